This design comes from an exercise in tuning for small area on the open sky130 flow, not from production work.
The RTL was checked by simulation tests, not by an equivalence proof against the original design.
The runs stand in the order in which they began. Some may have run side by side, so a run need not build on the results above it, and the first need not be the original design.
Not every run is shown, and edits may drop behaviour that the tests do not exercise.
The clock port is modelled as an ideal driver; clocking choices that lean on that would not hold on a real chip.

### flow/config.mk
export PLATFORM = sky130hd
export DESIGN_NAME = top
export DESIGN_NICKNAME = top
export VERILOG_FILES = /design/flow/design.v
export SDC_FILE = /design/flow/constraint.sdc
export NUM_CORES = 4
export LEC_CHECK = 0
export CAP_MARGIN = 20
export CORE_MARGIN = 2
export CORE_UTILIZATION = 40
export PLACE_DENSITY = 0.6
export SLEW_MARGIN = 20
### flow/constraint.sdc
create_clock -name core_clock -period 6.7 [get_ports {clk}]
set_input_delay 1.3400 -clock core_clock [delete_from_list [all_inputs] [get_ports {clk}]]
set_output_delay 1.3400 -clock core_clock [all_outputs]
set_load 0.01 [all_outputs]
### flow/design.v
`timescale 1ns / 1ps
module vgaf(
    input  clk148,         
    input  rst_n,          
    input  BTNU,           
    output wire h_sync,        
    output wire v_sync,        
    output reg [3:0] red,      
    output reg [3:0] green,    
    output reg [3:0] blue,     
    output reg point_scored    
);
    localparam H_PIXELS = 1920;     
    localparam H_FP     = 88;       
    localparam H_SYNC   = 44;       
    localparam H_BP     = 148;      
    localparam H_TOTAL  = H_PIXELS + H_FP + H_SYNC + H_BP;   
    localparam V_LINES  = 1080;     
    localparam V_FP     = 4;        
    localparam V_SYNC   = 5;        
    localparam V_BP     = 36;       
    localparam V_TOTAL  = V_LINES + V_FP + V_SYNC + V_BP;    
    reg [11:0] h_count;   
    reg [11:0] v_count;   
    reg [11:0] circle_y;    
    reg [11:0] wall_x;  
    reg [11:0] hole_y;      
    localparam HOLE_HEIGHT = 300;  
    localparam CIRCLE_X = 200;     
    reg [8:0] gravity_cnt;     
    reg [21:0] wall_cnt;       
    reg jump_request;           
    reg [3:0] jump_counter;     
    reg prev_BTNU;              
    reg game_over;              
    wire visible = (h_count < H_PIXELS) && (v_count < V_LINES);   
    wire collision = (CIRCLE_X + 20 >= wall_x && CIRCLE_X - 20 <= wall_x + 80) &&
                     (circle_y - 20 < hole_y || circle_y + 20 > hole_y + HOLE_HEIGHT);
    always @(posedge clk148 or posedge rst_n) begin
        if (rst_n)
            h_count <= 0;
        else if (h_count == H_TOTAL - 1)
            h_count <= 0;             
        else
            h_count <= h_count + 1;   
    end
    always @(posedge clk148 or posedge rst_n) begin
        if (rst_n)
            v_count <= 0;
        else if (h_count == H_TOTAL - 1) begin
            if (v_count == V_TOTAL - 1)
                v_count <= 0;           
            else
                v_count <= v_count + 1;
        end
    end
    assign h_sync = (h_count >= H_PIXELS + H_FP && h_count < H_PIXELS + H_FP + H_SYNC);
    assign v_sync = (v_count >= V_LINES + V_FP && v_count < V_LINES + V_FP + V_SYNC);
    always @(posedge clk148 or posedge rst_n) begin
        if (rst_n) begin
            prev_BTNU <= 0;
            jump_request <= 0;
            jump_counter <= 0;
        end else begin
            prev_BTNU <= BTNU;   
            if (BTNU && !prev_BTNU)
                jump_request <= 1;   
            if (jump_request) begin
                if (jump_counter <= 10)
                    jump_counter <= jump_counter + 1;   
                else begin
                    jump_counter <= 0;
                    jump_request <= 0;   
                end
            end
        end
    end
always @(posedge clk148 or posedge rst_n) begin
        if (rst_n)
            gravity_cnt <= 0;
        else
            gravity_cnt <= gravity_cnt + 1;
    end
    always @(posedge clk148 or posedge rst_n) begin
        if (rst_n)
            circle_y <= 270;   
        else if (jump_request && jump_counter <= 10 && circle_y > 5)
            circle_y <= circle_y - 3;   
        else if (!jump_request && gravity_cnt == 125 && circle_y < 1080)
            circle_y <= circle_y + 2;   
    end
    always @(posedge clk148 or posedge rst_n) begin
        if (rst_n) begin
            wall_cnt <= 0;
            wall_x <= H_PIXELS;   
        end else if (!game_over) begin
            if (wall_cnt == 200) begin
                wall_cnt <= 0;
                if (wall_x > 0)
                    wall_x <= wall_x - 4;   
                else
                    wall_x <= H_PIXELS;     
            end else begin
                wall_cnt <= wall_cnt + 1;
            end
        end
    end
    always @(posedge clk148 or posedge rst_n) begin
        if (rst_n) begin
            hole_y <= 300;          
            point_scored <= 0;      
        end else if (!game_over) begin
            if (wall_cnt == 200 && wall_x == 0) begin
                hole_y <= (hole_y == 300) ? 500 : 300;   
                point_scored <= 1;                        
            end else begin
                point_scored <= 0;
            end
        end else begin
            point_scored <= 0;   
        end
    end
    always @(posedge clk148 or posedge rst_n) begin
        if (rst_n)
            game_over <= 0;
        else if (collision)
            game_over <= 1;   
    end
    always @(*) begin
        red = 0;
        green = 0;
        blue = 0;
        if (visible) begin
            if (game_over) begin
                red = 4'b1111;
            end else begin
                if (h_count >= CIRCLE_X - 20 && h_count < CIRCLE_X + 20 &&
                    v_count >= circle_y - 20 && v_count < circle_y + 20) begin
                    if (h_count >= CIRCLE_X + 10 && h_count < CIRCLE_X + 20 &&
                        v_count >= circle_y - 5 && v_count < circle_y + 5) begin
                        red = 4'b1111;
                        green = 4'b1000;
                        blue = 4'b0000;
                    end else begin
                        red = 4'b1111;
                        green = 4'b1111;
                        blue = 0;
                    end
                end
                if (h_count >= wall_x && h_count < wall_x + 80) begin
                    if (v_count < hole_y || v_count > hole_y + HOLE_HEIGHT) begin
                        green = 4'b1111;
                        blue = 4'b1111;
                    end
                end
            end
        end
    end
endmodule
`timescale 1ns / 1ps
module score(
    input clk148,         
    input rst_n,          
    input point,          
    output reg [3:0] an,  
    output reg [6:0] seg  
);
    reg [7:0] score;           
    reg [3:0] digit;           
    reg [16:0] refresh_cnt;   
    reg digit_sel;         
    always @(posedge clk148 or posedge rst_n) begin
        if (rst_n) 
            score <= 0;   
        else if (point) begin
            if (score < 99) 
                score <= score + 1;   
        end
    end
    always @(posedge clk148 or posedge rst_n) begin
        if (rst_n) begin
            refresh_cnt <= 0;
            digit_sel <= 0;
        end else begin
        refresh_cnt <= refresh_cnt + 1;
        if (refresh_cnt == 100_000) begin   
            refresh_cnt <= 0;
            digit_sel <= ~digit_sel;         
        end
        end
    end
    always @(*) begin
        case (digit_sel)
            1'b0: begin
                digit = score % 10;    
                an = 4'b1110;          
            end
            1'b1: begin
                digit = score / 10;    
                an = 4'b1101;          
            end
        endcase
        case (digit)
            4'd0: seg = 7'b1000000;
            4'd1: seg = 7'b1111001;
            4'd2: seg = 7'b0100100;
            4'd3: seg = 7'b0110000;
            4'd4: seg = 7'b0011001;
            4'd5: seg = 7'b0010010;
            4'd6: seg = 7'b0000010;
            4'd7: seg = 7'b1111000;
            4'd8: seg = 7'b0000000;
            4'd9: seg = 7'b0010000;
            default: seg = 7'b1111111;  
        endcase
    end
endmodule
`timescale 1ns / 1ps
module top( 
    input  clk,
    input   rst_n,
    input   BTNU,
    output  h_sync,
    output  v_sync,
    output  wire [3:0] red,
    output wire [3:0] green,
    output wire [3:0] blue,
    output [3:0] an,
output [6:0] seg
);
    wire point_scored;
    vgaf vga_inst (
        .clk148(clk),
        .rst_n(rst_n),
        .BTNU(BTNU),
        .h_sync(h_sync),
        .v_sync(v_sync),
        .red(red),
        .green(green),
        .blue(blue),
        .point_scored(point_scored)  );
        score scor_inst(
    .clk148(clk),         
    .rst_n(rst_n),
    .point(point_scored),
    .an(an),
    .seg(seg)
);
endmodule
### flow/run.sh
#!/bin/bash
# synth_recipe.tcl (not shown) runs the flow's synth.tcl, then flattens the netlist and writes it again
# the make line also repeats each setting of config.mk as NAME=value (left out here)
make -C /OpenROAD-flow-scripts/flow DESIGN_CONFIG=/design/flow/config.mk WORK_HOME=/design/flow/orfs CLKGATE_MAP_FILE= SYNTH_SCRIPT=/design/flow/synth_recipe.tcl finish
==> impl_metrics.json, run 1 <==
{
  "ys_ff_latch": 113,
  "hold_depth": 1,
  "place.gp.congestion": 0.835,
  "final_common_cell": "ha_1",
  "core-area_um2": 22800,
  "slew_violations": 0,
  "route.detailed.drc": 0,
  "syn2layout_area_growth_pct": 12.3,
  "num_vias": 7297,
  "fmax_mhz": 161,
  "startpoint_type": "flip-flop",
  "reg2reg_to": "vga_inst.game_over$_DFFE_PP0P_",
  "r2r_start": "vga_inst.circle_y[3]$_DFFE_PP1P_",
  "slew_headroom_pct": 28.8,
  "grt_antenna_before_repair": 0,
  "crit_family": "compound AO/OA/AOI/OAI gates",
  "grtUsageMet2_pct": 27.8,
  "worst-setup-path-type": "reg -> out",
  "vias_per_cell": 5.27,
  "wirelength_um": 20000,
  "synth-edff-count": 0,
  "ant_nets": 0,
  "grt_pass1_wl_um": 34400,
  "yosysSeqAreaShare_pct": 30.4,
  "htreeDepth": 4,
  "track_usage_pct": 17.2,
  "worst_slew_pin_slew_ns": 1.05,
  "setup-violations-final": 0,
  "placed_area_um2": 9800,
  "synth_area_um2": 9330,
  "cap_violations": 0,
  "cts_hold_buf": 0,
  "hold_viol_final": 0,
  "postSynthCellCount": 1056,
  "gr-max-usage-layer": "met2",
  "synth_cell_types": 72,
  "most-common-layout-cells": "ha_1 (121), dfrtp_1 (103), nor2_1 (89)",
  "grt_pass1_vias": 7070,
  "portBuffers": 25,
  "diodes": 0,
  "worstPathArrival_ns": 4.88,
  "clock_latency_ns": 0.42,
  "post_cts_buffers": 0,
  "skew_ns": 0.00976,
  "r2r_cells": 12,
  "end_kind": "primary output",
  "rsz0062_at_grt": "false",
  "final_nets": 1184,
  "clockBufferDepth": 2,
  "hold_start": "vga_inst.prev_BTNU$_DFF_PP0_",
  "holdWs_ns": 0.432,
  "wl_per_cell_um": 14.4,
  "num_io_pins": 28,
  "dr.first_iter.drc_count": 405,
  "cts_tree": "done",
  "finalSetupTns_ns": 0,
  "grt-ovfl-total": 0,
  "use_met1_pct": 23.5,
  "path_max_fanout": 21,
  "finish.instance_area_um2": 10500,
  "path_cells": "nor2_1 > inv_1 > ha_1 > nand2b_1 > o211a_1 > o211a_1 > nor3_1 > o21ai_1 > a221oi_4 > a21boi_0 > nor3b_2 > ha_1 > and3_1 > a211oi_2 > clkdlybuf4s50_1",
  "synth_warnings": 2,
  "synthFlopType": "dfrtp_1",
  "die_x_um": 157,
  "fin_crit_ns": 6.22,
  "slowest_delay_ns": 0.56,
  "grt_max_degree": 69,
  "cts-root-buf": "clkbuf_16",
  "min_period_over_period_pct": 92.9,
  "timing.critical_path.buf_inv": 2,
  "first_pass_iters": 4,
  "hpwl_um": 14600,
  "async_flop_share_pct": 100,
  "worst_hold_path.endpoint": "vga_inst.jump_request$_DFF_PP0_",
  "path_clk_slew_ns": 0.05,
  "post_cts_resized": 0,
  "r2r_slack_ns": 3.57,
  "crit_slowest_cell": "clkdlybuf4s50_1",
  "synth_area_per_cell_um2": 8.83,
  "dieArea_um2": 24600,
  "grt_util_met3_pct": 3.16,
  "layout-drive-gt1-share_pct": 6.44,
  "required_ns": 5.36,
  "cts_buffers": 17,
  "fp.dieH_um": 157,
  "status": "timing/DRC/antenna clean",
  "min_path_type": "reg -> reg",
  "start_util_pct": 40.9,
  "rows": 55,
  "cts_sinks": 113
}
per-layer routing:
layer / up-vias / share of wire, %
met3: 17 / 2.7
met1: 3466 / 49
met5: - / 0
met2: 86 / 47
li1: 3728 / -
met4: 0 / 0.96
synthesized netlist by cell type, types with 30 or more instances:
| master | count | area, µm² |
|---|---|---|
| dfrtp_1 | 104 | 2600 |
| nor2_1 | 89 | 334 |
| nand2_1 | 63 | 236 |
| xnor2_1 | 83 | 727 |
| ha_1 | 121 | 1510 |
| xor2_1 | 40 | 350 |
| inv_1 | 65 | 244 |
| o21ai_0 | 46 | 230 |
| nand3_1 | 37 | 185 |
| nand4_1 | 35 | 219 |
| a21oi_1 | 52 | 260 |
| clkbuf_1 | 30 | 113 |
metrics by stage:
step                      util [%]  setup slack (ns)  cells
after floorplan                  -              1.52   1057
after global placement        43.0             0.914   1354
after detailed placement      43.0             0.790   1354
after CTS                     46.0             0.326   1385
after global routing          46.0             0.120   1385
final                         46.0             0.476   1385
cells by family (layout without fill, tap and decap cells):
logic type,Yosys count,in the layout,synth area share (%)
AO/OA/AOI/OAI,205,205,14.7
XOR/XNOR,123,123,11.6
adder cells (fa/ha/maj),123,123,16.4
buffers and inverters,118,133,5.42
flip-flops,113,113,30.4
multiplexers,10,10,1.11
other,1,2,0.0402
AND/OR/NAND/NOR,363,363,20.3
how the worst max path moves through the flow:
| stage | start | end | slack [ns] | depth (start not counted) |
|---|---|---|---|---|
| after floorplan | scor_inst.score[5]$_DFFE_PP0P_ | seg[3] | 1.52 | 16 |
| after detailed placement | scor_inst.score[6]$_DFFE_PP0P_ | seg[3] | 0.79 | 16 |
| after global placement | scor_inst.score[6]$_DFFE_PP0P_ | seg[3] | 0.91 | 16 |
| after global routing | scor_inst.score[6]$_DFFE_PP0P_ | seg[5] | 0.12 | 17 |
| final | scor_inst.score[6]$_DFFE_PP0P_ | seg[3] | 0.48 | 15 |
| after CTS | scor_inst.score[6]$_DFFE_PP0P_ | seg[3] | 0.33 | 16 |
layout make-up:
class / instances / area, µm²
inverters: 67 / 254
well taps: 313 / 392
fillers: 2177 / 12300
clock inverters: 10 / 206
flip-flops and latches: 113 / 2840
clock buffers: 21 / 460
repair buffers: 35 / 325
multi-input cells: 826 / 5990
flip-flops by register name, summed over array words and instances (netlist names):
signal / flops
vga_inst.jump_request: 1
vga_inst.circle_y: 12
vga_inst.hole_y: 2
vga_inst.jump_counter: 4
vga_inst.prev_BTNU: 1
vga_inst.point_scored: 1
vga_inst.game_over: 1
vga_inst.wall_cnt: 22
vga_inst.v_count: 12
vga_inst.gravity_cnt: 9
vga_inst.h_count: 12
scor_inst.refresh_cnt: 17
scor_inst.digit_sel: 1
scor_inst.score: 8
vga_inst.wall_x: 10
Power of run 1 is not shown: the default activity estimate is doubtful for this run.
==> run 2: changes to the inputs <==
==> flow/design.v (replaced) <==
`timescale 1ns / 1ps
module vgaf(
    input  clk148,
    input  rst_n,            
    input  BTNU,
    output h_sync,
    output v_sync,
    output [3:0] red,
    output [3:0] green,
    output [3:0] blue,
    output reg point_scored
);
    function ge12;   
        input [11:0] x; input [11:0] c;
        integer i; reg r;
        begin
            r = 1'b1;
            for (i = 0; i < 12; i = i + 1)
                r = c[i] ? (x[i] & r) : (x[i] | r);
            ge12 = r;
        end
    endfunction
    function [11:0] inc12;
        input [11:0] x; input cin;
        integer i; reg c;
        begin
            c = cin;
            for (i = 0; i < 12; i = i + 1) begin
                inc12[i] = x[i] ^ c;
                c = c & x[i];
            end
        end
    endfunction
    function [11:0] add12;
        input [11:0] a; input [11:0] b; input cin;
        integer i; reg c;
        begin
            c = cin;
            for (i = 0; i < 12; i = i + 1) begin
                add12[i] = a[i] ^ b[i] ^ c;
                c = (a[i] & b[i]) | (c & (a[i] ^ b[i]));
            end
        end
    endfunction
    reg [11:0] h_count;      
    reg [10:0] v_count;      
    reg [5:0]  grav_hi;      
    reg [10:0] circle_y;     
    reg [8:0]  wall_u;       
    reg        hole_hi;      
    reg [7:0]  wall_cnt;     
    reg [3:0]  jump;         
    reg        prev_BTNU;
    reg        game_over;
    wire h_end = h_count[11] & h_count[7] & h_count[4] & h_count[2] & h_count[1] & h_count[0];  
    wire v_end = v_count[10] & v_count[6] & v_count[5] & v_count[2];                              
    wire [11:0] h_inc = inc12(h_count, 1'b1);
    always @(posedge clk148 or posedge rst_n) begin
        if (rst_n)
            h_count <= 0;
        else
            h_count <= h_end ? 12'd0 : h_inc;
    end
    wire [11:0] v_inc = inc12({1'b0, v_count}, h_end);
    always @(posedge clk148 or posedge rst_n) begin
        if (rst_n)
            v_count <= 0;
        else
            v_count <= (h_end & v_end) ? 11'd0 : v_inc[10:0];
    end
    assign h_sync = ge12(h_count, 2008) && !ge12(h_count, 2052);
    assign v_sync = ge12(v_count, 1084) && !ge12(v_count, 1089);
    wire jumping = jump[3] | jump[2];
    wire rising = jumping & ~(&jump);            
    wire [11:0] j_inc = inc12({8'd0, jump}, 1'b1);
    always @(posedge clk148 or posedge rst_n) begin
        if (rst_n) begin
            prev_BTNU <= 0;
            jump <= 0;
        end else begin
            prev_BTNU <= BTNU;
            if (jumping)
                jump <= j_inc[3:0];
            else if (BTNU && !prev_BTNU)
                jump <= 4'd4;
        end
    end
    wire [11:0] g_inc = inc12({6'd0, grav_hi}, &h_count[2:0]);
    always @(posedge clk148 or posedge rst_n) begin
        if (rst_n)
            grav_hi <= 0;
        else
            grav_hi <= g_inc[5:0];
    end
    wire grav = (grav_hi == 6'd15) && (h_count[2:0] == 3'd5);    
    wire up   = rising && ge12(circle_y, 6);
    wire down = !jumping && grav && !ge12(circle_y, 1080);
    wire [11:0] cy_next = add12({1'b0, circle_y}, {4'd0, {8{up}}, up, down, up}, 1'b0);   
    always @(posedge clk148 or posedge rst_n) begin
        if (rst_n)
            circle_y <= 270;
        else
            circle_y <= cy_next[10:0];
    end
    localparam [7:0] W_START = 8'b00000100;
    localparam [7:0] W_LAST  = 8'b00001010;
    localparam [7:0] W_MASK  = 8'b11110101;
    wire w_last = ((wall_cnt ^ W_LAST) & W_MASK) == 8'd0;
    wire w_fb = wall_cnt[2] ^ wall_cnt[7];
    wire wall_end = wall_u[8] & wall_u[7] & wall_u[6] & wall_u[5];    
    always @(posedge clk148 or posedge rst_n) begin
        if (rst_n)
            wall_cnt <= W_START;
        else
            wall_cnt <= {wall_cnt[6:4], wall_cnt[3] & ~w_last, wall_cnt[2:0], w_fb};
    end
    wire wrap = w_last & wall_end;
    wire [11:0] u_inc = inc12({3'd0, wall_u}, w_last);
    always @(posedge clk148 or posedge rst_n) begin
        if (rst_n) begin
            wall_u <= 9'd0;
            hole_hi <= 0;
        end else begin
            wall_u <= wrap ? 9'd0 : u_inc[8:0];
            hole_hi <= hole_hi ^ wrap;
        end
    end
    always @(posedge clk148 or posedge rst_n) begin
        if (rst_n)
            point_scored <= 0;
        else
            point_scored <= wrap & ~game_over;
    end
    wire wall_hit_x = ge12(wall_u, 425) && !ge12(wall_u, 456);      
    wire cy_ge20 = ge12(circle_y, 20);
    wire out_hole = hole_hi ? ((cy_ge20 && !ge12(circle_y, 520)) || ge12(circle_y, 781))
                            : ((cy_ge20 && !ge12(circle_y, 320)) || ge12(circle_y, 581));
    always @(posedge clk148 or posedge rst_n) begin
        if (rst_n)
            game_over <= 0;
        else
            game_over <= game_over | (wall_hit_x & out_hole);
    end
    wire visible = !ge12(h_count, 1920) && !ge12(v_count, 1080);
    wire [11:0] e = add12({1'b0, v_count}, {1'b0, ~circle_y}, 1'b0);
    wire bird_v = ge12(e[10:0], 2027) || !ge12(e[10:0], 19);
    wire beak_v = ge12(e[10:0], 2042) || !ge12(e[10:0], 4);
    wire bird = cy_ge20 && bird_v && ge12(h_count, 180) && !ge12(h_count, 220);
    wire beak = beak_v && ge12(h_count, 210);
    wire [11:0] s = add12({3'd0, h_count[10:2]}, {3'd0, wall_u}, 1'b0);
    wire wall_v = hole_hi ? (!ge12(v_count, 500) || ge12(v_count, 801)) : (!ge12(v_count, 300) || ge12(v_count, 601));
    wire wall = ge12(s, 480) && !ge12(s, 500) && wall_v;
    wire live = visible & ~game_over;
    wire px_wall = live & wall;
    wire px_bird = live & bird;
    wire px_body = px_bird & ~beak;
    assign red   = {4{visible & (game_over | bird)}};
    assign green = {px_wall | px_bird, {3{px_wall | px_body}}};
    assign blue  = {4{px_wall}};
endmodule
`timescale 1ns / 1ps
module score(
    input clk148,
    input rst_n,             
    input point,
    output [3:0] an,
    output reg [6:0] seg
);
    reg [3:0] ones, tens;
    reg [16:0] refresh;      
    reg digit_sel;
    wire sat = tens[3] & tens[0] & ones[3] & ones[0];    
    wire ones9 = ones[3] & ones[0];
    wire inc_ones = point & ~sat;
    wire inc_tens = inc_ones & ones9;
    wire [3:0] ones_inc = {ones[3] ^ (inc_ones & ones[2] & ones[1] & ones[0]),
                           ones[2] ^ (inc_ones & ones[1] & ones[0]),
                           ones[1] ^ (inc_ones & ones[0]),
                           ones[0] ^ inc_ones};
    wire [3:0] tens_inc = {tens[3] ^ (inc_tens & tens[2] & tens[1] & tens[0]),
                           tens[2] ^ (inc_tens & tens[1] & tens[0]),
                           tens[1] ^ (inc_tens & tens[0]),
                           tens[0] ^ inc_tens};
    always @(posedge clk148 or posedge rst_n) begin
        if (rst_n) begin
            ones <= 0;
            tens <= 0;
        end else begin
            ones <= inc_tens ? 4'd0 : ones_inc;
            tens <= tens_inc;
        end
    end
    localparam [16:0] R_START = 17'b01100100110110001;
    localparam [16:0] R_LAST  = 17'b10110010011011010;
    localparam [16:0] R_MASK  = 17'b11110011111111011;
    wire r_last = ((refresh ^ R_LAST) & R_MASK) == 17'd0;
    wire r_fb = refresh[11] ^ refresh[16];
    always @(posedge clk148 or posedge rst_n) begin
        if (rst_n) begin
            refresh <= R_START;
            digit_sel <= 0;
        end else begin
            refresh <= {refresh[15:3], refresh[2] , refresh[1] & ~r_last, refresh[0], r_fb};
            digit_sel <= digit_sel ^ r_last;
        end
    end
    assign an = {2'b11, ~digit_sel, digit_sel};
    wire [3:0] digit = digit_sel ? tens : ones;
    always @(*) begin
        case (digit)
            4'd0: seg = 7'b1000000;
            4'd1: seg = 7'b1111001;
            4'd2: seg = 7'b0100100;
            4'd3: seg = 7'b0110000;
            4'd4: seg = 7'b0011001;
            4'd5: seg = 7'b0010010;
            4'd6: seg = 7'b0000010;
            4'd7: seg = 7'b1111000;
            4'd8: seg = 7'b0000000;
            4'd9: seg = 7'b0010000;
            default: seg = 7'b1111111;
        endcase
    end
endmodule
`timescale 1ns / 1ps
module top(
    input  clk,
    input  rst_n,
    input  BTNU,
    output h_sync,
    output v_sync,
    output wire [3:0] red,
    output wire [3:0] green,
    output wire [3:0] blue,
    output [3:0] an,
    output [6:0] seg
);
    wire point_scored;
    vgaf vga_inst (
        .clk148(clk),
        .rst_n(rst_n),
        .BTNU(BTNU),
        .h_sync(h_sync),
        .v_sync(v_sync),
        .red(red),
        .green(green),
        .blue(blue),
        .point_scored(point_scored)
    );
    score scor_inst (
        .clk148(clk),
        .rst_n(rst_n),
        .point(point_scored),
        .an(an),
        .seg(seg)
    );
endmodule
==> impl_metrics.json, run 2 <==
{
  "slew_violations": 0,
  "grt_pass1_vias": 3196,
  "cts-root-buf": "clkbuf_16",
  "seq_area_um2": 2290,
  "so_faults": "negative setup slack",
  "start_util_pct": 41.3,
  "cts_sinks": 91,
  "dpl.cell_count": 616,
  "yosysSeqAreaShare_pct": 45.9,
  "synthTopCellsByCount": "dfrtp_1 (78), ha_1 (46), inv_1 (45)",
  "place_ws_ns": -0.557,
  "ys_ff_latch": 91,
  "finalSetupTns_ns": -0.0130,
  "fp.dieH_um": 116,
  "setup-violations-final": 1,
  "r2r_slack_ns": 0.65,
  "worstPathArrival_ns": 5.37,
  "place.gp.congestion": 0.883,
  "clockBufferDepth": 2,
  "r2r_start": "vga_inst.circle_y[4]$_DFF_PP0_",
  "cts_hold_buf": 0,
  "path_cells": "ha_2 > inv_2 > fa_1 > inv_2 > fa_2 > fa_2 > fa_2 > fa_2 > fa_2 > fa_2 > fa_2 > inv_2 > fa_2 > xnor2_2 > xnor2_2 > or3_1 > a32oi_2 > o21ai_2 > buf_4 > clkdlybuf4s15_2",
  "crit_family": "adder cells",
  "holdWs_ns": 0.352,
  "grt_max_degree": 76,
  "clock_latency_ns": 0.34,
  "crit_slowest_cell": "dfrtp_1",
  "final_cells": 637,
  "yosysTopAreaCell": "dfrtp_1",
  "portBuffers": 25,
  "reg_top3": "scor_inst.refresh: 17 flops, vga_inst.h_count: 12 flops",
  "postSynthCellCount": 429,
  "min_period_over_period_pct": 100,
  "rsz0062_at_grt": "true",
  "cts_tree": "done",
  "slew_headroom_pct": 37.8,
  "skew_ns": 0.00570,
  "synth_area_um2": 5000,
  "worst_slew_pin_slew_ns": 0.934,
  "wirelength_um": 9270,
  "async_flop_share_pct": 100,
  "min_path_type": "reg -> reg",
  "synthFlopType": "dfrtp_1",
  "hpwl_um": 6680,
  "num_vias": 3163,
  "most-common-layout-cells": "dfrtp_1 (78), ha_1 (45), inv_1 (41)",
  "fmax_mhz": 149,
  "grt_pass1_wl_um": 15900,
  "final_common_cell": "dfrtp_1",
  "final_nets": 538,
  "fin_crit_ns": 6.71,
  "multi_input_area_um2": 2520,
  "status": "finished with violations",
  "cts_buffers": 9,
  "layout-drive-gt1-share_pct": 17.3,
  "rows": 40,
  "grt_antenna_before_repair": 0,
  "timing.critical_path.from": "vga_inst.v_count[0]$_DFF_PP0_",
  "synth-edff-count": 0,
  "timing.critical_path.buf_inv": 5,
  "num_io_pins": 28,
  "cap_violations": 0,
  "dr.first_iter.drc_count": 159,
  "synth_cell_types": 57,
  "worst_slack_ns": -0.0130,
  "path_max_fanout": 4,
  "die_x_um": 116,
  "vias_per_cell": 4.97,
  "cp.depth": 20,
  "wl_per_cell_um": 14.5,
  "end_kind": "primary output",
  "synth_most_common_cell": "dfrtp_1",
  "route.detailed.drc": 0,
  "diodes": 0,
  "yosysTopAreaCellShare_pct": 39.1,
  "grt-ovfl-total": 0,
  "synth_area_per_cell_um2": 11.6,
  "worst-setup-path-type": "reg -> out",
  "critPathCapture": "green[1]",
  "hold_viol_final": 0,
  "dieArea_um2": 13400,
  "htreeDepth": 3,
  "top_register": "scor_inst.refresh",
  "synth.area.top_cells": "dfrtp_1 (39%), ha_1 (12%), fa_1 (10%), dfstp_2 (6.8%), inv_1 (3.4%)",
  "required_ns": 5.36,
  "nFillCells": 1145,
  "path_clk_slew_ns": 0.07,
  "synth_warnings": 2,
  "slowest_delay_ns": 0.40,
  "cp_common_cell": "fa_2",
  "track_usage_pct": 15.4,
  "largest_reg_flops": 17,
  "reg2reg_to": "vga_inst.circle_y[10]$_DFF_PP0_",
  "startpoint_type": "flip-flop",
  "ant_nets": 0,
  "syn2layout_area_growth_pct": 17.5,
  "r2r_cells": 18,
  "core-area_um2": 12100,
  "first_pass_iters": 5
}
## run 2: final cells by class
cell class	instances	share of cell area (%)
clock inverters	6	1.66
well taps	168	3.58
flip-flops and latches	91	39.0
clock buffers	10	4.07
multi-input cells	276	42.8
repair buffers	41	5.90
inverters	45	2.90
## run 2: repair_timing
action                     4_1_cts  5_1_grt
buffers inserted                 2        3
pin swaps                       14        1
gates resized for setup         31       19
setup endpoints to repair        8       12
## run 2: kinds of logic (layout without fill, tap and decap cells)
kind of cell    count (synthesis)  after routing  share of synthesized area (%)
flops                          91             91                           45.9
other cells                     1              2                         0.0750
fa+ha+maj                      71             71                           21.5
xor+xnor                       16             16                           2.80
simple gates                  118            118                           13.6
buf+inv                        63            102                           5.63
compound gates                 63             63                           9.19
mux                             6              6                           1.25
## run 2: worst min-delay path by stage
stage / from / end / slack, ns / cells past startpoint
finish: scor_inst.refresh[12]$_DFF_PP0_ / scor_inst.refresh[13]$_DFF_PP0_ / 0.35 / 0
global route: vga_inst.wall_cnt[1]$_DFF_PP0_ / vga_inst.wall_cnt[2]$_DFF_PP1_ / 0.36 / 0
CTS: scor_inst.refresh[12]$_DFF_PP0_ / scor_inst.refresh[13]$_DFF_PP0_ / 0.35 / 0
detailed placement: vga_inst.wall_cnt[1]$_DFF_PP0_ / vga_inst.wall_cnt[2]$_DFF_PP1_ / 0.34 / 0
global placement: scor_inst.refresh[2]$_DFF_PP0_ / scor_inst.refresh[3]$_DFF_PP0_ / 0.34 / 0
floorplan: scor_inst.refresh[12]$_DFF_PP0_ / scor_inst.refresh[13]$_DFF_PP0_ / 0.33 / 0
## run 2: routing by layer
| layer | global-route usage [%] | wire length (µm) | share of wire [%] | up-vias |
|---|---|---|---|---|
| met5 | 0 | 0 | 0 | - |
| met1 | 22.8 | 4720 | 51 | 1565 |
| met3 | 2.41 | 217 | 2.3 | 12 |
| li1 | - | - | - | 1535 |
| met4 | 6.98 | 192 | 2.1 | 0 |
| met2 | 22.3 | 4140 | 45 | 51 |
## run 2: metrics by stage
stage	cell area, µm²	utilization [%]
2_1_floorplan	5010	-
3_3_place_gp	5440	44.9
3_5_place_dp	5440	44.9
4_1_cts	5840	48.2
5_1_grt	5870	48.5
6_report	5870	48.5
Power of run 2 is not shown: the default activity estimate is doubtful for this run.
==> run 3: changes to the inputs <==
--- a/flow/config.mk
+++ b/flow/config.mk
@@ -8,5 +8,5 @@
 export CAP_MARGIN = 20
 export CORE_MARGIN = 2
-export CORE_UTILIZATION = 40
-export PLACE_DENSITY = 0.6
+export CORE_UTILIZATION = 70
+export PLACE_DENSITY = 0.8
 export SLEW_MARGIN = 20
==> impl_metrics.json, run 3 <==
{
  "status": "timing/DRC/antenna clean",
  "synthFlopType": "dfrtp_1",
  "num_io_pins": 28,
  "final_core_utilization_pct": 81.5,
  "path_max_fanout": 3,
  "clock_latency_ns": 0.36,
  "dr.first_iter.drc_count": 168,
  "nFillCells": 415,
  "diodes": 0,
  "largest_reg_flops": 17,
  "worst-setup-path-type": "reg -> out",
  "portBuffers": 25,
  "dieArea_um2": 7830,
  "fp.dieH_um": 88.5,
  "synth_cell_types": 57,
  "cts_buffers": 9,
  "rsz0062_at_grt": "true",
  "min_path_type": "reg -> reg",
  "end_kind": "primary output",
  "r2r_start": "vga_inst.circle_y[4]$_DFF_PP0_",
  "grt_pass1_wl_um": 16200,
  "synth_most_common_cell": "dfrtp_1",
  "fmax_mhz": 151,
  "skew_ns": 0.00737,
  "reg2reg_to": "vga_inst.circle_y[10]$_DFF_PP0_",
  "cts_sinks": 91,
  "syn2layout_area_growth_pct": 12.0,
  "yosysTopAreaCellShare_pct": 39.1,
  "yosysSeqAreaShare_pct": 45.9,
  "path_clk_slew_ns": 0.10,
  "hold_start": "scor_inst.refresh[7]$_DFF_PP1_",
  "cts_tree": "done",
  "finalSetupTns_ns": 0,
  "wirelength_um": 9270,
  "yosysTopAreaCell": "dfrtp_1",
  "hold_viol_final": 0,
  "synth-edff-count": 0,
  "grt_max_degree": 92,
  "grt_pass1_vias": 3426,
  "most-common-layout-cells": "dfrtp_1 (78), ha_1 (45), inv_1 (41)",
  "final_common_cell": "dfrtp_1",
  "setup-violations-final": 0,
  "final_cells": 561,
  "required_ns": 5.36,
  "synthTopCellsByCount": "dfrtp_1 (78), ha_1 (46), inv_1 (45)",
  "startpoint_type": "flip-flop",
  "layout-drive-gt1-share_pct": 17.0,
  "first_pass_iters": 4,
  "async_flop_share_pct": 100,
  "synth.area.top_cells": "dfrtp_1 (39%), ha_1 (12%), fa_1 (10%), dfstp_2 (6.8%), inv_1 (3.4%)",
  "htreeDepth": 3,
  "grt_antenna_before_repair": 0,
  "route.detailed.drc": 0,
  "place.gp.congestion": 0.842,
  "synth_warnings": 2,
  "cap_violations": 0,
  "rows": 30,
  "cts-root-buf": "clkbuf_8",
  "wl_per_cell_um": 16.5,
  "slew_headroom_pct": 39.1,
  "min_period_over_period_pct": 99.1,
  "holdWs_ns": 0.367,
  "die_x_um": 88.5,
  "final_nets": 534,
  "slew_violations": 0,
  "worstPathArrival_ns": 5.30,
  "timing.critical_path.from": "vga_inst.circle_y[0]$_DFF_PP0_",
  "clockBufferDepth": 2,
  "r2r_cells": 18,
  "core-area_um2": 6870,
  "num_vias": 3333,
  "track_usage_pct": 27.5,
  "synth_area_um2": 5000,
  "r2r_slack_ns": 0.45,
  "worst_hold_path.endpoint": "scor_inst.refresh[8]$_DFF_PP1_",
  "grt-ovfl-total": 0,
  "top_register": "scor_inst.refresh",
  "hpwl_um": 7000,
  "fin_crit_ns": 6.64,
  "worst_slew_pin_slew_ns": 0.910,
  "ant_nets": 0,
  "hold_depth": 0,
  "synth_area_per_cell_um2": 11.6,
  "vias_per_cell": 5.94,
  "dpl.cell_count": 543,
  "start_util_pct": 72.8,
  "ys_ff_latch": 91,
  "postSynthCellCount": 429,
  "reg_top3": "scor_inst.refresh: 17 flops, vga_inst.h_count: 12 flops"
}
-- run 3: routing by layer --
| metal | up-vias | track usage [%] | wire length [µm] |
|---|---|---|---|
| li1 | 1535 | - | - |
| met1 | 1668 | 39.5 | 4130 |
| met2 | 103 | 42.2 | 4450 |
| met3 | 27 | 5.22 | 460 |
| met4 | 0 | 10.9 | 237 |
| met5 | - | 0 | 0 |
-- run 3: worst max-delay path: stages, from the launching register on --
cell and delay [ns]:
dfrtp_1 0.36, inv_1 0.05, ha_2 0.18, inv_2 0.05, fa_1 0.17, inv_2 0.04
fa_2 0.36, fa_2 0.38, fa_2 0.37, fa_2 0.37, fa_2 0.37, fa_2 0.37
fa_2 0.39, inv_2 0.07, fa_2 0.21, xnor2_2 0.11, xnor2_1 0.11, buf_4 0.15
or3_4 0.37, a32oi_2 0.18, o21ai_2 0.08, buf_2 0.15
-- run 3: timing repair --
item / 4_1_cts / 5_1_grt
endpoints found under the setup margin: 8 / 12
buffers inserted: 2 / 0
pin swaps: 11 / 2
hold buffers: 0 / 0
gates cloned: 0 / 0
gates resized for setup: 28 / 26
-- run 3: layout make-up --
type	instances	area (µm²)	area share, %
Clock buffer	9	124	2.21
Clock inverter	7	67.6	1.21
Inverter	45	170	3.04
Multi-Input combinational cell	276	2520	45.0
Sequential cell	91	2290	41.0
Tap cell	96	120	2.15
Timing Repair Buffer	37	304	5.43
-- run 3: how the worst max path moves through the flow --
stage | to | cells past startpoint | slack, ns
floorplan | green[1] | 19 | 0.06
global placement | green[2] | 20 | -0.34
detailed placement | green[1] | 19 | -0.50
CTS | green[1] | 21 | 0.005
global route | green[2] | 21 | -0.14
finish | green[1] | 21 | 0.06
-- run 3: kinds of logic after synthesis --
kind of cell | after synthesis | synth area share (%)
and+or+nand+nor | 118 | 13.6
DFF | 91 | 45.9
adders and majority gates | 71 | 21.5
AOI/OAI and AO/OA | 63 | 9.19
buffers and inverters | 63 | 5.63
xor gates and xnor gates | 16 | 2.80
muxes | 6 | 1.25
other | 1 | 0.0750
-- run 3: per-stage QoR --
step                      cell area (µm²)  setup WS [ns]
final                                5600         0.0573
after global routing                 5600         -0.138
after CTS                            5560        0.00479
after detailed placement             5340         -0.503
after global placement               5340         -0.344
after floorplan                      5010         0.0564
Power of run 3 is not shown: the default activity estimate is doubtful for this run.
==> run 4: changes to the inputs <==
--- a/flow/design.v
+++ b/flow/design.v
@@ -11,14 +11,4 @@
     output reg point_scored
 );
-    function ge12;   
-        input [11:0] x; input [11:0] c;
-        integer i; reg r;
-        begin
-            r = 1'b1;
-            for (i = 0; i < 12; i = i + 1)
-                r = c[i] ? (x[i] & r) : (x[i] | r);
-            ge12 = r;
-        end
-    endfunction
     function [11:0] inc12;
         input [11:0] x; input cin;
@@ -46,6 +36,6 @@
     reg [10:0] v_count;      
     reg [5:0]  grav_hi;      
-    reg [10:0] circle_y;     
-    reg [8:0]  wall_u;       
+    reg [10:0] bird_n;       
+    reg [8:0]  wall_n;       
     reg        hole_hi;      
     reg [7:0]  wall_cnt;     
@@ -53,22 +43,22 @@
     reg        prev_BTNU;
     reg        game_over;
-    wire h_end = h_count[11] & h_count[7] & h_count[4] & h_count[2] & h_count[1] & h_count[0];  
-    wire v_end = v_count[10] & v_count[6] & v_count[5] & v_count[2];                              
+    wire h_end = ((h_count[11] & h_count[7] & h_count[4] & h_count[2] & h_count[1] & h_count[0]));
+    wire v_end = ((v_count[10] & v_count[6] & v_count[5] & v_count[2]));
+    wire v_wrap = h_end & v_end;
     wire [11:0] h_inc = inc12(h_count, 1'b1);
-    always @(posedge clk148 or posedge rst_n) begin
-        if (rst_n)
+    wire [11:0] v_inc = inc12({1'b0, v_count}, h_end);
+    always @(posedge clk148 or posedge rst_n) begin
+        if (rst_n) begin
             h_count <= 0;
-        else
-            h_count <= h_end ? 12'd0 : h_inc;
-    end
-    wire [11:0] v_inc = inc12({1'b0, v_count}, h_end);
-    always @(posedge clk148 or posedge rst_n) begin
-        if (rst_n)
             v_count <= 0;
-        else
-            v_count <= (h_end & v_end) ? 11'd0 : v_inc[10:0];
-    end
-    assign h_sync = ge12(h_count, 2008) && !ge12(h_count, 2052);
-    assign v_sync = ge12(v_count, 1084) && !ge12(v_count, 1089);
+        end else begin
+            h_count <= h_inc & ~{h_end, 3'b0, h_end, 2'b0, h_end, h_end, 3'b0};          
+            v_count <= v_inc[10:0] & ~{v_wrap, 3'b0, v_wrap, v_wrap, 2'b0, v_wrap, 1'b0, v_wrap};  
+        end
+    end
+    wire h_sync_w = ((h_count[11] & ~h_count[7] & ~h_count[6] & ~h_count[5] & ~h_count[4] & ~h_count[3] & ~h_count[2]) | (h_count[10] & h_count[9] & h_count[8] & h_count[7] & h_count[6] & h_count[4] & h_count[3]) | (h_count[10] & h_count[9] & h_count[8] & h_count[7] & h_count[6] & h_count[5]));
+    wire v_sync_w = ((v_count[10] & v_count[6] & ~v_count[5] & ~v_count[4] & ~v_count[3] & ~v_count[2] & ~v_count[1] & ~v_count[0]) | (v_count[10] & v_count[5] & v_count[4] & v_count[3] & v_count[2]));
+    assign h_sync = h_sync_w;    
+    assign v_sync = v_sync_w;    
     wire jumping = jump[3] | jump[2];
     wire rising = jumping & ~(&jump);            
@@ -94,12 +84,15 @@
     end
     wire grav = (grav_hi == 6'd15) && (h_count[2:0] == 3'd5);    
-    wire up   = rising && ge12(circle_y, 6);
-    wire down = !jumping && grav && !ge12(circle_y, 1080);
-    wire [11:0] cy_next = add12({1'b0, circle_y}, {4'd0, {8{up}}, up, down, up}, 1'b0);   
-    always @(posedge clk148 or posedge rst_n) begin
-        if (rst_n)
-            circle_y <= 270;
-        else
-            circle_y <= cy_next[10:0];
+    wire rise_ok = ~((~bird_n[10] & ~bird_n[9] & bird_n[4]) | (~bird_n[10] & ~bird_n[9] & bird_n[3] & bird_n[2] & bird_n[1] & bird_n[0]));
+    wire fall_ok = ~((~bird_n[10] & bird_n[7] & ~bird_n[5] & ~bird_n[2]) | (~bird_n[10] & bird_n[9] & ~bird_n[5] & ~bird_n[1] & ~bird_n[0]));
+    wire cy_ge20 = ((~bird_n[4] & ~bird_n[3] & ~bird_n[2] & ~bird_n[1] & ~bird_n[0]) | (bird_n[10]) | (bird_n[7]));
+    wire up   = rising & rise_ok;
+    wire down = ~jumping & grav & fall_ok;
+    wire [11:0] bn_next = add12({1'b0, bird_n}, {1'b0, {9{down}}, up | down, up}, 1'b0);   
+    always @(posedge clk148 or posedge rst_n) begin
+        if (rst_n)
+            bird_n <= 11'd1798;      
+        else
+            bird_n <= bn_next[10:0];
     end
     localparam [7:0] W_START = 8'b00000100;
@@ -108,5 +101,4 @@
     wire w_last = ((wall_cnt ^ W_LAST) & W_MASK) == 8'd0;
     wire w_fb = wall_cnt[2] ^ wall_cnt[7];
-    wire wall_end = wall_u[8] & wall_u[7] & wall_u[6] & wall_u[5];    
     always @(posedge clk148 or posedge rst_n) begin
         if (rst_n)
@@ -115,12 +107,14 @@
             wall_cnt <= {wall_cnt[6:4], wall_cnt[3] & ~w_last, wall_cnt[2:0], w_fb};
     end
-    wire wrap = w_last & wall_end;
-    wire [11:0] u_inc = inc12({3'd0, wall_u}, w_last);
-    always @(posedge clk148 or posedge rst_n) begin
-        if (rst_n) begin
-            wall_u <= 9'd0;
+    wire wall_zero = ((~wall_n[8] & ~wall_n[7] & ~wall_n[6] & ~wall_n[5]));
+    wire hit_x = ~((~wall_n[8]) | (~wall_n[7]) | (~wall_n[6]) | (~wall_n[5] & ~wall_n[4] & ~wall_n[3]) | (wall_n[5] & wall_n[3]) | (wall_n[5] & wall_n[4]) | (~wall_n[4] & wall_n[3] & ~wall_n[2] & ~wall_n[1] & ~wall_n[0]));
+    wire wrap = w_last & wall_zero;
+    wire [11:0] n_inc = inc12({3'd0, wall_n}, w_last);
+    always @(posedge clk148 or posedge rst_n) begin
+        if (rst_n) begin
+            wall_n <= 9'd32;         
             hole_hi <= 0;
         end else begin
-            wall_u <= wrap ? 9'd0 : u_inc[8:0];
+            wall_n <= {n_inc[8:6], n_inc[5] | wrap, n_inc[4:1], n_inc[0] & ~wrap};    
             hole_hi <= hole_hi ^ wrap;
         end
@@ -132,23 +126,31 @@
             point_scored <= wrap & ~game_over;
     end
-    wire wall_hit_x = ge12(wall_u, 425) && !ge12(wall_u, 456);      
-    wire cy_ge20 = ge12(circle_y, 20);
-    wire out_hole = hole_hi ? ((cy_ge20 && !ge12(circle_y, 520)) || ge12(circle_y, 781))
-                            : ((cy_ge20 && !ge12(circle_y, 320)) || ge12(circle_y, 581));
+    wire out_hole0 = ((bird_n[9] & bird_n[8]) | (bird_n[10] & ~bird_n[9] & ~bird_n[8]) | (bird_n[8] & ~bird_n[7]) | (bird_n[8] & ~bird_n[6]) | (~bird_n[8] & bird_n[7] & bird_n[6] & bird_n[5]) | (bird_n[8] & ~bird_n[5] & ~bird_n[4]) | (~bird_n[8] & bird_n[7] & bird_n[6] & bird_n[4] & bird_n[3]) | (~bird_n[8] & bird_n[7] & bird_n[6] & bird_n[4] & bird_n[2] & bird_n[1]) | (~bird_n[10] & ~bird_n[4] & ~bird_n[3] & ~bird_n[2] & ~bird_n[1] & ~bird_n[0]) | (~bird_n[8] & bird_n[7] & bird_n[6] & bird_n[4] & bird_n[2] & bird_n[0]));
+    wire out_hole1 = ((bird_n[10] & ~bird_n[9] & ~bird_n[8]) | (bird_n[9] & bird_n[8]) | (~bird_n[8] & bird_n[7]) | (bird_n[9] & bird_n[5]) | (~bird_n[8] & bird_n[6]) | (bird_n[9] & bird_n[4]) | (bird_n[8] & ~bird_n[7] & ~bird_n[6] & ~bird_n[5] & ~bird_n[4] & ~bird_n[3]) | (bird_n[9] & bird_n[3] & bird_n[2] & bird_n[1]) | (bird_n[9] & bird_n[3] & bird_n[2] & bird_n[0]) | (~bird_n[10] & ~bird_n[4] & ~bird_n[3] & ~bird_n[2] & ~bird_n[1] & ~bird_n[0]));
+    wire out_hole = hole_hi ? out_hole1 : out_hole0;
     always @(posedge clk148 or posedge rst_n) begin
         if (rst_n)
             game_over <= 0;
         else
-            game_over <= game_over | (wall_hit_x & out_hole);
-    end
-    wire visible = !ge12(h_count, 1920) && !ge12(v_count, 1080);
-    wire [11:0] e = add12({1'b0, v_count}, {1'b0, ~circle_y}, 1'b0);
-    wire bird_v = ge12(e[10:0], 2027) || !ge12(e[10:0], 19);
-    wire beak_v = ge12(e[10:0], 2042) || !ge12(e[10:0], 4);
-    wire bird = cy_ge20 && bird_v && ge12(h_count, 180) && !ge12(h_count, 220);
-    wire beak = beak_v && ge12(h_count, 210);
-    wire [11:0] s = add12({3'd0, h_count[10:2]}, {3'd0, wall_u}, 1'b0);
-    wire wall_v = hole_hi ? (!ge12(v_count, 500) || ge12(v_count, 801)) : (!ge12(v_count, 300) || ge12(v_count, 601));
-    wire wall = ge12(s, 480) && !ge12(s, 500) && wall_v;
+            game_over <= game_over | (hit_x & out_hole);
+    end
+    wire vis_h = ~((h_count[11]) | (h_count[10] & h_count[9] & h_count[8] & h_count[7]));
+    wire vis_v = ~((v_count[10] & v_count[5] & v_count[4] & v_count[3]) | (v_count[10] & v_count[6]));
+    wire visible = vis_h & vis_v;
+    wire [11:0] f12 = add12({1'b0, v_count}, {1'b0, bird_n}, 1'b0);
+    wire [10:0] f = f12[10:0];
+    wire bird_h = ~((~h_count[7]) | (~h_count[6] & ~h_count[5]) | (h_count[6] & h_count[5]) | (h_count[8]) | (h_count[9]) | (h_count[10]) | (~h_count[6] & ~h_count[4]) | (h_count[5] & ~h_count[3] & ~h_count[2]) | (h_count[6] & h_count[4] & h_count[3] & h_count[2]));
+    wire beak_h = ~((~h_count[4]) | (~h_count[3] & ~h_count[2] & ~h_count[1]) | (~h_count[6]));
+    wire bird_v = ((~f[10] & ~f[9] & ~f[8] & ~f[7] & ~f[6] & ~f[5]) | (~f[10] & ~f[9] & ~f[8] & ~f[7] & ~f[6] & ~f[4] & ~f[3]));
+    wire beak_v = ((~f[4] & f[3] & f[2] & f[1] & f[0]) | (f[4] & ~f[3]) | (f[4] & ~f[2] & ~f[1] & ~f[0]));
+    wire bird = cy_ge20 & bird_v & bird_h;
+    wire beak = beak_v & beak_h;
+    wire [11:0] s12 = add12({3'd0, h_count[10:2]}, {3'd0, wall_n}, 1'b0);
+    wire [8:0] s = s12[8:0];
+    wire wall_v0 = ~((~v_count[9] & v_count[8] & v_count[5] & v_count[3] & v_count[2]) | (~v_count[9] & v_count[8] & v_count[5] & v_count[4]) | (~v_count[9] & v_count[8] & v_count[6]) | (~v_count[9] & v_count[8] & v_count[7]) | (v_count[9] & ~v_count[8] & ~v_count[7] & ~v_count[6]) | (v_count[9] & ~v_count[8] & ~v_count[7] & ~v_count[5] & ~v_count[4]) | (v_count[9] & ~v_count[8] & ~v_count[7] & ~v_count[5] & ~v_count[3]) | (v_count[9] & ~v_count[8] & ~v_count[7] & ~v_count[5] & ~v_count[2] & ~v_count[1] & ~v_count[0]));
+    wire wall_v1 = ~((~v_count[9] & v_count[8] & v_count[7] & v_count[6] & v_count[5] & v_count[4] & v_count[2]) | (~v_count[9] & v_count[8] & v_count[7] & v_count[6] & v_count[5] & v_count[4] & v_count[3]) | (v_count[9] & ~v_count[8]) | (v_count[9] & ~v_count[7] & ~v_count[6] & ~v_count[5]) | (v_count[9] & ~v_count[7] & ~v_count[6] & ~v_count[4] & ~v_count[3] & ~v_count[2] & ~v_count[1] & ~v_count[0]));
+    wire wall_h = ((~s[8] & ~s[7] & ~s[6] & ~s[5] & ~s[4]) | (~s[8] & ~s[7] & ~s[6] & ~s[5] & ~s[3] & ~s[2]));
+    wire wall_v = hole_hi ? wall_v1 : wall_v0;
+    wire wall = wall_h & wall_v;
     wire live = visible & ~game_over;
     wire px_wall = live & wall;
@@ -187,5 +189,5 @@
             tens <= 0;
         end else begin
-            ones <= inc_tens ? 4'd0 : ones_inc;
+            ones <= ones_inc & ~{inc_tens, 1'b0, inc_tens, 1'b0};    
             tens <= tens_inc;
         end
==> impl_metrics.json, run 4 <==
{
  "status": "finished with violations",
  "so_faults": "negative setup slack",
  "path_cells": "ha_2 > inv_2 > fa_2 > fa_2 > fa_2 > fa_2 > fa_2 > inv_2 > fa_2 > fa_2 > inv_2 > fa_2 > inv_2 > fa_1 > or4b_4 > a2111oi_4 > o2111ai_1 > a21o_1 > a21boi_2 > buf_2",
  "largest_reg_flops": 17,
  "synth.area.top_cells": "dfrtp_1 (40%), ha_1 (12%), fa_1 (10%), dfstp_2 (8.3%), inv_1 (2.9%)",
  "required_ns": 5.36,
  "hold_depth": 0,
  "track_usage_pct": 25.4,
  "grt_pass1_wl_um": 14400,
  "finalSetupTns_ns": -0.801,
  "fp.dieH_um": 86.5,
  "rsz0062_at_grt": "true",
  "synthTopCellsByCount": "dfrtp_1 (76), ha_1 (46), inv_1 (37)",
  "path_clk_slew_ns": 0.09,
  "timing.critical_path.buf_inv": 5,
  "async_flop_share_pct": 100,
  "final_core_utilization_pct": 79.2,
  "yosysTopAreaCell": "dfrtp_1",
  "clock_latency_ns": 0.36,
  "cap_violations": 0,
  "dpl.cell_count": 485,
  "diodes": 0,
  "final_cells": 502,
  "hold_viol_final": 0,
  "syn2layout_area_growth_pct": 11.1,
  "num_vias": 2997,
  "grt_antenna_before_repair": 0,
  "synth_most_common_cell": "dfrtp_1",
  "wirelength_um": 8570,
  "final_nets": 490,
  "num_io_pins": 28,
  "place.gp.congestion": 0.840,
  "yosysSeqAreaShare_pct": 48.2,
  "grt_max_degree": 74,
  "core-area_um2": 6680,
  "route.detailed.drc": 0,
  "hpwl_um": 6280,
  "yosysTopAreaCellShare_pct": 39.9,
  "skew_ns": 0.00758,
  "rows": 30,
  "startpoint_type": "flip-flop",
  "synth_area_per_cell_um2": 12.3,
  "slew_violations": 0,
  "fmax_mhz": 147,
  "hold_start": "vga_inst.wall_cnt[1]$_DFF_PP0_",
  "synth_area_um2": 4760,
  "cp_common_cell": "fa_2",
  "cts_hold_buf": 0,
  "r2r_cells": 16,
  "worstPathArrival_ns": 5.47,
  "most-common-layout-cells": "dfrtp_1 (76), ha_1 (45), inv_1 (31)",
  "worst-setup-path-type": "reg -> out",
  "synthFlopType": "dfrtp_1",
  "worst_slew_pin_slew_ns": 0.873,
  "layout-drive-gt1-share_pct": 18.0,
  "start_util_pct": 71.3,
  "cts_buffers": 9,
  "min_period_over_period_pct": 102,
  "fin_crit_ns": 6.81,
  "cts_tree": "done",
  "grt_pass1_vias": 3027,
  "r2r_slack_ns": 1.28,
  "htreeDepth": 3,
  "top_register": "scor_inst.refresh",
  "min_path_type": "reg -> reg",
  "timing.critical_path.from": "vga_inst.bird_n[0]$_DFF_PP0_",
  "ys_ff_latch": 91,
  "setup-violations-final": 8,
  "postSynthCellCount": 388,
  "first_pass_iters": 4,
  "slowest_delay_ns": 0.50,
  "grt-ovfl-total": 0,
  "wl_per_cell_um": 17.1,
  "die_x_um": 86.5,
  "path_max_fanout": 4,
  "clockBufferDepth": 2,
  "crit_family": "adder cells",
  "cts-root-buf": "clkbuf_8",
  "portBuffers": 25,
  "cp.depth": 20,
  "worst_hold_path.endpoint": "vga_inst.wall_cnt[2]$_DFF_PP1_",
  "final_common_cell": "dfrtp_1",
  "crit_slowest_cell": "or4b_4",
  "synth_warnings": 2,
  "ant_nets": 0,
  "end_kind": "primary output",
  "dr.first_iter.drc_count": 168,
  "dieArea_um2": 7480,
  "reg2reg_to": "vga_inst.bird_n[10]$_DFF_PP1_",
  "synth-edff-count": 0,
  "slew_headroom_pct": 41.8,
  "worst_slack_ns": -0.111,
  "reg_top3": "scor_inst.refresh: 17 flops, vga_inst.h_count: 12 flops",
  "cts_sinks": 91,
  "place_ws_ns": -0.590,
  "r2r_start": "vga_inst.bird_n[0]$_DFF_PP0_",
  "vias_per_cell": 5.97,
  "synth_cell_types": 56
}
## run 4: worst max-delay path by stage
stage                     endpoint  slack (ns)
after floorplan             red[1]       0.007
after global placement      red[1]       -0.40
after detailed placement  green[1]       -0.59
after CTS                   red[3]       -0.26
after global routing        red[0]       -0.31
final                       red[0]       -0.11
## run 4: what timing repair did
action	in CTS	in global routing
gates resized for setup	39	4
setup buffers	1	0
pin swaps	14	5
setup endpoints to repair	8	8
## run 4: cell families (layout without fill, tap and decap cells)
group | count (synthesis) | in the layout | share of synthesized area, %
adder cells (fa/ha/maj) | 70 | 70 | 22.2
multiplexers | 7 | 7 | 1.63
flip-flops | 91 | 91 | 48.2
XOR/XNOR | 18 | 18 | 3.31
buffers and inverters | 54 | 87 | 5.20
AO/OA/AOI/OAI | 62 | 62 | 9.38
other | 1 | 2 | 0.0787
AND/OR/NAND/NOR | 85 | 85 | 10.0
## run 4: layer usage
metal,vias to the layer above,global-route usage [%],wire [µm]
li1,1399,-,-
met4,0,7.81,129
met5,-,0,0
met2,70,41.1,4260
met3,13,5.90,376
met1,1515,34.5,3810
## run 4: stage by stage
step           cell area, µm²  hold slack (ns)
5_1_grt                  5290            0.371
6_report                 5290            0.358
4_1_cts                  5280            0.360
2_1_floorplan            4790            0.331
3_3_place_gp             5090            0.333
3_5_place_dp             5090            0.339
## run 4: final cells by class
cell class	instances	area, µm²
multi-input cells	244	2270
flip-flops and latches	91	2300
inverters	37	140
clock inverters	6	72.6
well taps	80	100
fillers	414	1390
repair buffers	34	278
clock buffers	10	138
Power of run 4 is not shown: the default activity estimate is doubtful for this run.
==> run 5: changes to the inputs <==
--- a/flow/config.mk
+++ b/flow/config.mk
@@ -9,4 +9,6 @@
 export CORE_MARGIN = 2
 export CORE_UTILIZATION = 70
+export CTS_CLUSTER_DIAMETER = 200
+export CTS_CLUSTER_SIZE = 100
 export PLACE_DENSITY = 0.8
 export SLEW_MARGIN = 20
==> impl_metrics.json, run 5 <==
{
  "grt-ovfl-total": 0,
  "nFillCells": 414,
  "end_kind": "primary output",
  "worst_slew_pin_slew_ns": 0.873,
  "die_x_um": 86.5,
  "min_path_type": "reg -> reg",
  "synth-edff-count": 0,
  "rsz0062_at_grt": "true",
  "syn2layout_area_growth_pct": 11.1,
  "grt_pass1_wl_um": 14400,
  "place.gp.congestion": 0.840,
  "dr.first_iter.drc_count": 168,
  "slowest_delay_ns": 0.50,
  "rows": 30,
  "final_core_utilization_pct": 79.2,
  "start_util_pct": 71.3,
  "skew_ns": 0.00758,
  "wl_per_cell_um": 17.1,
  "wirelength_um": 8570,
  "slew_headroom_pct": 41.8,
  "hold_viol_final": 0,
  "fin_crit_ns": 6.81,
  "grt_pass1_vias": 3027,
  "path_clk_slew_ns": 0.09,
  "min_period_over_period_pct": 102,
  "slew_violations": 0,
  "grt_antenna_before_repair": 0,
  "cts_buffers": 9,
  "synthTopCellsByCount": "dfrtp_1 (76), ha_1 (46), inv_1 (37)",
  "cts_hold_buf": 0,
  "worstPathArrival_ns": 5.47,
  "ant_nets": 0,
  "clock_latency_ns": 0.36,
  "diodes": 0,
  "portBuffers": 25,
  "final_nets": 490,
  "htreeDepth": 3,
  "path_cells": "ha_2 > inv_2 > fa_2 > fa_2 > fa_2 > fa_2 > fa_2 > inv_2 > fa_2 > fa_2 > inv_2 > fa_2 > inv_2 > fa_1 > or4b_4 > a2111oi_4 > o2111ai_1 > a21o_1 > a21boi_2 > buf_2",
  "most-common-layout-cells": "dfrtp_1 (76), ha_1 (45), inv_1 (31)",
  "synth_most_common_cell": "dfrtp_1",
  "synth_cell_types": 56,
  "route.detailed.drc": 0,
  "core-area_um2": 6680,
  "postSynthCellCount": 388,
  "largest_reg_flops": 17,
  "first_pass_iters": 4,
  "status": "finished with violations",
  "crit_slowest_cell": "or4b_4",
  "vias_per_cell": 5.97,
  "startpoint_type": "flip-flop",
  "so_faults": "negative setup slack",
  "synth_warnings": 2,
  "cts-root-buf": "clkbuf_8",
  "final_cells": 502,
  "yosysTopAreaCell": "dfrtp_1",
  "synthFlopType": "dfrtp_1",
  "num_vias": 2997,
  "hpwl_um": 6280,
  "required_ns": 5.36,
  "clockBufferDepth": 2,
  "reg_top3": "scor_inst.refresh: 17 flops, vga_inst.h_count: 12 flops",
  "path_max_fanout": 4,
  "layout-drive-gt1-share_pct": 18.0,
  "cts_sinks": 91,
  "setup-violations-final": 8,
  "track_usage_pct": 25.4,
  "holdWs_ns": 0.358,
  "worst-setup-path-type": "reg -> out",
  "async_flop_share_pct": 100,
  "cp_common_cell": "fa_2",
  "yosysTopAreaCellShare_pct": 39.9,
  "dpl.cell_count": 485,
  "num_io_pins": 28,
  "top_register": "scor_inst.refresh",
  "synth_area_per_cell_um2": 12.3,
  "final_common_cell": "dfrtp_1",
  "yosysSeqAreaShare_pct": 48.2,
  "synth.area.top_cells": "dfrtp_1 (40%), ha_1 (12%), fa_1 (10%), dfstp_2 (8.3%), inv_1 (2.9%)",
  "synth_area_um2": 4760,
  "worst_slack_ns": -0.111,
  "cap_violations": 0,
  "cts_tree": "done",
  "dieArea_um2": 7480,
  "ys_ff_latch": 91,
  "fp.dieH_um": 86.5,
  "grt_max_degree": 74,
  "fmax_mhz": 147
}
run 5: worst max-delay path, delay by kind of cell, from the launching register on:
| family | cells | cell delay, ns |
|---|---|---|
| compound gates | 4 | 0.77 |
| fa+ha+maj | 10 | 3.09 |
| buf+inv | 5 | 0.38 |
| flops | 1 | 0.38 |
| simple gates | 1 | 0.50 |
run 5: worst paths after layout:
kind | startpoint | endpoint | slack, ns | cells past startpoint
worst max-delay path | vga_inst.bird_n[0]$_DFF_PP0_ | red[0] | -0.11 | 20
worst min-delay path | vga_inst.wall_cnt[1]$_DFF_PP0_ | vga_inst.wall_cnt[2]$_DFF_PP1_ | 0.36 | 0
worst max register to register | vga_inst.bird_n[0]$_DFF_PP0_ | vga_inst.bird_n[10]$_DFF_PP1_ | 1.28 | 16
worst min register to register | vga_inst.wall_cnt[1]$_DFF_PP0_ | vga_inst.wall_cnt[2]$_DFF_PP1_ | 0.36 | 0
max in group asynchronous | rst_n | vga_inst.v_count[7]$_DFF_PP0_ | 4.31 | 3
min in group asynchronous | rst_n | vga_inst.wall_n[0]$_DFF_PP0_ | 1.23 | 2
run 5: final cells by class:
class / instances / area [µm²] / area share [%]
Clock buffer: 10 / 138 / 2.60
Multi-Input combinational cell: 244 / 2270 / 42.9
Timing Repair Buffer: 34 / 278 / 5.25
Inverter: 37 / 140 / 2.65
Clock inverter: 6 / 72.6 / 1.37
Tap cell: 80 / 100 / 1.89
Sequential cell: 91 / 2300 / 43.4
run 5: cells by family (layout without fill, tap and decap cells):
logic type | count (synthesis) | after routing | synth area share [%]
muxes | 7 | 7 | 1.63
adders and majority gates | 70 | 70 | 22.2
DFF | 91 | 91 | 48.2
xor gates and xnor gates | 18 | 18 | 3.31
other | 1 | 2 | 0.0787
and+or+nand+nor | 85 | 85 | 10.0
AOI/OAI and AO/OA | 62 | 62 | 9.38
buffers and inverters | 54 | 87 | 5.20
run 5: through the flow:
| step | setup WS (ns) | TNS [ns] | area (µm²) |
|---|---|---|---|
| finish | -0.111 | -0.801 | 5290 |
| global route | -0.315 | -2.36 | 5290 |
| CTS | -0.255 | -1.89 | 5280 |
| detailed placement | -0.590 | -4.53 | 5090 |
| global placement | -0.399 | -3.06 | 5090 |
| floorplan | 0.00673 | 0 | 4790 |
run 5: timing repair:
action                                  4_1_cts  5_1_grt
resized for setup                            39        4
setup buffers                                 1        0
pin swaps                                    14        5
gates cloned                                  0        0
endpoints found under the setup margin        8        8
run 5: layer usage:
metal / vias to the layer above / part of all wire, % / GRT usage [%]
met5: - / 0 / 0
met2: 70 / 50 / 41.1
met3: 13 / 4.4 / 5.90
met4: 0 / 1.5 / 7.81
li1: 1399 / - / -
met1: 1515 / 44 / 34.5
Power of run 5 is not shown: the default activity estimate is doubtful for this run.
==> run 6: changes to the inputs <==
--- a/flow/design.v
+++ b/flow/design.v
@@ -138,17 +138,25 @@
     wire vis_v = ~((v_count[10] & v_count[5] & v_count[4] & v_count[3]) | (v_count[10] & v_count[6]));
     wire visible = vis_h & vis_v;
-    wire [11:0] f12 = add12({1'b0, v_count}, {1'b0, bird_n}, 1'b0);
-    wire [10:0] f = f12[10:0];
+    wire [11:0] f12 = add12({6'd0, v_count[5:0]}, {6'd0, bird_n[5:0]}, 1'b0);
+    wire [5:0] f = f12[5:0];
+    wire [4:0] fa = v_count[10:6], fb = bird_n[10:6];
+    wire f_hi31 = &(fa ^ fb);
+    wire f_hi0 = ~(fa[0] ^ fb[0]) & ((fa[4:1] ^ fb[4:1]) == (fa[3:0] | fb[3:0]));
+    wire f_hi_zero = f12[6] ? f_hi31 : f_hi0;
     wire bird_h = ~((~h_count[7]) | (~h_count[6] & ~h_count[5]) | (h_count[6] & h_count[5]) | (h_count[8]) | (h_count[9]) | (h_count[10]) | (~h_count[6] & ~h_count[4]) | (h_count[5] & ~h_count[3] & ~h_count[2]) | (h_count[6] & h_count[4] & h_count[3] & h_count[2]));
     wire beak_h = ~((~h_count[4]) | (~h_count[3] & ~h_count[2] & ~h_count[1]) | (~h_count[6]));
-    wire bird_v = ((~f[10] & ~f[9] & ~f[8] & ~f[7] & ~f[6] & ~f[5]) | (~f[10] & ~f[9] & ~f[8] & ~f[7] & ~f[6] & ~f[4] & ~f[3]));
-    wire beak_v = ((~f[4] & f[3] & f[2] & f[1] & f[0]) | (f[4] & ~f[3]) | (f[4] & ~f[2] & ~f[1] & ~f[0]));
+    wire bird_v = f_hi_zero & (~f[5] | (~f[4] & ~f[3]));
+    wire beak_v = (~f[4] & f[3] & f[2] & f[1] & f[0]) | (f[4] & ~f[3]) | (f[4] & ~f[2] & ~f[1] & ~f[0]);    
     wire bird = cy_ge20 & bird_v & bird_h;
     wire beak = beak_v & beak_h;
-    wire [11:0] s12 = add12({3'd0, h_count[10:2]}, {3'd0, wall_n}, 1'b0);
-    wire [8:0] s = s12[8:0];
+    wire [11:0] s12 = add12({7'd0, h_count[6:2]}, {7'd0, wall_n[4:0]}, 1'b0);
+    wire [4:0] s = s12[4:0];
+    wire [3:0] sa = h_count[10:7], sb = wall_n[8:5];
+    wire s_hi15 = &(sa ^ sb);
+    wire s_hi0 = ~(sa[0] ^ sb[0]) & ((sa[3:1] ^ sb[3:1]) == (sa[2:0] | sb[2:0]));
+    wire s_hi_zero = s12[5] ? s_hi15 : s_hi0;
     wire wall_v0 = ~((~v_count[9] & v_count[8] & v_count[5] & v_count[3] & v_count[2]) | (~v_count[9] & v_count[8] & v_count[5] & v_count[4]) | (~v_count[9] & v_count[8] & v_count[6]) | (~v_count[9] & v_count[8] & v_count[7]) | (v_count[9] & ~v_count[8] & ~v_count[7] & ~v_count[6]) | (v_count[9] & ~v_count[8] & ~v_count[7] & ~v_count[5] & ~v_count[4]) | (v_count[9] & ~v_count[8] & ~v_count[7] & ~v_count[5] & ~v_count[3]) | (v_count[9] & ~v_count[8] & ~v_count[7] & ~v_count[5] & ~v_count[2] & ~v_count[1] & ~v_count[0]));
     wire wall_v1 = ~((~v_count[9] & v_count[8] & v_count[7] & v_count[6] & v_count[5] & v_count[4] & v_count[2]) | (~v_count[9] & v_count[8] & v_count[7] & v_count[6] & v_count[5] & v_count[4] & v_count[3]) | (v_count[9] & ~v_count[8]) | (v_count[9] & ~v_count[7] & ~v_count[6] & ~v_count[5]) | (v_count[9] & ~v_count[7] & ~v_count[6] & ~v_count[4] & ~v_count[3] & ~v_count[2] & ~v_count[1] & ~v_count[0]));
-    wire wall_h = ((~s[8] & ~s[7] & ~s[6] & ~s[5] & ~s[4]) | (~s[8] & ~s[7] & ~s[6] & ~s[5] & ~s[3] & ~s[2]));
+    wire wall_h = s_hi_zero & (~s[4] | (~s[3] & ~s[2]));
     wire wall_v = hole_hi ? wall_v1 : wall_v0;
     wire wall = wall_h & wall_v;
@@ -167,28 +175,37 @@
     input point,
     output [3:0] an,
-    output reg [6:0] seg
+    output [6:0] seg
 );
     reg [3:0] ones, tens;
     reg [16:0] refresh;      
     reg digit_sel;
-    wire sat = tens[3] & tens[0] & ones[3] & ones[0];    
-    wire ones9 = ones[3] & ones[0];
+    wire [3:0] digit = digit_sel ? tens : ones;
+    wire ones_t0 = ~(1'b0);
+    wire ones_t1 = ((~ones[3] & ones[0]));
+    wire ones_t2 = ((ones[1] & ones[0]));
+    wire ones_t3 = ((ones[3] & ones[0]) | (ones[2] & ones[1] & ones[0]));
+    wire ones_9 = ((ones[3] & ones[0]));
+    wire tens_t0 = ~(1'b0);
+    wire tens_t1 = ((~tens[3] & tens[0]));
+    wire tens_t2 = ((tens[1] & tens[0]));
+    wire tens_t3 = ((tens[3] & tens[0]) | (tens[2] & tens[1] & tens[0]));
+    wire tens_9 = ((tens[3] & tens[0]));
+    wire seg_0 = ((~digit[3] & ~digit[2] & ~digit[1] & digit[0]) | (digit[2] & ~digit[1] & ~digit[0]));
+    wire seg_1 = ((digit[2] & ~digit[1] & digit[0]) | (digit[2] & digit[1] & ~digit[0]));
+    wire seg_2 = ((~digit[2] & digit[1] & ~digit[0]));
+    wire seg_3 = ((~digit[3] & ~digit[2] & ~digit[1] & digit[0]) | (digit[2] & ~digit[1] & ~digit[0]) | (digit[2] & digit[1] & digit[0]));
+    wire seg_4 = ((digit[0]) | (digit[2] & ~digit[1]));
+    wire seg_5 = ((~digit[3] & ~digit[2] & digit[0]) | (~digit[2] & digit[1]) | (digit[1] & digit[0]));
+    wire seg_6 = ((~digit[3] & ~digit[2] & ~digit[1]) | (digit[2] & digit[1] & digit[0]));
+    wire sat = tens_9 & ones_9;                  
     wire inc_ones = point & ~sat;
-    wire inc_tens = inc_ones & ones9;
-    wire [3:0] ones_inc = {ones[3] ^ (inc_ones & ones[2] & ones[1] & ones[0]),
-                           ones[2] ^ (inc_ones & ones[1] & ones[0]),
-                           ones[1] ^ (inc_ones & ones[0]),
-                           ones[0] ^ inc_ones};
-    wire [3:0] tens_inc = {tens[3] ^ (inc_tens & tens[2] & tens[1] & tens[0]),
-                           tens[2] ^ (inc_tens & tens[1] & tens[0]),
-                           tens[1] ^ (inc_tens & tens[0]),
-                           tens[0] ^ inc_tens};
-    always @(posedge clk148 or posedge rst_n) begin
-        if (rst_n) begin
-            ones <= 0;
-            tens <= 0;
-        end else begin
-            ones <= ones_inc & ~{inc_tens, 1'b0, inc_tens, 1'b0};    
-            tens <= tens_inc;
+    wire inc_tens = inc_ones & ones_9;
+    always @(posedge clk148 or posedge rst_n) begin
+        if (rst_n) begin
+            ones <= 4'd0;
+            tens <= 4'd0;
+        end else begin
+            ones <= ones ^ ({4{inc_ones}} & {ones_t3, ones_t2, ones_t1, ones_t0});
+            tens <= tens ^ ({4{inc_tens}} & {tens_t3, tens_t2, tens_t1, tens_t0});
         end
     end
@@ -203,25 +220,10 @@
             digit_sel <= 0;
         end else begin
-            refresh <= {refresh[15:3], refresh[2] , refresh[1] & ~r_last, refresh[0], r_fb};
+            refresh <= {refresh[15:2], refresh[1] & ~r_last, refresh[0], r_fb};
             digit_sel <= digit_sel ^ r_last;
         end
     end
     assign an = {2'b11, ~digit_sel, digit_sel};
-    wire [3:0] digit = digit_sel ? tens : ones;
-    always @(*) begin
-        case (digit)
-            4'd0: seg = 7'b1000000;
-            4'd1: seg = 7'b1111001;
-            4'd2: seg = 7'b0100100;
-            4'd3: seg = 7'b0110000;
-            4'd4: seg = 7'b0011001;
-            4'd5: seg = 7'b0010010;
-            4'd6: seg = 7'b0000010;
-            4'd7: seg = 7'b1111000;
-            4'd8: seg = 7'b0000000;
-            4'd9: seg = 7'b0010000;
-            default: seg = 7'b1111111;
-        endcase
-    end
+    assign seg = {seg_6, seg_5, seg_4, seg_3, seg_2, seg_1, seg_0};
 endmodule
 `timescale 1ns / 1ps
--- a/flow/config.mk
+++ b/flow/config.mk
@@ -9,6 +9,4 @@
 export CORE_MARGIN = 2
 export CORE_UTILIZATION = 70
-export CTS_CLUSTER_DIAMETER = 200
-export CTS_CLUSTER_SIZE = 100
 export PLACE_DENSITY = 0.8
 export SLEW_MARGIN = 20
==> impl_metrics.json, run 6 <==
{
  "synth-edff-count": 0,
  "worst_hold_path.endpoint": "scor_inst.refresh[13]$_DFF_PP0_",
  "grt-ovfl-total": 0,
  "vias_per_cell": 5.82,
  "cts-root-buf": "clkbuf_8",
  "wirelength_um": 8150,
  "yosysTopAreaCellShare_pct": 40.0,
  "most-common-layout-cells": "dfrtp_1 (76), ha_1 (46), inv_1 (40)",
  "num_io_pins": 28,
  "htreeDepth": 3,
  "synth_cell_types": 56,
  "cap_violations": 0,
  "synth.area.top_cells": "dfrtp_1 (40%), ha_1 (12%), dfstp_2 (8.3%), fa_1 (7.2%), inv_1 (3.2%)",
  "path_cells": "inv_1 > fa_1 > fa_1 > fa_1 > inv_1 > fa_1 > fa_1 > o21ai_0 > and3_1 > o2111ai_1 > o31ai_1 > clkdlybuf4s50_1",
  "final_nets": 484,
  "hpwl_um": 5900,
  "seq_area_um2": 2300,
  "slowest_delay_ns": 0.61,
  "skew_ns": 0.0145,
  "status": "timing/DRC/antenna clean",
  "worstPathArrival_ns": 4.45,
  "first_pass_iters": 5,
  "r2r_start": "vga_inst.bird_n[0]$_DFF_PP0_",
  "syn2layout_area_growth_pct": 8.73,
  "reg_top3": "scor_inst.refresh: 17 flops, vga_inst.h_count: 12 flops",
  "yosysTopAreaCell": "dfrtp_1",
  "synth_warnings": 2,
  "clockBufferDepth": 2,
  "synthFlopType": "dfrtp_1",
  "start_util_pct": 71.2,
  "worst_slew_pin_slew_ns": 0.772,
  "top_register": "scor_inst.refresh",
  "layout-drive-gt1-share_pct": 9.93,
  "grt_antenna_before_repair": 0,
  "placed_area_um2": 4960,
  "portBuffers": 25,
  "final_core_utilization_pct": 77.4,
  "rows": 30,
  "ys_ff_latch": 91,
  "final_common_cell": "dfrtp_1",
  "reg2reg_to": "vga_inst.bird_n[10]$_DFF_PP1_",
  "worst-setup-path-type": "reg -> out",
  "hold_start": "scor_inst.refresh[12]$_DFF_PP0_",
  "min_period_over_period_pct": 86.5,
  "setup-violations-final": 0,
  "fmax_mhz": 173,
  "r2r_slack_ns": 1.44,
  "cp_common_cell": "fa_1",
  "fp.dieH_um": 86.4,
  "min_path_type": "reg -> reg",
  "startpoint_type": "flip-flop",
  "dr.first_iter.drc_count": 198,
  "die_x_um": 86.4,
  "nFillCells": 447,
  "async_flop_share_pct": 100,
  "wl_per_cell_um": 16.2,
  "end_kind": "primary output",
  "hold_viol_final": 0,
  "fin_crit_ns": 5.79,
  "post_cts_buffers": 0,
  "rsz0062_at_grt": "false",
  "path_clk_slew_ns": 0.09,
  "track_usage_pct": 24.0,
  "synthTopCellsByCount": "dfrtp_1 (76), ha_1 (46), inv_1 (41)",
  "grt_pass1_wl_um": 13700,
  "hold_depth": 0,
  "synth_most_common_cell": "dfrtp_1",
  "num_vias": 2928,
  "finish.instance_area_um2": 5170,
  "route.detailed.drc": 0,
  "grt_pass1_vias": 2875,
  "clock_latency_ns": 0.37,
  "synth_area_um2": 4760,
  "dieArea_um2": 7470,
  "finalSetupTns_ns": 0,
  "yosysSeqAreaShare_pct": 48.3,
  "required_ns": 5.36,
  "postSynthCellCount": 402,
  "final_cells": 503,
  "slew_headroom_pct": 48.6,
  "grt_max_degree": 92,
  "ant_nets": 0,
  "dpl.cell_count": 487,
  "cts_buffers": 9,
  "largest_reg_flops": 17,
  "diodes": 0,
  "cts_hold_buf": 0,
  "core-area_um2": 6680,
  "cts_sinks": 91,
  "cts_tree": "done",
  "synth_area_per_cell_um2": 11.8,
  "slew_violations": 0,
  "place.gp.congestion": 0.872,
  "path_max_fanout": 3,
  "crit_slowest_cell": "clkdlybuf4s50_1",
  "multi_input_area_um2": 2140,
  "post_cts_resized": 0,
  "r2r_cells": 18
}
==> run 6: changes by cell type after synthesis, sizes merged, moves of 4 or more <==
cell and change:
a21oi -5, a31oi +4, buf +10, clkbuf -4, fa -7, inv +4
nand2 +8, o21a -5, o21ai +4, xor2 +4
==> run 6: final cells by class <==
class / instances / area share [%]
clock buffers: 10 / 2.66
clock inverters: 6 / 1.38
inverters: 41 / 3.00
multi-input cells: 248 / 41.5
flip-flops and latches: 91 / 44.4
well taps: 80 / 1.93
repair buffers: 27 / 5.20
==> run 6: layer usage <==
metal	track usage [%]	vias up	share of wire (%)
met5	0	-	0
met4	7.81	0	1.4
met3	5.43	9	4.4
met2	39.3	61	50
met1	32.3	1444	44
li1	-	1414	-
==> run 6: metrics by stage <==
step,setup WS (ns),hold slack (ns)
finish,0.905,0.360
detailed placement,1.27,0.337
floorplan,1.75,0.331
global placement,1.39,0.333
global route,0.680,0.374
CTS,0.863,0.364
==> run 6: critical path: cells and delay by family, from the launching register on <==
kind | cells | cell delay, ns
flip-flops | 1 | 0.55
buffers and inverters | 3 | 0.79
AND/OR/NAND/NOR | 1 | 0.19
AO/OA/AOI/OAI | 3 | 0.67
adder cells (fa/ha/maj) | 5 | 1.91
==> run 6: worst max path at each step <==
stage	to	slack (ns)	startpoint
after floorplan	green[1]	1.75	vga_inst.bird_n[1]$_DFF_PP1_
after global placement	green[1]	1.39	vga_inst.bird_n[0]$_DFF_PP0_
after detailed placement	green[0]	1.27	vga_inst.bird_n[0]$_DFF_PP0_
after CTS	green[0]	0.86	vga_inst.bird_n[0]$_DFF_PP0_
after global routing	green[2]	0.68	vga_inst.bird_n[0]$_DFF_PP0_
final	green[0]	0.91	vga_inst.bird_n[1]$_DFF_PP1_
==> run 6: logic make-up after synthesis <==
family / count (synthesis) / share of synthesized area (%)
buffers and inverters: 64 / 6.76
adder cells (fa/ha/maj): 63 / 19.2
AO/OA/AOI/OAI: 55 / 7.92
AND/OR/NAND/NOR: 97 / 11.8
multiplexers: 7 / 1.53
other: 1 / 0.0788
flip-flops: 91 / 48.3
XOR/XNOR: 24 / 4.42
Power of run 6 is not shown: the default activity estimate is doubtful for this run.
==> run 7: changes to the inputs <==
==> flow/flow/run.sh (new file) <==
#!/bin/bash
# Own layout flow: the standard flow (standard.sh), with the smallest
# buffer on the ports and no dummy clock loads in CTS.
set -e
export BUFFER_PORTS_ARGS="-buffer_cell sky130_fd_sc_hd__buf_1"
export CTS_ARGS="-sink_clustering_enable -repair_clock_nets -dont_use_dummy_load"
bash standard.sh > standard.log 2>&1
==> flow/standard.sh (new file) <==
#!/bin/bash
# synth_recipe.tcl (not shown) runs the flow's synth.tcl, then flattens the netlist and writes it again
# the make line also repeats each setting of config.mk as NAME=value (left out here)
make -C /OpenROAD-flow-scripts/flow DESIGN_CONFIG=/design/flow/config.mk WORK_HOME=/design/flow/orfs CLKGATE_MAP_FILE= SYNTH_SCRIPT=/design/flow/synth_recipe.tcl "${@:-finish}"
removed: flow/run.sh
==> impl_metrics.json, run 7 <==
{
  "yosys.area_share.adder_pct": 19.2,
  "worst_slew_pin_slew_ns": 0.793,
  "synth_xor_area_share_pct": 4.42,
  "dr.first_iter.drc_count": 162,
  "required_ns": 5.36,
  "most-common-layout-cells": "dfrtp_1 (76), ha_1 (46), inv_1 (40)",
  "fmax_mhz": 186,
  "nFillCells": 464,
  "min_path_type": "reg -> reg",
  "yosysTopAreaCellShare_pct": 40.0,
  "synth_cell_types": 56,
  "diodes": 0,
  "first_pass_iters": 4,
  "syn2layout_area_growth_pct": 3.65,
  "cap_violations": 0,
  "skew_ns": 0.0401,
  "async_flop_share_pct": 100,
  "hold_viol_final": 0,
  "slew_violations": 0,
  "cts_hold_buf": 0,
  "dpl.cell_count": 487,
  "htreeDepth": 3,
  "cts_buffers": 9,
  "grt_antenna_before_repair": 0,
  "synth_most_common_cell": "dfrtp_1",
  "synth_warnings": 2,
  "synth_mux_area_share_pct": 1.53,
  "synthSimpleGateAreaFrac_pct": 11.8,
  "grt_pass1_wl_um": 13200,
  "worst-setup-path-type": "reg -> out",
  "num_io_pins": 28,
  "clockBufferDepth": 2,
  "crit_slowest_cell": "dfstp_2",
  "core-area_um2": 6680,
  "clock_latency_ns": 0.37,
  "path_cells": "inv_1 > fa_1 > fa_1 > fa_1 > inv_1 > fa_1 > fa_1 > o21ai_0 > and3_1 > o2111ai_1 > o31ai_1 > buf_1",
  "die_x_um": 86.4,
  "end_kind": "primary output",
  "track_usage_pct": 23.0,
  "path_max_fanout": 3,
  "status": "timing/DRC/antenna clean",
  "grt_max_degree": 92,
  "hpwl_um": 5750,
  "synth_area_per_cell_um2": 11.8,
  "startpoint_type": "flip-flop",
  "fp.dieH_um": 86.4,
  "layout-drive-gt1-share_pct": 8.41,
  "cts_sinks": 91,
  "synth_compound_area_share_pct": 7.91,
  "setup-violations-final": 0,
  "start_util_pct": 71.2,
  "synth_top_family_by_area": "adder cells",
  "post_cts_buffers": 0,
  "reg_top3": "scor_inst.refresh: 17 flops, vga_inst.h_count: 12 flops",
  "place.gp.congestion": 0.891,
  "portBuffers": 25,
  "timing.critical_path.buf_inv": 3,
  "final_common_cell": "dfrtp_1",
  "num_vias": 2949,
  "slowest_delay_ns": 0.55,
  "postSynthCellCount": 402,
  "synth_area_um2": 4760,
  "synth.area.top_cells": "dfrtp_1 (40%), ha_1 (12%), dfstp_2 (8.3%), fa_1 (7.2%), inv_1 (3.2%)",
  "worstPathArrival_ns": 4.03,
  "top_register": "scor_inst.refresh",
  "final_cells": 496,
  "fin_crit_ns": 5.37,
  "cts_tree": "done",
  "vias_per_cell": 5.95,
  "final_nets": 484,
  "yosysSeqAreaShare_pct": 48.3,
  "path_clk_slew_ns": 0.10,
  "grt_pass1_vias": 2843,
  "rsz0062_at_grt": "false",
  "synth-edff-count": 0,
  "slew_headroom_pct": 47.1,
  "ys_ff_latch": 91,
  "grt-ovfl-total": 0,
  "finalSetupTns_ns": 0,
  "wirelength_um": 7950,
  "crit_family": "adder cells",
  "largest_reg_flops": 17,
  "ant_nets": 0,
  "synthTopCellsByCount": "dfrtp_1 (76), ha_1 (46), inv_1 (41)",
  "wl_per_cell_um": 16.0,
  "cp_common_cell": "fa_1",
  "yosysTopAreaCell": "dfrtp_1",
  "min_period_over_period_pct": 80.1,
  "synthFlopType": "dfrtp_1",
  "route.detailed.drc": 0,
  "rows": 30,
  "cts-root-buf": "clkbuf_8",
  "dieArea_um2": 7470,
  "post_cts_resized": 0
}
run 7: cell type report:
class	count	area, µm²	share of cell area (%)
multi-input combinational	248	2140	43.5
tap	80	100	2.03
inverter	41	155	3.15
timing repair buffer	27	113	2.28
sequential	91	2300	46.5
clock buffer	9	124	2.51
run 7: through the flow:
stage,area (µm²),setup WS [ns],util (%),hold slack (ns)
after floorplan,4760,1.75,-,0.331
after global placement,4800,1.77,71.9,0.335
after detailed placement,4800,1.54,71.9,0.341
after CTS,4930,1.29,73.8,0.339
after global routing,4930,1.14,73.8,0.345
final,4930,1.33,73.8,0.338
run 7: logic make-up after synthesis:
group	Yosys count
muxes	7
other	1
DFF	91
adders and majority gates	63
and+or+nand+nor	97
xor gates and xnor gates	24
buffers and inverters	64
AOI/OAI and AO/OA	55
run 7: worst paths after layout:
path | from | to | slack [ns] | cells past startpoint
max | vga_inst.bird_n[1]$_DFF_PP1_ | green[1] | 1.33 | 12
min | vga_inst.wall_cnt[1]$_DFF_PP0_ | vga_inst.wall_cnt[2]$_DFF_PP1_ | 0.34 | 0
max reg2reg | vga_inst.bird_n[0]$_DFF_PP0_ | vga_inst.bird_n[10]$_DFF_PP1_ | 1.54 | 18
min reg2reg | vga_inst.wall_cnt[1]$_DFF_PP0_ | vga_inst.wall_cnt[2]$_DFF_PP1_ | 0.34 | 0
max in group asynchronous | rst_n | vga_inst.h_count[1]$_DFF_PP0_ | 4.97 | 3
min in group asynchronous | rst_n | vga_inst.bird_n[6]$_DFF_PP0_ | 1.17 | 3
run 7: worst reg2reg max path, cell delays in order (launching register included):
cell	delay, ns
dfrtp_1	0.41
nor2_1	0.20
a22oi_1	0.09
nor3_1	0.21
nor4_2	0.09
buf_4	0.22
nor2_1	0.14
fa_1	0.19
inv_1	0.05
fa_1	0.39
fa_1	0.42
fa_1	0.41
fa_1	0.40
fa_1	0.39
fa_1	0.40
fa_1	0.39
fa_1	0.38
xnor2_1	0.18
xnor2_1	0.15
run 7: layer usage:
metal  track usage [%]  wire length, µm  vias to the layer above
met5                 0                0                        -
met4              8.10              116                        0
met3              4.19              358                       14
met2              36.8             3900                       71
met1              32.2             3580                     1460
li1                  -                -                     1404
Power of run 7 is not shown: the default activity estimate is doubtful for this run.
==> run 8: changes to the inputs <==
==> flow/flow/run.sh (replaced) <==
#!/bin/bash
# Own layout flow: the standard flow (standard.sh), with the smallest
# buffer on the ports and no dummy clock loads in CTS.
set -e
export BUFFER_PORTS_ARGS="-buffer_cell sky130_fd_sc_hd__buf_1"
export CTS_ARGS="-sink_clustering_enable -repair_clock_nets -dont_use_dummy_load -sink_clustering_size 30 -sink_clustering_max_diameter 100"
bash standard.sh > standard.log 2>&1
==> impl_metrics.json, run 8 <==
{
  "status": "timing/DRC/antenna clean",
  "worst-setup-path-type": "reg -> out",
  "syn2layout_area_growth_pct": 3.65,
  "diodes": 0,
  "layout-drive-gt1-share_pct": 8.41,
  "yosys.area_share.adder_pct": 19.2,
  "synth_top_family_by_area": "adder cells",
  "postSynthCellCount": 402,
  "finalSetupTns_ns": 0,
  "slew_headroom_pct": 47.1,
  "top_register": "scor_inst.refresh",
  "fin_crit_ns": 5.37,
  "post_cts_resized": 0,
  "num_vias": 2949,
  "wirelength_um": 7950,
  "synthSimpleGateAreaFrac_pct": 11.8,
  "yosysSeqAreaShare_pct": 48.3,
  "ys_ff_latch": 91,
  "finish.instance_area_um2": 4930,
  "vias_per_cell": 5.95,
  "track_usage_pct": 23.0,
  "grt_antenna_before_repair": 0,
  "synthTopCellsByCount": "dfrtp_1 (76), ha_1 (46), inv_1 (41)",
  "rows": 30,
  "end_kind": "primary output",
  "route.detailed.drc": 0,
  "cts-root-buf": "clkbuf_8",
  "path_max_fanout": 3,
  "final_nets": 484,
  "setup-violations-final": 0,
  "clockBufferDepth": 2,
  "hold_viol_final": 0,
  "synth_xor_area_share_pct": 4.42,
  "hpwl_um": 5750,
  "htreeDepth": 3,
  "synth_warnings": 2,
  "cap_violations": 0,
  "synth_mux_area_share_pct": 1.53,
  "cts_buffers": 9,
  "grt_pass1_vias": 2843,
  "wl_per_cell_um": 16.0,
  "min_path_type": "reg -> reg",
  "place.gp.congestion": 0.891,
  "yosysTopAreaCell": "dfrtp_1",
  "start_util_pct": 71.2,
  "portBuffers": 25,
  "grt_pass1_wl_um": 13200,
  "cts_sinks": 91,
  "clock_latency_ns": 0.37,
  "most-common-layout-cells": "dfrtp_1 (76), ha_1 (46), inv_1 (40)",
  "grt_max_degree": 92,
  "synth_most_common_cell": "dfrtp_1",
  "num_io_pins": 28,
  "core-area_um2": 6680,
  "skew_ns": 0.0401,
  "synth_area_per_cell_um2": 11.8,
  "worstPathArrival_ns": 4.03,
  "path_clk_slew_ns": 0.10,
  "rsz0062_at_grt": "false",
  "startpoint_type": "flip-flop",
  "grt-ovfl-total": 0,
  "required_ns": 5.36,
  "dieArea_um2": 7470,
  "async_flop_share_pct": 100,
  "placed_area_um2": 4800,
  "largest_reg_flops": 17,
  "ant_nets": 0,
  "worst_slew_pin_slew_ns": 0.793,
  "nFillCells": 464,
  "fp.dieH_um": 86.4,
  "final_common_cell": "dfrtp_1",
  "post_cts_buffers": 0,
  "r2r_cells": 18,
  "fmax_mhz": 186,
  "cts_hold_buf": 0,
  "synth-edff-count": 0,
  "cts_tree": "done",
  "synth.area.top_cells": "dfrtp_1 (40%), ha_1 (12%), dfstp_2 (8.3%), fa_1 (7.2%), inv_1 (3.2%)",
  "reg_top3": "scor_inst.refresh: 17 flops, vga_inst.h_count: 12 flops",
  "synthFlopType": "dfrtp_1",
  "hold_depth": 0,
  "synth_compound_area_share_pct": 7.91,
  "synth_area_um2": 4760,
  "slew_violations": 0,
  "synth_cell_types": 56,
  "dr.first_iter.drc_count": 162,
  "first_pass_iters": 4,
  "die_x_um": 86.4,
  "min_period_over_period_pct": 80.1,
  "yosysTopAreaCellShare_pct": 40.0
}
==> run 8: final timing paths <==
path	end	slack [ns]	start
worst max-delay path	green[1]	1.33	vga_inst.bird_n[1]$_DFF_PP1_
worst min-delay path	vga_inst.wall_cnt[2]$_DFF_PP1_	0.34	vga_inst.wall_cnt[1]$_DFF_PP0_
max in group asynchronous	vga_inst.h_count[1]$_DFF_PP0_	4.97	rst_n
worst max register to register	vga_inst.bird_n[10]$_DFF_PP1_	1.54	vga_inst.bird_n[0]$_DFF_PP0_
min in group asynchronous	vga_inst.bird_n[6]$_DFF_PP0_	1.17	rst_n
worst min register to register	vga_inst.wall_cnt[2]$_DFF_PP1_	0.34	vga_inst.wall_cnt[1]$_DFF_PP0_
==> run 8: logic make-up after synthesis <==
| kind of cell | count (synthesis) |
|---|---|
| AOI/OAI and AO/OA | 55 |
| xor gates and xnor gates | 24 |
| adders and majority gates | 63 |
| buffers and inverters | 64 |
| DFF | 91 |
| muxes | 7 |
| other | 1 |
| and+or+nand+nor | 97 |
==> run 8: critical path: stages, from the launching register on <==
cell       delay, ns
dfstp_2         0.55
inv_1           0.08
fa_1            0.42
fa_1            0.46
fa_1            0.42
inv_1           0.08
fa_1            0.22
fa_1            0.41
o21ai_0         0.11
and3_1          0.19
o2111ai_1       0.17
o31ai_1         0.37
buf_1           0.19
==> run 8: layer usage <==
| metal | track usage, % | routed length, µm |
|---|---|---|
| met1 | 32.2 | 3580 |
| met3 | 4.19 | 358 |
| met4 | 8.10 | 116 |
| met5 | 0 | 0 |
| met2 | 36.8 | 3900 |
==> run 8: area by class of cell <==
| cell class | count | area [µm²] | area share [%] |
|---|---|---|---|
| Inverter | 41 | 155 | 3.15 |
| Clock buffer | 9 | 124 | 2.51 |
| Sequential cell | 91 | 2300 | 46.5 |
| Timing Repair Buffer | 27 | 113 | 2.28 |
| Multi-Input combinational cell | 248 | 2140 | 43.5 |
| Tap cell | 80 | 100 | 2.03 |
==> run 8: per-stage QoR <==
| step | hold slack (ns) | util [%] | instances | setup WS (ns) |
|---|---|---|---|---|
| floorplan | 0.331 | - | 403 | 1.75 |
| global placement | 0.335 | 71.9 | 487 | 1.77 |
| detailed placement | 0.341 | 71.9 | 487 | 1.54 |
| CTS | 0.339 | 73.8 | 496 | 1.29 |
| global route | 0.345 | 73.8 | 496 | 1.14 |
| finish | 0.338 | 73.8 | 496 | 1.33 |
Power of run 8 is not shown: the default activity estimate is doubtful for this run.
==> run 9: changes to the inputs <==
==> flow/flow/run.sh (replaced) <==
#!/bin/bash
# Own layout flow: the standard flow (standard.sh), with the smallest
# buffer on the ports and no dummy clock loads in CTS.
set -e
export BUFFER_PORTS_ARGS="-buffer_cell sky130_fd_sc_hd__buf_1"
export CTS_ARGS="-sink_clustering_enable -repair_clock_nets -dont_use_dummy_load -sink_clustering_size 100 -sink_clustering_max_diameter 500 -buf_list {sky130_fd_sc_hd__clkbuf_4 sky130_fd_sc_hd__clkbuf_8 sky130_fd_sc_hd__clkbuf_16}"
bash standard.sh > standard.log 2>&1
==> impl_metrics.json, run 9 <==
{
  "cap_violations": 0,
  "r2r_slack_ns": 1.54,
  "startpoint_type": "flip-flop",
  "hold_viol_final": 0,
  "worst_slack_ns": 1.33,
  "path_max_fanout": 3,
  "core-area_um2": 6680,
  "portBuffers": 25,
  "grt_antenna_before_repair": 0,
  "synth_warnings": 2,
  "slew_violations": 0,
  "rsz0062_at_grt": "false",
  "worst_slew_pin_slew_ns": 0.793,
  "path_clk_slew_ns": 0.10,
  "synth-edff-count": 0,
  "hold_depth": 0,
  "min_path_type": "reg -> reg",
  "largest_reg_flops": 17,
  "num_vias": 2949,
  "min_period_over_period_pct": 80.1,
  "synth_area_per_cell_um2": 11.8,
  "synth_cell_types": 56,
  "setup-violations-final": 0,
  "fmax_mhz": 186,
  "r2r_start": "vga_inst.bird_n[0]$_DFF_PP0_",
  "grt_pass1_vias": 2843,
  "dr.first_iter.drc_count": 162,
  "worstPathArrival_ns": 4.03,
  "grt_max_degree": 92,
  "cts_buffers": 9,
  "cts-root-buf": "clkbuf_8",
  "rows": 30,
  "wirelength_um": 7950,
  "reg2reg_to": "vga_inst.bird_n[10]$_DFF_PP1_",
  "skew_ns": 0.0401,
  "wl_per_cell_um": 16.0,
  "diodes": 0,
  "required_ns": 5.36,
  "final_nets": 484,
  "end_kind": "primary output",
  "fin_crit_ns": 5.37,
  "synthFlopType": "dfrtp_1",
  "clock_latency_ns": 0.37,
  "clockBufferDepth": 2,
  "status": "timing/DRC/antenna clean",
  "first_pass_iters": 4,
  "top_register": "scor_inst.refresh",
  "slew_headroom_pct": 47.1,
  "yosysTopAreaCellShare_pct": 40.0,
  "syn2layout_area_growth_pct": 3.65,
  "ant_nets": 0,
  "cts_tree": "done",
  "grt-ovfl-total": 0,
  "grt_pass1_wl_um": 13200,
  "route.detailed.drc": 0,
  "num_io_pins": 28,
  "most-common-layout-cells": "dfrtp_1 (76), ha_1 (46), inv_1 (40)",
  "worst_hold_path.endpoint": "vga_inst.wall_cnt[2]$_DFF_PP1_",
  "htreeDepth": 3,
  "yosysTopAreaCell": "dfrtp_1",
  "fp.dieH_um": 86.4,
  "finish.instance_area_um2": 4930,
  "die_x_um": 86.4,
  "r2r_cells": 18,
  "yosysSeqAreaShare_pct": 48.3,
  "synthTopCellsByCount": "dfrtp_1 (76), ha_1 (46), inv_1 (41)",
  "cts_sinks": 91,
  "post_cts_resized": 0,
  "postSynthCellCount": 402,
  "vias_per_cell": 5.95,
  "synth.area.top_cells": "dfrtp_1 (40%), ha_1 (12%), dfstp_2 (8.3%), fa_1 (7.2%), inv_1 (3.2%)",
  "track_usage_pct": 23.0,
  "synth_most_common_cell": "dfrtp_1",
  "place.gp.congestion": 0.891,
  "start_util_pct": 71.2,
  "hold_start": "vga_inst.wall_cnt[1]$_DFF_PP0_",
  "placed_area_um2": 4800,
  "worst-setup-path-type": "reg -> out",
  "place_ws_ns": 1.54,
  "synth_area_um2": 4760,
  "post_cts_buffers": 0,
  "final_common_cell": "dfrtp_1",
  "cts_hold_buf": 0,
  "reg_top3": "scor_inst.refresh: 17 flops, vga_inst.h_count: 12 flops",
  "async_flop_share_pct": 100,
  "dieArea_um2": 7470,
  "hpwl_um": 5750,
  "ys_ff_latch": 91,
  "finalSetupTns_ns": 0,
  "layout-drive-gt1-share_pct": 8.41
}
==> run 9: worst max-delay path by stage <==
| stage | depth (start not counted) | startpoint | slack, ns | to |
|---|---|---|---|---|
| global placement | 18 | vga_inst.bird_n[0]$_DFF_PP0_ | 1.77 | vga_inst.bird_n[10]$_DFF_PP1_ |
| global route | 12 | vga_inst.bird_n[1]$_DFF_PP1_ | 1.14 | green[1] |
| CTS | 12 | vga_inst.bird_n[1]$_DFF_PP1_ | 1.29 | green[1] |
| detailed placement | 18 | vga_inst.bird_n[0]$_DFF_PP0_ | 1.54 | vga_inst.bird_n[10]$_DFF_PP1_ |
| finish | 12 | vga_inst.bird_n[1]$_DFF_PP1_ | 1.33 | green[1] |
| floorplan | 12 | vga_inst.bird_n[1]$_DFF_PP1_ | 1.75 | green[1] |
==> run 9: worst max-delay path, cell delays in order (launching register included) <==
cell and delay (ns):
dfstp_2 0.55, inv_1 0.08, fa_1 0.42, fa_1 0.46, fa_1 0.42, inv_1 0.08
fa_1 0.22, fa_1 0.41, o21ai_0 0.11, and3_1 0.19, o2111ai_1 0.17, o31ai_1 0.37
buf_1 0.19
==> run 9: layout make-up <==
class / instances / area [µm²]
flip-flops and latches: 91 / 2300
multi-input cells: 248 / 2140
fillers: 464 / 1750
inverters: 41 / 155
clock buffers: 9 / 124
repair buffers: 27 / 113
well taps: 80 / 100
==> run 9: cells by family (layout without fill, tap and decap cells) <==
logic type                 count (synthesis)  in the layout  share of synthesized area, %
buffers and inverters                     64             77                          6.76
muxes                                      7              7                          1.53
xor gates and xnor gates                  24             24                          4.42
and+or+nand+nor                           97             97                          11.8
DFF                                       91             91                          48.3
adders and majority gates                 63             63                          19.2
other                                      1              2                        0.0788
AOI/OAI and AO/OA                         55             55                          7.92
==> run 9: per-stage QoR <==
stage	cells	util [%]	hold slack [ns]
floorplan	403	-	0.331
global placement	487	71.9	0.335
detailed placement	487	71.9	0.341
CTS	496	73.8	0.339
global route	496	73.8	0.345
finish	496	73.8	0.338
==> run 9: per-layer routing <==
metal	routed length, µm	global-route usage (%)	share of wire, %
met2	3900	36.8	49
met1	3580	32.2	45
met3	358	4.19	4.5
met4	116	8.10	1.5
met5	0	0	0
Power of run 9 is not shown: the default activity estimate is doubtful for this run.
==> run 10: changes to the inputs <==
==> flow/flow/run.sh (replaced) <==
#!/bin/bash
# Own layout flow: the standard flow (standard.sh), with the smallest
# buffer on the ports and no dummy clock loads in CTS.
set -e
export BUFFER_PORTS_ARGS="-buffer_cell sky130_fd_sc_hd__buf_1"
export CTS_ARGS="-repair_clock_nets -dont_use_dummy_load -root_buf sky130_fd_sc_hd__clkbuf_16 -buf_list sky130_fd_sc_hd__clkbuf_16"
bash standard.sh > standard.log 2>&1
==> impl_metrics.json, run 10 <==
{
  "num_io_pins": 28,
  "yosysSeqAreaShare_pct": 48.3,
  "finalSetupTns_ns": 0,
  "worst-setup-path-type": "reg -> out",
  "synth_warnings": 2,
  "r2r_start": "vga_inst.bird_n[0]$_DFF_PP0_",
  "wirelength_um": 8200,
  "synth_most_common_cell": "dfrtp_1",
  "skew_ns": 0.0260,
  "synthTopCellsByCount": "dfrtp_1 (76), ha_1 (46), inv_1 (41)",
  "top_register": "scor_inst.refresh",
  "status": "timing/DRC/antenna clean",
  "wl_per_cell_um": 16.5,
  "final_nets": 484,
  "dr.first_iter.drc_count": 185,
  "worstPathArrival_ns": 4.05,
  "cts-root-buf": "clkbuf_16",
  "post_cts_buffers": 0,
  "cts_sinks": 91,
  "post_cts_resized": 0,
  "cts_tree": "done",
  "vias_per_cell": 5.96,
  "htreeDepth": 3,
  "place.gp.congestion": 0.891,
  "portBuffers": 25,
  "route.detailed.drc": 0,
  "end_kind": "primary output",
  "cts_buffers": 9,
  "min_path_type": "reg -> reg",
  "track_usage_pct": 23.5,
  "clock_latency_ns": 0.34,
  "cap_violations": 0,
  "async_flop_share_pct": 100,
  "most-common-layout-cells": "dfrtp_1 (76), ha_1 (46), inv_1 (40)",
  "grt-ovfl-total": 0,
  "r2r_slack_ns": 1.52,
  "postSynthCellCount": 402,
  "num_vias": 2956,
  "cts_hold_buf": 0,
  "rows": 30,
  "core-area_um2": 6680,
  "reg2reg_to": "vga_inst.bird_n[10]$_DFF_PP1_",
  "ys_ff_latch": 91,
  "die_x_um": 86.4,
  "synth_area_um2": 4760,
  "yosysTopAreaCell": "dfrtp_1",
  "setup-violations-final": 0,
  "worst_slew_pin_slew_ns": 0.796,
  "clockBufferDepth": 2,
  "diodes": 0,
  "yosysTopAreaCellShare_pct": 40.0,
  "grt_max_degree": 92,
  "synth_area_per_cell_um2": 11.8,
  "hold_depth": 0,
  "grt_pass1_vias": 2907,
  "place_ws_ns": 1.54,
  "syn2layout_area_growth_pct": 5.78,
  "grt_antenna_before_repair": 0,
  "hpwl_um": 5750,
  "final_common_cell": "dfrtp_1",
  "slew_headroom_pct": 47.0,
  "hold_viol_final": 0,
  "min_period_over_period_pct": 80.4,
  "synth-edff-count": 0,
  "path_max_fanout": 3,
  "fp.dieH_um": 86.4,
  "rsz0062_at_grt": "false",
  "slew_violations": 0,
  "dieArea_um2": 7470,
  "first_pass_iters": 4,
  "grt_pass1_wl_um": 13500,
  "fmax_mhz": 186,
  "ant_nets": 0,
  "synth_cell_types": 56,
  "hold_start": "vga_inst.wall_cnt[1]$_DFF_PP0_",
  "startpoint_type": "flip-flop",
  "path_clk_slew_ns": 0.07,
  "reg_top3": "scor_inst.refresh: 17 flops, vga_inst.h_count: 12 flops",
  "synthFlopType": "dfrtp_1",
  "largest_reg_flops": 17,
  "worst_slack_ns": 1.31,
  "start_util_pct": 71.2,
  "required_ns": 5.36,
  "fin_crit_ns": 5.39,
  "worst_hold_path.endpoint": "vga_inst.wall_cnt[2]$_DFF_PP1_",
  "layout-drive-gt1-share_pct": 8.41,
  "synth.area.top_cells": "dfrtp_1 (40%), ha_1 (12%), dfstp_2 (8.3%), fa_1 (7.2%), inv_1 (3.2%)",
  "r2r_cells": 18
}
run 10: cell counts after synthesis:
Identical to the previous run, type by type.
run 10: final cells by class:
class | count | area [µm²]
Inverter | 41 | 155
Tap cell | 80 | 100
Timing Repair Buffer | 27 | 113
Multi-Input combinational cell | 248 | 2140
Clock buffer | 9 | 225
Fill cell | 442 | 1650
Sequential cell | 91 | 2300
run 10: worst max path at each step:
stage	start	slack [ns]	cells past startpoint	endpoint
floorplan	vga_inst.bird_n[1]$_DFF_PP1_	1.75	12	green[1]
global placement	vga_inst.bird_n[0]$_DFF_PP0_	1.77	18	vga_inst.bird_n[10]$_DFF_PP1_
detailed placement	vga_inst.bird_n[0]$_DFF_PP0_	1.54	18	vga_inst.bird_n[10]$_DFF_PP1_
CTS	vga_inst.bird_n[1]$_DFF_PP1_	1.28	12	green[1]
global route	vga_inst.bird_n[0]$_DFF_PP0_	1.14	13	green[1]
finish	vga_inst.bird_n[1]$_DFF_PP1_	1.31	12	green[1]
run 10: critical path: stages (launching register included):
cell,delay (ns)
dfstp_2,0.54
inv_1,0.08
fa_1,0.43
fa_1,0.48
fa_1,0.44
inv_1,0.09
fa_1,0.22
fa_1,0.41
o21ai_0,0.12
and3_1,0.19
o2111ai_1,0.17
o31ai_1,0.37
buf_1,0.19
run 10: logic make-up after synthesis:
logic type | after synthesis | share of synthesized area (%)
AOI/OAI and AO/OA | 55 | 7.92
other | 1 | 0.0788
xor gates and xnor gates | 24 | 4.42
muxes | 7 | 1.53
DFF | 91 | 48.3
buffers and inverters | 64 | 6.76
and+or+nand+nor | 97 | 11.8
adders and majority gates | 63 | 19.2
run 10: through the flow:
stage,instance area [µm²],instances,hold WS [ns],utilization [%]
finish,5030,496,0.345,75.3
floorplan,4760,403,0.331,-
CTS,5030,496,0.343,75.3
global route,5030,496,0.350,75.3
detailed placement,4800,487,0.341,71.9
global placement,4800,487,0.335,71.9
run 10: layer usage:
layer / wire length (µm) / track usage (%) / vias up
li1: - / - / 1406
met1: 3650 / 31.9 / 1478
met2: 4100 / 38.6 / 60
met3: 327 / 3.52 / 12
met4: 124 / 8.95 / 0
met5: 0 / 0 / -
Power of run 10 is not shown: the default activity estimate is doubtful for this run.
==> run 11: changes to the inputs <==
==> flow/flow/run.sh (replaced) <==
#!/bin/bash
# Own layout flow: the standard flow (standard.sh) with three changes:
#  - synthesis maps the logic with an area-oriented ABC script (abc_area.script);
#    everything else in synthesis, registers included, is the standard flow's own;
#  - the ports get the smallest buffer (buf_1);
#  - the clock tree is built by pre_cts.tcl (four clkbuf_8 fed by the port).
set -euo pipefail
F="$PWD/flow"
cat > "$F/my_synth.tcl" <<EOT
proc abc {args} {
  set i [lsearch \$args -script]
  if {\$i >= 0} { lset args [expr {\$i + 1}] $F/abc_area.script }
  yosys abc {*}\$args
}
source $PWD/synth_recipe.tcl
EOT
export BUFFER_PORTS_ARGS="-buffer_cell sky130_fd_sc_hd__buf_1"
export PRE_CTS_TCL="$F/pre_cts.tcl"
bash standard.sh SYNTH_SCRIPT="$F/my_synth.tcl" finish > standard.log 2>&1
==> flow/flow/abc_area.script (new file) <==
&get -n
&st
&syn2
&dch -f
&nf -a -R 1000
&put
mfs2
&get -n
&st
&syn2
&dch -f
&nf -a -R 1000
&put
mfs2
&get -n
&st
&dch -f
&nf -a -R 1000
&put
topo
==> flow/flow/clk.tcl (new file) <==
# Hand-built clock tree: the clock port drives NB leaf clock buffers, each
# driving an equal share of the flip-flops, split by recursive bisection of
# their placed locations; each buffer is placed at the centre of its share.
proc clk_split { sinks k } {
  if {$k == 1} { return [list $sinks] }
  set xs {}; set ys {}
  foreach s $sinks { lappend xs [lindex $s 1]; lappend ys [lindex $s 2] }
  set xs [lsort -real $xs]; set ys [lsort -real $ys]
  set axis [expr {([lindex $xs end] - [lindex $xs 0]) >= ([lindex $ys end] - [lindex $ys 0]) ? 1 : 2}]
  set sorted [lsort -real -index $axis $sinks]
  set k1 [expr {$k / 2}]
  set n1 [expr {int(round([llength $sinks] * double($k1) / $k))}]
  return [concat [clk_split [lrange $sorted 0 [expr {$n1 - 1}]] $k1] \
                 [clk_split [lrange $sorted $n1 end] [expr {$k - $k1}]]]
}

proc manual_clock_tree { nb bufname } {
  set block [ord::get_db_block]
  set clknet [$block findNet clk]
  set master [[ord::get_db] findMaster $bufname]
  set sinks {}
  foreach it [$clknet getITerms] {
    set b [[$it getInst] getBBox]
    lappend sinks [list $it [expr {([$b xMin] + [$b xMax]) / 2.0}] [expr {([$b yMin] + [$b yMax]) / 2.0}]]
  }
  set k 0
  foreach group [clk_split $sinks $nb] {
    set buf [odb::dbInst_create $block $master clkbuf_leaf_$k]
    set net [odb::dbNet_create $block clknet_leaf_$k]
    $net setSigType CLOCK
    [$buf findITerm A] connect $clknet
    [$buf findITerm X] connect $net
    set sx 0; set sy 0
    foreach s $group {
      set it [lindex $s 0]; $it disconnect; $it connect $net
      set sx [expr {$sx + [lindex $s 1]}]; set sy [expr {$sy + [lindex $s 2]}]
    }
    set m [llength $group]
    $buf setLocation [expr {int($sx / $m)}] [expr {int($sy / $m)}]
    $buf setPlacementStatus PLACED
    incr k
  }
}
==> flow/flow/my_synth.tcl (new file) <==
proc abc {args} {
  set i [lsearch $args -script]
  if {$i >= 0} { lset args [expr {$i + 1}] /design/flow/flow/abc_area.script }
  yosys abc {*}$args
}
source /design/flow/synth_recipe.tcl
==> flow/flow/pre_cts.tcl (new file) <==
# PRE_CTS hook: build the clock tree by hand (the clock port drives four
# clkbuf_8, each driving a cluster of flip-flops) and have TritonCTS skip
# those nets, so it adds no further levels or dummy loads.
source [file join [file dirname [info script]] clk.tcl]
manual_clock_tree 3 sky130_fd_sc_hd__clkbuf_16
set_cts_config -skip_nets {clk clknet_leaf_0 clknet_leaf_1 clknet_leaf_2}
==> impl_metrics.json, run 11 <==
{
  "final_core_utilization_pct": 75.0,
  "grt_antenna_before_repair": 0,
  "grt_pass1_wl_um": 13800,
  "worst_slew_pin_slew_ns": 1.02,
  "synth_warnings": 2,
  "largest_reg_flops": 17,
  "grt_pass1_vias": 2942,
  "post_cts_buffers": 0,
  "min_path_type": "reg -> reg",
  "path_max_fanout": 3,
  "final_nets": 478,
  "rsz0062_at_grt": "false",
  "grt_max_degree": 92,
  "route.detailed.drc": 0,
  "path_clk_slew_ns": 0.11,
  "hold_viol_final": 0,
  "synth_area_per_cell_um2": 11.6,
  "synth_most_common_cell": "dfrtp_1",
  "finish.instance_area_um2": 4760,
  "final_common_cell": "dfrtp_1",
  "diodes": 0,
  "place.gp.congestion": 0.848,
  "wl_per_cell_um": 16.2,
  "ant_nets": 0,
  "skew_ns": 0.00844,
  "core-area_um2": 6350,
  "slew_headroom_pct": 31.3,
  "top_register": "scor_inst.refresh",
  "synth_area_um2": 4610,
  "min_period_over_period_pct": 87.3,
  "cts_hold_buf": 0,
  "clock_latency_ns": 0.17,
  "synth.area.top_cells": "dfrtp_1 (41%), ha_1 (12%), dfstp_2 (8.5%), fa_1 (7.4%), clkinv_1 (3.3%)",
  "yosysSeqAreaShare_pct": 49.8,
  "portBuffers": 25,
  "vias_per_cell": 5.95,
  "post_cts_resized": 0,
  "finalSetupTns_ns": 0,
  "synth_cell_types": 46,
  "hpwl_um": 5950,
  "status": "timing/DRC/antenna clean",
  "reg_top3": "scor_inst.refresh: 17 flops, vga_inst.h_count: 12 flops",
  "worst-setup-path-type": "reg -> out",
  "nFillCells": 419,
  "grt-ovfl-total": 0,
  "track_usage_pct": 23.1,
  "wirelength_um": 7910,
  "first_pass_iters": 5,
  "yosysTopAreaCellShare_pct": 41.2,
  "dieArea_um2": 7250,
  "num_vias": 2898,
  "end_kind": "primary output",
  "num_io_pins": 28,
  "synthTopCellsByCount": "dfrtp_1 (76), ha_1 (46), clkinv_1 (40)",
  "dr.first_iter.drc_count": 206,
  "fp.dieH_um": 85.2,
  "synth-edff-count": 0,
  "start_util_pct": 72.6,
  "synthFlopType": "dfrtp_1",
  "setup-violations-final": 0,
  "fin_crit_ns": 5.85,
  "die_x_um": 85.2,
  "yosysTopAreaCell": "dfrtp_1",
  "postSynthCellCount": 398,
  "worstPathArrival_ns": 4.51,
  "fmax_mhz": 171,
  "rows": 29,
  "async_flop_share_pct": 100,
  "layout-drive-gt1-share_pct": 5.37,
  "cap_violations": 0,
  "required_ns": 5.36,
  "slew_violations": 0,
  "placed_area_um2": 4690,
  "most-common-layout-cells": "dfrtp_1 (76), ha_1 (46), clkinv_1 (39)",
  "syn2layout_area_growth_pct": 3.31,
  "startpoint_type": "flip-flop",
  "ys_ff_latch": 91
}
run 11: cell families (layout without fill, tap and decap cells):
logic type / Yosys count / in the layout / synth area share [%]
simple gates: 103 / 103 / 11.0
flops: 91 / 91 / 49.8
fa+ha+maj: 63 / 63 / 19.9
compound gates: 59 / 59 / 8.60
buf+inv: 59 / 70 / 6.35
xor+xnor: 18 / 18 / 3.42
mux: 4 / 4 / 0.895
other cells: 1 / 2 / 0.0813
run 11: layer usage:
| layer | track usage (%) | up-vias | part of all wire (%) |
|---|---|---|---|
| met1 | 34.5 | 1433 | 45 |
| met5 | 0 | - | 0 |
| met4 | 3.32 | 0 | 1.5 |
| li1 | - | 1384 | - |
| met3 | 1.65 | 12 | 4.6 |
| met2 | 38.8 | 69 | 49 |
run 11: path summary, 6_finish.rpt:
check	from	end	slack, ns	cells after the start
worst min-delay path	vga_inst.wall_cnt[1]$_DFF_PP0_	vga_inst.wall_cnt[2]$_DFF_PP1_	0.37	0
worst min register to register	vga_inst.wall_cnt[1]$_DFF_PP0_	vga_inst.wall_cnt[2]$_DFF_PP1_	0.37	0
worst max register to register	vga_inst.bird_n[9]$_DFF_PP1_	vga_inst.bird_n[10]$_DFF_PP1_	1.32	18
max in group asynchronous	rst_n	scor_inst.tens[2]$_DFF_PP0_	4.84	3
min in group asynchronous	rst_n	vga_inst.wall_cnt[6]$_DFF_PP0_	1.37	3
worst max-delay path	vga_inst.bird_n[1]$_DFF_PP1_	green[1]	0.85	13
run 11: critical path, cell delays in order, from the launching register on:
cell	delay [ns]
dfstp_2	0.56
clkinv_1	0.13
fa_1	0.44
fa_1	0.46
fa_1	0.43
clkinv_1	0.07
fa_1	0.20
fa_1	0.39
o21ai_0	0.10
o2111ai_1	0.15
a2111oi_0	0.61
nand2_1	0.18
o21ai_0	0.40
buf_1	0.22
run 11: layout make-up:
| cell class | instances | area (µm²) | area share (%) |
|---|---|---|---|
| Sequential cell | 91 | 2300 | 48.2 |
| Multi-Input combinational cell | 249 | 2030 | 42.7 |
| Inverter | 40 | 151 | 3.18 |
| Timing Repair Buffer | 27 | 113 | 2.36 |
| Tap cell | 77 | 96.3 | 2.02 |
| Buffer | 3 | 75.1 | 1.58 |
run 11: through the flow:
step                      instances  hold slack, ns  setup slack, ns
after floorplan                 399           0.331             1.28
after global placement          484           0.336             1.30
after detailed placement        484           0.340             1.19
after CTS                       487           0.342             1.10
after global routing            487           0.374            0.538
final                           487           0.369            0.849
Power of run 11 is not shown: the default activity estimate is doubtful for this run.
==> run 12: changes to the inputs <==
==> flow/flow/pre_cts.tcl (replaced) <==
# PRE_CTS hook: build the clock tree by hand (the clock port drives four
# clkbuf_8, each driving a cluster of flip-flops) and have TritonCTS skip
# those nets, so it adds no further levels or dummy loads.
source [file join [file dirname [info script]] clk.tcl]
manual_clock_tree 4 sky130_fd_sc_hd__clkbuf_16
set_cts_config -skip_nets {clk clknet_leaf_0 clknet_leaf_1 clknet_leaf_2 clknet_leaf_3}
==> impl_metrics.json, run 12 <==
{
  "skew_ns": 0.0126,
  "holdWs_ns": 0.361,
  "start_util_pct": 72.6,
  "largest_reg_flops": 17,
  "syn2layout_area_growth_pct": 3.85,
  "synthTopCellsByCount": "dfrtp_1 (76), ha_1 (46), clkinv_1 (40)",
  "grt_antenna_before_repair": 0,
  "track_usage_pct": 23.1,
  "route.detailed.drc": 0,
  "final_nets": 479,
  "critPathCapture": "red[3]",
  "grt_pass1_vias": 2952,
  "rows": 29,
  "layout-drive-gt1-share_pct": 5.60,
  "hold_viol_final": 0,
  "synth_area_um2": 4610,
  "yosysTopAreaCellShare_pct": 41.2,
  "synth_cell_types": 46,
  "fin_crit_ns": 5.67,
  "wirelength_um": 7830,
  "end_kind": "primary output",
  "r2r_slack_ns": 1.32,
  "grt-ovfl-total": 0,
  "cap_violations": 0,
  "ys_ff_latch": 91,
  "post_cts_resized": 0,
  "yosysSeqAreaShare_pct": 49.8,
  "dieArea_um2": 7250,
  "r2r_cells": 18,
  "worstPathArrival_ns": 4.33,
  "async_flop_share_pct": 100,
  "synth-edff-count": 0,
  "grt_pass1_wl_um": 13800,
  "fmax_mhz": 176,
  "slew_headroom_pct": 35.2,
  "fp.dieH_um": 85.2,
  "ant_nets": 0,
  "postSynthCellCount": 398,
  "finalSetupTns_ns": 0,
  "setup-violations-final": 0,
  "synthFlopType": "dfrtp_1",
  "cts_hold_buf": 0,
  "startpoint_type": "flip-flop",
  "diodes": 0,
  "reg2reg_to": "vga_inst.bird_n[10]$_DFF_PP1_",
  "timing.critical_path.from": "vga_inst.bird_n[1]$_DFF_PP1_",
  "hpwl_um": 5950,
  "path_clk_slew_ns": 0.09,
  "final_cells": 488,
  "min_period_over_period_pct": 84.7,
  "most-common-layout-cells": "dfrtp_1 (76), ha_1 (46), clkinv_1 (39)",
  "post_cts_buffers": 0,
  "core-area_um2": 6350,
  "wl_per_cell_um": 16.0,
  "status": "timing/DRC/antenna clean",
  "synth.area.top_cells": "dfrtp_1 (41%), ha_1 (12%), dfstp_2 (8.5%), fa_1 (7.4%), clkinv_1 (3.3%)",
  "yosysTopAreaCell": "dfrtp_1",
  "slew_violations": 0,
  "place.gp.congestion": 0.848,
  "worst-setup-path-type": "reg -> out",
  "num_vias": 2895,
  "vias_per_cell": 5.93,
  "final_common_cell": "dfrtp_1",
  "min_path_type": "reg -> reg",
  "dpl.cell_count": 484,
  "portBuffers": 25,
  "worst_slew_pin_slew_ns": 0.964,
  "num_io_pins": 28,
  "dr.first_iter.drc_count": 151,
  "hold_start": "vga_inst.wall_cnt[1]$_DFF_PP0_",
  "nFillCells": 417,
  "reg_top3": "scor_inst.refresh: 17 flops, vga_inst.h_count: 12 flops",
  "r2r_start": "vga_inst.bird_n[9]$_DFF_PP1_",
  "clock_latency_ns": 0.16,
  "path_max_fanout": 4,
  "synth_warnings": 2,
  "required_ns": 5.36,
  "grt_max_degree": 92,
  "synth_most_common_cell": "dfrtp_1",
  "first_pass_iters": 5,
  "synth_area_per_cell_um2": 11.6,
  "die_x_um": 85.2,
  "rsz0062_at_grt": "false",
  "top_register": "scor_inst.refresh"
}
[run 12: logic make-up (layout without fill, tap and decap cells)]
kind of cell    count (synthesis)  count (layout)  synth area share [%]
other cells                     1               2                0.0813
fa+ha+maj                      63              63                  19.9
buf+inv                        59              71                  6.35
mux                             4               4                 0.895
flops                          91              91                  49.8
xor+xnor                       18              18                  3.42
simple gates                  103             103                  11.0
compound gates                 59              59                  8.60
[run 12: through the flow]
step / cell area (µm²) / worst slack, ns / util, %
floorplan: 4620 / 1.28 / -
global route: 4790 / 0.611 / 75.4
global placement: 4690 / 1.30 / 73.8
CTS: 4790 / 1.19 / 75.4
detailed placement: 4690 / 1.19 / 73.8
finish: 4790 / 1.03 / 75.4
[run 12: layout make-up]
| type | instances | area, µm² | area share, % |
|---|---|---|---|
| timing repair buffer | 27 | 113 | 2.35 |
| buffer | 4 | 100 | 2.09 |
| multi-input combinational | 249 | 2030 | 42.5 |
| tap | 77 | 96.3 | 2.01 |
| sequential | 91 | 2300 | 47.9 |
| inverter | 40 | 151 | 3.16 |
[run 12: worst min path at each step]
stage | cells past startpoint | end | slack [ns]
4_1_cts | 0 | vga_inst.wall_cnt[2]$_DFF_PP1_ | 0.34
2_1_floorplan | 0 | scor_inst.refresh[13]$_DFF_PP0_ | 0.33
6_report | 0 | vga_inst.wall_cnt[2]$_DFF_PP1_ | 0.36
5_1_grt | 0 | scor_inst.refresh[15]$_DFF_PP1_ | 0.38
3_5_place_dp | 0 | scor_inst.refresh[3]$_DFF_PP0_ | 0.34
3_3_place_gp | 0 | scor_inst.refresh[13]$_DFF_PP0_ | 0.34
[run 12: routing by layer]
layer | part of all wire [%] | vias up | GRT usage (%) | routed length, µm
met4 | 1.4 | 0 | 3.03 | 113
met2 | 48 | 64 | 38.7 | 3740
met1 | 47 | 1428 | 34.4 | 3660
li1 | - | 1390 | - | -
met5 | 0 | - | 0 | 0
met3 | 4.0 | 13 | 2.04 | 312
[run 12: worst max-delay path, stage by stage, from the launching register on]
cell	delay (ns)
dfstp_2	0.55
clkinv_1	0.13
fa_1	0.44
fa_1	0.46
fa_1	0.42
clkinv_1	0.07
fa_1	0.20
fa_1	0.39
o21ai_0	0.10
o2111ai_1	0.14
a2111oi_0	0.50
nor2_1	0.08
nor4_1	0.49
buf_1	0.21
Power of run 12 is not shown: the default activity estimate is doubtful for this run.
==> run 13: changes to the inputs <==
==> flow/flow/pre_cts.tcl (replaced) <==
# PRE_CTS hook: build the clock tree by hand (the clock port drives four
# clkbuf_8, each driving a cluster of flip-flops) and have TritonCTS skip
# those nets, so it adds no further levels or dummy loads.
source [file join [file dirname [info script]] clk.tcl]
manual_clock_tree 3 sky130_fd_sc_hd__clkbuf_16
set_cts_config -skip_nets {clk clknet_leaf_0 clknet_leaf_1 clknet_leaf_2}
removed: flow/flow/my_synth.tcl
==> impl_metrics.json, run 13 <==
{
  "rsz0062_at_grt": "false",
  "route.detailed.drc": 0,
  "wirelength_um": 7910,
  "vias_per_cell": 5.95,
  "layout-drive-gt1-share_pct": 5.37,
  "synth_most_common_cell": "dfrtp_1",
  "core-area_um2": 6350,
  "cts_hold_buf": 0,
  "status": "timing/DRC/antenna clean",
  "diodes": 0,
  "end_kind": "primary output",
  "synth.area.top_cells": "dfrtp_1 (41%), ha_1 (12%), dfstp_2 (8.5%), fa_1 (7.4%), clkinv_1 (3.3%)",
  "cap_violations": 0,
  "grt_max_degree": 92,
  "num_io_pins": 28,
  "startpoint_type": "flip-flop",
  "final_nets": 478,
  "synth-edff-count": 0,
  "syn2layout_area_growth_pct": 3.31,
  "track_usage_pct": 23.1,
  "hpwl_um": 5950,
  "grt_antenna_before_repair": 0,
  "dr.first_iter.drc_count": 206,
  "yosysSeqAreaShare_pct": 49.8,
  "ys_ff_latch": 91,
  "timing.critical_path.from": "vga_inst.bird_n[1]$_DFF_PP1_",
  "top_register": "scor_inst.refresh",
  "synth_area_per_cell_um2": 11.6,
  "grt_pass1_vias": 2942,
  "worst-setup-path-type": "reg -> out",
  "portBuffers": 25,
  "min_path_type": "reg -> reg",
  "die_x_um": 85.2,
  "grt_pass1_wl_um": 13800,
  "dieArea_um2": 7250,
  "rows": 29,
  "reg2reg_to": "vga_inst.bird_n[10]$_DFF_PP1_",
  "min_period_over_period_pct": 87.3,
  "synth_cell_types": 46,
  "path_max_fanout": 3,
  "final_core_utilization_pct": 75.0,
  "synth_area_um2": 4610,
  "reg_top3": "scor_inst.refresh: 17 flops, vga_inst.h_count: 12 flops",
  "hold_viol_final": 0,
  "r2r_cells": 18,
  "r2r_slack_ns": 1.32,
  "worstPathArrival_ns": 4.51,
  "fp.dieH_um": 85.2,
  "grt-ovfl-total": 0,
  "clock_latency_ns": 0.17,
  "critPathCapture": "green[1]",
  "path_clk_slew_ns": 0.11,
  "synthTopCellsByCount": "dfrtp_1 (76), ha_1 (46), clkinv_1 (40)",
  "post_cts_buffers": 0,
  "slew_violations": 0,
  "first_pass_iters": 5,
  "post_cts_resized": 0,
  "fmax_mhz": 171,
  "start_util_pct": 72.6,
  "slew_headroom_pct": 31.3,
  "place.gp.congestion": 0.848,
  "most-common-layout-cells": "dfrtp_1 (76), ha_1 (46), clkinv_1 (39)",
  "ant_nets": 0,
  "setup-violations-final": 0,
  "yosysTopAreaCell": "dfrtp_1",
  "postSynthCellCount": 398,
  "r2r_start": "vga_inst.bird_n[9]$_DFF_PP1_",
  "wl_per_cell_um": 16.2,
  "nFillCells": 419,
  "final_common_cell": "dfrtp_1",
  "largest_reg_flops": 17,
  "synth_warnings": 2,
  "synthFlopType": "dfrtp_1",
  "yosysTopAreaCellShare_pct": 41.2,
  "async_flop_share_pct": 100,
  "finalSetupTns_ns": 0,
  "num_vias": 2898,
  "worst_slew_pin_slew_ns": 1.02,
  "required_ns": 5.36,
  "fin_crit_ns": 5.85,
  "skew_ns": 0.00844
}
-- run 13: cell counts after synthesis --
No cell type changed its count.
-- run 13: per-stage QoR --
step	cell area, µm²	setup slack (ns)	cells	hold slack, ns
after global routing	4760	0.538	487	0.374
final	4760	0.849	487	0.369
after detailed placement	4690	1.19	484	0.340
after floorplan	4620	1.28	399	0.331
after CTS	4760	1.10	487	0.342
after global placement	4690	1.30	484	0.336
-- run 13: worst min path at each step --
stage                                                from                              end  slack [ns]  cells past startpoint
after detailed placement   scor_inst.refresh[2]$_DFF_PP0_   scor_inst.refresh[3]$_DFF_PP0_        0.34                      0
after global placement    scor_inst.refresh[12]$_DFF_PP0_  scor_inst.refresh[13]$_DFF_PP0_        0.34                      0
after CTS                  vga_inst.wall_cnt[1]$_DFF_PP0_   vga_inst.wall_cnt[2]$_DFF_PP1_        0.34                      0
after global routing       vga_inst.wall_cnt[1]$_DFF_PP0_   vga_inst.wall_cnt[2]$_DFF_PP1_        0.37                      0
after floorplan           scor_inst.refresh[12]$_DFF_PP0_  scor_inst.refresh[13]$_DFF_PP0_        0.33                      0
final                      vga_inst.wall_cnt[1]$_DFF_PP0_   vga_inst.wall_cnt[2]$_DFF_PP1_        0.37                      0
-- run 13: cell families (layout without fill, tap and decap cells) --
| logic type | count (synthesis) | after routing | synth area share (%) |
|---|---|---|---|
| AND/OR/NAND/NOR | 103 | 103 | 11.0 |
| flip-flops | 91 | 91 | 49.8 |
| adder cells (fa/ha/maj) | 63 | 63 | 19.9 |
| AO/OA/AOI/OAI | 59 | 59 | 8.60 |
| buffers and inverters | 59 | 70 | 6.35 |
| XOR/XNOR | 18 | 18 | 3.42 |
| multiplexers | 4 | 4 | 0.895 |
| other | 1 | 2 | 0.0813 |
-- run 13: worst max-delay path, stage by stage, from the launching register on --
cell and delay, ns:
dfstp_2 0.56, clkinv_1 0.13, fa_1 0.44, fa_1 0.46
fa_1 0.43, clkinv_1 0.07, fa_1 0.20, fa_1 0.39
o21ai_0 0.10, o2111ai_1 0.15, a2111oi_0 0.61, nand2_1 0.18
o21ai_0 0.40, buf_1 0.22
-- run 13: area by class of cell --
type | instances | area (µm²) | share of cell area, %
Sequential cell | 91 | 2300 | 48.2
Multi-Input combinational cell | 249 | 2030 | 42.7
Inverter | 40 | 151 | 3.18
Timing Repair Buffer | 27 | 113 | 2.36
Tap cell | 77 | 96.3 | 2.02
Buffer | 3 | 75.1 | 1.58
-- run 13: layer usage --
layer	up-vias	wire length, µm	GRT usage, %
met5	-	0	0
met4	0	118	3.32
met3	12	367	1.65
met2	69	3870	38.8
met1	1433	3550	34.5
li1	1384	-	-
Power of run 13 is not shown: the default activity estimate is doubtful for this run.
==> run 14: changes to the inputs <==
==> flow/flow/run.sh (replaced) <==
#!/bin/bash
# Own layout flow: the standard flow (standard.sh) with three changes:
#  - synthesis maps the logic with an area-oriented ABC script (abc_area.script)
#    and extracts only full adders (no half adders) before it; everything else
#    in synthesis, registers included, is the standard flow's own;
#  - the ports get the smallest buffer (buf_1);
#  - the clock tree is built by pre_cts.tcl (three clkbuf_16 fed by the port).
set -euo pipefail
F="$PWD/flow"
cat > "$F/my_synth.tcl" <<EOT
proc abc {args} {
  set i [lsearch \$args -script]
  if {\$i >= 0} { lset args [expr {\$i + 1}] $F/abc_area.script }
  yosys abc {*}\$args
}
proc extract_fa {args} { yosys extract_fa -fa }
source $PWD/synth_recipe.tcl
EOT
export BUFFER_PORTS_ARGS="-buffer_cell sky130_fd_sc_hd__buf_1"
export PRE_CTS_TCL="$F/pre_cts.tcl"
bash standard.sh SYNTH_SCRIPT="$F/my_synth.tcl" finish > standard.log 2>&1
==> flow/flow/my_synth.tcl (new file) <==
proc abc {args} {
  set i [lsearch $args -script]
  if {$i >= 0} { lset args [expr {$i + 1}] /design/flow/flow/abc_area.script }
  yosys abc {*}$args
}
proc extract_fa {args} { yosys extract_fa -fa }
source /design/flow/synth_recipe.tcl
==> impl_metrics.json, run 14 <==
{
  "finalSetupTns_ns": 0,
  "rsz0062_at_grt": "false",
  "clock_latency_ns": 0.18,
  "num_vias": 3081,
  "top_register": "scor_inst.refresh",
  "slowest_delay_ns": 0.56,
  "startpoint_type": "flip-flop",
  "grt_pass1_vias": 2894,
  "route.detailed.drc": 0,
  "path_cells": "clkinv_1 > fa_1 > fa_1 > fa_1 > clkinv_1 > fa_1 > fa_1 > o21ai_0 > nand4_1 > nor4_1 > nand2_1 > o21ai_0 > buf_1",
  "syn2layout_area_growth_pct": 3.39,
  "synth_most_common_cell": "dfrtp_1",
  "num_io_pins": 28,
  "path_clk_slew_ns": 0.11,
  "diodes": 0,
  "grt_max_degree": 92,
  "die_x_um": 84.2,
  "post_cts_buffers": 0,
  "yosysTopAreaCell": "dfrtp_1",
  "place.gp.congestion": 0.867,
  "fmax_mhz": 178,
  "reg_top3": "scor_inst.refresh: 17 flops, vga_inst.h_count: 12 flops",
  "synthFlopType": "dfrtp_1",
  "slew_headroom_pct": 47.8,
  "postSynthCellCount": 423,
  "synth.area.top_cells": "dfrtp_1 (42%), dfstp_2 (8.8%), fa_1 (7.6%), xnor2_1 (4.5%), nor2_1 (3.5%)",
  "status": "timing/DRC/antenna clean",
  "hold_viol_final": 0,
  "min_period_over_period_pct": 83.8,
  "synth_area_um2": 4500,
  "final_nets": 457,
  "synth_area_per_cell_um2": 10.6,
  "post_cts_resized": 0,
  "final_common_cell": "dfrtp_1",
  "synth_warnings": 2,
  "worst_slack_ns": 1.09,
  "ant_nets": 0,
  "setup-violations-final": 0,
  "layout-drive-gt1-share_pct": 5.06,
  "slew_violations": 0,
  "wirelength_um": 7920,
  "holdWs_ns": 0.361,
  "fp.dieH_um": 84.2,
  "start_util_pct": 71.7,
  "end_kind": "primary output",
  "vias_per_cell": 6.02,
  "async_flop_share_pct": 100,
  "grt-ovfl-total": 0,
  "yosysTopAreaCellShare_pct": 42.2,
  "core-area_um2": 6280,
  "portBuffers": 25,
  "worst-setup-path-type": "reg -> out",
  "worstPathArrival_ns": 4.27,
  "synth-edff-count": 0,
  "yosysSeqAreaShare_pct": 51.0,
  "grt_pass1_wl_um": 13900,
  "worst_slew_pin_slew_ns": 0.783,
  "track_usage_pct": 23.2,
  "ys_ff_latch": 91,
  "most-common-layout-cells": "dfrtp_1 (76), nor2_1 (42), nand2_1 (31)",
  "hpwl_um": 5730,
  "dr.first_iter.drc_count": 228,
  "rows": 29,
  "synthTopCellsByCount": "dfrtp_1 (76), nor2_1 (42), nand2_1 (31)",
  "grt_antenna_before_repair": 0,
  "crit_slowest_cell": "dfstp_2",
  "required_ns": 5.36,
  "wl_per_cell_um": 15.5,
  "largest_reg_flops": 17,
  "synth_cell_types": 47,
  "fin_crit_ns": 5.61,
  "first_pass_iters": 4,
  "skew_ns": 0.0130,
  "cp_common_cell": "fa_1",
  "cts_hold_buf": 0,
  "dieArea_um2": 7090,
  "path_max_fanout": 3,
  "place_ws_ns": 1.34,
  "cap_violations": 0,
  "min_path_type": "reg -> reg"
}
[run 14: changes by cell type after synthesis, sizes merged, moves of 3 or more]
cell / delta
o21ai: +9
clkinv: -19
nand2: +8
and3: +6
nor2: +14
xor2: +10
nor3: +12
a21oi: +8
a211oi: +3
a31oi: +3
nor2b: -4
xnor2: +13
o31ai: +4
ha: -46
[run 14: critical path: cells and delay by family, from the launching register on]
family	cells	cell delay (ns)
AOI/OAI and AO/OA	2	0.62
adders and majority gates	5	1.92
buffers and inverters	3	0.41
DFF	1	0.56
and+or+nand+nor	3	0.60
[run 14: per-stage QoR]
stage / cells / cell area [µm²] / util, %
2_1_floorplan: 424 / 4510 / -
3_3_place_gp: 509 / 4580 / 72.9
3_5_place_dp: 509 / 4580 / 72.9
4_1_cts: 512 / 4650 / 74.1
5_1_grt: 512 / 4660 / 74.2
6_report: 512 / 4660 / 74.2
[run 14: metal layers]
| metal | vias to the layer above | share of wire (%) | track usage, % | routed length [µm] |
|---|---|---|---|---|
| met5 | - | 0 | 0 | 0 |
| met4 | 0 | 1.2 | 2.79 | 97 |
| met3 | 8 | 2.7 | 0.885 | 214 |
| met2 | 59 | 47 | 35.8 | 3750 |
| met1 | 1526 | 49 | 38.9 | 3870 |
| li1 | 1488 | - | - | - |
[run 14: worst paths after layout]
kind / startpoint / endpoint / slack [ns] / cells after the start
max in group asynchronous: rst_n / scor_inst.ones[0]$_DFF_PP0_ / 4.83 / 3
worst max register to register: vga_inst.bird_n[0]$_DFF_PP0_ / vga_inst.bird_n[10]$_DFF_PP1_ / 1.39 / 18
min in group asynchronous: rst_n / vga_inst.v_count[4]$_DFF_PP0_ / 1.36 / 3
worst min-delay path: vga_inst.wall_cnt[1]$_DFF_PP0_ / vga_inst.wall_cnt[2]$_DFF_PP1_ / 0.36 / 0
worst max-delay path: vga_inst.bird_n[1]$_DFF_PP1_ / green[2] / 1.09 / 13
worst min register to register: vga_inst.wall_cnt[1]$_DFF_PP0_ / vga_inst.wall_cnt[2]$_DFF_PP1_ / 0.36 / 0
[run 14: kinds of logic (layout without fill, tap and decap cells)]
logic type | Yosys count | count (layout) | synth area share (%)
adder cells (fa/ha/maj) | 17 | 17 | 7.56
flip-flops | 91 | 91 | 51.0
AND/OR/NAND/NOR | 150 | 150 | 16.8
multiplexers | 4 | 4 | 0.917
buffers and inverters | 40 | 51 | 4.92
XOR/XNOR | 41 | 41 | 7.97
AO/OA/AOI/OAI | 79 | 79 | 10.8
other | 1 | 2 | 0.0833
[run 14: final cells by class]
| cell class | count | area (µm²) |
|---|---|---|
| plain buffers | 3 | 75.1 |
| fillers | 471 | 1620 |
| inverters | 21 | 80.1 |
| multi-input cells | 293 | 2000 |
| flip-flops and latches | 91 | 2300 |
| well taps | 77 | 96.3 |
| repair buffers | 27 | 113 |
Power of run 14 is not shown: the default activity estimate is doubtful for this run.
==> run 15: changes to the inputs <==
==> flow/flow/pre_cts.tcl (replaced) <==
# PRE_CTS hook: build the clock tree by hand (the clock port drives three
# clkbuf_16, each driving an equal share of the flip-flops) and have TritonCTS skip
# those nets, so it adds no further levels or dummy loads.
source [file join [file dirname [info script]] clk.tcl]
manual_clock_tree 3 sky130_fd_sc_hd__clkbuf_16
set_cts_config -skip_nets {clk clknet_leaf_0 clknet_leaf_1 clknet_leaf_2}
removed: flow/flow/my_synth.tcl
==> impl_metrics.json, run 15 <==
{
  "status": "timing/DRC/antenna clean",
  "num_vias": 3081,
  "synth_most_common_cell": "dfrtp_1",
  "grt_pass1_vias": 2894,
  "worst_slew_pin_slew_ns": 0.783,
  "ant_nets": 0,
  "drt-met1-wl_um": 3870,
  "synth_warnings": 2,
  "synthTopCellsByCount": "dfrtp_1 (76), nor2_1 (42), nand2_1 (31)",
  "hpwl_um": 5730,
  "fin_crit_ns": 5.61,
  "yosysTopAreaCell": "dfrtp_1",
  "largest_reg_flops": 17,
  "min_path_type": "reg -> reg",
  "worst_hold_path.endpoint": "vga_inst.wall_cnt[2]$_DFF_PP1_",
  "required_ns": 5.36,
  "worst-setup-path-type": "reg -> out",
  "rows": 29,
  "fp.dieH_um": 84.2,
  "worstPathArrival_ns": 4.27,
  "r2r_start": "vga_inst.bird_n[0]$_DFF_PP0_",
  "final_nets": 457,
  "r2r_slack_ns": 1.39,
  "wl_met3_um": 214,
  "place.gp.congestion": 0.867,
  "cts_hold_buf": 0,
  "synth.area.top_cells": "dfrtp_1 (42%), dfstp_2 (8.8%), fa_1 (7.6%), xnor2_1 (4.5%), nor2_1 (3.5%)",
  "route.detailed.drc": 0,
  "grt_antenna_before_repair": 0,
  "grt-ovfl-total": 0,
  "clock_latency_ns": 0.18,
  "topRoutingLayerUsed": "met4",
  "synth_area_per_cell_um2": 10.6,
  "final_common_cell": "dfrtp_1",
  "final_cells": 512,
  "yosysSeqAreaShare_pct": 51.0,
  "setup-violations-final": 0,
  "layout-drive-gt1-share_pct": 5.06,
  "vias_per_cell": 6.02,
  "wl_per_cell_um": 15.5,
  "min_period_over_period_pct": 83.8,
  "portBuffers": 25,
  "post_cts_buffers": 0,
  "startpoint_type": "flip-flop",
  "slew_headroom_pct": 47.8,
  "fmax_mhz": 178,
  "path_max_fanout": 3,
  "grt_max_degree": 92,
  "dieArea_um2": 7090,
  "hold_depth": 0,
  "yosysTopAreaCellShare_pct": 42.2,
  "top_register": "scor_inst.refresh",
  "num_io_pins": 28,
  "async_flop_share_pct": 100,
  "dpl.cell_count": 509,
  "holdWs_ns": 0.361,
  "wirelength_um": 7920,
  "postSynthCellCount": 423,
  "synth_cell_types": 47,
  "met2WireLength_um": 3750,
  "place_ws_ns": 1.34,
  "slowest_delay_ns": 0.56,
  "start_util_pct": 71.7,
  "crit_slowest_cell": "dfstp_2",
  "ys_ff_latch": 91,
  "diodes": 0,
  "r2r_cells": 18,
  "path_clk_slew_ns": 0.11,
  "synthFlopType": "dfrtp_1",
  "cp_common_cell": "fa_1",
  "synth_area_um2": 4500,
  "reg_top3": "scor_inst.refresh: 17 flops, vga_inst.h_count: 12 flops",
  "post_cts_resized": 0,
  "synth-edff-count": 0,
  "syn2layout_area_growth_pct": 3.39,
  "reg2reg_to": "vga_inst.bird_n[10]$_DFF_PP1_",
  "timing.critical_path.from": "vga_inst.bird_n[1]$_DFF_PP1_",
  "hold_start": "vga_inst.wall_cnt[1]$_DFF_PP0_",
  "grt_pass1_wl_um": 13900,
  "first_pass_iters": 4,
  "cap_violations": 0,
  "path_cells": "clkinv_1 > fa_1 > fa_1 > fa_1 > clkinv_1 > fa_1 > fa_1 > o21ai_0 > nand4_1 > nor4_1 > nand2_1 > o21ai_0 > buf_1",
  "hold_viol_final": 0,
  "end_kind": "primary output",
  "worst_slack_ns": 1.09,
  "most-common-layout-cells": "dfrtp_1 (76), nor2_1 (42), nand2_1 (31)",
  "dr.first_iter.drc_count": 228,
  "rsz0062_at_grt": "false",
  "finalSetupTns_ns": 0,
  "track_usage_pct": 23.2,
  "skew_ns": 0.0130,
  "core-area_um2": 6280,
  "die_x_um": 84.2,
  "slew_violations": 0
}
run 15: how the worst max path moves through the flow:
stage / end / slack [ns]
finish: green[2] / 1.09
CTS: green[0] / 1.33
global route: green[0] / 0.88
detailed placement: green[0] / 1.34
floorplan: vga_inst.bird_n[10]$_DFF_PP1_ / 1.54
global placement: green[2] / 1.48
run 15: critical path, delay by kind of cell (launching register included):
family,cells,cell delay (ns)
and+or+nand+nor,3,0.60
buffers and inverters,3,0.41
AOI/OAI and AO/OA,2,0.62
DFF,1,0.56
adders and majority gates,5,1.92
run 15: area by class of cell:
type / instances / area [µm²]
sequential: 91 / 2300
fill: 471 / 1620
tap: 77 / 96.3
inverter: 21 / 80.1
buffer: 3 / 75.1
multi-input combinational: 293 / 2000
timing repair buffer: 27 / 113
run 15: per-stage QoR:
stage | util (%) | instance area (µm²)
after floorplan | - | 4510
after global placement | 72.9 | 4580
after detailed placement | 72.9 | 4580
after CTS | 74.1 | 4650
after global routing | 74.2 | 4660
final | 74.2 | 4660
run 15: layer usage:
metal / track usage (%) / vias to the layer above
met5: 0 / -
met4: 2.79 / 0
met3: 0.885 / 8
met2: 35.8 / 59
met1: 38.9 / 1526
li1: - / 1488
run 15: kinds of logic after synthesis:
kind of cell    Yosys count  synth area share, %
simple gates            150                 16.8
compound gates           79                 10.8
other cells               1               0.0833
mux                       4                0.917
xor+xnor                 41                 7.97
buf+inv                  40                 4.92
flops                    91                 51.0
fa+ha+maj                17                 7.56
Power of run 15 is not shown: the default activity estimate is doubtful for this run.
==> run 16: changes to the inputs <==
--- a/flow/design.v
+++ b/flow/design.v
@@ -50,8 +50,8 @@
     always @(posedge clk148 or posedge rst_n) begin
         if (rst_n) begin
-            h_count <= 0;
+            h_count <= 12'd0;
             v_count <= 0;
         end else begin
-            h_count <= h_inc & ~{h_end, 3'b0, h_end, 2'b0, h_end, h_end, 3'b0};          
+            h_count <= (h_inc & ~{h_end, 1'b0, 1'b0, 1'b0, h_end, 1'b0, 1'b0, h_end, h_end, 1'b0, 1'b0, 1'b0}) | {1'b0, 1'b0, 1'b0, 1'b0, 1'b0, 1'b0, 1'b0, 1'b0, 1'b0, 1'b0, 1'b0, 1'b0};
             v_count <= v_inc[10:0] & ~{v_wrap, 3'b0, v_wrap, v_wrap, 2'b0, v_wrap, 1'b0, v_wrap};  
         end
@@ -59,6 +59,6 @@
     wire h_sync_w = ((h_count[11] & ~h_count[7] & ~h_count[6] & ~h_count[5] & ~h_count[4] & ~h_count[3] & ~h_count[2]) | (h_count[10] & h_count[9] & h_count[8] & h_count[7] & h_count[6] & h_count[4] & h_count[3]) | (h_count[10] & h_count[9] & h_count[8] & h_count[7] & h_count[6] & h_count[5]));
     wire v_sync_w = ((v_count[10] & v_count[6] & ~v_count[5] & ~v_count[4] & ~v_count[3] & ~v_count[2] & ~v_count[1] & ~v_count[0]) | (v_count[10] & v_count[5] & v_count[4] & v_count[3] & v_count[2]));
-    assign h_sync = h_sync_w;    
-    assign v_sync = v_sync_w;    
+    assign h_sync = h_sync_w;
+    assign v_sync = v_sync_w;
     wire jumping = jump[3] | jump[2];
     wire rising = jumping & ~(&jump);            
@@ -116,5 +116,5 @@
             hole_hi <= 0;
         end else begin
-            wall_n <= {n_inc[8:6], n_inc[5] | wrap, n_inc[4:1], n_inc[0] & ~wrap};    
+            wall_n <= (n_inc[8:0] & ~{1'b0, 1'b0, 1'b0, 1'b0, 1'b0, 1'b0, 1'b0, 1'b0, wrap}) | {1'b0, 1'b0, 1'b0, wrap, 1'b0, 1'b0, 1'b0, 1'b0, 1'b0};    
             hole_hi <= hole_hi ^ wrap;
         end
@@ -126,7 +126,6 @@
             point_scored <= wrap & ~game_over;
     end
-    wire out_hole0 = ((bird_n[9] & bird_n[8]) | (bird_n[10] & ~bird_n[9] & ~bird_n[8]) | (bird_n[8] & ~bird_n[7]) | (bird_n[8] & ~bird_n[6]) | (~bird_n[8] & bird_n[7] & bird_n[6] & bird_n[5]) | (bird_n[8] & ~bird_n[5] & ~bird_n[4]) | (~bird_n[8] & bird_n[7] & bird_n[6] & bird_n[4] & bird_n[3]) | (~bird_n[8] & bird_n[7] & bird_n[6] & bird_n[4] & bird_n[2] & bird_n[1]) | (~bird_n[10] & ~bird_n[4] & ~bird_n[3] & ~bird_n[2] & ~bird_n[1] & ~bird_n[0]) | (~bird_n[8] & bird_n[7] & bird_n[6] & bird_n[4] & bird_n[2] & bird_n[0]));
-    wire out_hole1 = ((bird_n[10] & ~bird_n[9] & ~bird_n[8]) | (bird_n[9] & bird_n[8]) | (~bird_n[8] & bird_n[7]) | (bird_n[9] & bird_n[5]) | (~bird_n[8] & bird_n[6]) | (bird_n[9] & bird_n[4]) | (bird_n[8] & ~bird_n[7] & ~bird_n[6] & ~bird_n[5] & ~bird_n[4] & ~bird_n[3]) | (bird_n[9] & bird_n[3] & bird_n[2] & bird_n[1]) | (bird_n[9] & bird_n[3] & bird_n[2] & bird_n[0]) | (~bird_n[10] & ~bird_n[4] & ~bird_n[3] & ~bird_n[2] & ~bird_n[1] & ~bird_n[0]));
-    wire out_hole = hole_hi ? out_hole1 : out_hole0;
+    wire [11:0] oh_x = {hole_hi, bird_n};
+    wire out_hole = ((oh_x[9] & oh_x[8]) | (oh_x[10] & ~oh_x[9] & ~oh_x[8]) | (oh_x[11] & ~oh_x[8] & oh_x[7]) | (~oh_x[11] & oh_x[8] & ~oh_x[7]) | (oh_x[11] & ~oh_x[8] & oh_x[6]) | (~oh_x[11] & oh_x[8] & ~oh_x[6]) | (oh_x[11] & ~oh_x[8] & oh_x[5]) | (~oh_x[8] & oh_x[7] & oh_x[6] & oh_x[5]) | (oh_x[11] & oh_x[9] & oh_x[4]) | (~oh_x[11] & oh_x[8] & ~oh_x[5] & ~oh_x[4]) | (~oh_x[8] & oh_x[7] & oh_x[6] & oh_x[4] & oh_x[3]) | (oh_x[8] & ~oh_x[7] & ~oh_x[6] & ~oh_x[5] & ~oh_x[4] & ~oh_x[3]) | (oh_x[11] & oh_x[9] & oh_x[3] & oh_x[2] & oh_x[1]) | (~oh_x[8] & oh_x[7] & oh_x[6] & oh_x[4] & oh_x[2] & oh_x[1]) | (~oh_x[10] & ~oh_x[4] & ~oh_x[3] & ~oh_x[2] & ~oh_x[1] & ~oh_x[0]) | (oh_x[11] & oh_x[9] & oh_x[3] & oh_x[2] & oh_x[0]) | (~oh_x[8] & oh_x[7] & oh_x[6] & oh_x[4] & oh_x[2] & oh_x[0]));
     always @(posedge clk148 or posedge rst_n) begin
         if (rst_n)
@@ -156,8 +155,7 @@
     wire s_hi0 = ~(sa[0] ^ sb[0]) & ((sa[3:1] ^ sb[3:1]) == (sa[2:0] | sb[2:0]));
     wire s_hi_zero = s12[5] ? s_hi15 : s_hi0;
-    wire wall_v0 = ~((~v_count[9] & v_count[8] & v_count[5] & v_count[3] & v_count[2]) | (~v_count[9] & v_count[8] & v_count[5] & v_count[4]) | (~v_count[9] & v_count[8] & v_count[6]) | (~v_count[9] & v_count[8] & v_count[7]) | (v_count[9] & ~v_count[8] & ~v_count[7] & ~v_count[6]) | (v_count[9] & ~v_count[8] & ~v_count[7] & ~v_count[5] & ~v_count[4]) | (v_count[9] & ~v_count[8] & ~v_count[7] & ~v_count[5] & ~v_count[3]) | (v_count[9] & ~v_count[8] & ~v_count[7] & ~v_count[5] & ~v_count[2] & ~v_count[1] & ~v_count[0]));
-    wire wall_v1 = ~((~v_count[9] & v_count[8] & v_count[7] & v_count[6] & v_count[5] & v_count[4] & v_count[2]) | (~v_count[9] & v_count[8] & v_count[7] & v_count[6] & v_count[5] & v_count[4] & v_count[3]) | (v_count[9] & ~v_count[8]) | (v_count[9] & ~v_count[7] & ~v_count[6] & ~v_count[5]) | (v_count[9] & ~v_count[7] & ~v_count[6] & ~v_count[4] & ~v_count[3] & ~v_count[2] & ~v_count[1] & ~v_count[0]));
     wire wall_h = s_hi_zero & (~s[4] | (~s[3] & ~s[2]));
-    wire wall_v = hole_hi ? wall_v1 : wall_v0;
+    wire [11:0] wv_x = {hole_hi, v_count};
+    wire wall_v = ~((~wv_x[11] & ~wv_x[9] & wv_x[8] & wv_x[5] & wv_x[3] & wv_x[2]) | (~wv_x[11] & ~wv_x[9] & wv_x[8] & wv_x[5] & wv_x[4]) | (~wv_x[11] & ~wv_x[9] & wv_x[8] & wv_x[6]) | (~wv_x[11] & ~wv_x[9] & wv_x[8] & wv_x[7]) | (~wv_x[9] & wv_x[8] & wv_x[7] & wv_x[6] & wv_x[5] & wv_x[4] & wv_x[2]) | (~wv_x[9] & wv_x[8] & wv_x[7] & wv_x[6] & wv_x[5] & wv_x[4] & wv_x[3]) | (wv_x[9] & ~wv_x[8] & ~wv_x[7] & ~wv_x[6]) | (wv_x[9] & ~wv_x[8] & ~wv_x[7] & ~wv_x[5] & ~wv_x[4]) | (wv_x[9] & ~wv_x[8] & ~wv_x[7] & ~wv_x[5] & ~wv_x[3]) | (wv_x[9] & ~wv_x[8] & ~wv_x[7] & ~wv_x[5] & ~wv_x[2] & ~wv_x[1] & ~wv_x[0]) | (wv_x[11] & wv_x[9] & ~wv_x[8]) | (wv_x[11] & wv_x[9] & ~wv_x[7] & ~wv_x[6] & ~wv_x[5]) | (wv_x[11] & wv_x[9] & ~wv_x[7] & ~wv_x[6] & ~wv_x[4] & ~wv_x[3] & ~wv_x[2] & ~wv_x[1] & ~wv_x[0]));
     wire wall = wall_h & wall_v;
     wire live = visible & ~game_over;
==> impl_metrics.json, run 16 <==
{
  "portBuffers": 25,
  "worst-setup-path-type": "reg -> out",
  "finalSetupTns_ns": 0,
  "min_path_type": "reg -> reg",
  "syn2layout_area_growth_pct": 3.32,
  "post_cts_buffers": 0,
  "nFillCells": 448,
  "route.detailed.drc": 0,
  "status": "timing/DRC/antenna clean",
  "crit_family": "adder cells",
  "synthTopCellsByCount": "dfrtp_1 (76), nor2_1 (42), nand2_1 (33)",
  "worstPathArrival_ns": 4.02,
  "fp.dieH_um": 84.0,
  "path_max_fanout": 4,
  "die_x_um": 84.0,
  "top_register": "scor_inst.refresh",
  "dieArea_um2": 7060,
  "most-common-layout-cells": "dfrtp_1 (76), nor2_1 (42), nand2_1 (33)",
  "rsz0062_at_grt": "false",
  "diodes": 0,
  "r2r_slack_ns": 1.50,
  "async_flop_share_pct": 100,
  "slowest_delay_ns": 0.57,
  "slew_violations": 0,
  "final_cells": 514,
  "cts_hold_buf": 0,
  "hold_viol_final": 0,
  "layout-drive-gt1-share_pct": 5.03,
  "synth_cell_types": 47,
  "placed_area_um2": 4560,
  "largest_reg_flops": 17,
  "grt_pass1_vias": 2946,
  "fin_crit_ns": 5.36,
  "yosysTopAreaCell": "dfrtp_1",
  "ys_ff_latch": 91,
  "r2r_start": "vga_inst.bird_n[9]$_DFF_PP1_",
  "grt_max_degree": 62,
  "num_io_pins": 28,
  "multi_input_area_um2": 1970,
  "slew_headroom_pct": 26.6,
  "worst_slew_pin_slew_ns": 1.09,
  "end_kind": "primary output",
  "seq_area_um2": 2300,
  "hold_start": "scor_inst.refresh[12]$_DFF_PP0_",
  "path_clk_slew_ns": 0.11,
  "cp_common_cell": "fa_1",
  "holdWs_ns": 0.360,
  "post_cts_resized": 0,
  "synth_most_common_cell": "dfrtp_1",
  "clock_latency_ns": 0.17,
  "synth_area_um2": 4480,
  "setup-violations-final": 0,
  "first_pass_iters": 4,
  "crit_slowest_cell": "dfstp_2",
  "core-area_um2": 6280,
  "path_cells": "clkinv_1 > fa_1 > fa_1 > fa_1 > clkinv_1 > fa_1 > fa_1 > o21ai_0 > nand4_1 > nor4_1 > a21o_1 > o31a_1 > buf_1",
  "dpl.cell_count": 511,
  "timing.critical_path.buf_inv": 3,
  "cap_violations": 0,
  "synth.area.top_cells": "dfrtp_1 (42%), dfstp_2 (8.8%), fa_1 (7.6%), xor2_1 (3.9%), xnor2_1 (3.7%)",
  "rows": 29,
  "dr.first_iter.drc_count": 173,
  "track_usage_pct": 23.4,
  "num_vias": 3030,
  "timing.critical_path.from": "vga_inst.bird_n[1]$_DFF_PP1_",
  "place.gp.congestion": 0.852,
  "skew_ns": 0.0105,
  "min_period_over_period_pct": 80.0,
  "grt-ovfl-total": 0,
  "grt_pass1_wl_um": 13800,
  "synth_area_per_cell_um2": 10.6,
  "synth-edff-count": 0,
  "synthFlopType": "dfrtp_1",
  "final_common_cell": "dfrtp_1",
  "finish.instance_area_um2": 4630,
  "yosysSeqAreaShare_pct": 51.2,
  "reg_top3": "scor_inst.refresh: 17 flops, vga_inst.h_count: 12 flops",
  "start_util_pct": 71.4,
  "hpwl_um": 5810,
  "postSynthCellCount": 425,
  "fmax_mhz": 187,
  "wl_per_cell_um": 15.3,
  "ant_nets": 0,
  "synth_warnings": 2,
  "startpoint_type": "flip-flop",
  "wirelength_um": 7880,
  "final_nets": 459,
  "vias_per_cell": 5.89,
  "required_ns": 5.36,
  "grt_antenna_before_repair": 0,
  "yosysTopAreaCellShare_pct": 42.4
}
==> run 16: worst paths after layout <==
| check | end | cells after the start |
|---|---|---|
| max | green[2] | 13 |
| min | scor_inst.refresh[13]$_DFF_PP0_ | 0 |
| max reg2reg | vga_inst.bird_n[10]$_DFF_PP1_ | 17 |
| min reg2reg | scor_inst.refresh[13]$_DFF_PP0_ | 0 |
| max in group asynchronous | vga_inst.game_over$_DFF_PP0_ | 3 |
| min in group asynchronous | vga_inst.grav_hi[2]$_DFF_PP0_ | 2 |
==> run 16: worst register-to-register path, stage by stage (launching register included) <==
cell      delay, ns
dfstp_2        0.65
a22oi_1        0.09
nor3_1         0.21
nor4_2         0.08
buf_4          0.20
nor2_1         0.15
fa_1           0.20
clkinv_1       0.07
fa_1           0.38
fa_1           0.40
fa_1           0.41
fa_1           0.40
fa_1           0.39
fa_1           0.39
fa_1           0.40
fa_1           0.39
xnor2_1        0.19
xnor2_1        0.14
==> run 16: kinds of logic after synthesis <==
| family | synth area share [%] |
|---|---|
| simple gates | 16.8 |
| flops | 51.2 |
| compound gates | 10.4 |
| buf+inv | 5.11 |
| xor+xnor | 7.62 |
| fa+ha+maj | 7.59 |
| mux | 1.14 |
| other cells | 0.0836 |
==> run 16: area by class of cell <==
| class | instances | share of cell area (%) |
|---|---|---|
| well taps | 77 | 2.08 |
| flip-flops and latches | 91 | 49.6 |
| multi-input cells | 293 | 42.5 |
| repair buffers | 27 | 2.35 |
| inverters | 23 | 1.89 |
| plain buffers | 3 | 1.62 |
==> run 16: through the flow <==
step	worst slack [ns]	utilization [%]
after floorplan	1.57	-
after global placement	1.53	72.6
after detailed placement	1.52	72.6
after CTS	1.48	73.8
after global routing	1.07	73.8
final	1.34	73.8
==> run 16: metal layers <==
layer	wire length (µm)	vias to the layer above	GRT usage, %
li1	-	1475	-
met1	3670	1484	34.5
met2	3790	58	39.0
met3	232	13	1.19
met4	191	0	5.28
met5	0	-	0
Power of run 16 is not shown: the default activity estimate is doubtful for this run.
==> run 17: changes to the inputs <==
==> flow/flow/my_synth.tcl (new file) <==
proc abc {args} {
  set i [lsearch $args -script]
  if {$i >= 0} { lset args [expr {$i + 1}] /design/flow/flow/abc_area.script }
  yosys abc {*}$args
}
proc extract_fa {args} { yosys extract_fa -fa }
source /design/flow/synth_recipe.tcl
--- a/flow/config.mk
+++ b/flow/config.mk
@@ -8,5 +8,5 @@
 export CAP_MARGIN = 20
 export CORE_MARGIN = 2
-export CORE_UTILIZATION = 70
-export PLACE_DENSITY = 0.8
+export CORE_UTILIZATION = 85
+export PLACE_DENSITY = 0.9
 export SLEW_MARGIN = 20
==> impl_metrics.json, run 17 <==
{
  "cp_common_cell": "fa_1",
  "yosysTopAreaCellShare_pct": 42.4,
  "crit_slowest_cell": "dfstp_2",
  "synth_cell_types": 47,
  "grtUsageMet2_pct": 61.9,
  "start_util_pct": 87.8,
  "hold_viol_final": 0,
  "wirelength_um": 9890,
  "min_path_type": "reg -> reg",
  "diodes": 0,
  "grt_antenna_before_repair": 0,
  "core-area_um2": 5110,
  "startpoint_type": "flip-flop",
  "hpwl_um": 7280,
  "min_period_over_period_pct": 80.7,
  "grt_pass1_wl_um": 16800,
  "largest_reg_flops": 17,
  "clock_latency_ns": 0.17,
  "route.detailed.drc": 0,
  "cap_violations": 0,
  "grt_util_met3_pct": 3.79,
  "most-common-layout-cells": "dfrtp_1 (76), nor2_1 (42), nand2_1 (33)",
  "finalSetupTns_ns": 0,
  "post_cts_buffers": 0,
  "end_kind": "primary output",
  "synth_area_um2": 4480,
  "path_clk_slew_ns": 0.11,
  "final_nets": 460,
  "synthTopCellsByCount": "dfrtp_1 (76), nor2_1 (42), nand2_1 (33)",
  "timing.critical_path.buf_inv": 3,
  "rows": 26,
  "first_pass_iters": 6,
  "fmax_mhz": 185,
  "num_io_pins": 28,
  "r2r_slack_ns": 1.32,
  "skew_ns": 0.00852,
  "slew_headroom_pct": 37.8,
  "yosysSeqAreaShare_pct": 51.2,
  "syn2layout_area_growth_pct": 3.38,
  "gr-max-usage-layer": "met2",
  "layout-drive-gt1-share_pct": 5.25,
  "ant_nets": 0,
  "wl_per_cell_um": 19.5,
  "grt_pass1_vias": 3394,
  "synth_area_per_cell_um2": 10.6,
  "postSynthCellCount": 425,
  "synth_most_common_cell": "dfrtp_1",
  "dr.first_iter.drc_count": 386,
  "fin_crit_ns": 5.40,
  "worst-setup-path-type": "reg -> out",
  "die_x_um": 76.6,
  "top_register": "scor_inst.refresh",
  "worstPathArrival_ns": 4.06,
  "final_cells": 508,
  "post_cts_resized": 0,
  "synthFlopType": "dfrtp_1",
  "dpl.cell_count": 505,
  "finish.instance_area_um2": 4640,
  "portBuffers": 25,
  "status": "timing/DRC/antenna clean",
  "nFillCells": 223,
  "synth.area.top_cells": "dfrtp_1 (42%), dfstp_2 (8.8%), fa_1 (7.6%), xor2_1 (3.9%), xnor2_1 (3.7%)",
  "track_usage_pct": 35.9,
  "setup-violations-final": 0,
  "ys_ff_latch": 91,
  "vias_per_cell": 6.67,
  "slew_violations": 0,
  "final_core_utilization_pct": 90.8,
  "path_cells": "clkinv_1 > fa_1 > fa_1 > fa_1 > clkinv_1 > fa_1 > fa_1 > o21ai_0 > a21oi_1 > a21oi_1 > nor4_1 > a21o_1 > o31a_1 > buf_1",
  "slowest_delay_ns": 0.58,
  "fp.dieH_um": 76.6,
  "yosysTopAreaCell": "dfrtp_1",
  "reg_top3": "scor_inst.refresh: 17 flops, vga_inst.h_count: 12 flops",
  "grt-ovfl-total": 0,
  "final_common_cell": "dfrtp_1",
  "crit_family": "adder cells",
  "placed_area_um2": 4560,
  "place.gp.congestion": 0.845,
  "use_met1_pct": 48.4,
  "rsz0062_at_grt": "false",
  "dieArea_um2": 5870,
  "required_ns": 5.36,
  "worst_slew_pin_slew_ns": 0.924,
  "cts_hold_buf": 0,
  "path_max_fanout": 4,
  "multi_input_area_um2": 1970,
  "grt_max_degree": 92,
  "num_vias": 3388,
  "synth-edff-count": 0,
  "async_flop_share_pct": 100,
  "seq_area_um2": 2300,
  "synth_warnings": 2
}
run 17: cell types whose count changed in the layout (fill, tap and decap cells not counted):
cell / change
buf_6: +1
run 17: worst paths after layout:
path                                                     start                             end  cells past startpoint
worst max-delay path              vga_inst.bird_n[1]$_DFF_PP1_                        green[0]                     14
max in group asynchronous                                rst_n    vga_inst.prev_BTNU$_DFF_PP0_                      3
worst min register to register  scor_inst.refresh[2]$_DFF_PP0_  scor_inst.refresh[3]$_DFF_PP0_                      0
worst max register to register    vga_inst.bird_n[0]$_DFF_PP0_   vga_inst.bird_n[10]$_DFF_PP1_                     18
min in group asynchronous                                rst_n    vga_inst.wall_n[2]$_DFF_PP0_                      3
worst min-delay path            scor_inst.refresh[2]$_DFF_PP0_  scor_inst.refresh[3]$_DFF_PP0_                      0
run 17: logic make-up (layout without fill, tap and decap cells):
logic type	after synthesis	count (layout)	share of synthesized area, %
compound gates	77	77	10.4
xor+xnor	39	39	7.62
fa+ha+maj	17	17	7.59
buf+inv	42	54	5.11
flops	91	91	51.2
mux	5	5	1.14
other cells	1	2	0.0836
simple gates	153	153	16.8
run 17: layout make-up:
class,instances,share of cell area [%]
Sequential cell,91,49.5
Multi-Input combinational cell,293,42.5
Timing Repair Buffer,28,2.59
Inverter,23,1.89
Tap cell,70,1.89
Buffer,3,1.62
run 17: through the flow:
step,hold slack (ns),setup slack (ns)
finish,0.365,1.30
global route,0.378,1.07
CTS,0.341,1.34
detailed placement,0.359,1.37
global placement,0.333,1.62
floorplan,0.331,1.57
run 17: layer usage:
| layer | vias to the layer above | wire, µm |
|---|---|---|
| li1 | 1472 | - |
| met4 | 0 | 403 |
| met1 | 1647 | 3760 |
| met2 | 218 | 5040 |
| met5 | - | 0 |
| met3 | 51 | 692 |
run 17: worst reg2reg max path: stages, from the launching register on:
cell,delay [ns]
dfrtp_1,0.49
nor2_1,0.18
a22oi_1,0.09
nor3_1,0.22
nor4_2,0.09
buf_4,0.21
nor2_1,0.16
fa_1,0.20
clkinv_1,0.07
fa_1,0.38
fa_1,0.39
fa_1,0.40
fa_1,0.40
fa_1,0.40
fa_1,0.40
fa_1,0.43
fa_1,0.40
xnor2_1,0.25
xnor2_1,0.16
Power of run 17 is not shown: the default activity estimate is doubtful for this run.
==> run 18: changes to the inputs <==
--- a/flow/flow/pre_cts.tcl
+++ b/flow/flow/pre_cts.tcl
@@ -3,4 +3,4 @@
 # those nets, so it adds no further levels or dummy loads.
 source [file join [file dirname [info script]] clk.tcl]
-manual_clock_tree 3 sky130_fd_sc_hd__clkbuf_16
+manual_clock_tree 3 sky130_fd_sc_hd__buf_12
 set_cts_config -skip_nets {clk clknet_leaf_0 clknet_leaf_1 clknet_leaf_2}
--- a/flow/config.mk
+++ b/flow/config.mk
@@ -8,5 +8,5 @@
 export CAP_MARGIN = 20
 export CORE_MARGIN = 2
-export CORE_UTILIZATION = 85
-export PLACE_DENSITY = 0.9
+export CORE_UTILIZATION = 70
+export PLACE_DENSITY = 0.8
 export SLEW_MARGIN = 20
==> impl_metrics.json, run 18 <==
{
  "final_nets": 459,
  "cp_common_cell": "fa_1",
  "hpwl_um": 5810,
  "yosysSeqAreaShare_pct": 51.2,
  "rows": 29,
  "ant_nets": 0,
  "num_io_pins": 28,
  "die_x_um": 84.0,
  "syn2layout_area_growth_pct": 2.99,
  "top_register": "scor_inst.refresh",
  "post_cts_resized": 0,
  "layout-drive-gt1-share_pct": 5.03,
  "grt_pass1_wl_um": 13700,
  "diodes": 0,
  "status": "timing/DRC/antenna clean",
  "ys_ff_latch": 91,
  "grt_max_degree": 62,
  "r2r_cells": 17,
  "critPathCapture": "green[2]",
  "track_usage_pct": 23.2,
  "min_path_type": "reg -> reg",
  "synth_most_common_cell": "dfrtp_1",
  "final_common_cell": "dfrtp_1",
  "fmax_mhz": 187,
  "skew_ns": 0.0116,
  "post_cts_buffers": 0,
  "synth_area_um2": 4480,
  "reg2reg_to": "vga_inst.bird_n[10]$_DFF_PP1_",
  "most-common-layout-cells": "dfrtp_1 (76), nor2_1 (42), nand2_1 (33)",
  "first_pass_iters": 4,
  "setup-violations-final": 0,
  "timing.critical_path.from": "vga_inst.bird_n[1]$_DFF_PP1_",
  "route.detailed.drc": 0,
  "slew_violations": 0,
  "dr.first_iter.drc_count": 177,
  "r2r_slack_ns": 1.51,
  "cts_hold_buf": 0,
  "fin_crit_ns": 5.33,
  "worst-setup-path-type": "reg -> out",
  "synthTopCellsByCount": "dfrtp_1 (76), nor2_1 (42), nand2_1 (33)",
  "synth.area.top_cells": "dfrtp_1 (42%), dfstp_2 (8.8%), fa_1 (7.6%), xor2_1 (3.9%), xnor2_1 (3.7%)",
  "dieArea_um2": 7060,
  "start_util_pct": 71.4,
  "postSynthCellCount": 425,
  "hold_viol_final": 0,
  "finalSetupTns_ns": 0,
  "grt-ovfl-total": 0,
  "slowest_delay_ns": 0.58,
  "min_period_over_period_pct": 79.6,
  "r2r_start": "vga_inst.bird_n[9]$_DFF_PP1_",
  "synth_cell_types": 47,
  "crit_slowest_cell": "dfstp_2",
  "yosysTopAreaCell": "dfrtp_1",
  "fp.dieH_um": 84.0,
  "worstPathArrival_ns": 3.99,
  "end_kind": "primary output",
  "wl_per_cell_um": 15.2,
  "grt_pass1_vias": 2930,
  "rsz0062_at_grt": "false",
  "synthFlopType": "dfrtp_1",
  "synth-edff-count": 0,
  "wirelength_um": 7840,
  "slew_headroom_pct": 27.8,
  "clock_latency_ns": 0.14,
  "grt_antenna_before_repair": 0,
  "required_ns": 5.36,
  "synth_warnings": 2,
  "path_clk_slew_ns": 0.11,
  "cap_violations": 0,
  "vias_per_cell": 5.92,
  "reg_top3": "scor_inst.refresh: 17 flops, vga_inst.h_count: 12 flops",
  "num_vias": 3045,
  "path_cells": "clkinv_1 > fa_1 > fa_1 > fa_1 > clkinv_1 > fa_1 > fa_1 > o21ai_0 > nand4_1 > nor4_1 > a21o_1 > o31a_1 > buf_1",
  "startpoint_type": "flip-flop",
  "portBuffers": 25,
  "core-area_um2": 6280,
  "async_flop_share_pct": 100,
  "yosysTopAreaCellShare_pct": 42.4,
  "largest_reg_flops": 17,
  "worst_slew_pin_slew_ns": 1.07,
  "path_max_fanout": 4,
  "place.gp.congestion": 0.852,
  "synth_area_per_cell_um2": 10.6
}
==> run 18: cell counts after synthesis <==
No cell type changed its count.
==> run 18: kinds of logic (layout without fill, tap and decap cells) <==
group	after synthesis	in the layout	share of synthesized area [%]
AOI/OAI and AO/OA	77	77	10.4
xor gates and xnor gates	39	39	7.62
adders and majority gates	17	17	7.59
buffers and inverters	42	53	5.11
DFF	91	91	51.2
muxes	5	5	1.14
other	1	2	0.0836
and+or+nand+nor	153	153	16.8
==> run 18: layer usage <==
metal	vias to the layer above	wire [µm]	share of wire [%]	global-route usage (%)
met1	1493	3640	46	34.5
met3	12	231	2.9	1.19
li1	1473	-	-	-
met2	67	3780	48	39.0
met4	0	187	2.4	4.40
met5	-	0	0	0
==> run 18: worst max-delay path, delay by kind of cell, from the launching register on <==
kind	cells	cell delay, ns
compound gates	3	0.47
fa+ha+maj	5	1.94
simple gates	2	0.49
flops	1	0.58
buf+inv	3	0.38
==> run 18: cell type report <==
class                      count  area, µm²
sequential                    91       2300
multi-input combinational    293       1970
fill                         449       1660
timing repair buffer          27        109
tap                           77       96.3
inverter                      23       87.6
buffer                         3       60.1
==> run 18: worst min-delay path by stage <==
| stage | end | depth (start not counted) | slack, ns | start |
|---|---|---|---|---|
| floorplan | scor_inst.refresh[13]$_DFF_PP0_ | 0 | 0.33 | scor_inst.refresh[12]$_DFF_PP0_ |
| finish | scor_inst.refresh[13]$_DFF_PP0_ | 0 | 0.36 | scor_inst.refresh[12]$_DFF_PP0_ |
| global placement | scor_inst.refresh[13]$_DFF_PP0_ | 0 | 0.33 | scor_inst.refresh[12]$_DFF_PP0_ |
| CTS | scor_inst.refresh[13]$_DFF_PP0_ | 0 | 0.34 | scor_inst.refresh[12]$_DFF_PP0_ |
| global route | scor_inst.refresh[13]$_DFF_PP0_ | 0 | 0.37 | scor_inst.refresh[12]$_DFF_PP0_ |
| detailed placement | scor_inst.refresh[3]$_DFF_PP0_ | 0 | 0.34 | scor_inst.refresh[2]$_DFF_PP0_ |
==> run 18: through the flow <==
step / utilization (%) / hold slack, ns / cell area [µm²] / std cells / setup slack (ns)
global route: 73.6 / 0.368 / 4620 / 514 / 1.09
CTS: 73.6 / 0.337 / 4620 / 514 / 1.48
detailed placement: 72.6 / 0.336 / 4560 / 511 / 1.52
floorplan: - / 0.331 / 4490 / 426 / 1.57
finish: 73.6 / 0.360 / 4620 / 514 / 1.37
global placement: 72.6 / 0.334 / 4560 / 511 / 1.53
Power of run 18 is not shown: the default activity estimate is doubtful for this run.
==> run 19: changes to the inputs <==
--- a/flow/flow/run.sh
+++ b/flow/flow/run.sh
@@ -5,5 +5,5 @@
 #    in synthesis, registers included, is the standard flow's own;
 #  - the ports get the smallest buffer (buf_1);
-#  - the clock tree is built by pre_cts.tcl (three clkbuf_16 fed by the port).
+#  - the clock tree is built by pre_cts.tcl (three buf_12 fed by the port).
 set -euo pipefail
 F="$PWD/flow"
==> flow/flow/pre_cts.tcl (replaced) <==
# PRE_CTS hook: build the clock tree by hand (the clock port drives three
# buf_12, each driving an equal share of the flip-flops) and have TritonCTS skip
# those nets, so it adds no further levels or dummy loads.
source [file join [file dirname [info script]] clk.tcl]
manual_clock_tree 3 sky130_fd_sc_hd__buf_12
set_cts_config -skip_nets {clk clknet_leaf_0 clknet_leaf_1 clknet_leaf_2}
removed: flow/flow/my_synth.tcl
==> impl_metrics.json, run 19 <==
{
  "wirelength_um": 7840,
  "skew_ns": 0.0116,
  "grt_pass1_wl_um": 13700,
  "synth.area.top_cells": "dfrtp_1 (42%), dfstp_2 (8.8%), fa_1 (7.6%), xor2_1 (3.9%), xnor2_1 (3.7%)",
  "synth_area_um2": 4480,
  "synth_cell_types": 47,
  "num_vias": 3045,
  "path_clk_slew_ns": 0.11,
  "portBuffers": 25,
  "synth-edff-count": 0,
  "fmax_mhz": 187,
  "wl_per_cell_um": 15.2,
  "status": "timing/DRC/antenna clean",
  "top_register": "scor_inst.refresh",
  "synthFlopType": "dfrtp_1",
  "rsz0062_at_grt": "false",
  "cap_violations": 0,
  "required_ns": 5.36,
  "ant_nets": 0,
  "rows": 29,
  "path_max_fanout": 4,
  "cts_hold_buf": 0,
  "yosysTopAreaCellShare_pct": 42.4,
  "diodes": 0,
  "vias_per_cell": 5.92,
  "final_common_cell": "dfrtp_1",
  "worstPathArrival_ns": 3.99,
  "yosysTopAreaCell": "dfrtp_1",
  "final_cells": 514,
  "final_core_utilization_pct": 73.6,
  "worst_slew_pin_slew_ns": 1.07,
  "post_cts_resized": 0,
  "postSynthCellCount": 425,
  "grt_pass1_vias": 2930,
  "synth_warnings": 2,
  "layout-drive-gt1-share_pct": 5.03,
  "syn2layout_area_growth_pct": 2.99,
  "fin_crit_ns": 5.33,
  "startpoint_type": "flip-flop",
  "dpl.cell_count": 511,
  "end_kind": "primary output",
  "slew_violations": 0,
  "synthTopCellsByCount": "dfrtp_1 (76), nor2_1 (42), nand2_1 (33)",
  "grt-ovfl-total": 0,
  "post_cts_buffers": 0,
  "dieArea_um2": 7060,
  "route.detailed.drc": 0,
  "most-common-layout-cells": "dfrtp_1 (76), nor2_1 (42), nand2_1 (33)",
  "final_nets": 459,
  "core-area_um2": 6280,
  "synth_most_common_cell": "dfrtp_1",
  "clock_latency_ns": 0.14,
  "grt_antenna_before_repair": 0,
  "dr.first_iter.drc_count": 177,
  "grt_max_degree": 62,
  "async_flop_share_pct": 100,
  "ys_ff_latch": 91,
  "first_pass_iters": 4,
  "slew_headroom_pct": 27.8,
  "min_period_over_period_pct": 79.6,
  "min_path_type": "reg -> reg",
  "reg_top3": "scor_inst.refresh: 17 flops, vga_inst.h_count: 12 flops",
  "die_x_um": 84.0,
  "hpwl_um": 5810,
  "place.gp.congestion": 0.852,
  "yosysSeqAreaShare_pct": 51.2,
  "finalSetupTns_ns": 0,
  "holdWs_ns": 0.360,
  "num_io_pins": 28,
  "largest_reg_flops": 17,
  "synth_area_per_cell_um2": 10.6,
  "hold_viol_final": 0,
  "start_util_pct": 71.4,
  "track_usage_pct": 23.2,
  "worst-setup-path-type": "reg -> out",
  "fp.dieH_um": 84.0,
  "setup-violations-final": 0
}
[run 19: cell counts after synthesis]
Identical to the previous run, type by type.
[run 19: critical path: stages (launching register included)]
cell	delay (ns)
dfstp_2	0.58
clkinv_1	0.14
fa_1	0.45
fa_1	0.47
fa_1	0.44
clkinv_1	0.07
fa_1	0.19
fa_1	0.39
o21ai_0	0.09
nand4_1	0.12
nor4_1	0.37
a21o_1	0.19
o31a_1	0.19
buf_1	0.17
[run 19: worst paths after layout]
| kind | end | slack [ns] | depth (start not counted) | startpoint |
|---|---|---|---|---|
| worst max register to register | vga_inst.bird_n[10]$_DFF_PP1_ | 1.51 | 17 | vga_inst.bird_n[9]$_DFF_PP1_ |
| worst min-delay path | scor_inst.refresh[13]$_DFF_PP0_ | 0.36 | 0 | scor_inst.refresh[12]$_DFF_PP0_ |
| max in group asynchronous | vga_inst.v_count[7]$_DFF_PP0_ | 4.41 | 3 | rst_n |
| worst max-delay path | green[2] | 1.37 | 13 | vga_inst.bird_n[1]$_DFF_PP1_ |
| min in group asynchronous | scor_inst.refresh[13]$_DFF_PP0_ | 1.17 | 2 | rst_n |
| worst min register to register | scor_inst.refresh[13]$_DFF_PP0_ | 0.36 | 0 | scor_inst.refresh[12]$_DFF_PP0_ |
[run 19: cell families after synthesis]
group                      count (synthesis)  share of synthesized area (%)
AOI/OAI and AO/OA                         77                           10.4
xor gates and xnor gates                  39                           7.62
adders and majority gates                 17                           7.59
buffers and inverters                     42                           5.11
DFF                                       91                           51.2
muxes                                      5                           1.14
other                                      1                         0.0836
and+or+nand+nor                          153                           16.8
[run 19: stage by stage]
stage                     worst slack [ns]  area, µm²
final                                 1.37       4620
after global routing                  1.09       4620
after CTS                             1.48       4620
after detailed placement              1.52       4560
after global placement                1.53       4560
after floorplan                       1.57       4490
[run 19: area by class of cell]
type / instances / area (µm²)
repair buffers: 27 / 109
multi-input cells: 293 / 1970
flip-flops and latches: 91 / 2300
well taps: 77 / 96.3
inverters: 23 / 87.6
plain buffers: 3 / 60.1
fillers: 449 / 1660
[run 19: routing by layer]
| metal | global-route usage (%) | routed length, µm |
|---|---|---|
| met1 | 34.5 | 3640 |
| met2 | 39.0 | 3780 |
| met3 | 1.19 | 231 |
| met4 | 4.40 | 187 |
| met5 | 0 | 0 |
Power of run 19 is not shown: the default activity estimate is doubtful for this run.

static timing again, ports no longer ideal:
How much do the figures lean on ideal ports? The routed layouts below were timed once more, with nothing changed but the port constraints.
Step 1 (the two cells are an assumption about what drives the block):
set clk [get_ports {clk}]
set_driving_cell -lib_cell sky130_fd_sc_hd__clkbuf_16 $clk
set_driving_cell -lib_cell sky130_fd_sc_hd__buf_2 [delete_from_list [all_inputs] $clk]
Step 2 moves the port delays by t, midway between the first and last clock arrival at a register: inputs arrive t later, outputs are due t later. That takes back most of the time a late clock gives input paths.
a / b / c = ideal / step 1 / step 2; a / b = the first two.
run	t, ns	setup slack, ns	slew at the worst register clock pin (ns)
run 1	0.457	0.476 / 0.433 / 0.890	0.06 / 0.06
run 2	0.376	-0.013 / -0.049 / 0.327	0.07 / 0.07
run 3	0.393	0.057 / 0.026 / 0.418	0.10 / 0.10
run 4	0.391	-0.111 / -0.142 / 0.249	0.09 / 0.09
run 5	0.391	-0.111 / -0.142 / 0.249	0.09 / 0.09
run 6	0.393	0.905 / 0.874 / 1.267	0.10 / 0.10
run 7	0.381	1.334 / 1.304 / 1.539	0.10 / 0.10
run 8	0.381	1.334 / 1.304 / 1.539	0.10 / 0.10
run 9	0.381	1.334 / 1.304 / 1.539	0.10 / 0.10
run 10	0.366	1.311 / 1.275 / 1.517	0.07 / 0.07
run 11	0.232	0.849 / 0.785 / 1.018	0.11 / 0.11
run 12	0.228	1.025 / 0.948 / 1.177	0.09 / 0.09
run 13	0.232	0.849 / 0.785 / 1.018	0.11 / 0.11
run 14	0.231	1.087 / 1.024 / 1.256	0.12 / 0.12
run 15	0.231	1.087 / 1.024 / 1.256	0.12 / 0.12
run 16	0.228	1.342 / 1.278 / 1.504	0.11 / 0.11
run 17	0.230	1.296 / 1.231 / 1.317	0.11 / 0.11
run 18	0.205	1.366 / 1.299 / 1.504	0.11 / 0.11
run 19	0.205	1.366 / 1.299 / 1.504	0.11 / 0.11
